This design comes from an exercise in tuning for small area on the open sky130 flow, not from production work. Function was checked by simulation only, so behaviour that the tests miss may differ from the original. Runs are listed by start time; runs that overlapped did not see each other's results, and the first one shown may already differ from the original design. Not every run is shown, and edits may drop behaviour that the tests do not exercise. In runs 14 to 24 the design's own scripts or RTL, not TritonCTS, make the clock network. The clock input has no modelled driver; a real chip could not lean on it and would need a root buffer or a full tree. Power figures rest on the tool's default switching activity, not on a simulated workload.

--- design/flow/constraint.sdc ---
create_clock -name core_clock -period 35.0 [get_ports {clk}]
set_input_delay 7.0000 -clock core_clock [delete_from_list [all_inputs] [get_ports {clk}]]
set_output_delay 7.0000 -clock core_clock [all_outputs]
set_load 0.01 [all_outputs]
--- design/flow/design.v ---
`timescale 1ns / 1ps
module btn_debounce(
    input clk,               
    input rst,               
    input en,                
    input btn_in,            
    output wire btn_status   
    );
    reg [19:0] btn_shift;    
    always @ (posedge clk)
        if (rst)
            btn_shift <= 20'd0;
        else if (en)
        btn_shift <= {btn_shift[18:0], btn_in};  
    assign btn_status = &btn_shift;              
endmodule
`timescale 1ns / 1ps
module debounce_div(
    input clk,                   
    input rst,                   
    output clk_deb,              
    output deb_en                
    );
    reg [3:0] cnt;               
    assign clk_deb = cnt[3];     
    assign deb_en = (cnt == 4'b0111);
    always @(posedge clk)
        if (rst)
            cnt <= 0;            
        else
            cnt <= cnt + 1;      
endmodule
`timescale 1ns / 1ps
module clk_gen(
    output reg clk_div,
    output tick,                             
    input clk, rst);
    reg [2:0] cnt;       
    assign tick = cnt[2] & ~clk_div;
    always @ (posedge clk)                   
    begin
        if (rst == 1'b1) begin               
            cnt <= 0;
            clk_div <= 0;
            end
        else if (cnt[2] == 1'b1) begin       
            clk_div <= ~clk_div;             
            cnt <= 0;                        
            end
        else
            cnt <= cnt + 1;                  
    end
endmodule
`timescale 1ns / 1ps
module digit_selector(
    output reg [3:0] digit_sel,
    input clk, rst,
    input en                 
    );
    reg [1:0] dig_cnt;       
    always @ (posedge clk)
    begin   
        if (rst == 1'b1)             
            dig_cnt <= 0;
        else if (!en)
            dig_cnt <= dig_cnt;
        else if (dig_cnt == 2'b11)   
            dig_cnt <= 0;
        else
            dig_cnt <= dig_cnt + 1;  
     end
    always @ (*)
    begin
        case (dig_cnt)
            2'b00:      digit_sel = 4'b1110;
            2'b01:      digit_sel = 4'b1101;
            2'b10:      digit_sel = 4'b1011;
            2'b11:      digit_sel = 4'b0111;
            default:    digit_sel = 4'b1111;
        endcase
    end                                   
endmodule
`timescale 1ns / 1ps
module hex_num_gen(
    output reg [3:0] hex_num,
    input [3:0] digit_sel,
    input [15:0] sw
    );
    always @ (*)
    begin
        case (digit_sel)
            4'b1110:    hex_num = sw[3:0];
            4'b1101:    hex_num = sw[7:4];
            4'b1011:    hex_num = sw[11:8];
            4'b0111:    hex_num = sw[15:12];
            default:    hex_num = 4'b0000;
        endcase
    end
endmodule
`timescale 1ns / 1ps
module sseg_digit(
    input [3:0] sw,
    output [3:0] an,
    output dp,
    output reg [6:0] seg
    );
    assign an = 4'b1110;
    assign dp = 1'b1;
    always @ (*)
    begin
        if (sw==4'h0) seg = 7'b1000000;
        else if (sw==4'h1) seg = 7'b1111001;
        else if (sw==4'h2) seg = 7'b0100100;
        else if (sw==4'h3) seg = 7'b0110000;
        else if (sw==4'h4) seg = 7'b0011001;
        else if (sw==4'h5) seg = 7'b0010010;
        else if (sw==4'h6) seg = 7'b0000010;
        else if (sw==4'h7) seg = 7'b1111000;
        else if (sw==4'h8) seg = 7'b0000000;
        else if (sw==4'h9) seg = 7'b0011000;
        else if (sw==4'ha) seg = 7'b0001000;
        else if (sw==4'hb) seg = 7'b0000011;
        else if (sw==4'hc) seg = 7'b1000110;
        else if (sw==4'hd) seg = 7'b0100001;
        else if (sw==4'he) seg = 7'b0000110;
        else if (sw==4'hf) seg = 7'b0001110;
        else seg = 7'b1111111;
    end
endmodule
`timescale 1ns / 1ps
module sseg_disp(
    output [6:0] seg,
    output [3:0] an,
    output dp, clkd,
    input [15:0] sw,
    input btnC,
    input clk
    );
    wire [3:0] not_used;         
    wire [3:0] hex_num;          
    wire tick;                   
    clk_gen U1(                      
        .clk_div (clkd),
        .tick (tick),
        .clk (clk),
        .rst (btnC)
    );
    digit_selector U2(               
        .digit_sel (an),
        .clk (clk),
        .en (tick),
        .rst (btnC)
    );
    hex_num_gen U3(                  
        .hex_num (hex_num),
        .digit_sel (an),
        .sw (sw)
    );
    sseg_digit U4(                 
        .seg (seg),
        .an (not_used),
        .dp (dp),
        .sw (hex_num)
    );
endmodule
`timescale 1ns / 1ps
module mem_calc(
    input wire [15:0] data_in,       
    input wire clk,                  
    input wire rst,                  
    input [2:0] sel_func,            
    input wire [1:0] addr,           
    output [15:0] data_out           
    );
    reg [15:0] data_temp;            
    reg [15:0] mem [0:3];            
    assign data_out = data_temp;     
    always @ (posedge clk)
    begin
        if (rst) begin
            mem[0] <= 16'd0;
            mem[1] <= 16'd0;
            mem[2] <= 16'd0;
            mem[3] <= 16'd0;
            data_temp <= 16'd0;
        end
        else if (|sel_func)               
            mem[addr] <= data_in;    
        else
            data_temp <= mem[addr];  
    end
endmodule
`timescale 1ns / 1ps
module func_sel(
    input clk,                                   
    input rst,                                   
    input sel_add, sel_sub, sel_mult, sel_div,   
    output reg [2:0] sel_func                    
    );                                           
    parameter [2:0]
        wait2strt   = 3'b000,        
        add_func    = 3'b001,        
        mult_func   = 3'b010,        
        sub_func    = 3'b011,        
        div_func    = 3'b100;        
    reg [2:0] curr_state, next_state;    
    wire [3:0] sel;                                      
    assign sel = {sel_add, sel_mult, sel_sub, sel_div};  
    always @ (*) begin                                   
        next_state = wait2strt;
        case (curr_state)
            wait2strt   :   if      (sel == 4'b1000)     
                                next_state = add_func;   
                            else if (sel == 4'b0100)     
                                next_state = mult_func;  
                            else if (sel == 4'b0010)     
                                next_state = sub_func;   
                            else if (sel == 4'b0001)     
                                next_state = div_func;   
                            else                         
                                next_state = wait2strt;  
            add_func    :   if      (sel == 4'b0100)     
                                next_state = mult_func;  
                            else if (sel == 4'b0010)     
                                next_state = sub_func;   
                            else if (sel == 4'b0001)     
                                next_state = div_func;   
                            else if (sel == 4'b1000)     
                                next_state = add_func;   
                            else                         
                                next_state = wait2strt;  
            mult_func   :   if      (sel == 4'b0010)     
                                next_state = sub_func;   
                            else if (sel == 4'b0001)     
                                next_state = div_func;   
                            else if (sel == 4'b1000)     
                                next_state = add_func;   
                            else if (sel == 4'b0100)     
                                next_state = mult_func;  
                            else                         
                                next_state = wait2strt;  
            sub_func    :   if      (sel == 4'b0001)     
                                next_state = div_func;   
                            else if (sel == 4'b1000)     
                                next_state = add_func;   
                            else if (sel == 4'b0100)     
                                next_state = mult_func;  
                            else if (sel == 4'b0010)     
                                next_state = sub_func;   
                            else                         
                                next_state = wait2strt;  
            div_func    :   if      (sel == 4'b1000)     
                                next_state = add_func;   
                            else if (sel == 4'b0100)     
                                next_state = mult_func;  
                            else if (sel == 4'b0010)     
                                next_state = sub_func;   
                            else if (sel == 4'b0001)     
                                next_state = div_func;   
                            else                         
                                next_state = wait2strt;  
            default     :   next_state = wait2strt;
        endcase
    end
    always @ (*)                                 
    begin
        case (curr_state)
            add_func    :   sel_func = 3'b001;   
            mult_func   :   sel_func = 3'b010;   
            sub_func    :   sel_func = 3'b011;   
            div_func    :   sel_func = 3'b100;   
            default     :   sel_func = 3'b000;   
        endcase
    end
    always @ (posedge clk)
    begin
        if (rst)
            curr_state <= wait2strt;     
        else
        curr_state <= next_state;    
    end    
endmodule
`timescale 1ns / 1ps
module calc_func_top(
    input clk,           
    input rst,           
    input [15:0] sw,     
    input btnC,          
    input btnU,          
    input btnD,          
    input btnR,          
    input btnL,          
    output [3:0] an,     
    output [6:0] seg,    
    output dp,           
    output [15:0] led    
    );
    wire [15:0] data_out;                        
    wire clk_deb;                                
    wire deb_en;                                 
    wire [2:0] sel_func;                         
    wire add_in, mult_in, sub_in, div_in;        
    wire execute;                                
    reg [15:0] data_in;                          
    wire [15:0] disp_data;                       
    reg [1:0] addr;                              
    reg add_tml, mult_tml, sub_tml, div_tml;     
    reg sel_add, sel_sub, sel_mult, sel_div;     
    reg en_add, en_mult, en_sub, en_div;         
    reg add_p, mult_p, sub_p, div_p;             
    sseg_disp   disp    (.sw(disp_data), .clk(clk), .btnC(rst), .seg(seg), .an(an), .dp(dp));                   
    mem_calc    mem     (.clk(clk), .rst(rst), .data_in(data_in), .addr(addr), .sel_func(sel_func), .data_out(data_out));   
    debounce_div div1   (.clk(clk), .rst(rst), .clk_deb(clk_deb), .deb_en(deb_en));                                                          
    btn_debounce up     (.clk(clk), .rst(rst), .en(deb_en), .btn_in(btnU), .btn_status(add_in));                                     
    btn_debounce down   (.clk(clk), .rst(rst), .en(deb_en), .btn_in(btnD), .btn_status(sub_in));                                     
    btn_debounce left   (.clk(clk), .rst(rst), .en(deb_en), .btn_in(btnL), .btn_status(div_in));                                     
    btn_debounce right  (.clk(clk), .rst(rst), .en(deb_en), .btn_in(btnR), .btn_status(mult_in));                                    
    btn_debounce center (.clk(clk), .rst(rst), .en(deb_en), .btn_in(btnC), .btn_status(execute));                                    
    func_sel    f1      (.clk(clk), .rst(rst), .sel_add(sel_add), .sel_mult(sel_mult), .sel_sub(sel_sub), .sel_div(sel_div), .sel_func(sel_func));
    assign led[15:12] = {!sel_add, !sel_mult, !sel_sub, !sel_div};   
    assign led[6:4] = sel_func;                                      
    assign led[1:0] = addr;                                          
    assign led[3:2] = 0;                                             
    assign led[11:7] = 0;
    always @ (*)                             
    begin
        if (sel_func == 3'b001)              
            data_in = sw[15:8] + sw[7:0];    
        else if (sel_func == 3'b010)         
            data_in = sw[15:8] * sw[7:0];    
        else if (sel_func == 3'b011)         
            data_in = sw[15:8] - sw[7:0];    
        else if (sel_func == 3'b100)         
            data_in = (sw[7:0] == 8'd0) ? 16'hffff : sw[15:8] / sw[7:0];    
        else
            data_in = 16'h0000;              
    end
    assign disp_data = data_out;     
    always @ (*)                                             
    begin
        en_add = execute && add_in;                          
        en_mult = execute && mult_in;                        
        en_sub = execute && sub_in;                          
        en_div = execute && div_in;                          
        if (en_add)                  
        begin
            sel_add = 1;             
            sel_mult = 0;
            sel_sub = 0;
            sel_div = 0;
        end
        else if (en_mult)            
        begin
            sel_add = 0;             
            sel_mult = 1;
            sel_sub = 0;
            sel_div = 0;
        end
        else if (en_sub)             
        begin
            sel_add = 0;             
            sel_mult = 0;
            sel_sub = 1;
            sel_div = 0;
        end
        else if (en_div)             
        begin
            sel_add = 0;             
            sel_mult = 0;
            sel_sub = 0;
            sel_div = 1;
        end
        else
        begin                        
            sel_add = 0;
            sel_mult = 0;
            sel_sub = 0;
            sel_div = 0;
        end     
    end
    always @ (posedge clk)
    begin
        if (rst) begin
            add_tml <= 1'b0;
            mult_tml <= 1'b0;
            sub_tml <= 1'b0;
            div_tml <= 1'b0;
        end else begin
        add_tml <= add_in;                   
        mult_tml <= mult_in;                 
        sub_tml <= sub_in;                   
        div_tml <= div_in;                   
        end
    end
    always @ (*)
    begin                                   
        add_p = add_in && !add_tml;          
        mult_p = mult_in && !mult_tml;       
        sub_p = sub_in && !sub_tml;          
        div_p = div_in && !div_tml;          
    end
    always @ (posedge clk)
    begin
        if (rst)
            addr <= 2'b00;           
        else if (add_p)
            addr <= 2'b00;           
        else if (mult_p)
            addr <= 2'b01;           
        else if (sub_p)
            addr <= 2'b10;           
        else if (div_p)
            addr <= 2'b11;           
    end
endmodule
--- design/flow/config.mk ---
export PLATFORM = sky130hd
export DESIGN_NAME = calc_func_top
export DESIGN_NICKNAME = calc_func_top
export VERILOG_FILES = /design/flow/design.v
export SDC_FILE = /design/flow/constraint.sdc
export NUM_CORES = 4
export LEC_CHECK = 0
export CAP_MARGIN = 20
export CORE_MARGIN = 2
export CORE_UTILIZATION = 40
export SLEW_MARGIN = 20
--- design/flow/run.sh ---
#!/bin/bash
# synth_recipe.tcl (not shown) runs the flow's synth.tcl, then flattens the netlist and writes it again
# the make line also repeats each setting of config.mk as NAME=value (left out here)
make -C /OpenROAD-flow-scripts/flow DESIGN_CONFIG=/design/flow/config.mk WORK_HOME=/design/flow/orfs CLKGATE_MAP_FILE= SYNTH_SCRIPT=/design/flow/synth_recipe.tcl finish
==> impl_metrics.yaml, run 1 <==
status:
  outcome: "finished clean"
synthesis:
  yosysTopAreaCell: "dfxtp_1"
  synth_most_common_cell: "nand2_1"
  synth-async-reset-ratio_pct: 0
  synthAdderAreaFrac_pct: 17.0
  synth_cell_types: 116
  avgSynthCellArea_um2: 8.27
  synth_common_cells: "nand2_1, a21oi_1, nor2_1, ha_1, dfxtp_1"
  synth_xor_area_share_pct: 3.43
  synth_compound_area_share_pct: 20.2
  ys_ff_latch: 199
  synth_mux_area_share_pct: 4.36
  synth_ff_type: "dfxtp_1"
  yosysSeqAreaShare_pct: 27.8
  synth-simple-area-share_pct: 21.7
  yosys_warnings: 9
  netlist_instances: 2008
  netlist.area_leader.share_pct: 16.3
  synth_area_mm2: 0.0166
  netlist_top_cells_area: "dfxtp_1, ha_1, edfxtp_1"
  synth_edf_count: 64
  synth_top_family_by_area: "simple AND/OR/NAND/NOR gates"
grt:
  grt_pass1_vias: 14086
  track_usage_pct: 20.0
  grt_pass1_wl_um: 71900
  antenna_found_initial: 0
  grt_max_degree: 101
  grt-ovfl-total: 0
floorplan:
  fp.dieH_um: 208
  die_area_mm2: 0.0432
  start_util_pct: 40.6
  core-area_mm2: 0.0409
  fp-row-count: 74
  die_w_um: 208
  ios: 51
timing:
  relSlewSlack_pct: 34.5
  slew_viol_final: 0
  setup_viol: 0
  post-route-min-period_ns: 33.30
  finalHoldViolations: 0
  hold_ws_ns: 0.443
  fin_crit_sh_pct: 95.1
  skew_ns: 0.00957
  worstMarginPinSlew_ns: 0.982
  max_freq_mhz: 30.0
route:
  wl_um: 44300
  ant_nets: 0
  drcViolationCount: 0
  vias: 14505
  via_per_inst: 5.55
  avgRoutedWirePerCell_um: 16.9
  drtPass1Iterations: 5
  drt_iter0_drc: 943
setup_path:
  required_ns: 35.16
  critPathLaunchType: "input port"
  rr_startpoint: "f1.curr_state[0]"
  cpPeakStageDelay_ns: 0.54
  setup.worst_path.start: "sw[0]"
  endpoint_kind: "flip-flop"
  cpMostUsedCell: "o21a_1"
  path_max_fanout: 7
  worstPathArrival_ns: 33.46
  crit_slowest_cell: "clkdlybuf4s50_1"
  crit_type: "in2reg"
power_and_ir_drop:
  power_density_mw_per_mm2: 70.5
  finalPower_mw: 1.32
  ir_drop_uv: 99.4
  leakage_nw: 7.48
placement:
  place.gp.congestion: 0.943
  placed_cells: 2552
  dp_hpwl_um: 32500
  io_buffer_count: 42
hold_path:
  worstHoldStart: "disp.U1.cnt[0]"
  hold_path.class: "reg2reg"
clocking:
  clock_latency_ns: 0.43
  path_clk_slew_ns: 0.07
  clockRootBuffer: "clkbuf_16"
  htree_levels: 4
  hold_buffers: 0
  numCtsBuffers: 17
  cts_buffer_depth: 2
  cts_tree: "done"
  clock_sinks: 199
run:
  cap_violations: 0
finish:
  n_antenna_cell: 0
  layout.cells.non_filler: 2614
  drive_gt1_share_pct: 12.4
  syn2layout_area_growth_pct: 12.3
  fin_nets: 2293
placed cells by master (no fill, tap or decap), drive strengths merged, types with 11 or more instances in the layout:
cell type	instances
a21oi	233
nor3	60
xor2	25
o21bai	15
xnor2	40
or2	13
nand3	24
o31ai	18
nand2b	20
o21a	43
inv	123
o21ai	57
edfxtp	64
fa	38
o211ai	18
conb	16
nor2	181
mux4	16
nand4	39
a21o	21
nand2	345
a31oi	11
or3	16
dfxtp	135
ha	163
clkbuf	20
clkdlybuf4s50	40
buf	72
mux2	23
o22ai	11
and2	22
path summary, 6_finish.rpt:
path | to | cells after the start | slack, ns
worst max-delay path | mem.mem[2][0] | 130 | 1.70
worst min-delay path | disp.U1.cnt[0] | 1 | 0.44
worst max register to register | mem.mem[2][5] | 7 | 31.56
worst min register to register | disp.U1.cnt[0] | 1 | 0.44
critical path: cells and delay by family:
family                   cells  cell delay [ns]
AO/OA/AOI/OAI               72            13.73
AND/OR/NAND/NOR             36             6.31
adder cells (fa/ha/maj)     14             4.15
multiplexers                 4             1.22
buffers and inverters        4             0.99
power by group:
group | switching [mW] | internal (mW) | total, mW
Sequential | 0.00191 | 0.243 | 0.245
Clock | 0.0892 | 0.101 | 0.191
Combinational | 0.467 | 0.413 | 0.880
through the flow:
step,worst slack (ns),utilization [%],cell area [um2],setup TNS [ns]
2_1_floorplan,1.70,-,16700,0
3_3_place_gp,0.872,43.0,17600,0
3_5_place_dp,-0.248,43.0,17600,-0.952
4_1_cts,0.145,44.5,18200,0
5_1_grt,-0.176,45.6,18700,-0.633
6_report,1.70,45.6,18700,0
flip-flops by register name, indices dropped and copies added, names as in the netlist:
name,cells
right.btn_shift,20
mem.mem,64
f1.curr_state,3
sub_tml,1
disp.U1.cnt,3
center.btn_shift,20
div_tml,1
add_tml,1
disp.U1.clk_div,1
left.btn_shift,20
addr,2
down.btn_shift,20
mem.data_temp,16
up.btn_shift,20
div1.cnt,4
disp.U2.dig_cnt,2
mult_tml,1
per-layer routing:
layer | vias to the layer above | wire length, um | part of all wire [%] | track usage (%)
li1 | 7223 | - | - | -
met1 | 6837 | 20300 | 46 | 26.5
met2 | 383 | 21000 | 48 | 34.2
met3 | 62 | 2030 | 4.6 | 2.59
met4 | 0 | 901 | 2.0 | 5.82
met5 | - | 0 | 0 | 0
cell type report:
class / instances / area, um2
Clock inverter: 12 / 110
Clock buffer: 20 / 478
Multi-Input combinational cell: 1619 / 11400
Inverter: 119 / 448
Sequential cell: 199 / 4620
Timing Repair Buffer: 113 / 957
Fill cell: 4051 / 22300
Tap cell: 532 / 666
timing repair:
action / CTS / global route
resized for setup: 0 / 51
endpoints found under the setup margin: 0 / 8
endpoints found under the hold margin: 0 / 0
buffers inserted: 0 / 29
cell families (layout without fill, tap and decap cells):
group | after synthesis | count (layout)
and+or+nand+nor | 777 | 777
AOI/OAI and AO/OA | 509 | 510
buffers and inverters | 205 | 264
adders and majority gates | 203 | 203
DFF | 199 | 199
xor gates and xnor gates | 65 | 65
muxes | 48 | 48
other | 2 | 16
==> run 2: changes to the inputs <==
==> design/flow/design.v (replaced) <==
module calc_func_top(
    input clk,
    input rst,
    input [15:0] sw,
    input btnC,
    input btnU,
    input btnD,
    input btnR,
    input btnL,
    output [3:0] an,
    output [6:0] seg,
    output dp,
    output [15:0] led
    );
    wire [7:0] a = sw[15:8];
    wire [7:0] b = sw[7:0];
    reg [3:0] dcnt;
    always @(posedge clk)
        if (rst) dcnt <= 4'd0;
        else     dcnt <= dcnt + 4'd1;
    wire sen  = (dcnt == 4'd7);      
    wire post = (dcnt == 4'd8);      
    wire lvl_c, lvl_u, lvl_d, lvl_r, lvl_l;
    wire new_u, new_d, new_r, new_l;
    deb dc (.clk(clk), .rst(rst), .sen(sen), .btn(btnC), .lvl(lvl_c), .fresh());
    deb du (.clk(clk), .rst(rst), .sen(sen), .btn(btnU), .lvl(lvl_u), .fresh(new_u));
    deb dd (.clk(clk), .rst(rst), .sen(sen), .btn(btnD), .lvl(lvl_d), .fresh(new_d));
    deb dr (.clk(clk), .rst(rst), .sen(sen), .btn(btnR), .lvl(lvl_r), .fresh(new_r));
    deb dl (.clk(clk), .rst(rst), .sen(sen), .btn(btnL), .lvl(lvl_l), .fresh(new_l));
    wire add_p  = post & new_u;
    wire mult_p = post & new_r;
    wire sub_p  = post & new_d;
    wire div_p  = post & new_l;
    wire sel_add  = lvl_c & lvl_u;
    wire sel_mult = lvl_c & lvl_r & ~lvl_u;
    wire sel_sub  = lvl_c & lvl_d & ~lvl_u & ~lvl_r;
    wire sel_div  = lvl_c & lvl_l & ~lvl_u & ~lvl_r & ~lvl_d;
    reg [2:0] state;
    always @(posedge clk)
        if (rst) state <= 3'd0;
        else     state <= {sel_div, sel_mult | sel_sub, sel_add | sel_sub};
    reg [1:0] addr;
    always @(posedge clk)
        if (rst)         addr <= 2'd0;
        else if (add_p)  addr <= 2'd0;
        else if (mult_p) addr <= 2'd1;
        else if (sub_p)  addr <= 2'd2;
        else if (div_p)  addr <= 2'd3;
    assign led = {~sel_add, ~sel_mult, ~sel_sub, ~sel_div, 5'd0, state, 2'd0, addr};
    wire is_add  = (state == 3'd1);
    wire is_mult = (state == 3'd2);
    wire is_sub  = (state == 3'd3);
    wire is_div  = state[2];
    wire [8:0] as = {1'b0, a} + {1'b0, b ^ {8{is_sub}}} + {8'd0, is_sub};
    wire [15:0] r_as = is_sub ? {{8{~as[8]}}, as[7:0]} : {7'd0, as};
    wire [15:0] r_mul = a * b;
    wire bz = (b == 8'd0);
    wire [7:0] q;
    wire [7:0] r7, r6, r5, r4, r3, r2, r1;
    divstep #(1) s7 (.t(a[7]),           .b(b), .q(q[7]), .rout(r7[0:0]));
    divstep #(2) s6 (.t({r7[0:0], a[6]}), .b(b), .q(q[6]), .rout(r6[1:0]));
    divstep #(3) s5 (.t({r6[1:0], a[5]}), .b(b), .q(q[5]), .rout(r5[2:0]));
    divstep #(4) s4 (.t({r5[2:0], a[4]}), .b(b), .q(q[4]), .rout(r4[3:0]));
    divstep #(5) s3 (.t({r4[3:0], a[3]}), .b(b), .q(q[3]), .rout(r3[4:0]));
    divstep #(6) s2 (.t({r3[4:0], a[2]}), .b(b), .q(q[2]), .rout(r2[5:0]));
    divstep #(7) s1 (.t({r2[5:0], a[1]}), .b(b), .q(q[1]), .rout(r1[6:0]));
    divstep #(8) s0 (.t({r1[6:0], a[0]}), .b(b), .q(q[0]), .rout());
    assign r7[7:1] = 7'd0; assign r6[7:2] = 6'd0; assign r5[7:3] = 5'd0;
    assign r4[7:4] = 4'd0; assign r3[7:5] = 3'd0; assign r2[7:6] = 2'd0; assign r1[7] = 1'b0;
    wire [15:0] r_div = {{8{bz}}, q};
    wire [15:0] data_in = is_div ? r_div : is_mult ? r_mul : r_as;
    reg [15:0] mem0, mem1, mem2, mem3, disp;
    wire wr = |state;
    wire [15:0] wdata = rst ? 16'd0 : data_in;
    always @(posedge clk) begin
        if (rst | (wr & (addr == 2'd0))) mem0 <= wdata;
        if (rst | (wr & (addr == 2'd1))) mem1 <= wdata;
        if (rst | (wr & (addr == 2'd2))) mem2 <= wdata;
        if (rst | (wr & (addr == 2'd3))) mem3 <= wdata;
    end
    reg [15:0] rdata;
    always @(*)
        case (addr)
            2'd0: rdata = mem0;
            2'd1: rdata = mem1;
            2'd2: rdata = mem2;
            default: rdata = mem3;
        endcase
    always @(posedge clk)
        if (rst)      disp <= 16'd0;
        else if (!wr) disp <= rdata;
    reg [2:0] cnt;
    reg clkd;
    reg [1:0] dig;
    always @(posedge clk)
        if (rst) begin
            cnt <= 3'd0; clkd <= 1'b0; dig <= 2'd0;
        end else if (cnt[2]) begin
            cnt <= 3'd0; clkd <= ~clkd;
            if (!clkd) dig <= dig + 2'd1;
        end else
            cnt <= cnt + 3'd1;
    assign an = ~(4'd1 << dig);
    reg [3:0] nib;
    always @(*)
        case (dig)
            2'd0: nib = disp[3:0];
            2'd1: nib = disp[7:4];
            2'd2: nib = disp[11:8];
            default: nib = disp[15:12];
        endcase
    reg [6:0] s;
    always @(*)
        case (nib)
            4'h0: s = 7'b1000000;
            4'h1: s = 7'b1111001;
            4'h2: s = 7'b0100100;
            4'h3: s = 7'b0110000;
            4'h4: s = 7'b0011001;
            4'h5: s = 7'b0010010;
            4'h6: s = 7'b0000010;
            4'h7: s = 7'b1111000;
            4'h8: s = 7'b0000000;
            4'h9: s = 7'b0011000;
            4'ha: s = 7'b0001000;
            4'hb: s = 7'b0000011;
            4'hc: s = 7'b1000110;
            4'hd: s = 7'b0100001;
            4'he: s = 7'b0000110;
            default: s = 7'b0001110;
        endcase
    assign seg = s;
    assign dp = 1'b1;
endmodule
module deb(
    input clk,
    input rst,
    input sen,
    input btn,
    output lvl,
    output fresh
    );
    reg [4:0] c;
    always @(posedge clk)
        if (rst)
            c <= 5'd0;
        else if (sen)
            c <= !btn ? 5'd0 : (c >= 5'd20) ? 5'd21 : c + 5'd1;
    assign lvl = (c >= 5'd20);
    assign fresh = (c == 5'd20);
endmodule
module divstep #(parameter W = 8) (
    input [W-1:0] t,
    input [7:0] b,
    output q,
    output [W-1:0] rout
    );
    wire hi_zero;
    generate
        if (W < 8) begin : g_hi
            assign hi_zero = (b[7:W] == 0);
        end else begin : g_nohi
            assign hi_zero = 1'b1;
        end
    endgenerate
    wire [W:0] d = {1'b0, t} - {1'b0, b[W-1:0]};
    assign q = hi_zero & ~d[W];
    assign rout = q ? d[W-1:0] : t;
endmodule
==> impl_metrics.yaml, run 2 <==
status:
  outcome: "finished clean"
hold_path:
  holdPathEnd: "cnt[0]"
  hold_path.class: "reg2reg"
  worstHoldStart: "cnt[0]"
  min_path_cells: 1
route:
  vias: 7501
  drt_iter0_drc: 561
  avgRoutedWirePerCell_um: 15.8
  drtPass1Iterations: 6
  ant_nets: 0
  wl_um: 22000
  drcViolationCount: 0
  via_per_inst: 5.38
setup_path:
  setup.worst_path.start: "sw[7]"
  path_max_fanout: 12
  worstPathArrival_ns: 18.48
  crit_slowest_cell: "clkdlybuf4s50_1"
  rr_endpoint: "mem1[13]"
  ff2ff_setup_slack_ns: 30.67
  crit_type: "in2reg"
  endpoint_kind: "flip-flop"
  ff2ff_path_depth: 16
  rr_startpoint: "state[2]"
  required_ns: 35.14
  critPathLaunchType: "input port"
  cpPeakStageDelay_ns: 0.72
synthesis:
  synth_edf_count: 64
  yosys_warnings: 2
  avgSynthCellArea_um2: 9.41
  synth_most_common_cell: "nand2_1"
  netlist.area_leader.share_pct: 19.9
  synth-async-reset-ratio_pct: 0
  synth_ff_type: "edfxtp_1"
  yosysTopAreaCell: "edfxtp_1"
  ys_ff_latch: 120
  synth_common_cells: "nand2_1, ha_1, inv_1, nor2_1, a21oi_1"
  netlist_instances: 1026
  synth_area_mm2: 0.00966
  yosysSeqAreaShare_pct: 31.5
  synth_cell_types: 71
  netlist_top_cells_area: "edfxtp_1, ha_1, dfxtp_1"
placement:
  dp_hpwl_um: 16400
  place.gp.congestion: 0.885
  pre_cts_ws_ns: 16.28
  io_buffer_count: 42
  placed_cells: 1362
power_and_ir_drop:
  leakage_nw: 4.64
  p_int_mw: 0.330
  power_density_mw_per_mm2: 43.4
  combinationalPowerShare_pct: 30.2
  finalPower_mw: 0.477
  switchingPower_mw: 0.147
  clockPowerShare_pct: 36.6
  switching_share_pct: 30.8
  ir_drop_uv: 33.0
  seqPwrFrac_pct: 33.2
clocking:
  cts_tree: "done"
  clock_sinks: 120
  hold_buffers: 0
  clockRootBuffer: "clkbuf_16"
  htree_levels: 4
  cts_resized: 0
  numCtsBuffers: 17
  path_clk_slew_ns: 0.05
  clock_latency_ns: 0.41
  cts_buffer_depth: 2
  postCtsSetupRepairBufs: 0
grt:
  grt_max_degree: 64
  antenna_found_initial: 0
  grt-ovfl-total: 0
  track_usage_pct: 17.5
  grt_pass1_wl_um: 36400
  grt_pass1_vias: 7243
timing:
  setup_viol: 0
  slew_viol_final: 0
  post-route-min-period_ns: 18.34
  max_freq_mhz: 54.5
  worstMarginPinSlew_ns: 1.06
  skew_ns: 0.0105
  fin_crit_sh_pct: 52.4
  rsz0062_at_grt: "no"
  relSlewSlack_pct: 28.9
  hold_ws_ns: 0.428
  worst_slack_ns: 16.66
  tns_ns: 0
  finalHoldViolations: 0
finish:
  n_antenna_cell: 0
  fin_nets: 1238
  fillers: 2268
  most-common-layout-cells: "nand2_1, ha_1, inv_1"
  layout.cells.non_filler: 1394
  drive_gt1_share_pct: 6.98
  final_common_cell: "nand2_1"
  syn2layout_area_growth_pct: 13.7
floorplan:
  die_area_mm2: 0.0254
  core-area_mm2: 0.0236
  die_w_um: 159
  ios: 51
  fp.dieH_um: 159
  fp-row-count: 56
  start_util_pct: 40.9
run:
  cap_violations: 0
-- run 2: cell count changes in the layout (fill, tap and decap cells not counted), moves of 16 or more --
cell	before	now
nand2_1	343	113
xnor2_1	40	18
nor3_1	58	27
dfxtp_1	135	56
a21oi_1	212	71
nor2_1	176	72
nand4_1	39	6
buf_4	71	10
ha_1	163	110
o21a_1	43	11
a21oi_2	16	0
-- run 2: layout make-up --
type	instances	area (um2)	area share [%]
clock buffer	17	425	3.87
clock inverter	15	176	1.61
inverter	109	409	3.73
multi-input combinational	762	6040	55.0
sequential	120	3040	27.7
tap	319	399	3.63
timing repair buffer	52	490	4.47
-- run 2: cells by family after synthesis --
| family | after synthesis | share of synthesized area, % |
|---|---|---|
| buf+inv | 150 | 6.28 |
| simple gates | 319 | 15.8 |
| fa+ha+maj | 153 | 23.2 |
| xor+xnor | 28 | 2.54 |
| compound gates | 217 | 14.5 |
| flops | 120 | 31.5 |
| mux | 37 | 6.12 |
| other cells | 2 | 0.0778 |
-- run 2: layer usage --
| metal | share of wire (%) | track usage [%] | vias to the layer above |
|---|---|---|---|
| li1 | - | - | 3712 |
| met1 | 47 | 23.5 | 3561 |
| met2 | 47 | 29.2 | 198 |
| met3 | 4.0 | 2.63 | 30 |
| met4 | 1.8 | 5.25 | 0 |
| met5 | 0 | 0 | - |
-- run 2: per-stage QoR --
| stage | instance area, um2 | util, % |
|---|---|---|
| final | 11000 | 46.5 |
| after global routing | 11000 | 46.5 |
| after CTS | 11000 | 46.5 |
| after detailed placement | 10400 | 44.0 |
| after global placement | 10400 | 43.9 |
| after floorplan | 9680 | - |
-- run 2: power by group through the flow --
stage,combinational (mW),sequential [mW],clock [mW]
after floorplan,0.109,0.160,0
after global placement,0.143,0.161,0
after detailed placement,0.143,0.161,0
after CTS,0.145,0.158,0.178
after global routing,0.164,0.159,0.184
final,0.144,0.158,0.175
-- run 2: worst max path at each step --
stage | end | slack, ns
2_1_floorplan | mem0[0] | 17.94
3_5_place_dp | mem0[0] | 16.28
4_1_cts | mem2[0] | 16.70
3_3_place_gp | mem0[0] | 16.56
6_report | mem2[0] | 16.66
5_1_grt | mem2[0] | 15.80
-- run 2: critical path, delay by kind of cell --
kind	cells	cell delay [ns]
AO/OA/AOI/OAI	18	4.59
adder cells (fa/ha/maj)	7	2.24
buffers and inverters	4	0.94
multiplexers	3	0.91
AND/OR/NAND/NOR	12	2.79
==> run 3: changes to the inputs <==
==> design/flow/design.v (replaced) <==
module mul8(
    input [7:0] a,
    input [7:0] b,
    output [15:0] p
    );
    wire pp_0_0 = ~(a[0] & b[0]);
    wire pp_0_1 = ~(a[1] & b[0]);
    wire pp_0_2 = ~(a[2] & b[0]);
    wire pp_0_3 = ~(a[3] & b[0]);
    wire pp_0_4 = ~(a[4] & b[0]);
    wire pp_0_5 = ~(a[5] & b[0]);
    wire pp_0_6 = ~(a[6] & b[0]);
    wire pp_0_7 = ~(a[7] & b[0]);
    wire pp_1_0 = ~(a[0] & b[1]);
    wire pp_1_1 = ~(a[1] & b[1]);
    wire pp_1_2 = ~(a[2] & b[1]);
    wire pp_1_3 = ~(a[3] & b[1]);
    wire pp_1_4 = ~(a[4] & b[1]);
    wire pp_1_5 = ~(a[5] & b[1]);
    wire pp_1_6 = ~(a[6] & b[1]);
    wire pp_1_7 = ~(a[7] & b[1]);
    wire pp_2_0 = ~(a[0] & b[2]);
    wire pp_2_1 = ~(a[1] & b[2]);
    wire pp_2_2 = ~(a[2] & b[2]);
    wire pp_2_3 = ~(a[3] & b[2]);
    wire pp_2_4 = ~(a[4] & b[2]);
    wire pp_2_5 = ~(a[5] & b[2]);
    wire pp_2_6 = ~(a[6] & b[2]);
    wire pp_2_7 = ~(a[7] & b[2]);
    wire pp_3_0 = ~(a[0] & b[3]);
    wire pp_3_1 = ~(a[1] & b[3]);
    wire pp_3_2 = ~(a[2] & b[3]);
    wire pp_3_3 = ~(a[3] & b[3]);
    wire pp_3_4 = ~(a[4] & b[3]);
    wire pp_3_5 = ~(a[5] & b[3]);
    wire pp_3_6 = ~(a[6] & b[3]);
    wire pp_3_7 = ~(a[7] & b[3]);
    wire pp_4_0 = ~(a[0] & b[4]);
    wire pp_4_1 = ~(a[1] & b[4]);
    wire pp_4_2 = ~(a[2] & b[4]);
    wire pp_4_3 = ~(a[3] & b[4]);
    wire pp_4_4 = ~(a[4] & b[4]);
    wire pp_4_5 = ~(a[5] & b[4]);
    wire pp_4_6 = ~(a[6] & b[4]);
    wire pp_4_7 = ~(a[7] & b[4]);
    wire pp_5_0 = ~(a[0] & b[5]);
    wire pp_5_1 = ~(a[1] & b[5]);
    wire pp_5_2 = ~(a[2] & b[5]);
    wire pp_5_3 = ~(a[3] & b[5]);
    wire pp_5_4 = ~(a[4] & b[5]);
    wire pp_5_5 = ~(a[5] & b[5]);
    wire pp_5_6 = ~(a[6] & b[5]);
    wire pp_5_7 = ~(a[7] & b[5]);
    wire pp_6_0 = ~(a[0] & b[6]);
    wire pp_6_1 = ~(a[1] & b[6]);
    wire pp_6_2 = ~(a[2] & b[6]);
    wire pp_6_3 = ~(a[3] & b[6]);
    wire pp_6_4 = ~(a[4] & b[6]);
    wire pp_6_5 = ~(a[5] & b[6]);
    wire pp_6_6 = ~(a[6] & b[6]);
    wire pp_6_7 = ~(a[7] & b[6]);
    wire pp_7_0 = ~(a[0] & b[7]);
    wire pp_7_1 = ~(a[1] & b[7]);
    wire pp_7_2 = ~(a[2] & b[7]);
    wire pp_7_3 = ~(a[3] & b[7]);
    wire pp_7_4 = ~(a[4] & b[7]);
    wire pp_7_5 = ~(a[5] & b[7]);
    wire pp_7_6 = ~(a[6] & b[7]);
    wire pp_7_7 = ~(a[7] & b[7]);
    wire hs1, hc2;
    han u_hs1 (.x(pp_0_1), .y(pp_1_0), .s(hs1), .c(hc2));
    wire fs3, fc4;
    fa u_fs3 (.x(pp_0_2), .y(pp_1_1), .z(pp_2_0), .s(fs3), .c(fc4));
    wire hs5, hc6;
    han u_hs5 (.x(fs3), .y(hc2), .s(hs5), .c(hc6));
    wire fs7, fc8;
    fa u_fs7 (.x(pp_0_3), .y(pp_1_2), .z(pp_2_1), .s(fs7), .c(fc8));
    wire fs9, fc10;
    fa u_fs9 (.x(pp_3_0), .y(fc4), .z(fs7), .s(fs9), .c(fc10));
    wire hs11, hc12;
    han u_hs11 (.x(fs9), .y(hc6), .s(hs11), .c(hc12));
    wire fs13, fc14;
    fa u_fs13 (.x(pp_0_4), .y(pp_1_3), .z(pp_2_2), .s(fs13), .c(fc14));
    wire fs15, fc16;
    fa u_fs15 (.x(pp_3_1), .y(pp_4_0), .z(fc8), .s(fs15), .c(fc16));
    wire fs17, fc18;
    fa u_fs17 (.x(fs13), .y(fc10), .z(fs15), .s(fs17), .c(fc18));
    wire hs19, hc20;
    han u_hs19 (.x(fs17), .y(hc12), .s(hs19), .c(hc20));
    wire fs21, fc22;
    fa u_fs21 (.x(pp_0_5), .y(pp_1_4), .z(pp_2_3), .s(fs21), .c(fc22));
    wire fs23, fc24;
    fa u_fs23 (.x(pp_3_2), .y(pp_4_1), .z(pp_5_0), .s(fs23), .c(fc24));
    wire fs25, fc26;
    fa u_fs25 (.x(fc14), .y(fs21), .z(fs23), .s(fs25), .c(fc26));
    wire fs27, fc28;
    fa u_fs27 (.x(fc16), .y(fs25), .z(fc18), .s(fs27), .c(fc28));
    wire hs29, hc30;
    han u_hs29 (.x(fs27), .y(hc20), .s(hs29), .c(hc30));
    wire fs31, fc32;
    fa u_fs31 (.x(pp_0_6), .y(pp_1_5), .z(pp_2_4), .s(fs31), .c(fc32));
    wire fs33, fc34;
    fa u_fs33 (.x(pp_3_3), .y(pp_4_2), .z(pp_5_1), .s(fs33), .c(fc34));
    wire fs35, fc36;
    fa u_fs35 (.x(pp_6_0), .y(fc22), .z(fc24), .s(fs35), .c(fc36));
    wire fs37, fc38;
    fa u_fs37 (.x(fs31), .y(fs33), .z(fc26), .s(fs37), .c(fc38));
    wire fs39, fc40;
    fa u_fs39 (.x(fs35), .y(fs37), .z(fc28), .s(fs39), .c(fc40));
    wire hs41, hc42;
    han u_hs41 (.x(fs39), .y(hc30), .s(hs41), .c(hc42));
    wire fs43, fc44;
    fa u_fs43 (.x(pp_0_7), .y(pp_1_6), .z(pp_2_5), .s(fs43), .c(fc44));
    wire fs45, fc46;
    fa u_fs45 (.x(pp_3_4), .y(pp_4_3), .z(pp_5_2), .s(fs45), .c(fc46));
    wire fs47, fc48;
    fa u_fs47 (.x(pp_6_1), .y(pp_7_0), .z(fc32), .s(fs47), .c(fc48));
    wire fs49, fc50;
    fa u_fs49 (.x(fc34), .y(fs43), .z(fs45), .s(fs49), .c(fc50));
    wire fs51, fc52;
    fa u_fs51 (.x(fc36), .y(fs47), .z(fs49), .s(fs51), .c(fc52));
    wire fs53, fc54;
    fa u_fs53 (.x(fc38), .y(fs51), .z(fc40), .s(fs53), .c(fc54));
    wire hs55, hc56;
    han u_hs55 (.x(fs53), .y(hc42), .s(hs55), .c(hc56));
    wire fs57, fc58;
    fa u_fs57 (.x(pp_1_7), .y(pp_2_6), .z(pp_3_5), .s(fs57), .c(fc58));
    wire fs59, fc60;
    fa u_fs59 (.x(pp_4_4), .y(pp_5_3), .z(pp_6_2), .s(fs59), .c(fc60));
    wire fs61, fc62;
    fa u_fs61 (.x(pp_7_1), .y(fc44), .z(fc46), .s(fs61), .c(fc62));
    wire fs63, fc64;
    fa u_fs63 (.x(fs57), .y(fs59), .z(fc48), .s(fs63), .c(fc64));
    wire fs65, fc66;
    fa u_fs65 (.x(fc50), .y(fs61), .z(fc52), .s(fs65), .c(fc66));
    wire fs67, fc68;
    fa u_fs67 (.x(fs63), .y(fs65), .z(fc54), .s(fs67), .c(fc68));
    wire hs69, hc70;
    han u_hs69 (.x(fs67), .y(hc56), .s(hs69), .c(hc70));
    wire fs71, fc72;
    fa u_fs71 (.x(pp_2_7), .y(pp_3_6), .z(pp_4_5), .s(fs71), .c(fc72));
    wire fs73, fc74;
    fa u_fs73 (.x(pp_5_4), .y(pp_6_3), .z(pp_7_2), .s(fs73), .c(fc74));
    wire fs75, fc76;
    fa u_fs75 (.x(fc58), .y(fc60), .z(fs71), .s(fs75), .c(fc76));
    wire fs77, fc78;
    fa u_fs77 (.x(fs73), .y(fc62), .z(fs75), .s(fs77), .c(fc78));
    wire fs79, fc80;
    fa u_fs79 (.x(fc64), .y(fs77), .z(fc66), .s(fs79), .c(fc80));
    wire fs81, fc82;
    fa u_fs81 (.x(fs79), .y(fc68), .z(hc70), .s(fs81), .c(fc82));
    wire fs83, fc84;
    fa u_fs83 (.x(pp_3_7), .y(pp_4_6), .z(pp_5_5), .s(fs83), .c(fc84));
    wire fs85, fc86;
    fa u_fs85 (.x(pp_6_4), .y(pp_7_3), .z(fc72), .s(fs85), .c(fc86));
    wire fs87, fc88;
    fa u_fs87 (.x(fc74), .y(fs83), .z(fc76), .s(fs87), .c(fc88));
    wire fs89, fc90;
    fa u_fs89 (.x(fs85), .y(fc78), .z(fs87), .s(fs89), .c(fc90));
    wire fs91, fc92;
    fa u_fs91 (.x(fs89), .y(fc80), .z(fc82), .s(fs91), .c(fc92));
    wire fs93, fc94;
    fa u_fs93 (.x(pp_4_7), .y(pp_5_6), .z(pp_6_5), .s(fs93), .c(fc94));
    wire fs95, fc96;
    fa u_fs95 (.x(pp_7_4), .y(fc84), .z(fs93), .s(fs95), .c(fc96));
    wire fs97, fc98;
    fa u_fs97 (.x(fc86), .y(fs95), .z(fc88), .s(fs97), .c(fc98));
    wire fs99, fc100;
    fa u_fs99 (.x(fc90), .y(fs97), .z(fc92), .s(fs99), .c(fc100));
    wire fs101, fc102;
    fa u_fs101 (.x(pp_5_7), .y(pp_6_6), .z(pp_7_5), .s(fs101), .c(fc102));
    wire fs103, fc104;
    fa u_fs103 (.x(fc94), .y(fs101), .z(fc96), .s(fs103), .c(fc104));
    wire fs105, fc106;
    fa u_fs105 (.x(fs103), .y(fc98), .z(fc100), .s(fs105), .c(fc106));
    wire fs107, fc108;
    fa u_fs107 (.x(pp_6_7), .y(pp_7_6), .z(fc102), .s(fs107), .c(fc108));
    wire fs109, fc110;
    fa u_fs109 (.x(fs107), .y(fc104), .z(fc106), .s(fs109), .c(fc110));
    wire fs111, fc112;
    fa u_fs111 (.x(pp_7_7), .y(fc108), .z(fc110), .s(fs111), .c(fc112));
    assign p[0] = ~pp_0_0;
    assign p[1] = ~hs1;
    assign p[2] = ~hs5;
    assign p[3] = ~hs11;
    assign p[4] = ~hs19;
    assign p[5] = ~hs29;
    assign p[6] = ~hs41;
    assign p[7] = ~hs55;
    assign p[8] = ~hs69;
    assign p[9] = ~fs81;
    assign p[10] = ~fs91;
    assign p[11] = ~fs99;
    assign p[12] = ~fs105;
    assign p[13] = ~fs109;
    assign p[14] = ~fs111;
    assign p[15] = ~fc112;
endmodule
module han(input x, input y, output s, output c);
    assign s = ~(x ^ y);
    assign c = x | y;
endmodule
module calc_func_top(
    input clk,
    input rst,
    input [15:0] sw,
    input btnC,
    input btnU,
    input btnD,
    input btnR,
    input btnL,
    output [3:0] an,
    output [6:0] seg,
    output dp,
    output [15:0] led
    );
    wire [7:0] a = sw[15:8];
    wire [7:0] b = sw[7:0];
    reg [3:0] dcnt;
    always @(posedge clk)
        if (rst) dcnt <= 4'd0;
        else     dcnt <= dcnt + 4'd1;
    wire sen  = (dcnt == 4'd7);      
    wire post = (dcnt == 4'd8);      
    localparam [4:0] S20 = 5'b11011, S21 = 5'b10110;
    reg [4:0] cc, cu, cd, cr, cl;
    always @(posedge clk)
        if (rst | sen) begin
            cc <= (btnC & ~rst) ? step(cc) : 5'd0;
            cu <= (btnU & ~rst) ? step(cu) : 5'd0;
            cd <= (btnD & ~rst) ? step(cd) : 5'd0;
            cr <= (btnR & ~rst) ? step(cr) : 5'd0;
            cl <= (btnL & ~rst) ? step(cl) : 5'd0;
        end
    function [4:0] step(input [4:0] c);
        step = (c == S21) ? S21 : {c[3:0], ~(c[4] ^ c[2])};
    endfunction
    wire lvl_c = (cc == S20) | (cc == S21);
    wire lvl_u = (cu == S20) | (cu == S21);
    wire lvl_d = (cd == S20) | (cd == S21);
    wire lvl_r = (cr == S20) | (cr == S21);
    wire lvl_l = (cl == S20) | (cl == S21);
    wire add_p  = post & (cu == S20);
    wire mult_p = post & (cr == S20);
    wire sub_p  = post & (cd == S20);
    wire div_p  = post & (cl == S20);
    wire sel_add  = lvl_c & lvl_u;
    wire sel_mult = lvl_c & lvl_r & ~lvl_u;
    wire sel_sub  = lvl_c & lvl_d & ~lvl_u & ~lvl_r;
    wire sel_div  = lvl_c & lvl_l & ~lvl_u & ~lvl_r & ~lvl_d;
    reg [2:0] state;
    always @(posedge clk)
        if (rst) state <= 3'd0;
        else     state <= {sel_div, sel_mult | sel_sub, sel_add | sel_sub};
    reg [1:0] addr;
    always @(posedge clk)
        if (rst)         addr <= 2'd0;
        else if (add_p)  addr <= 2'd0;
        else if (mult_p) addr <= 2'd1;
        else if (sub_p)  addr <= 2'd2;
        else if (div_p)  addr <= 2'd3;
    assign led = {~sel_add, ~sel_mult, ~sel_sub, ~sel_div, 5'd0, state, 2'd0, addr};
    wire wr      = |state;
    wire is_div  = state[2];
    wire is_mult = state[1] & ~state[0];
    wire is_sub  = state[1] & state[0];
    wire [7:0] as;
    wire       as_c;
    addsub8 u_as (.a(a), .b(b), .sub(is_sub), .s(as), .co(as_c));
    wire [15:0] p;
    mul8 u_mul (.a(a), .b(b), .p(p));
    wire [7:0] q;
    wire bz;
    div8 u_div (.a(a), .b(b), .q(q), .bz(bz));
    wire [15:0] r_as  = {{7{is_sub & ~as_c}}, as_c ^ is_sub, as};
    wire [15:0] r_div = {{8{bz}}, q};
    wire g_div = is_div & ~rst;
    wire g_mul = is_mult & ~rst;
    wire g_as  = ~is_div & ~is_mult & ~rst;
    wire [15:0] wdata = ({16{g_div}} & r_div) | ({16{g_mul}} & p) | ({16{g_as}} & r_as);
    reg [15:0] mem0, mem1, mem2, mem3, disp;
    always @(posedge clk) begin
        if (rst | (wr & (addr == 2'd0))) mem0 <= wdata;
        if (rst | (wr & (addr == 2'd1))) mem1 <= wdata;
        if (rst | (wr & (addr == 2'd2))) mem2 <= wdata;
        if (rst | (wr & (addr == 2'd3))) mem3 <= wdata;
    end
    wire r0 = ~rst & (addr == 2'd0);
    wire r1 = ~rst & (addr == 2'd1);
    wire r2 = ~rst & (addr == 2'd2);
    wire r3 = ~rst & (addr == 2'd3);
    wire [15:0] rdata = ({16{r0}} & mem0) | ({16{r1}} & mem1) | ({16{r2}} & mem2) | ({16{r3}} & mem3);
    always @(posedge clk)
        if (rst | ~wr) disp <= rdata;
    reg [2:0] cnt;
    reg clkd;
    reg [1:0] dig;
    always @(posedge clk)
        if (rst) begin
            cnt <= 3'd0; clkd <= 1'b0; dig <= 2'd0;
        end else if (cnt[2]) begin
            cnt <= 3'd0; clkd <= ~clkd;
            if (!clkd) dig <= dig + 2'd1;
        end else
            cnt <= cnt + 3'd1;
    assign an = ~(4'd1 << dig);
    reg [3:0] nib;
    always @(*)
        case (dig)
            2'd0: nib = disp[3:0];
            2'd1: nib = disp[7:4];
            2'd2: nib = disp[11:8];
            default: nib = disp[15:12];
        endcase
    reg [6:0] s;
    always @(*)
        case (nib)
            4'h0: s = 7'b1000000;
            4'h1: s = 7'b1111001;
            4'h2: s = 7'b0100100;
            4'h3: s = 7'b0110000;
            4'h4: s = 7'b0011001;
            4'h5: s = 7'b0010010;
            4'h6: s = 7'b0000010;
            4'h7: s = 7'b1111000;
            4'h8: s = 7'b0000000;
            4'h9: s = 7'b0011000;
            4'ha: s = 7'b0001000;
            4'hb: s = 7'b0000011;
            4'hc: s = 7'b1000110;
            4'hd: s = 7'b0100001;
            4'he: s = 7'b0000110;
            default: s = 7'b0001110;
        endcase
    assign seg = s;
    assign dp = 1'b1;
endmodule
module addsub8(
    input [7:0] a,
    input [7:0] b,
    input sub,
    output [7:0] s,
    output co
    );
    wire [8:0] c;
    assign c[0] = sub;
    genvar i;
    generate
        for (i = 0; i < 8; i = i + 1) begin : g_bit
            fa u_fa (.x(a[i]), .y(b[i] ^ sub), .z(c[i]), .s(s[i]), .c(c[i+1]));
        end
    endgenerate
    assign co = c[8];
endmodule
module div8(
    input [7:0] a,
    input [7:0] b,
    output [7:0] q,
    output bz
    );
    wire [7:0] nb = ~b;
    wire [8:1] hz;
    assign hz[8] = 1'b1;
    genvar w, j;
    generate
        for (w = 7; w >= 1; w = w - 1) begin : g_hz
            assign hz[w] = hz[w+1] & nb[w];
        end
    endgenerate
    assign bz = hz[1] & nb[0];
    wire [71:0] rem;
    generate
        for (w = 1; w <= 8; w = w + 1) begin : g_step
            wire [w-1:0] tt;
            if (w == 1) begin : g_first
                assign tt = a[7];
            end else begin : g_next
                assign tt = {rem[8*(w-1) +: w-1], a[8-w]};
            end
            wire [w:0] c;
            wire [w-1:0] d;
            assign d[0] = tt[0] ^ b[0];
            assign c[1] = tt[0] | nb[0];
            for (j = 1; j < w; j = j + 1) begin : g_bit
                if (w < 8) begin : g_fa
                    fa u_fa (.x(tt[j]), .y(nb[j]), .z(c[j]), .s(d[j]), .c(c[j+1]));
                end else begin : g_cmp
                    assign d[j] = 1'b0;
                    assign c[j+1] = (tt[j] & nb[j]) | (tt[j] & c[j]) | (nb[j] & c[j]);
                end
            end
            assign q[8-w] = hz[w] & c[w];
            assign rem[8*w +: w] = q[8-w] ? d : tt;
        end
    endgenerate
endmodule
module fa(input x, input y, input z, output s, output c);
    assign s = x ^ y ^ z;
    assign c = (x & y) | (x & z) | (y & z);
endmodule
--- a/design/flow/config.mk
+++ b/design/flow/config.mk
@@ -10,2 +10,4 @@
 export CORE_UTILIZATION = 40
+export CTS_BUF_LIST = sky130_fd_sc_hd__clkbuf_8
+export CTS_CLUSTER_SIZE = 30
 export SLEW_MARGIN = 20
==> impl_metrics.yaml, run 3 <==
finish:
  final_common_cell: "edfxtp_1"
  fin_nets: 952
  fillers: 1969
  most-common-layout-cells: "edfxtp_1, inv_1, nand2_1"
  finalInstanceArea_mm2: 0.00962
  n_antenna_cell: 0
  syn2layout_area_growth_pct: 12.1
  drive_gt1_share_pct: 8.59
synthesis:
  netlist_instances: 771
  yosysTopAreaCell: "edfxtp_1"
  synth_common_cells: "edfxtp_1, inv_1, nand2_1, nor2_1, fa_1"
  synth-async-reset-ratio_pct: 0
  synth_edf_count: 105
  synth_ff_type: "edfxtp_1"
  yosysSeqAreaShare_pct: 40.2
  avgSynthCellArea_um2: 11.1
  netlist_top_cells_area: "edfxtp_1, fa_1, ha_1"
  synth_area_mm2: 0.00858
  netlist.area_leader.share_pct: 36.7
  synth_cell_types: 68
  synth_most_common_cell: "edfxtp_1"
  yosys_warnings: 1
  ys_ff_latch: 120
setup_path:
  cpPeakStageDelay_ns: 0.91
  required_ns: 35.16
  crit_type: "in2reg"
  worstPathArrival_ns: 21.20
  endpoint_kind: "flip-flop"
  cpMostUsedCell: "fa_1"
  crit_slowest_cell: "clkdlybuf4s50_1"
  path_max_fanout: 18
  critPathLaunchType: "input port"
power_and_ir_drop:
  clockPowerShare_pct: 29.1
  seqPwrFrac_pct: 44.3
  combinationalPowerShare_pct: 26.6
  finalPower_mw: 0.381
  power_density_mw_per_mm2: 39.6
  leakage_nw: 3.88
  switching_share_pct: 29.3
  ir_drop_uv: 22.0
  switchingPower_mw: 0.112
  p_int_mw: 0.269
clocking:
  clockRootBuffer: "clkbuf_8"
  hold_buffers: 0
  cts_tree: "done"
  cts_buffer_depth: 2
  path_clk_slew_ns: 0.06
  clock_sinks: 120
  numCtsBuffers: 17
  cts_resized: 0
  postCtsSetupRepairBufs: 0
  clock_latency_ns: 0.42
  htree_levels: 4
floorplan:
  die_w_um: 150
  fp-row-count: 53
  fp.dieH_um: 150
  core-area_mm2: 0.0210
  ios: 51
  die_area_mm2: 0.0226
  start_util_pct: 40.8
status:
  outcome: "finished clean"
grt:
  grt_pass1_wl_um: 29600
  track_usage_pct: 16.9
  grt_max_degree: 26
  grt_pass1_vias: 5649
  grt-ovfl-total: 0
  antenna_found_initial: 0
route:
  drt_iter0_drc: 354
  drtPass1Iterations: 5
  vias: 5657
  avgRoutedWirePerCell_um: 16.2
  ant_nets: 0
  via_per_inst: 5.13
  drcViolationCount: 0
  wl_um: 17900
timing:
  post-route-min-period_ns: 21.04
  relSlewSlack_pct: 36.4
  tns_ns: 0
  setup_viol: 0
  slew_viol_final: 0
  rsz0062_at_grt: "no"
  max_freq_mhz: 47.5
  finalHoldViolations: 0
  skew_ns: 0.00873
  fin_crit_sh_pct: 60.1
  worstMarginPinSlew_ns: 0.952
  hold_ws_ns: 0.420
placement:
  place.gp.congestion: 0.868
  io_buffer_count: 42
  placed_area_mm2: 0.00927
  dp_hpwl_um: 13100
run:
  cap_violations: 0
hold_path:
  hold_path.class: "reg2reg"
==> run 3: cell types whose count changed after synthesis, moves of 25 or more <==
cell / before / now
ha_1: 110 / 44
and2_1: 3 / 53
a21oi_1: 71 / 27
dfxtp_1: 56 / 15
edfxtp_1: 64 / 105
nand2_1: 113 / 79
fa_1: 43 / 70
inv_1: 106 / 81
==> run 3: final cells by class <==
class / count / area (um2) / area share [%]
Sequential cell: 120 / 3450 / 35.9
Multi-Input combinational cell: 543 / 4680 / 48.6
Clock buffer: 17 / 234 / 2.43
Inverter: 82 / 308 / 3.20
Clock inverter: 14 / 118 / 1.22
Tap cell: 275 / 344 / 3.58
Timing Repair Buffer: 51 / 488 / 5.07
==> run 3: stage by stage <==
step                      setup WS [ns]  util [%]  cells
after floorplan                   15.62         -    777
after global placement            13.97      44.1   1071
after detailed placement          13.61      44.1   1071
after CTS                         14.04      45.8   1102
after global routing              12.94      45.8   1102
final                             13.96      45.8   1102
==> run 3: cell families (layout without fill, tap and decap cells) <==
family          after synthesis  count (layout)  share of synthesized area [%]
fa+ha+maj                   115             115                           22.9
buf+inv                     114             164                           5.60
other cells                   2               8                         0.0875
simple gates                271             271                           15.7
xor+xnor                     22              22                           2.24
flops                       120             120                           40.2
mux                          21              21                           4.81
compound gates              106             106                           8.43
==> run 3: power groups by stage <==
stage                     sequential, mW  combinational, mW  clock (mW)
after floorplan                    0.170             0.0717           0
after global placement             0.171              0.101           0
after detailed placement           0.172              0.102           0
after CTS                          0.169              0.103       0.114
after global routing               0.169              0.118       0.120
final                              0.169              0.101       0.111
==> run 3: worst paths after layout <==
check                 from       end  slack (ns)  cells past startpoint
hold / removal      cnt[0]    cnt[0]        0.42                      1
hold reg to reg     cnt[0]    cnt[0]        0.42                      1
setup / recovery     sw[3]   mem0[0]       13.96                     53
setup reg to reg  state[0]  mem1[14]       30.38                     14
==> run 3: routing by layer <==
layer	vias up	GRT usage [%]	share of wire, %	wire [um]
met2	127	27.5	48	8660
met3	18	2.64	3.4	602
met4	0	4.20	1.1	204
li1	2718	-	-	-
met5	-	0	0	0
met1	2794	23.9	47	8430
==> run 3: worst max-delay path, delay by kind of cell <==
family / cells / cell delay, ns
multiplexers: 1 / 0.50
AND/OR/NAND/NOR: 17 / 3.00
buffers and inverters: 2 / 0.97
adder cells (fa/ha/maj): 21 / 7.26
AO/OA/AOI/OAI: 12 / 2.44
==> run 4: changes to the inputs <==
--- a/design/flow/config.mk
+++ b/design/flow/config.mk
@@ -10,4 +10,3 @@
 export CORE_UTILIZATION = 40
-export CTS_BUF_LIST = sky130_fd_sc_hd__clkbuf_8
-export CTS_CLUSTER_SIZE = 30
+export CTS_BUF_LIST = sky130_fd_sc_hd__clkbuf_4
 export SLEW_MARGIN = 20
==> impl_metrics.yaml, run 4 <==
synthesis:
  synth-async-reset-ratio_pct: 0
  synth_mux_area_share_pct: 4.81
  yosysSeqAreaShare_pct: 40.2
  synth_top_family_by_area: "adder cells"
  synth_most_common_cell: "edfxtp_1"
  synth_common_cells: "edfxtp_1, inv_1, nand2_1, nor2_1, fa_1"
  synth_cell_types: 68
  netlist.area_leader.share_pct: 36.7
  yosysTopAreaCell: "edfxtp_1"
  synth_xor_area_share_pct: 2.24
  avgSynthCellArea_um2: 11.1
  synth_area_mm2: 0.00858
  synth_edf_count: 105
  netlist_instances: 771
  synth_compound_area_share_pct: 8.43
  synth_ff_type: "edfxtp_1"
  synthAdderAreaFrac_pct: 22.9
  synth-simple-area-share_pct: 15.7
  ys_ff_latch: 120
  netlist_top_cells_area: "edfxtp_1, fa_1, ha_1"
  yosys_warnings: 1
placement:
  io_buffer_count: 42
  pre_cts_ws_ns: 13.61
  placed_area_mm2: 0.00927
  dp_hpwl_um: 13100
  place.gp.congestion: 0.868
route:
  drtPass1Iterations: 5
  drcViolationCount: 0
  ant_nets: 0
  drt_iter0_drc: 310
  avgRoutedWirePerCell_um: 16.1
  via_per_inst: 5.12
  wl_um: 17800
  vias: 5643
clocking:
  numCtsBuffers: 17
  clockRootBuffer: "clkbuf_4"
  cts_tree: "done"
  clock_sinks: 120
  cts_buffer_depth: 2
  clock_latency_ns: 0.51
  postCtsSetupRepairBufs: 0
  hold_buffers: 0
  cts_resized: 0
  path_clk_slew_ns: 0.10
  htree_levels: 4
finish:
  syn2layout_area_growth_pct: 11.0
  final_common_cell: "edfxtp_1"
  fin_nets: 952
  fillers: 1973
  most-common-layout-cells: "edfxtp_1, inv_1, nand2_1"
  finalInstanceArea_mm2: 0.00953
  drive_gt1_share_pct: 8.83
timing:
  worstMarginPinSlew_ns: 0.999
  slew_viol_final: 0
  post-route-min-period_ns: 20.96
  tns_ns: 0
  worst_slack_ns: 14.04
  fin_crit_sh_pct: 59.9
  skew_ns: 0.0181
  rsz0062_at_grt: "no"
  hold_ws_ns: 0.424
  relSlewSlack_pct: 33.2
  finalHoldViolations: 0
  setup_viol: 0
  max_freq_mhz: 47.7
hold_path:
  hold_path.class: "reg2reg"
grt:
  grt_pass1_wl_um: 29300
  grt_pass1_vias: 5639
  grt_max_degree: 26
  track_usage_pct: 16.7
  antenna_found_initial: 1
  grt-ovfl-total: 0
setup_path:
  crit_type: "in2reg"
  worstPathArrival_ns: 21.22
  cpMostUsedCell: "fa_1"
  critPathLaunchType: "input port"
  path_max_fanout: 18
  path_delay_family: "adder cells"
  cpPeakStageDelay_ns: 0.94
  endpoint_kind: "flip-flop"
  crit_slowest_cell: "clkdlybuf4s50_1"
  required_ns: 35.25
  path_buf_inv: 2
status:
  outcome: "finished clean"
floorplan:
  die_w_um: 150
  die_area_mm2: 0.0226
  ios: 51
  fp-row-count: 53
  core-area_mm2: 0.0210
  fp.dieH_um: 150
  start_util_pct: 40.8
power_and_ir_drop:
  leakage_nw: 3.83
  power_density_mw_per_mm2: 37.7
  ir_drop_uv: 18.0
run:
  cap_violations: 0
-- run 4: cell counts after synthesis --
No cell type changed its count.
-- run 4: cell type report --
type / instances / area (um2) / area share (%)
Multi-Input combinational cell: 543 / 4680 / 49.1
Sequential cell: 120 / 3450 / 36.3
Timing Repair Buffer: 51 / 488 / 5.12
Tap cell: 275 / 344 / 3.61
Inverter: 82 / 308 / 3.23
Clock buffer: 19 / 143 / 1.50
Clock inverter: 12 / 110 / 1.16
Antenna cell: 1 / 2.50 / 0.0263
-- run 4: worst reg2reg max path, delay by kind of cell, from the launching register on --
family / cells / cell delay (ns)
compound gates: 2 / 0.39
xor+xnor: 1 / 0.35
simple gates: 1 / 0.34
buf+inv: 2 / 0.13
fa+ha+maj: 8 / 2.72
flops: 1 / 0.44
-- run 4: cells by family (layout without fill, tap and decap cells) --
family,count (synthesis),count (layout)
flip-flops,120,120
buffers and inverters,114,164
multiplexers,21,21
other,2,9
adder cells (fa/ha/maj),115,115
XOR/XNOR,22,22
AND/OR/NAND/NOR,271,271
AO/OA/AOI/OAI,106,106
-- run 4: power by group --
| group | switching, mW | internal (mW) |
|---|---|---|
| Sequential | 0.00344 | 0.165 |
| Combinational | 0.0577 | 0.0435 |
| Clock | 0.0477 | 0.0421 |
-- run 4: metal layers --
layer,track usage [%],vias to the layer above,routed length (um)
li1,-,2722,-
met5,0,-,0
met3,2.27,15,536
met1,23.6,2795,8470
met4,4.62,0,221
met2,27.2,111,8540
-- run 4: metrics by stage --
| step | utilization, % | cells | power [mW] |
|---|---|---|---|
| after floorplan | - | 777 | 0.242 |
| after global placement | 44.1 | 1071 | 0.272 |
| after detailed placement | 44.1 | 1071 | 0.274 |
| after CTS | 45.3 | 1102 | 0.364 |
| after global routing | 45.3 | 1103 | 0.385 |
| final | 45.3 | 1103 | 0.359 |
-- run 4: path summary, 6_finish.rpt --
check	startpoint	endpoint	slack, ns	cells after the start
min reg2reg	cnt[0]	cnt[0]	0.42	1
max	sw[3]	mem0[0]	14.04	53
min	cnt[0]	cnt[0]	0.42	1
max reg2reg	state[0]	mem0[14]	30.37	14
==> run 5: changes to the inputs <==
==> design/flow/flow/run.sh (new file) <==
#!/bin/bash
# Standard layout, with plain buf_1 cells as the port buffers and the
# synthesis buffers removed at floorplan (timing has ample slack).
set -euo pipefail
bash standard.sh "BUFFER_PORTS_ARGS=-buffer_cell sky130_fd_sc_hd__buf_1" REMOVE_ABC_BUFFERS=1 finish > standard_flow.log 2>&1
==> design/flow/standard.sh (new file) <==
#!/bin/bash
# synth_recipe.tcl (not shown) runs the flow's synth.tcl, then flattens the netlist and writes it again
# the make line also repeats each setting of config.mk as NAME=value (left out here)
make -C /OpenROAD-flow-scripts/flow DESIGN_CONFIG=/design/flow/config.mk WORK_HOME=/design/flow/orfs CLKGATE_MAP_FILE= SYNTH_SCRIPT=/design/flow/synth_recipe.tcl "${@:-finish}"
removed: design/flow/run.sh
==> impl_metrics.yaml, run 5 <==
timing:
  finalHoldViolations: 0
  rsz0062_at_grt: "no"
  slew_viol_final: 0
  worstMarginPinSlew_ns: 0.807
  post-route-min-period_ns: 20.16
  tns_ns: 0
  max_freq_mhz: 49.6
  fin_crit_sh_pct: 57.6
  skew_ns: 0.0125
  relSlewSlack_pct: 46.1
  setup_viol: 0
floorplan:
  ios: 51
  die_area_mm2: 0.0226
  core-area_mm2: 0.0210
  fp-row-count: 53
  die_w_um: 150
  fp.dieH_um: 150
  start_util_pct: 40.8
clocking:
  hold_buffers: 0
  numCtsBuffers: 17
  htree_levels: 4
  clockRootBuffer: "clkbuf_4"
  clock_sinks: 120
  postCtsSetupRepairBufs: 0
  cts_buffer_depth: 2
  cts_tree: "done"
  clock_latency_ns: 0.50
  path_clk_slew_ns: 0.10
  cts_resized: 0
grt:
  grt_pass1_vias: 5619
  grt-ovfl-total: 0
  antenna_found_initial: 1
  grt_pass1_wl_um: 29600
  grt_max_degree: 26
  track_usage_pct: 16.9
route:
  drt_iter0_drc: 400
  avgRoutedWirePerCell_um: 16.2
  drtPass1Iterations: 4
  wl_um: 17900
  vias: 5606
  via_per_inst: 5.07
  ant_nets: 0
  drcViolationCount: 0
synthesis:
  netlist.area_leader.share_pct: 36.7
  synth_cell_types: 68
  ys_ff_latch: 120
  synth_edf_count: 105
  synth_common_cells: "edfxtp_1, inv_1, nand2_1, nor2_1, fa_1"
  synth_most_common_cell: "edfxtp_1"
  yosysTopAreaCell: "edfxtp_1"
  netlist_top_cells_area: "edfxtp_1, fa_1, ha_1"
  yosys_warnings: 1
  synth-async-reset-ratio_pct: 0
  avgSynthCellArea_um2: 11.1
  synth_ff_type: "edfxtp_1"
  yosysSeqAreaShare_pct: 40.2
  synth_area_mm2: 0.00858
  netlist_instances: 771
finish:
  final_common_cell: "edfxtp_1"
  final_util_pct: 44.3
  fillers: 2000
  most-common-layout-cells: "edfxtp_1, inv_1, nand2_1"
  syn2layout_area_growth_pct: 8.38
  drive_gt1_share_pct: 8.93
  fin_nets: 955
setup_path:
  crit_type: "in2reg"
  cpMostUsedCell: "fa_1"
  endpoint_kind: "flip-flop"
  path_max_fanout: 12
  required_ns: 35.26
  cpPeakStageDelay_ns: 0.52
  critPathLaunchType: "input port"
  worstPathArrival_ns: 20.41
  crit_slowest_cell: "or3_1"
placement:
  place.gp.congestion: 0.860
  io_buffer_count: 42
  dp_hpwl_um: 12800
power_and_ir_drop:
  power_density_mw_per_mm2: 38.9
  finalPower_mw: 0.362
  ir_drop_uv: 15.8
  leakage_nw: 3.74
run:
  cap_violations: 0
hold_path:
  hold_path.class: "reg2reg"
status:
  outcome: "finished clean"
[run 5: path summary, 6_finish.rpt]
path,cells after the start,start,slack [ns],end
min reg2reg,1,cnt[0],0.43,cnt[0]
min,1,cnt[0],0.43,cnt[0]
max reg2reg,14,state[0],30.43,mem0[14]
max,55,sw[15],14.84,mem3[0]
[run 5: layout make-up]
cell class	instances	area [um2]	share of cell area (%)
Multi-Input combinational cell	543	4680	50.3
Inverter	82	308	3.31
Antenna cell	1	2.50	0.0269
Timing Repair Buffer	54	248	2.66
Clock inverter	12	135	1.45
Sequential cell	120	3450	37.1
Clock buffer	18	135	1.45
Tap cell	275	344	3.70
[run 5: cells by family (layout without fill, tap and decap cells)]
group | after synthesis | in the layout | share of synthesized area, %
fa+ha+maj | 115 | 115 | 22.9
compound gates | 106 | 106 | 8.43
mux | 21 | 21 | 4.81
flops | 120 | 120 | 40.2
other cells | 2 | 9 | 0.0875
xor+xnor | 22 | 22 | 2.24
simple gates | 271 | 271 | 15.7
buf+inv | 114 | 166 | 5.60
[run 5: power breakdown]
part | internal, mW | switching (mW)
combinational | 0.0406 | 0.0577
clock | 0.0482 | 0.0474
sequential | 0.165 | 0.00330
total | 0.254 | 0.108
[run 5: stage by stage]
| stage | cells | setup WS, ns | hold WS [ns] | instance area [um2] |
|---|---|---|---|---|
| 5_1_grt | 1105 | 13.91 | 0.476 | 9300 |
| 6_report | 1105 | 14.84 | 0.432 | 9300 |
| 2_1_floorplan | 745 | 15.86 | 0.396 | 8430 |
| 3_5_place_dp | 1074 | 14.39 | 0.412 | 9030 |
| 4_1_cts | 1104 | 14.92 | 0.432 | 9300 |
| 3_3_place_gp | 1074 | 14.74 | 0.412 | 9030 |
[run 5: per-layer routing]
layer	global-route usage [%]	share of wire (%)	vias up
li1	-	-	2729
met1	23.7	48	2766
met2	27.8	48	106
met3	2.42	3.1	5
met4	3.92	0.52	0
met5	0	0	-
[run 5: worst max-delay path, delay by kind of cell]
family / cells / cell delay (ns)
adder cells (fa/ha/maj): 22 / 7.41
AND/OR/NAND/NOR: 16 / 2.49
AO/OA/AOI/OAI: 12 / 2.33
buffers and inverters: 4 / 0.72
multiplexers: 1 / 0.46
==> run 6: changes to the inputs <==
==> design/flow/flow/run.sh (replaced) <==
#!/bin/bash
set -euo pipefail
bash standard.sh "BUFFER_PORTS_ARGS=-buffer_cell sky130_fd_sc_hd__buf_1" REMOVE_ABC_BUFFERS=1 \
  "CTS_ARGS=-sink_clustering_enable -repair_clock_nets -dont_use_dummy_load -sink_clustering_size 30 -sink_clustering_max_diameter 150 -buf_list sky130_fd_sc_hd__clkbuf_8 -root_buf sky130_fd_sc_hd__clkbuf_4" \
  finish > standard_flow.log 2>&1
==> impl_metrics.yaml, run 6 <==
status:
  outcome: "finished clean"
synthesis:
  netlist_instances: 771
  synth_edf_count: 105
  ys_ff_latch: 120
  synth_mux_area_share_pct: 4.81
  netlist.area_leader.share_pct: 36.7
  synth_cell_types: 68
  synth_top_family_by_area: "adder cells"
  synth_compound_area_share_pct: 8.43
  synth_area_mm2: 0.00858
  synth-simple-area-share_pct: 15.7
  yosys_warnings: 1
  avgSynthCellArea_um2: 11.1
  yosysSeqAreaShare_pct: 40.2
  yosysTopAreaCell: "edfxtp_1"
  synthAdderAreaFrac_pct: 22.9
  netlist_top_cells_area: "edfxtp_1, fa_1, ha_1"
  synth_xor_area_share_pct: 2.24
  synth_ff_type: "edfxtp_1"
  synth-async-reset-ratio_pct: 0
  synth_common_cells: "edfxtp_1, inv_1, nand2_1, nor2_1, fa_1"
  synth_most_common_cell: "edfxtp_1"
setup_path:
  cpPeakStageDelay_ns: 0.51
  crit_type: "in2reg"
  rr_endpoint: "mem3[14]"
  ff2ff_path_depth: 14
  rr_startpoint: "state[0]"
  endpoint_kind: "flip-flop"
  cpMostUsedCell: "fa_1"
  critPathLaunchType: "input port"
  required_ns: 35.31
  worstPathArrival_ns: 20.41
  crit_slowest_cell: "or3_1"
  ff2ff_setup_slack_ns: 30.44
  path_max_fanout: 12
grt:
  antenna_found_initial: 1
  track_usage_pct: 16.9
  grt_pass1_wl_um: 29500
  grt-ovfl-total: 0
  grt_pass1_vias: 5578
  grt_max_degree: 26
hold_path:
  holdPathEnd: "cnt[0]"
  min_path_cells: 1
  worstHoldStart: "cnt[0]"
  hold_path.class: "reg2reg"
run:
  cap_violations: 0
timing:
  rsz0062_at_grt: "no"
  slew_viol_final: 0
  worstMarginPinSlew_ns: 0.809
  setup_viol: 0
  finalHoldViolations: 0
  worst_slack_ns: 14.89
  fin_crit_sh_pct: 57.4
  post-route-min-period_ns: 20.11
  max_freq_mhz: 49.7
  tns_ns: 0
  relSlewSlack_pct: 46.0
  skew_ns: 0.0262
clocking:
  path_clk_slew_ns: 0.07
  clock_latency_ns: 0.56
  postCtsSetupRepairBufs: 0
  hold_buffers: 0
  cts_buffer_depth: 2
  htree_levels: 4
  cts_tree: "done"
  numCtsBuffers: 17
  cts_resized: 0
  clock_sinks: 120
  clockRootBuffer: "clkbuf_4"
floorplan:
  start_util_pct: 40.8
  die_area_mm2: 0.0226
  fp.dieH_um: 150
  ios: 51
  fp-row-count: 53
  die_w_um: 150
  core-area_mm2: 0.0210
route:
  drtPass1Iterations: 4
  ant_nets: 0
  via_per_inst: 5.08
  avgRoutedWirePerCell_um: 16.3
  vias: 5545
  drt_iter0_drc: 350
  drcViolationCount: 0
  wl_um: 17700
finish:
  fillers: 1997
  final_util_pct: 44.1
  finalInstanceArea_mm2: 0.00926
  final_common_cell: "edfxtp_1"
  drive_gt1_share_pct: 8.09
  most-common-layout-cells: "edfxtp_1, inv_1, nand2_1"
  syn2layout_area_growth_pct: 7.89
  layout.cells.non_filler: 1092
  fin_nets: 955
placement:
  pre_cts_ws_ns: 14.39
  placed_area_mm2: 0.00903
  io_buffer_count: 42
  placed_cells: 1074
  place.gp.congestion: 0.860
  dp_hpwl_um: 12800
power_and_ir_drop:
  ir_drop_uv: 19.1
  leakage_nw: 3.71
  power_density_mw_per_mm2: 37.9
==> run 6: how the worst max path moves through the flow <==
stage | from | to | slack, ns | cells after the start
after global placement | sw[15] | mem1[0] | 14.74 | 55
after global routing | sw[15] | mem1[0] | 13.96 | 56
after detailed placement | sw[15] | mem1[0] | 14.39 | 55
after CTS | sw[15] | mem3[0] | 14.97 | 55
after floorplan | sw[2] | mem0[0] | 15.86 | 50
final | sw[15] | mem3[0] | 14.89 | 55
==> run 6: worst max-delay path: cells and delay by family <==
kind	cells	cell delay, ns
AO/OA/AOI/OAI	12	2.33
adder cells (fa/ha/maj)	22	7.42
buffers and inverters	4	0.70
multiplexers	1	0.47
AND/OR/NAND/NOR	16	2.49
==> run 6: per-stage QoR <==
step	total power, mW	hold slack [ns]
CTS	0.356	0.426
global route	0.377	0.470
global placement	0.269	0.412
detailed placement	0.271	0.412
finish	0.351	0.426
floorplan	0.239	0.396
==> run 6: final cells by class <==
class                      count  area (um2)  share of cell area (%)
tap                          275         344                    3.72
timing repair buffer          54         248                    2.68
clock buffer                  17         228                    2.46
sequential                   120        3450                    37.3
multi-input combinational    543        4680                    50.5
inverter                      82         308                    3.32
antenna                        1        2.50                  0.0270
==> run 6: where the power goes <==
part	total [mW]	internal [mW]	switching (mW)
logic	0.0982	0.0406	0.0576
registers	0.169	0.165	0.00326
clock network	0.0846	0.0409	0.0437
==> run 6: kinds of logic after synthesis <==
logic type               Yosys count
AO/OA/AOI/OAI                    106
XOR/XNOR                          22
adder cells (fa/ha/maj)          115
buffers and inverters            114
flip-flops                       120
multiplexers                      21
other                              2
AND/OR/NAND/NOR                  271
==> run 6: routing by layer <==
| layer | global-route usage [%] | routed length [um] |
|---|---|---|
| met1 | 23.6 | 8360 |
| met2 | 27.6 | 8610 |
| met3 | 2.79 | 631 |
| met4 | 4.06 | 148 |
| met5 | 0 | 0 |
==> run 7: changes to the inputs <==
==> design/flow/flow/run.sh (replaced) <==
#!/bin/bash
set -euo pipefail
bash standard.sh "BUFFER_PORTS_ARGS=-buffer_cell sky130_fd_sc_hd__buf_1" REMOVE_ABC_BUFFERS=1 \
  "CTS_ARGS=-sink_clustering_enable -repair_clock_nets -dont_use_dummy_load -buf_list sky130_fd_sc_hd__clkbuf_4" \
  finish > standard_flow.log 2>&1
==> impl_metrics.yaml, run 7 <==
status:
  outcome: "finished clean"
finish:
  fin_nets: 955
  drive_gt1_share_pct: 8.09
  final_common_cell: "edfxtp_1"
  layout.cells.non_filler: 1092
  finalInstanceArea_mm2: 0.00916
  syn2layout_area_growth_pct: 6.72
  most-common-layout-cells: "edfxtp_1, inv_1, nand2_1"
timing:
  slew_viol_final: 0
  skew_ns: 0.0389
  finalHoldViolations: 0
  fin_crit_sh_pct: 57.5
  post-route-min-period_ns: 20.14
  max_freq_mhz: 49.6
  setup_viol: 0
  rsz0062_at_grt: "no"
  relSlewSlack_pct: 45.5
  worstMarginPinSlew_ns: 0.815
  tns_ns: 0
synthesis:
  synth_area_mm2: 0.00858
  yosysTopAreaCell: "edfxtp_1"
  synth-async-reset-ratio_pct: 0
  netlist_top_cells_area: "edfxtp_1, fa_1, ha_1"
  synth_ff_type: "edfxtp_1"
  avgSynthCellArea_um2: 11.1
  netlist.area_leader.share_pct: 36.7
  synth_cell_types: 68
  ys_ff_latch: 120
  synth_common_cells: "edfxtp_1, inv_1, nand2_1, nor2_1, fa_1"
  netlist_instances: 771
  yosys_warnings: 1
  yosysSeqAreaShare_pct: 40.2
  synth_edf_count: 105
  synth_most_common_cell: "edfxtp_1"
floorplan:
  ios: 51
  die_area_mm2: 0.0226
  die_w_um: 150
  core-area_mm2: 0.0210
  fp.dieH_um: 150
  start_util_pct: 40.8
  fp-row-count: 53
power_and_ir_drop:
  p_int_mw: 0.228
  ir_drop_uv: 15.0
  switching_share_pct: 30.9
  switchingPower_mw: 0.102
  power_density_mw_per_mm2: 36.0
  clockPowerShare_pct: 19.1
  leakage_nw: 3.67
  seqPwrFrac_pct: 51.1
  combinationalPowerShare_pct: 29.8
clocking:
  postCtsSetupRepairBufs: 0
  cts_resized: 0
  numCtsBuffers: 17
  cts_tree: "done"
  clockRootBuffer: "clkbuf_4"
  path_clk_slew_ns: 0.10
  hold_buffers: 0
  clock_sinks: 120
  clock_latency_ns: 0.50
  htree_levels: 4
  cts_buffer_depth: 2
route:
  drt_iter0_drc: 337
  ant_nets: 0
  drtPass1Iterations: 8
  avgRoutedWirePerCell_um: 16.3
  vias: 5596
  via_per_inst: 5.12
  drcViolationCount: 0
  wl_um: 17800
placement:
  dp_hpwl_um: 12800
  place.gp.congestion: 0.860
  placed_area_mm2: 0.00903
  io_buffer_count: 42
  placed_cells: 1074
setup_path:
  required_ns: 35.26
  critPathLaunchType: "input port"
  endpoint_kind: "flip-flop"
  path_max_fanout: 12
  crit_slowest_cell: "or3_1"
  worstPathArrival_ns: 20.40
  cpMostUsedCell: "fa_1"
  cpPeakStageDelay_ns: 0.51
  crit_type: "in2reg"
grt:
  track_usage_pct: 16.8
  grt_max_degree: 26
  grt-ovfl-total: 0
  antenna_found_initial: 1
  grt_pass1_wl_um: 29500
  grt_pass1_vias: 5588
run:
  cap_violations: 0
hold_path:
  hold_path.class: "reg2reg"
run 7: path summary, 6_finish.rpt:
check / from / endpoint / slack, ns / cells after the start
worst max register to register: state[0] / mem3[14] / 30.42 / 14
worst max-delay path: sw[15] / mem3[0] / 14.86 / 55
worst min-delay path: cnt[0] / cnt[0] / 0.43 / 1
worst min register to register: cnt[0] / cnt[0] / 0.43 / 1
run 7: area by class of cell:
class | instances | area, um2
inverters | 82 | 308
repair buffers | 54 | 248
clock buffers | 17 | 128
diodes | 1 | 2.50
well taps | 275 | 344
multi-input cells | 543 | 4680
fillers | 2014 | 11900
flip-flops and latches | 120 | 3450
run 7: cell families after synthesis:
family | Yosys count | synth area share (%)
xor gates and xnor gates | 22 | 2.24
DFF | 120 | 40.2
buffers and inverters | 114 | 5.60
adders and majority gates | 115 | 22.9
AOI/OAI and AO/OA | 106 | 8.43
other | 2 | 0.0875
and+or+nand+nor | 271 | 15.7
muxes | 21 | 4.81
run 7: metal layers:
metal	part of all wire [%]	vias up	track usage, %
li1	-	2711	-
met1	48	2760	23.6
met2	48	119	27.7
met3	3.5	6	2.79
met4	0.59	0	3.63
met5	0	-	0
run 7: critical path: cells and delay by family:
family          cells  cell delay, ns
fa+ha+maj          22            7.42
mux                 1            0.47
buf+inv             4            0.69
compound gates     12            2.33
simple gates       16            2.48
run 7: through the flow:
stage	worst slack (ns)	util, %	power (mW)	hold WS [ns]
floorplan	15.86	-	0.239	0.396
global placement	14.74	43.0	0.269	0.412
detailed placement	14.39	43.0	0.271	0.412
CTS	14.92	43.6	0.334	0.428
global route	13.92	43.6	0.355	0.472
finish	14.86	43.6	0.329	0.428
run 7: power by group through the flow:
stage | Sequential [mW] | Clock, mW | Combinational, mW
2_1_floorplan | 0.170 | 0 | 0.0691
3_3_place_gp | 0.171 | 0 | 0.0977
3_5_place_dp | 0.172 | 0 | 0.0992
4_1_cts | 0.168 | 0.0653 | 0.100
5_1_grt | 0.169 | 0.0703 | 0.115
6_report | 0.168 | 0.0629 | 0.0983
==> run 8: changes to the inputs <==
==> design/flow/flow/run.sh (replaced) <==
#!/bin/bash
set -euo pipefail
bash standard.sh "BUFFER_PORTS_ARGS=-buffer_cell sky130_fd_sc_hd__buf_1" REMOVE_ABC_BUFFERS=1 \
  "CTS_ARGS=-sink_clustering_enable -repair_clock_nets -dont_use_dummy_load -sink_clustering_size 30 -sink_buffer_max_cap_derate 1.0 -buf_list sky130_fd_sc_hd__clkbuf_4" \
  finish > standard_flow.log 2>&1
==> impl_metrics.yaml, run 8 <==
grt:
  track_usage_pct: 16.8
  grt_max_degree: 26
  grt-ovfl-total: 0
  use_met2_pct: 27.7
  grt_use_met3_pct: 2.79
  antenna_found_initial: 1
  grt_pass1_wl_um: 29500
  busiest_layer: "met2"
  grt_pass1_vias: 5588
  grtUsageMet1_pct: 23.6
finish:
  multi_input_area_mm2: 0.00468
  regArea_mm2: 0.00345
  finalInstanceArea_mm2: 0.00916
  drive_gt1_share_pct: 8.09
  fin_nets: 955
  fillers: 2014
  layout.cells.non_filler: 1092
  most-common-layout-cells: "edfxtp_1, inv_1, nand2_1"
  final_common_cell: "edfxtp_1"
  syn2layout_area_growth_pct: 6.72
synthesis:
  synth-simple-area-share_pct: 15.7
  synth-async-reset-ratio_pct: 0
  netlist_top_cells_area: "edfxtp_1, fa_1, ha_1"
  avgSynthCellArea_um2: 11.1
  yosysTopAreaCell: "edfxtp_1"
  yosys_warnings: 1
  synth_most_common_cell: "edfxtp_1"
  synth_ff_type: "edfxtp_1"
  synth_xor_area_share_pct: 2.24
  synth_common_cells: "edfxtp_1, inv_1, nand2_1, nor2_1, fa_1"
  synth_edf_count: 105
  synth_mux_area_share_pct: 4.81
  netlist_instances: 771
  synth_cell_types: 68
  ys_ff_latch: 120
  synth_compound_area_share_pct: 8.43
  netlist.area_leader.share_pct: 36.7
  synth_top_family_by_area: "adder cells"
  synth_area_mm2: 0.00858
  yosysSeqAreaShare_pct: 40.2
  synthAdderAreaFrac_pct: 22.9
route:
  drt_iter0_drc: 337
  vias: 5596
  wl_um: 17800
  avgRoutedWirePerCell_um: 16.3
  drtPass1Iterations: 8
  ant_nets: 0
  via_per_inst: 5.12
  drcViolationCount: 0
setup_path:
  required_ns: 35.26
  crit_type: "in2reg"
  ff2ff_path_depth: 14
  cpPeakStageDelay_ns: 0.51
  endpoint_kind: "flip-flop"
  critPathLaunchType: "input port"
  crit_slowest_cell: "or3_1"
  worstPathArrival_ns: 20.40
  cpMostUsedCell: "fa_1"
  path_max_fanout: 12
placement:
  placed_area_mm2: 0.00903
  dp_hpwl_um: 12800
  pre_cts_ws_ns: 14.39
  io_buffer_count: 42
  place.gp.congestion: 0.860
  placed_cells: 1074
timing:
  finalHoldViolations: 0
  worst_slack_ns: 14.86
  rsz0062_at_grt: "no"
  post-route-min-period_ns: 20.14
  worstMarginPinSlew_ns: 0.815
  relSlewSlack_pct: 45.5
  fin_crit_sh_pct: 57.5
  setup_viol: 0
  max_freq_mhz: 49.6
  skew_ns: 0.0389
  slew_viol_final: 0
  tns_ns: 0
clocking:
  clock_latency_ns: 0.50
  path_clk_slew_ns: 0.10
  postCtsSetupRepairBufs: 0
  htree_levels: 4
  cts_buffer_depth: 2
  clock_sinks: 120
  clockRootBuffer: "clkbuf_4"
  numCtsBuffers: 17
  cts_tree: "done"
  cts_resized: 0
  hold_buffers: 0
power_and_ir_drop:
  ir_drop_uv: 15.0
  leakage_nw: 3.67
  power_density_mw_per_mm2: 36.0
  finalPower_mw: 0.329
hold_path:
  min_path_cells: 1
  hold_path.class: "reg2reg"
floorplan:
  die_area_mm2: 0.0226
  core-area_mm2: 0.0210
  ios: 51
  die_w_um: 150
  fp.dieH_um: 150
  fp-row-count: 53
  start_util_pct: 40.8
run:
  cap_violations: 0
status:
  outcome: "finished clean"
-- run 8: final timing paths --
kind	slack [ns]	from	to
worst min-delay path	0.43	cnt[0]	cnt[0]
worst min register to register	0.43	cnt[0]	cnt[0]
worst max-delay path	14.86	sw[15]	mem3[0]
worst max register to register	30.42	state[0]	mem3[14]
-- run 8: logic make-up (layout without fill, tap and decap cells) --
kind of cell,after synthesis,count (layout)
flip-flops,120,120
buffers and inverters,114,153
XOR/XNOR,22,22
AND/OR/NAND/NOR,271,271
AO/OA/AOI/OAI,106,106
multiplexers,21,21
other,2,9
adder cells (fa/ha/maj),115,115
-- run 8: worst max-delay path: cells and delay by family --
| kind | cells | cell delay, ns |
|---|---|---|
| adders and majority gates | 22 | 7.42 |
| AOI/OAI and AO/OA | 12 | 2.33 |
| and+or+nand+nor | 16 | 2.48 |
| buffers and inverters | 4 | 0.69 |
| muxes | 1 | 0.47 |
-- run 8: report_power, final --
part	switching [mW]	total (mW)	internal, mW	leakage [nW]
registers	0.00327	0.168	0.165	1.22
logic	0.0577	0.0983	0.0406	2.37
clock network	0.0407	0.0629	0.0221	0.0782
-- run 8: through the flow --
step           utilization [%]  hold slack, ns
2_1_floorplan                -           0.396
3_3_place_gp              43.0           0.412
3_5_place_dp              43.0           0.412
4_1_cts                   43.6           0.428
5_1_grt                   43.6           0.472
6_report                  43.6           0.428
-- run 8: metal layers --
| layer | up-vias | wire length [um] |
|---|---|---|
| met5 | - | 0 |
| met2 | 119 | 8540 |
| li1 | 2711 | - |
| met1 | 2760 | 8510 |
| met3 | 6 | 622 |
| met4 | 0 | 105 |
-- run 8: area by class of cell --
| cell class | instances | share of cell area [%] |
|---|---|---|
| sequential | 120 | 37.7 |
| timing repair buffer | 54 | 2.70 |
| antenna | 1 | 0.0273 |
| inverter | 82 | 3.36 |
| multi-input combinational | 543 | 51.1 |
| clock buffer | 17 | 1.39 |
| tap | 275 | 3.76 |
==> run 9: changes to the inputs <==
==> design/flow/design.v (replaced) <==
module mul8(
    input [7:0] a,
    input [7:0] b,
    output [15:0] p
    );
    wire pp_0_0 = a[0] & b[0];
    wire pp_0_1 = a[1] & b[0];
    wire pp_0_2 = a[2] & b[0];
    wire pp_0_3 = a[3] & b[0];
    wire pp_0_4 = a[4] & b[0];
    wire pp_0_5 = a[5] & b[0];
    wire pp_0_6 = a[6] & b[0];
    wire pp_0_7 = a[7] & b[0];
    wire pp_1_0 = a[0] & b[1];
    wire pp_1_1 = a[1] & b[1];
    wire pp_1_2 = a[2] & b[1];
    wire pp_1_3 = a[3] & b[1];
    wire pp_1_4 = a[4] & b[1];
    wire pp_1_5 = a[5] & b[1];
    wire pp_1_6 = a[6] & b[1];
    wire pp_1_7 = a[7] & b[1];
    wire pp_2_0 = a[0] & b[2];
    wire pp_2_1 = a[1] & b[2];
    wire pp_2_2 = a[2] & b[2];
    wire pp_2_3 = a[3] & b[2];
    wire pp_2_4 = a[4] & b[2];
    wire pp_2_5 = a[5] & b[2];
    wire pp_2_6 = a[6] & b[2];
    wire pp_2_7 = a[7] & b[2];
    wire pp_3_0 = a[0] & b[3];
    wire pp_3_1 = a[1] & b[3];
    wire pp_3_2 = a[2] & b[3];
    wire pp_3_3 = a[3] & b[3];
    wire pp_3_4 = a[4] & b[3];
    wire pp_3_5 = a[5] & b[3];
    wire pp_3_6 = a[6] & b[3];
    wire pp_3_7 = a[7] & b[3];
    wire pp_4_0 = a[0] & b[4];
    wire pp_4_1 = a[1] & b[4];
    wire pp_4_2 = a[2] & b[4];
    wire pp_4_3 = a[3] & b[4];
    wire pp_4_4 = a[4] & b[4];
    wire pp_4_5 = a[5] & b[4];
    wire pp_4_6 = a[6] & b[4];
    wire pp_4_7 = a[7] & b[4];
    wire pp_5_0 = a[0] & b[5];
    wire pp_5_1 = a[1] & b[5];
    wire pp_5_2 = a[2] & b[5];
    wire pp_5_3 = a[3] & b[5];
    wire pp_5_4 = a[4] & b[5];
    wire pp_5_5 = a[5] & b[5];
    wire pp_5_6 = a[6] & b[5];
    wire pp_5_7 = a[7] & b[5];
    wire pp_6_0 = a[0] & b[6];
    wire pp_6_1 = a[1] & b[6];
    wire pp_6_2 = a[2] & b[6];
    wire pp_6_3 = a[3] & b[6];
    wire pp_6_4 = a[4] & b[6];
    wire pp_6_5 = a[5] & b[6];
    wire pp_6_6 = a[6] & b[6];
    wire pp_6_7 = a[7] & b[6];
    wire pp_7_0 = a[0] & b[7];
    wire pp_7_1 = a[1] & b[7];
    wire pp_7_2 = a[2] & b[7];
    wire pp_7_3 = a[3] & b[7];
    wire pp_7_4 = a[4] & b[7];
    wire pp_7_5 = a[5] & b[7];
    wire pp_7_6 = a[6] & b[7];
    wire pp_7_7 = a[7] & b[7];
    wire hs1 = pp_0_1 ^ pp_1_0;
    wire hc2 = pp_0_1 & pp_1_0;
    wire fs3 = pp_0_2 ^ pp_1_1 ^ pp_2_0;
    wire fc4 = (pp_0_2 & pp_1_1) | (pp_0_2 & pp_2_0) | (pp_1_1 & pp_2_0);
    wire hs5 = fs3 ^ hc2;
    wire hc6 = fs3 & hc2;
    wire fs7 = pp_0_3 ^ pp_1_2 ^ pp_2_1;
    wire fc8 = (pp_0_3 & pp_1_2) | (pp_0_3 & pp_2_1) | (pp_1_2 & pp_2_1);
    wire fs9 = pp_3_0 ^ fc4 ^ fs7;
    wire fc10 = (pp_3_0 & fc4) | (pp_3_0 & fs7) | (fc4 & fs7);
    wire hs11 = fs9 ^ hc6;
    wire hc12 = fs9 & hc6;
    wire fs13 = pp_0_4 ^ pp_1_3 ^ pp_2_2;
    wire fc14 = (pp_0_4 & pp_1_3) | (pp_0_4 & pp_2_2) | (pp_1_3 & pp_2_2);
    wire fs15 = pp_3_1 ^ pp_4_0 ^ fc8;
    wire fc16 = (pp_3_1 & pp_4_0) | (pp_3_1 & fc8) | (pp_4_0 & fc8);
    wire fs17 = fs13 ^ fc10 ^ fs15;
    wire fc18 = (fs13 & fc10) | (fs13 & fs15) | (fc10 & fs15);
    wire hs19 = fs17 ^ hc12;
    wire hc20 = fs17 & hc12;
    wire fs21 = pp_0_5 ^ pp_1_4 ^ pp_2_3;
    wire fc22 = (pp_0_5 & pp_1_4) | (pp_0_5 & pp_2_3) | (pp_1_4 & pp_2_3);
    wire fs23 = pp_3_2 ^ pp_4_1 ^ pp_5_0;
    wire fc24 = (pp_3_2 & pp_4_1) | (pp_3_2 & pp_5_0) | (pp_4_1 & pp_5_0);
    wire fs25 = fc14 ^ fs21 ^ fs23;
    wire fc26 = (fc14 & fs21) | (fc14 & fs23) | (fs21 & fs23);
    wire fs27 = fc16 ^ fs25 ^ fc18;
    wire fc28 = (fc16 & fs25) | (fc16 & fc18) | (fs25 & fc18);
    wire hs29 = fs27 ^ hc20;
    wire hc30 = fs27 & hc20;
    wire fs31 = pp_0_6 ^ pp_1_5 ^ pp_2_4;
    wire fc32 = (pp_0_6 & pp_1_5) | (pp_0_6 & pp_2_4) | (pp_1_5 & pp_2_4);
    wire fs33 = pp_3_3 ^ pp_4_2 ^ pp_5_1;
    wire fc34 = (pp_3_3 & pp_4_2) | (pp_3_3 & pp_5_1) | (pp_4_2 & pp_5_1);
    wire fs35 = pp_6_0 ^ fc22 ^ fc24;
    wire fc36 = (pp_6_0 & fc22) | (pp_6_0 & fc24) | (fc22 & fc24);
    wire fs37 = fs31 ^ fs33 ^ fc26;
    wire fc38 = (fs31 & fs33) | (fs31 & fc26) | (fs33 & fc26);
    wire fs39 = fs35 ^ fs37 ^ fc28;
    wire fc40 = (fs35 & fs37) | (fs35 & fc28) | (fs37 & fc28);
    wire hs41 = fs39 ^ hc30;
    wire hc42 = fs39 & hc30;
    wire fs43 = pp_0_7 ^ pp_1_6 ^ pp_2_5;
    wire fc44 = (pp_0_7 & pp_1_6) | (pp_0_7 & pp_2_5) | (pp_1_6 & pp_2_5);
    wire fs45 = pp_3_4 ^ pp_4_3 ^ pp_5_2;
    wire fc46 = (pp_3_4 & pp_4_3) | (pp_3_4 & pp_5_2) | (pp_4_3 & pp_5_2);
    wire fs47 = pp_6_1 ^ pp_7_0 ^ fc32;
    wire fc48 = (pp_6_1 & pp_7_0) | (pp_6_1 & fc32) | (pp_7_0 & fc32);
    wire fs49 = fc34 ^ fs43 ^ fs45;
    wire fc50 = (fc34 & fs43) | (fc34 & fs45) | (fs43 & fs45);
    wire fs51 = fc36 ^ fs47 ^ fs49;
    wire fc52 = (fc36 & fs47) | (fc36 & fs49) | (fs47 & fs49);
    wire fs53 = fc38 ^ fs51 ^ fc40;
    wire fc54 = (fc38 & fs51) | (fc38 & fc40) | (fs51 & fc40);
    wire hs55 = fs53 ^ hc42;
    wire hc56 = fs53 & hc42;
    wire fs57 = pp_1_7 ^ pp_2_6 ^ pp_3_5;
    wire fc58 = (pp_1_7 & pp_2_6) | (pp_1_7 & pp_3_5) | (pp_2_6 & pp_3_5);
    wire fs59 = pp_4_4 ^ pp_5_3 ^ pp_6_2;
    wire fc60 = (pp_4_4 & pp_5_3) | (pp_4_4 & pp_6_2) | (pp_5_3 & pp_6_2);
    wire fs61 = pp_7_1 ^ fc44 ^ fc46;
    wire fc62 = (pp_7_1 & fc44) | (pp_7_1 & fc46) | (fc44 & fc46);
    wire fs63 = fs57 ^ fs59 ^ fc48;
    wire fc64 = (fs57 & fs59) | (fs57 & fc48) | (fs59 & fc48);
    wire fs65 = fc50 ^ fs61 ^ fc52;
    wire fc66 = (fc50 & fs61) | (fc50 & fc52) | (fs61 & fc52);
    wire fs67 = fs63 ^ fs65 ^ fc54;
    wire fc68 = (fs63 & fs65) | (fs63 & fc54) | (fs65 & fc54);
    wire hs69 = fs67 ^ hc56;
    wire hc70 = fs67 & hc56;
    wire fs71 = pp_2_7 ^ pp_3_6 ^ pp_4_5;
    wire fc72 = (pp_2_7 & pp_3_6) | (pp_2_7 & pp_4_5) | (pp_3_6 & pp_4_5);
    wire fs73 = pp_5_4 ^ pp_6_3 ^ pp_7_2;
    wire fc74 = (pp_5_4 & pp_6_3) | (pp_5_4 & pp_7_2) | (pp_6_3 & pp_7_2);
    wire fs75 = fc58 ^ fc60 ^ fs71;
    wire fc76 = (fc58 & fc60) | (fc58 & fs71) | (fc60 & fs71);
    wire fs77 = fs73 ^ fc62 ^ fs75;
    wire fc78 = (fs73 & fc62) | (fs73 & fs75) | (fc62 & fs75);
    wire fs79 = fc64 ^ fs77 ^ fc66;
    wire fc80 = (fc64 & fs77) | (fc64 & fc66) | (fs77 & fc66);
    wire fs81 = fs79 ^ fc68 ^ hc70;
    wire fc82 = (fs79 & fc68) | (fs79 & hc70) | (fc68 & hc70);
    wire fs83 = pp_3_7 ^ pp_4_6 ^ pp_5_5;
    wire fc84 = (pp_3_7 & pp_4_6) | (pp_3_7 & pp_5_5) | (pp_4_6 & pp_5_5);
    wire fs85 = pp_6_4 ^ pp_7_3 ^ fc72;
    wire fc86 = (pp_6_4 & pp_7_3) | (pp_6_4 & fc72) | (pp_7_3 & fc72);
    wire fs87 = fc74 ^ fs83 ^ fc76;
    wire fc88 = (fc74 & fs83) | (fc74 & fc76) | (fs83 & fc76);
    wire fs89 = fs85 ^ fc78 ^ fs87;
    wire fc90 = (fs85 & fc78) | (fs85 & fs87) | (fc78 & fs87);
    wire fs91 = fs89 ^ fc80 ^ fc82;
    wire fc92 = (fs89 & fc80) | (fs89 & fc82) | (fc80 & fc82);
    wire fs93 = pp_4_7 ^ pp_5_6 ^ pp_6_5;
    wire fc94 = (pp_4_7 & pp_5_6) | (pp_4_7 & pp_6_5) | (pp_5_6 & pp_6_5);
    wire fs95 = pp_7_4 ^ fc84 ^ fs93;
    wire fc96 = (pp_7_4 & fc84) | (pp_7_4 & fs93) | (fc84 & fs93);
    wire fs97 = fc86 ^ fs95 ^ fc88;
    wire fc98 = (fc86 & fs95) | (fc86 & fc88) | (fs95 & fc88);
    wire fs99 = fc90 ^ fs97 ^ fc92;
    wire fc100 = (fc90 & fs97) | (fc90 & fc92) | (fs97 & fc92);
    wire fs101 = pp_5_7 ^ pp_6_6 ^ pp_7_5;
    wire fc102 = (pp_5_7 & pp_6_6) | (pp_5_7 & pp_7_5) | (pp_6_6 & pp_7_5);
    wire fs103 = fc94 ^ fs101 ^ fc96;
    wire fc104 = (fc94 & fs101) | (fc94 & fc96) | (fs101 & fc96);
    wire fs105 = fs103 ^ fc98 ^ fc100;
    wire fc106 = (fs103 & fc98) | (fs103 & fc100) | (fc98 & fc100);
    wire fs107 = pp_6_7 ^ pp_7_6 ^ fc102;
    wire fc108 = (pp_6_7 & pp_7_6) | (pp_6_7 & fc102) | (pp_7_6 & fc102);
    wire fs109 = fs107 ^ fc104 ^ fc106;
    wire fc110 = (fs107 & fc104) | (fs107 & fc106) | (fc104 & fc106);
    wire fs111 = pp_7_7 ^ fc108 ^ fc110;
    wire fc112 = (pp_7_7 & fc108) | (pp_7_7 & fc110) | (fc108 & fc110);
    assign p[0] = pp_0_0;
    assign p[1] = hs1;
    assign p[2] = hs5;
    assign p[3] = hs11;
    assign p[4] = hs19;
    assign p[5] = hs29;
    assign p[6] = hs41;
    assign p[7] = hs55;
    assign p[8] = hs69;
    assign p[9] = fs81;
    assign p[10] = fs91;
    assign p[11] = fs99;
    assign p[12] = fs105;
    assign p[13] = fs109;
    assign p[14] = fs111;
    assign p[15] = fc112;
endmodule
module calc_func_top(
    input clk,
    input rst,
    input [15:0] sw,
    input btnC,
    input btnU,
    input btnD,
    input btnR,
    input btnL,
    output [3:0] an,
    output [6:0] seg,
    output dp,
    output [15:0] led
    );
    wire [7:0] a = sw[15:8];
    wire [7:0] b = sw[7:0];
    reg [3:0] dcnt;
    always @(posedge clk)
        if (rst) dcnt <= 4'd0;
        else     dcnt <= {dcnt[2:0], dcnt[3] ^ dcnt[2] ^ (dcnt[2:0] == 3'd0)};
    wire sen  = (dcnt == 4'd13);     
    wire post = (dcnt == 4'd10);     
    localparam [4:0] S20 = 5'b11011, S21 = 5'b10110;
    reg [4:0] cc, cu, cd, cr, cl;
    always @(posedge clk)
        if (rst | sen) begin
            cc <= (btnC & ~rst) ? step(cc) : 5'd0;
            cu <= (btnU & ~rst) ? step(cu) : 5'd0;
            cd <= (btnD & ~rst) ? step(cd) : 5'd0;
            cr <= (btnR & ~rst) ? step(cr) : 5'd0;
            cl <= (btnL & ~rst) ? step(cl) : 5'd0;
        end
    function [4:0] step(input [4:0] c);
        step = (c == S21) ? S21 : {c[3:0], ~(c[4] ^ c[2])};
    endfunction
    wire lvl_c = (cc == S20) | (cc == S21);
    wire lvl_u = (cu == S20) | (cu == S21);
    wire lvl_d = (cd == S20) | (cd == S21);
    wire lvl_r = (cr == S20) | (cr == S21);
    wire lvl_l = (cl == S20) | (cl == S21);
    wire add_p  = post & (cu == S20);
    wire mult_p = post & (cr == S20);
    wire sub_p  = post & (cd == S20);
    wire div_p  = post & (cl == S20);
    wire sel_add  = lvl_c & lvl_u;
    wire sel_mult = lvl_c & lvl_r & ~lvl_u;
    wire sel_sub  = lvl_c & lvl_d & ~lvl_u & ~lvl_r;
    wire sel_div  = lvl_c & lvl_l & ~lvl_u & ~lvl_r & ~lvl_d;
    reg [2:0] state;
    always @(posedge clk)
        if (rst) state <= 3'd0;
        else     state <= {sel_div, sel_mult | sel_sub, sel_add | sel_sub};
    reg [1:0] addr;
    always @(posedge clk)
        if (rst)         addr <= 2'd0;
        else if (add_p)  addr <= 2'd0;
        else if (mult_p) addr <= 2'd1;
        else if (sub_p)  addr <= 2'd2;
        else if (div_p)  addr <= 2'd3;
    assign led = {~sel_add, ~sel_mult, ~sel_sub, ~sel_div, 5'd0, state, 2'd0, addr};
    wire wr      = |state;
    wire is_div  = state[2];
    wire is_mult = state[1] & ~state[0];
    wire is_sub  = state[1] & state[0];
    wire [7:0] as;
    wire       as_c;
    addsub8 u_as (.a(a), .b(b), .sub(is_sub), .s(as), .co(as_c));
    wire [15:0] p;
    mul8 u_mul (.a(a), .b(b), .p(p));
    wire [7:0] q;
    wire bz;
    div8 u_div (.a(a), .b(b), .q(q), .bz(bz));
    wire [15:0] r_as  = {{7{is_sub & ~as_c}}, as_c ^ is_sub, as};
    wire [15:0] r_div = {{8{bz}}, q};
    wire g_div = is_div & ~rst;
    wire g_mul = is_mult & ~rst;
    wire g_as  = ~is_div & ~is_mult & ~rst;
    wire [15:0] wdata = ({16{g_div}} & r_div) | ({16{g_mul}} & p) | ({16{g_as}} & r_as);
    reg [15:0] mem0, mem1, mem2, mem3, disp;
    always @(posedge clk) begin
        if (rst | (wr & (addr == 2'd0))) mem0 <= wdata;
        if (rst | (wr & (addr == 2'd1))) mem1 <= wdata;
        if (rst | (wr & (addr == 2'd2))) mem2 <= wdata;
        if (rst | (wr & (addr == 2'd3))) mem3 <= wdata;
    end
    wire r0 = ~rst & (addr == 2'd0);
    wire r1 = ~rst & (addr == 2'd1);
    wire r2 = ~rst & (addr == 2'd2);
    wire r3 = ~rst & (addr == 2'd3);
    wire [15:0] rdata = ({16{r0}} & mem0) | ({16{r1}} & mem1) | ({16{r2}} & mem2) | ({16{r3}} & mem3);
    always @(posedge clk)
        if (rst | ~wr) disp <= rdata;
    reg [2:0] cnt;
    reg clkd;
    reg [1:0] dig;
    always @(posedge clk)
        if (rst) begin
            cnt <= 3'd0; clkd <= 1'b0; dig <= 2'd0;
        end else if (cnt[2]) begin
            cnt <= 3'd0; clkd <= ~clkd;
            if (!clkd) dig <= {dig[0], ~dig[1]};    
        end else
            cnt <= cnt + 3'd1;
    assign an = {~(dig == 2'b10), ~(dig == 2'b11), ~(dig == 2'b01), ~(dig == 2'b00)};
    reg [3:0] nib;
    always @(*)
        case (dig)
            2'd0: nib = disp[3:0];
            2'd1: nib = disp[7:4];
            2'd3: nib = disp[11:8];
            default: nib = disp[15:12];
        endcase
    reg [6:0] s;
    always @(*)
        case (nib)
            4'h0: s = 7'b1000000;
            4'h1: s = 7'b1111001;
            4'h2: s = 7'b0100100;
            4'h3: s = 7'b0110000;
            4'h4: s = 7'b0011001;
            4'h5: s = 7'b0010010;
            4'h6: s = 7'b0000010;
            4'h7: s = 7'b1111000;
            4'h8: s = 7'b0000000;
            4'h9: s = 7'b0011000;
            4'ha: s = 7'b0001000;
            4'hb: s = 7'b0000011;
            4'hc: s = 7'b1000110;
            4'hd: s = 7'b0100001;
            4'he: s = 7'b0000110;
            default: s = 7'b0001110;
        endcase
    assign seg = s;
    assign dp = 1'b1;
endmodule
module addsub8(
    input [7:0] a,
    input [7:0] b,
    input sub,
    output [7:0] s,
    output co
    );
    wire [8:0] c;
    wire [7:0] bs = b ^ {8{sub}};
    assign c[0] = sub;
    genvar i;
    generate
        for (i = 0; i < 8; i = i + 1) begin : g_bit
            assign s[i] = a[i] ^ bs[i] ^ c[i];
            assign c[i+1] = (a[i] & bs[i]) | (a[i] & c[i]) | (bs[i] & c[i]);
        end
    endgenerate
    assign co = c[8];
endmodule
module div8(
    input [7:0] a,
    input [7:0] b,
    output [7:0] q,
    output bz
    );
    wire [7:0] nb = ~b;
    wire [8:1] hz;
    assign hz[8] = 1'b1;
    genvar w, j;
    generate
        for (w = 7; w >= 1; w = w - 1) begin : g_hz
            assign hz[w] = hz[w+1] & nb[w];
        end
    endgenerate
    assign bz = hz[1] & nb[0];
    wire [71:0] rem;
    generate
        for (w = 1; w <= 8; w = w + 1) begin : g_step
            wire [w-1:0] tt;
            if (w == 1) begin : g_first
                assign tt = a[7];
            end else begin : g_next
                assign tt = {rem[8*(w-1) +: w-1], a[8-w]};
            end
            wire [w:0] c;
            wire [w-1:0] d;
            assign c[1] = tt[0] | nb[0];
            for (j = 1; j < w; j = j + 1) begin : g_bit
                if (w < 8) begin : g_fa
                    assign d[j] = tt[j] ^ nb[j] ^ c[j];
                    assign c[j+1] = (tt[j] & nb[j]) | (tt[j] & c[j]) | (nb[j] & c[j]);
                end else begin : g_cmp
                    assign c[j+1] = (tt[j] & nb[j]) | (tt[j] & c[j]) | (nb[j] & c[j]);
                end
            end
            assign q[8-w] = hz[w] & c[w];
            if (w > 1) begin : g_rhi
                assign rem[8*w+1 +: w-1] = q[8-w] ? d[w-1:1] : tt[w-1:1];
            end
            assign rem[8*w] = tt[0] ^ (q[8-w] & b[0]);
        end
    endgenerate
endmodule
==> design/flow/flow/run.sh (replaced) <==
#!/bin/bash
# Layout flow: the standard flow (standard.sh) with these changes.
#  - Synthesis: synth_recipe.tcl with Yosys's internal "abc -fast" skipped
#    (synth -noabc), so extract_fa sees the adder cells as the RTL writes
#    them, and the final abc run using flow/abc_area.script (the ORFS speed
#    script with delay relaxed and without the buffering and upsizing steps).
#    Register inference and mapping are unchanged.
#  - Port buffers are buf_1 cells; synthesis buffers are removed at floorplan.
#  - Clock tree built from clkbuf_4 cells, without dummy loads.
# Each tool's output goes to standard_flow.log; ORFS also keeps its per-step
# logs under orfs/logs.
set -euo pipefail
work=$PWD
{
  sed '1s/yosys synth -nofsm -noshare /yosys synth -nofsm -noshare -noabc /' synth_recipe.tcl | head -1
  cat <<TCL
proc abc {args} {
  set i [lsearch -exact \$args -script]
  if { \$i >= 0 } { lset args [expr {\$i + 1}] $work/flow/abc_area.script }
  yosys abc {*}\$args
}
TCL
  tail -n +2 synth_recipe.tcl
} > custom_synth.tcl
grep -q -- '-noabc' custom_synth.tcl
bash standard.sh "SYNTH_SCRIPT=$work/custom_synth.tcl" \
  "BUFFER_PORTS_ARGS=-buffer_cell sky130_fd_sc_hd__buf_1" REMOVE_ABC_BUFFERS=1 \
  "CTS_ARGS=-sink_clustering_enable -repair_clock_nets -dont_use_dummy_load -buf_list sky130_fd_sc_hd__clkbuf_4" \
  finish > standard_flow.log 2>&1
==> design/flow/flow/abc_area.script (new file) <==
&get -n
&st
&dch
&nf -R 1000
&st
&syn2
&if -g -K 6
&synch2
&nf -R 1000
&st
&syn2
&if -g -K 6
&synch2
&nf -R 1000
&st
&syn2
&if -g -K 6
&synch2
&nf -R 1000
&st
&syn2
&if -g -K 6
&synch2
&nf -R 1000
&st
&syn2
&if -g -K 6
&synch2
&nf -R 1000
&put
topo
stime -c
dnsize -c
--- a/design/flow/config.mk
+++ b/design/flow/config.mk
@@ -10,3 +10,2 @@
 export CORE_UTILIZATION = 40
-export CTS_BUF_LIST = sky130_fd_sc_hd__clkbuf_4
 export SLEW_MARGIN = 20
==> impl_metrics.yaml, run 9 <==
status:
  outcome: "finished clean"
clocking:
  clock_sinks: 120
  numCtsBuffers: 17
  cts_resized: 0
  cts_tree: "done"
  cts_buffer_depth: 2
  clockRootBuffer: "clkbuf_4"
  clock_latency_ns: 0.53
  path_clk_slew_ns: 0.09
  htree_levels: 4
  postCtsSetupRepairBufs: 0
  hold_buffers: 0
finish:
  layout.cells.non_filler: 949
  drive_gt1_share_pct: 7.47
  most-common-layout-cells: "edfxtp_1, and2_0, fa_1"
  final_common_cell: "edfxtp_1"
  fin_nets: 798
  fillers: 1808
  syn2layout_area_growth_pct: 8.58
route:
  met3_length_um: 695
  avgRoutedWirePerCell_um: 17.4
  vias: 5014
  route.met2.wl_um: 8000
  drt_iter0_drc: 383
  drcViolationCount: 0
  m1WireLength_um: 7390
  drtPass1Iterations: 5
  ant_nets: 0
  via_per_inst: 5.28
  wl_um: 16500
  top_layer: "met4"
grt:
  track_usage_pct: 16.7
  grt_pass1_wl_um: 26400
  grt_pass1_vias: 5117
  grt_max_degree: 26
  antenna_found_initial: 1
  grt-ovfl-total: 0
setup_path:
  path_max_fanout: 16
  crit_type: "in2reg"
  crit_slowest_cell: "buf_1"
  cpPeakStageDelay_ns: 0.65
  setup.worst_path.start: "sw[4]"
  cpMostUsedCell: "fa_1"
  critPathLaunchType: "input port"
  rr_startpoint: "state[0]"
  worstPathArrival_ns: 23.10
  required_ns: 35.25
  ff2ff_path_depth: 16
  rr_endpoint: "mem3[8]"
  endpoint_kind: "flip-flop"
  ff2ff_setup_slack_ns: 29.45
floorplan:
  die_w_um: 144
  start_util_pct: 40.7
  core-area_mm2: 0.0194
  ios: 51
  fp.dieH_um: 144
  die_area_mm2: 0.0209
  fp-row-count: 51
synthesis:
  synth_common_cells: "edfxtp_1, and2_0, fa_1, nor2_1, nand2_1"
  yosysTopAreaCell: "edfxtp_1"
  synth_edf_count: 105
  netlist.area_leader.share_pct: 40.0
  avgSynthCellArea_um2: 12.8
  synth_cell_types: 51
  yosys_warnings: 1
  netlist_top_cells_area: "edfxtp_1, fa_1, and2_0"
  synth_most_common_cell: "edfxtp_1"
  ys_ff_latch: 120
  synth-async-reset-ratio_pct: 0
  yosysSeqAreaShare_pct: 43.8
  synth_ff_type: "edfxtp_1"
  synth_area_mm2: 0.00789
  netlist_instances: 616
timing:
  skew_ns: 0.0340
  setup_viol: 0
  relSlewSlack_pct: 25.2
  slew_viol_final: 0
  max_freq_mhz: 43.8
  finalHoldViolations: 0
  post-route-min-period_ns: 22.84
  fin_crit_sh_pct: 65.3
  worstMarginPinSlew_ns: 1.12
  tns_ns: 0
  rsz0062_at_grt: "no"
placement:
  io_buffer_count: 42
  place.gp.congestion: 0.833
  placed_cells: 931
  dp_hpwl_um: 12100
power_and_ir_drop:
  ir_drop_uv: 15.4
  power_density_mw_per_mm2: 37.8
  leakage_nw: 3.12
hold_path:
  holdPathEnd: "cnt[0]"
  worstHoldStart: "cnt[0]"
  hold_path.class: "reg2reg"
  min_path_cells: 1
run:
  cap_violations: 0
==> run 9: cells by family after synthesis <==
group | after synthesis | synth area share (%)
AND/OR/NAND/NOR | 250 | 16.8
flip-flops | 120 | 43.8
adder cells (fa/ha/maj) | 94 | 22.1
AO/OA/AOI/OAI | 80 | 6.84
multiplexers | 27 | 6.66
buffers and inverters | 23 | 1.52
XOR/XNOR | 20 | 2.22
other | 2 | 0.0952
==> run 9: routing by layer <==
metal,GRT usage [%],vias to the layer above
li1,-,2334
met1,22.2,2491
met2,27.5,155
met3,3.11,34
met4,6.29,0
met5,0,-
==> run 9: layout make-up <==
cell class | count | area, um2 | share of cell area [%]
Multi-Input combinational cell | 479 | 4360 | 50.9
Timing Repair Buffer | 53 | 240 | 2.80
Clock buffer | 17 | 128 | 1.49
Antenna cell | 1 | 2.50 | 0.0292
Tap cell | 265 | 332 | 3.87
Sequential cell | 120 | 3450 | 40.3
Inverter | 14 | 52.6 | 0.613
==> run 9: where the power goes <==
| part | internal, mW | switching, mW | leakage, nW |
|---|---|---|---|
| Clock | 0.0221 | 0.0407 | 0.0782 |
| Combinational | 0.0400 | 0.0515 | 1.82 |
| Sequential | 0.166 | 0.00369 | 1.22 |
| Total | 0.228 | 0.0959 | 3.12 |
==> run 9: how the worst max path moves through the flow <==
stage / to / slack [ns] / depth (start not counted)
6_report: mem0[0] / 12.16 / 52
3_5_place_dp: mem0[0] / 11.60 / 52
5_1_grt: mem0[0] / 11.21 / 52
3_3_place_gp: mem0[0] / 12.06 / 52
2_1_floorplan: mem0[0] / 12.74 / 50
4_1_cts: mem3[0] / 12.18 / 52
==> run 9: per-stage QoR <==
step / hold slack, ns / utilization (%) / setup slack (ns) / power [mW] / cell area, um2
after floorplan: 0.396 / - / 12.74 / 0.236 / 7840
after global placement: 0.406 / 43.5 / 12.06 / 0.262 / 8430
after detailed placement: 0.425 / 43.5 / 11.60 / 0.265 / 8430
after CTS: 0.440 / 44.1 / 12.18 / 0.328 / 8560
after global routing: 0.478 / 44.2 / 11.21 / 0.347 / 8570
final: 0.444 / 44.2 / 12.16 / 0.324 / 8570
==> run 9: worst max-delay path: cells and delay by family <==
family,cells,cell delay [ns]
AND/OR/NAND/NOR,12,2.62
adder cells (fa/ha/maj),25,10.43
buffers and inverters,3,0.97
XOR/XNOR,6,1.15
AO/OA/AOI/OAI,6,0.88
==> run 10: changes to the inputs <==
--- a/design/flow/config.mk
+++ b/design/flow/config.mk
@@ -7,5 +7,5 @@
 export LEC_CHECK = 0
-export CAP_MARGIN = 20
+export CAP_MARGIN = 0
 export CORE_MARGIN = 2
 export CORE_UTILIZATION = 40
-export SLEW_MARGIN = 20
+export SLEW_MARGIN = 0
==> impl_metrics.yaml, run 10 <==
synthesis:
  yosysTopAreaCell: "edfxtp_1"
  synth-async-reset-ratio_pct: 0
  netlist.area_leader.share_pct: 40.0
  synth_area_mm2: 0.00789
  yosys_warnings: 1
  yosysSeqAreaShare_pct: 43.8
  netlist_instances: 616
  synth_most_common_cell: "edfxtp_1"
  synth_common_cells: "edfxtp_1, and2_0, fa_1, nor2_1, nand2_1"
  synth_cell_types: 51
  synth_edf_count: 105
  netlist_top_cells_area: "edfxtp_1, fa_1, and2_0"
  synth_ff_type: "edfxtp_1"
  ys_ff_latch: 120
  avgSynthCellArea_um2: 12.8
finish:
  fin_nets: 798
  fillers: 1809
  syn2layout_area_growth_pct: 8.55
  layout.cells.non_filler: 949
  most-common-layout-cells: "edfxtp_1, and2_0, fa_1"
  final_common_cell: "edfxtp_1"
  drive_gt1_share_pct: 7.32
floorplan:
  core-area_mm2: 0.0194
  start_util_pct: 40.7
  ios: 51
  fp-row-count: 51
  die_w_um: 144
  die_area_mm2: 0.0209
  fp.dieH_um: 144
power_and_ir_drop:
  p_int_mw: 0.228
  leakage_nw: 3.13
  switching_share_pct: 29.6
  power_density_mw_per_mm2: 37.8
  combinationalPowerShare_pct: 28.3
  switchingPower_mw: 0.0960
  finalPower_mw: 0.324
  seqPwrFrac_pct: 52.3
  clockPowerShare_pct: 19.4
  ir_drop_uv: 15.4
clocking:
  hold_buffers: 0
  clock_latency_ns: 0.53
  path_clk_slew_ns: 0.09
  htree_levels: 4
  cts_tree: "done"
  cts_resized: 0
  cts_buffer_depth: 2
  clock_sinks: 120
  clockRootBuffer: "clkbuf_4"
  numCtsBuffers: 17
  postCtsSetupRepairBufs: 0
timing:
  fin_crit_sh_pct: 65.3
  setup_viol: 0
  rsz0062_at_grt: "no"
  max_freq_mhz: 43.8
  relSlewSlack_pct: 25.4
  worstMarginPinSlew_ns: 1.12
  slew_viol_final: 0
  tns_ns: 0
  finalHoldViolations: 0
  skew_ns: 0.0341
  post-route-min-period_ns: 22.84
grt:
  track_usage_pct: 16.7
  grt_pass1_vias: 5117
  grt_max_degree: 26
  antenna_found_initial: 1
  grt-ovfl-total: 0
  grt_pass1_wl_um: 26400
setup_path:
  worstPathArrival_ns: 23.10
  path_max_fanout: 16
  rr_startpoint: "state[0]"
  cpMostUsedCell: "fa_1"
  crit_type: "in2reg"
  setup.worst_path.start: "sw[4]"
  crit_slowest_cell: "buf_1"
  critPathLaunchType: "input port"
  endpoint_kind: "flip-flop"
  required_ns: 35.26
  cpPeakStageDelay_ns: 0.65
hold_path:
  worstHoldStart: "cnt[0]"
  hold_path.class: "reg2reg"
placement:
  placed_cells: 931
  dp_hpwl_um: 12100
  io_buffer_count: 42
  place.gp.congestion: 0.833
run:
  cap_violations: 0
route:
  avgRoutedWirePerCell_um: 17.4
  wl_um: 16500
  drt_iter0_drc: 383
  drcViolationCount: 0
  ant_nets: 0
  vias: 5010
  drtPass1Iterations: 5
  via_per_inst: 5.28
status:
  outcome: "finished clean"
-- run 10: cell counts after synthesis --
No cell type changed its count.
-- run 10: kinds of logic (layout without fill, tap and decap cells) --
kind of cell	after synthesis	count (layout)	synth area share, %
AO/OA/AOI/OAI	80	80	6.84
other	2	9	0.0952
multiplexers	27	27	6.66
buffers and inverters	23	84	1.52
adder cells (fa/ha/maj)	94	94	22.1
AND/OR/NAND/NOR	250	250	16.8
flip-flops	120	120	43.8
XOR/XNOR	20	20	2.22
-- run 10: final cells by class --
type	instances	area [um2]	area share (%)
sequential	120	3450	40.3
clock buffer	17	128	1.49
timing repair buffer	53	240	2.81
antenna	1	2.50	0.0292
inverter	14	52.6	0.614
multi-input combinational	479	4360	50.9
tap	265	332	3.87
-- run 10: power groups by stage --
stage	Clock, mW	Sequential [mW]	Combinational (mW)
6_report	0.0629	0.169	0.0915
5_1_grt	0.0709	0.170	0.105
4_1_cts	0.0654	0.170	0.0934
3_5_place_dp	0	0.173	0.0924
3_3_place_gp	0	0.172	0.0898
2_1_floorplan	0	0.171	0.0647
-- run 10: through the flow --
| step | setup slack [ns] | instance area [um2] | hold slack [ns] | util, % |
|---|---|---|---|---|
| after floorplan | 12.74 | 7840 | 0.396 | - |
| after global placement | 12.06 | 8430 | 0.406 | 43.5 |
| after detailed placement | 11.60 | 8430 | 0.425 | 43.5 |
| after CTS | 12.18 | 8560 | 0.440 | 44.1 |
| after global routing | 11.21 | 8560 | 0.478 | 44.1 |
| final | 12.16 | 8560 | 0.444 | 44.1 |
-- run 10: metal layers --
layer / up-vias / wire, um / GRT usage [%]
met5: - / 0 / 0
met4: 0 / 422 / 6.29
met3: 34 / 693 / 3.11
met2: 153 / 8000 / 27.5
met1: 2489 / 7390 / 22.2
li1: 2334 / - / -
-- run 10: worst max-delay path, delay by kind of cell --
family | cells | cell delay, ns
fa+ha+maj | 25 | 10.43
compound gates | 6 | 0.88
simple gates | 12 | 2.62
xor+xnor | 6 | 1.15
buf+inv | 3 | 0.97
-- run 10: final timing paths --
path | end | slack, ns | cells after the start
min reg2reg | cnt[0] | 0.44 | 1
max | mem0[0] | 12.16 | 52
min | cnt[0] | 0.44 | 1
max reg2reg | mem3[8] | 29.46 | 16
==> run 11: changes to the inputs <==
--- a/design/flow/config.mk
+++ b/design/flow/config.mk
@@ -9,3 +9,4 @@
 export CORE_MARGIN = 2
-export CORE_UTILIZATION = 40
+export CORE_UTILIZATION = 60
+export GPL_TIMING_DRIVEN = 0
 export SLEW_MARGIN = 0
==> impl_metrics.yaml, run 11 <==
setup_path:
  worstPathArrival_ns: 23.96
  critPathLaunchType: "input port"
  path_max_fanout: 16
  endpoint_kind: "flip-flop"
  required_ns: 35.21
  ff2ff_path_depth: 16
  rr_startpoint: "state[1]"
  crit_slowest_cell: "nor4_2"
  setup.worst_path.start: "sw[4]"
  cpPeakStageDelay_ns: 0.74
  crit_end: "mem1[0]"
  cpMostUsedCell: "fa_1"
  ff2ff_setup_slack_ns: 29.60
  rr_endpoint: "mem3[8]"
  crit_type: "in2reg"
grt:
  antenna_found_initial: 0
  grt_pass1_wl_um: 25100
  track_usage_pct: 23.2
  grt_max_degree: 27
  grt-ovfl-total: 0
  grt_pass1_vias: 5099
hold_path:
  hold_path.class: "reg2reg"
synthesis:
  yosysTopAreaCell: "edfxtp_1"
  yosysSeqAreaShare_pct: 43.8
  ys_ff_latch: 120
  synth-async-reset-ratio_pct: 0
  netlist_top_cells_area: "edfxtp_1, fa_1, and2_0"
  synth_common_cells: "edfxtp_1, and2_0, fa_1, nor2_1, nand2_1"
  avgSynthCellArea_um2: 12.8
  netlist_instances: 616
  synth_most_common_cell: "edfxtp_1"
  synth_area_mm2: 0.00789
  synth_ff_type: "edfxtp_1"
  netlist.area_leader.share_pct: 40.0
  yosys_warnings: 1
  synth_edf_count: 105
  synth_cell_types: 51
placement:
  placed_cells: 827
  dp_hpwl_um: 11100
  place.gp.congestion: 0.783
  io_buffer_count: 42
  pre_cts_ws_ns: 10.82
power_and_ir_drop:
  seqPwrFrac_pct: 52.7
  clockPowerShare_pct: 19.4
  p_int_mw: 0.227
  ir_drop_uv: 16.9
  combinationalPowerShare_pct: 27.8
  switching_share_pct: 29.3
  power_density_mw_per_mm2: 38.3
  switchingPower_mw: 0.0940
  leakage_nw: 3.07
clocking:
  postCtsSetupRepairBufs: 0
  clock_sinks: 120
  clock_latency_ns: 0.50
  clockRootBuffer: "clkbuf_4"
  htree_levels: 4
  path_clk_slew_ns: 0.08
  numCtsBuffers: 17
  cts_tree: "done"
  hold_buffers: 0
  cts_buffer_depth: 2
  cts_resized: 0
timing:
  post-route-min-period_ns: 23.76
  max_freq_mhz: 42.1
  worstMarginPinSlew_ns: 1.19
  tns_ns: 0
  skew_ns: 0.0335
  rsz0062_at_grt: "no"
  finalHoldViolations: 0
  slew_viol_final: 0
  fin_crit_sh_pct: 67.9
  relSlewSlack_pct: 20.6
  worst_slack_ns: 11.24
  hold_ws_ns: 0.431
  setup_viol: 0
finish:
  layout.cells.non_filler: 844
  multi_input_area_mm2: 0.00436
  fin_nets: 787
  syn2layout_area_growth_pct: 6.09
  drive_gt1_share_pct: 6.10
  regArea_mm2: 0.00345
  most-common-layout-cells: "edfxtp_1, and2_0, fa_1"
  fillers: 1002
  final_common_cell: "edfxtp_1"
  n_antenna_cell: 0
route:
  drt_iter0_drc: 319
  via_per_inst: 5.86
  wl_um: 15200
  ant_nets: 0
  drtPass1Iterations: 5
  avgRoutedWirePerCell_um: 18.1
  vias: 4945
  drcViolationCount: 0
floorplan:
  fp-row-count: 41
  die_area_mm2: 0.0141
  core-area_mm2: 0.0127
  die_w_um: 119
  start_util_pct: 62.0
  ios: 51
  fp.dieH_um: 119
run:
  cap_violations: 0
status:
  outcome: "finished clean"
-- run 11: stage by stage --
| stage | utilization (%) | power [mW] | area [um2] |
|---|---|---|---|
| 2_1_floorplan | - | 0.236 | 7840 |
| 3_3_place_gp | 64.6 | 0.258 | 8220 |
| 3_5_place_dp | 64.8 | 0.262 | 8240 |
| 4_1_cts | 65.8 | 0.324 | 8370 |
| 5_1_grt | 65.8 | 0.342 | 8370 |
| 6_report | 65.8 | 0.321 | 8370 |
-- run 11: worst min-delay path by stage --
stage          cells past startpoint   start     end
5_1_grt                            1  cnt[0]  cnt[0]
3_3_place_gp                       1  cnt[0]  cnt[0]
2_1_floorplan                      1  cnt[0]  cnt[0]
3_5_place_dp                       1  cnt[0]  cnt[0]
4_1_cts                            1  cnt[0]  cnt[0]
6_report                           1  cnt[0]  cnt[0]
-- run 11: logic make-up after synthesis --
kind of cell | Yosys count | share of synthesized area [%]
and+or+nand+nor | 250 | 16.8
DFF | 120 | 43.8
adders and majority gates | 94 | 22.1
AOI/OAI and AO/OA | 80 | 6.84
muxes | 27 | 6.66
buffers and inverters | 23 | 1.52
xor gates and xnor gates | 20 | 2.22
other | 2 | 0.0952
-- run 11: routing by layer --
layer	track usage [%]	share of wire, %	up-vias
met5	0	0	-
met4	6.92	1.2	0
met3	3.91	4.5	15
met2	38.9	49	157
met1	31.2	45	2463
li1	-	-	2310
-- run 11: layout make-up --
| class | count | area share (%) |
|---|---|---|
| multi-input combinational | 479 | 52.1 |
| sequential | 120 | 41.3 |
| tap | 172 | 2.57 |
| timing repair buffer | 42 | 1.88 |
| clock buffer | 17 | 1.52 |
| inverter | 14 | 0.628 |
-- run 11: power by group through the flow --
stage	clock network, mW	registers, mW	logic (mW)
after global placement	0	0.172	0.0858
after CTS	0.0645	0.169	0.0904
after detailed placement	0	0.173	0.0898
after floorplan	0	0.171	0.0647
final	0.0624	0.169	0.0893
after global routing	0.0695	0.170	0.103
-- run 11: critical path: cells and delay by family --
family / cells / cell delay (ns)
adder cells (fa/ha/maj): 25 / 10.55
AND/OR/NAND/NOR: 12 / 3.43
XOR/XNOR: 6 / 1.16
AO/OA/AOI/OAI: 6 / 0.95
buffers and inverters: 2 / 0.86
==> run 12: changes to the inputs <==
--- a/design/flow/config.mk
+++ b/design/flow/config.mk
@@ -9,3 +9,3 @@
 export CORE_MARGIN = 2
-export CORE_UTILIZATION = 60
+export CORE_UTILIZATION = 75
 export GPL_TIMING_DRIVEN = 0
==> impl_metrics.yaml, run 12 <==
power_and_ir_drop:
  p_int_mw: 0.227
  ir_drop_uv: 23.0
  finalPower_mw: 0.321
  switching_share_pct: 29.2
  switchingPower_mw: 0.0937
  combinationalPowerShare_pct: 28.3
  leakage_nw: 3.07
  power_density_mw_per_mm2: 38.6
  seqPwrFrac_pct: 52.8
  clockPowerShare_pct: 18.8
hold_path:
  hold_path.class: "reg2reg"
finish:
  final_util_pct: 81.0
  fin_nets: 787
  n_antenna_cell: 0
  layout.cells.non_filler: 808
  most-common-layout-cells: "edfxtp_1, and2_0, fa_1"
  fillers: 606
  final_common_cell: "edfxtp_1"
  finalInstanceArea_mm2: 0.00832
  syn2layout_area_growth_pct: 5.52
  drive_gt1_share_pct: 6.10
synthesis:
  ys_ff_latch: 120
  netlist_instances: 616
  synth_area_mm2: 0.00789
  netlist_top_cells_area: "edfxtp_1, fa_1, and2_0"
  avgSynthCellArea_um2: 12.8
  netlist.area_leader.share_pct: 40.0
  synth_cell_types: 51
  yosys_warnings: 1
  synth_most_common_cell: "edfxtp_1"
  synth_ff_type: "edfxtp_1"
  synth-async-reset-ratio_pct: 0
  yosysTopAreaCell: "edfxtp_1"
  yosysSeqAreaShare_pct: 43.8
  synth_common_cells: "edfxtp_1, and2_0, fa_1, nor2_1, nand2_1"
  synth_edf_count: 105
timing:
  tns_ns: 0
  rsz0062_at_grt: "no"
  setup_viol: 0
  worst_slack_ns: 11.54
  max_freq_mhz: 42.6
  slew_viol_final: 0
  hold_ws_ns: 0.419
  worstMarginPinSlew_ns: 1.13
  relSlewSlack_pct: 24.3
  skew_ns: 0.0249
  fin_crit_sh_pct: 67.0
  finalHoldViolations: 0
  post-route-min-period_ns: 23.46
setup_path:
  path_delay_family: "adder cells"
  path_buf_inv: 2
  required_ns: 35.25
  worstPathArrival_ns: 23.71
  crit_slowest_cell: "buf_1"
  endpoint_kind: "flip-flop"
  cpMostUsedCell: "fa_1"
  cpPeakStageDelay_ns: 0.69
  path_max_fanout: 18
  critPathLaunchType: "input port"
  crit_type: "in2reg"
placement:
  io_buffer_count: 42
  placed_area_mm2: 0.00819
  place.gp.congestion: 0.819
  pre_cts_ws_ns: 10.60
  placed_cells: 791
  dp_hpwl_um: 11400
floorplan:
  fp-row-count: 37
  die_area_mm2: 0.0114
  start_util_pct: 76.8
  fp.dieH_um: 107
  ios: 51
  core-area_mm2: 0.0103
  die_w_um: 107
run:
  cap_violations: 0
status:
  outcome: "finished clean"
route:
  drtPass1Iterations: 6
  ant_nets: 0
  via_per_inst: 6.24
  avgRoutedWirePerCell_um: 19.2
  vias: 5039
  drcViolationCount: 0
  drt_iter0_drc: 416
  wl_um: 15500
grt:
  grt-ovfl-total: 0
  grt_pass1_vias: 5169
  track_usage_pct: 29.7
  antenna_found_initial: 0
  grt_pass1_wl_um: 25300
  grt_max_degree: 27
clocking:
  htree_levels: 4
  cts_resized: 0
  path_clk_slew_ns: 0.10
  cts_buffer_depth: 2
  hold_buffers: 0
  clock_sinks: 120
  clockRootBuffer: "clkbuf_4"
  postCtsSetupRepairBufs: 0
  clock_latency_ns: 0.50
  numCtsBuffers: 17
  cts_tree: "done"
==> run 12: cell counts in the layout (fill, tap and decap cells not counted) <==
Identical to the previous run, type by type.
==> run 12: cell type report <==
type,instances,area [um2],area share (%)
tap,136,170,2.04
clock buffer,17,128,1.53
multi-input combinational,479,4360,52.4
sequential,120,3450,41.5
inverter,14,52.6,0.631
timing repair buffer,42,158,1.89
==> run 12: layer usage <==
layer	routed length (um)	share of wire (%)	GRT usage, %
met1	6170	40	38.1
met3	847	5.5	6.74
met5	0	0	0
met2	8240	53	51.8
met4	218	1.4	7.70
==> run 12: path summary, 6_finish.rpt <==
path / start / endpoint / slack, ns / cells after the start
min reg2reg: cnt[0] / cnt[0] / 0.42 / 1
max reg2reg: state[0] / mem1[8] / 29.55 / 16
max: sw[6] / mem0[0] / 11.54 / 51
min: cnt[0] / cnt[0] / 0.42 / 1
==> run 12: cells by family after synthesis <==
logic type	after synthesis	synth area share (%)
xor gates and xnor gates	20	2.22
AOI/OAI and AO/OA	80	6.84
muxes	27	6.66
and+or+nand+nor	250	16.8
adders and majority gates	94	22.1
buffers and inverters	23	1.52
DFF	120	43.8
other	2	0.0952
==> run 12: power groups by stage <==
| stage | Clock (mW) | Combinational, mW | Sequential (mW) |
|---|---|---|---|
| detailed placement | 0 | 0.0907 | 0.173 |
| finish | 0.0604 | 0.0910 | 0.170 |
| floorplan | 0 | 0.0647 | 0.171 |
| global route | 0.0672 | 0.103 | 0.171 |
| global placement | 0 | 0.0863 | 0.172 |
| CTS | 0.0614 | 0.0914 | 0.170 |
==> run 12: worst reg2reg max path: cells and delay by family, from the launching register on <==
kind            cells  cell delay (ns)
compound gates      1             0.37
flops               1             0.38
simple gates        1             0.39
buf+inv             4             0.45
fa+ha+maj          10             3.58
==> run 13: changes to the inputs <==
--- a/design/flow/config.mk
+++ b/design/flow/config.mk
@@ -7,6 +7,7 @@
 export LEC_CHECK = 0
-export CAP_MARGIN = 0
+export CAP_MARGIN = 20
 export CORE_MARGIN = 2
-export CORE_UTILIZATION = 75
+export CORE_UTILIZATION = 60
+export GPL_ROUTABILITY_DRIVEN = 0
 export GPL_TIMING_DRIVEN = 0
-export SLEW_MARGIN = 0
+export SLEW_MARGIN = 20
==> impl_metrics.yaml, run 13 <==
status:
  outcome: "finished clean"
timing:
  fin_crit_sh_pct: 66.9
  tns_ns: 0
  max_freq_mhz: 42.7
  finalHoldViolations: 0
  relSlewSlack_pct: 31.4
  post-route-min-period_ns: 23.42
  skew_ns: 0.0279
  slew_viol_final: 0
  worstMarginPinSlew_ns: 1.03
  setup_viol: 0
  rsz0062_at_grt: "no"
power_and_ir_drop:
  leakage_nw: 3.09
  combinationalPowerShare_pct: 28.4
  power_density_mw_per_mm2: 38.4
  clockPowerShare_pct: 19.2
  switchingPower_mw: 0.0950
  ir_drop_uv: 15.4
  p_int_mw: 0.228
  seqPwrFrac_pct: 52.4
  switching_share_pct: 29.4
floorplan:
  die_w_um: 119
  fp.dieH_um: 119
  fp-row-count: 41
  start_util_pct: 62.0
  ios: 51
  die_area_mm2: 0.0141
  core-area_mm2: 0.0127
clocking:
  hold_buffers: 0
  clock_sinks: 120
  path_clk_slew_ns: 0.08
  clockRootBuffer: "clkbuf_4"
  cts_buffer_depth: 2
  htree_levels: 4
  numCtsBuffers: 17
  clock_latency_ns: 0.49
  cts_resized: 0
  postCtsSetupRepairBufs: 0
  cts_tree: "done"
setup_path:
  endpoint_kind: "flip-flop"
  rr_endpoint: "mem2[8]"
  crit_slowest_cell: "buf_1"
  rr_startpoint: "state[0]"
  setup.worst_path.start: "sw[6]"
  worstPathArrival_ns: 23.62
  critPathLaunchType: "input port"
  crit_end: "mem3[0]"
  crit_type: "in2reg"
  ff2ff_path_depth: 16
  required_ns: 35.21
  cpMostUsedCell: "fa_1"
  cpPeakStageDelay_ns: 0.72
  path_max_fanout: 18
  ff2ff_setup_slack_ns: 29.59
route:
  avgRoutedWirePerCell_um: 18.2
  drcViolationCount: 0
  ant_nets: 0
  vias: 4991
  wl_um: 15400
  drt_iter0_drc: 237
  via_per_inst: 5.89
  drtPass1Iterations: 4
synthesis:
  synth_edf_count: 105
  netlist.area_leader.share_pct: 40.0
  netlist_instances: 616
  yosysSeqAreaShare_pct: 43.8
  synth_most_common_cell: "edfxtp_1"
  ys_ff_latch: 120
  avgSynthCellArea_um2: 12.8
  synth_area_mm2: 0.00789
  synth_common_cells: "edfxtp_1, and2_0, fa_1, nor2_1, nand2_1"
  yosys_warnings: 1
  synth_ff_type: "edfxtp_1"
  synth_cell_types: 51
  synth-async-reset-ratio_pct: 0
  yosysTopAreaCell: "edfxtp_1"
  netlist_top_cells_area: "edfxtp_1, fa_1, and2_0"
grt:
  track_usage_pct: 23.6
  grt_max_degree: 27
  grt_pass1_wl_um: 25700
  grt-ovfl-total: 0
  antenna_found_initial: 0
  grt_pass1_vias: 5087
placement:
  dp_hpwl_um: 11300
  io_buffer_count: 42
finish:
  fin_nets: 790
  final_common_cell: "edfxtp_1"
  multi_input_area_mm2: 0.00437
  fillers: 1003
  most-common-layout-cells: "edfxtp_1, and2_0, fa_1"
  regArea_mm2: 0.00345
  n_antenna_cell: 0
  final_util_pct: 66.1
  drive_gt1_share_pct: 6.96
  syn2layout_area_growth_pct: 6.63
run:
  cap_violations: 0
hold_path:
  hold_path.class: "reg2reg"
==> run 13: cell types whose count changed in the layout (fill, tap and decap cells not counted) <==
cell	before	now
clkbuf_2	0	1
buf_8	0	1
nor3_2	0	1
buf_6	0	1
nand2_1	48	47
nand2_2	0	1
buf_1	42	41
nor3_1	13	12
buf_4	0	1
==> run 13: metal layers <==
layer | vias to the layer above | global-route usage (%) | share of wire [%]
met2 | 131 | 38.8 | 50
met1 | 2540 | 32.9 | 46
met5 | - | 0 | 0
li1 | 2310 | - | -
met4 | 0 | 6.40 | 0.70
met3 | 10 | 3.81 | 3.9
==> run 13: layout make-up <==
type | instances | area share [%]
well taps | 172 | 2.56
inverters | 14 | 0.625
multi-input cells | 479 | 51.9
flip-flops and latches | 120 | 41.1
clock buffers | 17 | 1.52
repair buffers | 45 | 2.29
==> run 13: worst max-delay path: cells and delay by family <==
kind	cells	cell delay [ns]
fa+ha+maj	25	10.53
xor+xnor	6	1.16
buf+inv	3	1.07
simple gates	12	2.89
compound gates	6	0.92
==> run 13: power by group through the flow <==
| stage | Clock, mW | Sequential, mW | Combinational (mW) |
|---|---|---|---|
| 2_1_floorplan | 0 | 0.171 | 0.0647 |
| 6_report | 0.0620 | 0.169 | 0.0917 |
| 3_5_place_dp | 0 | 0.172 | 0.0920 |
| 5_1_grt | 0.0698 | 0.170 | 0.105 |
| 3_3_place_gp | 0 | 0.172 | 0.0858 |
| 4_1_cts | 0.0648 | 0.169 | 0.0924 |
==> run 13: cell families (layout without fill, tap and decap cells) <==
kind of cell,after synthesis,in the layout,share of synthesized area [%]
AOI/OAI and AO/OA,80,80,6.84
xor gates and xnor gates,20,20,2.22
adders and majority gates,94,94,22.1
buffers and inverters,23,76,1.52
DFF,120,120,43.8
muxes,27,27,6.66
other,2,8,0.0952
and+or+nand+nor,250,250,16.8
==> run 13: worst min-delay path by stage <==
stage          slack [ns]      to  depth (start not counted)    from
2_1_floorplan        0.40  cnt[0]                          1  cnt[0]
3_3_place_gp         0.41  cnt[0]                          1  cnt[0]
3_5_place_dp         0.42  cnt[0]                          1  cnt[0]
4_1_cts              0.43  cnt[0]                          1  cnt[0]
5_1_grt              0.43  cnt[0]                          1  cnt[0]
6_report             0.43  cnt[0]                          1  cnt[0]
==> run 13: through the flow <==
step | hold WS [ns] | power [mW] | setup slack (ns) | area [um2] | instances
3_3_place_gp | 0.406 | 0.258 | 10.69 | 8220 | 827
4_1_cts | 0.432 | 0.326 | 11.66 | 8400 | 847
6_report | 0.430 | 0.323 | 11.58 | 8410 | 847
3_5_place_dp | 0.419 | 0.264 | 11.15 | 8280 | 830
5_1_grt | 0.434 | 0.345 | 10.64 | 8410 | 847
2_1_floorplan | 0.396 | 0.236 | 12.74 | 7840 | 613
==> run 14: changes to the inputs <==
--- a/design/flow/flow/run.sh
+++ b/design/flow/flow/run.sh
@@ -12,2 +12,3 @@
 set -euo pipefail
+export CLK_LEAVES=4 CLK_ROWS=2 CLK_LEAF_CELL=sky130_fd_sc_hd__clkbuf_16
 work=$PWD
@@ -28,2 +29,3 @@
   "CTS_ARGS=-sink_clustering_enable -repair_clock_nets -dont_use_dummy_load -buf_list sky130_fd_sc_hd__clkbuf_4" \
+  "POST_CTS_TCL=$work/flow/clock_tree.tcl" \
   finish > standard_flow.log 2>&1
==> design/flow/flow/clock_tree.tcl (new file) <==
# POST_CTS hook: replace the clock tree that clock_tree_synthesis built with
# a two-level tree: the clock port drives N leaf buffers, each driving one
# cluster of flip-flops (equal-sized clusters by placed location).
set nleaf [expr { [info exists ::env(CLK_LEAVES)] ? $::env(CLK_LEAVES) : 4 }]
set leaf_cell [expr { [info exists ::env(CLK_LEAF_CELL)] ? $::env(CLK_LEAF_CELL) : "sky130_fd_sc_hd__clkbuf_8" }]
set db [ord::get_db]
set block [ord::get_db_block]
set clk_net [$block findNet clk]

# Collect the clock sinks (register clock pins) behind the CTS buffers and
# remove those buffers and their nets.
proc collect_sinks { net } {
  set sinks {}
  foreach it [$net getITerms] {
    if { [$it isInputSignal] == 0 && [$it isOutputSignal] } { continue }
    set inst [$it getInst]
    set m [[$inst getMaster] getName]
    if { [string match "*clkbuf*" $m] && [[$it getMTerm] getName] eq "A" } {
      set onet [[$inst findITerm X] getNet]
      lappend ::to_delete_insts $inst
      lappend ::to_delete_nets $onet
      set sinks [concat $sinks [collect_sinks $onet]]
    } else {
      lappend sinks $it
    }
  }
  return $sinks
}
set ::to_delete_insts {}
set ::to_delete_nets {}
set sinks [collect_sinks $clk_net]
puts "clock_tree.tcl: [llength $sinks] sinks, [llength $::to_delete_insts] CTS buffers removed, $nleaf leaves of $leaf_cell"
foreach it $sinks { $it disconnect }
foreach inst $::to_delete_insts { odb::dbInst_destroy $inst }
foreach n $::to_delete_nets { if { $n ne "NULL" && $n ne "" } { odb::dbNet_destroy $n } }

# Sink locations (centre of each instance).
set pts {}
foreach it $sinks {
  set bb [[$it getInst] getBBox]
  lappend pts [list [expr { ([$bb xMin] + [$bb xMax]) / 2.0 }] [expr { ([$bb yMin] + [$bb yMax]) / 2.0 }]]
}
# Balanced clusters: split the sinks into CLK_ROWS bands by y, then each
# band into equal groups by x.
set nrows [expr { [info exists ::env(CLK_ROWS)] ? $::env(CLK_ROWS) : 2 }]
set ncols [expr { $nleaf / $nrows }]
set n [llength $pts]
set idx {}
for { set i 0 } { $i < $n } { incr i } { lappend idx [list $i {*}[lindex $pts $i]] }
set byy [lsort -real -index 2 $idx]
set assign [lrepeat $n 0]
set cent {}
set k 0
for { set r 0 } { $r < $nrows } { incr r } {
  set lo [expr { $r * $n / $nrows }]; set hi [expr { ($r + 1) * $n / $nrows }]
  set band [lsort -real -index 1 [lrange $byy $lo [expr { $hi - 1 }]]]
  set m [llength $band]
  for { set c 0 } { $c < $ncols } { incr c } {
    set glo [expr { $c * $m / $ncols }]; set ghi [expr { ($c + 1) * $m / $ncols }]
    set sx 0.0; set sy 0.0
    foreach e [lrange $band $glo [expr { $ghi - 1 }]] {
      lset assign [lindex $e 0] $k
      set sx [expr { $sx + [lindex $e 1] }]; set sy [expr { $sy + [lindex $e 2] }]
    }
    set cnt [expr { $ghi - $glo }]
    lappend cent [list [expr { $sx / $cnt }] [expr { $sy / $cnt }]]
    incr k
  }
}
set nleaf $k

set master [$db findMaster $leaf_cell]
for { set k 0 } { $k < $nleaf } { incr k } {
  set inst [odb::dbInst_create $block $master "clkbuf_leaf_$k"]
  set net [odb::dbNet_create $block "clknet_leaf_$k"]
  $net setSigType CLOCK
  [$inst findITerm A] connect $clk_net
  [$inst findITerm X] connect $net
  set c 0
  for { set i 0 } { $i < $n } { incr i } {
    if { [lindex $assign $i] == $k } { [lindex $sinks $i] connect $net; incr c }
  }
  lassign [lindex $cent $k] cx cy
  $inst setLocation [expr { int($cx) }] [expr { int($cy) }]
  $inst setPlacementStatus PLACED
  puts "clock_tree.tcl: leaf $k drives $c sinks"
}
detailed_placement
check_placement -verbose
estimate_parasitics -placement
report_clock_skew
report_check_types -max_slew -max_capacitance -violators
--- a/design/flow/config.mk
+++ b/design/flow/config.mk
@@ -7,7 +7,6 @@
 export LEC_CHECK = 0
-export CAP_MARGIN = 20
+export CAP_MARGIN = 0
 export CORE_MARGIN = 2
 export CORE_UTILIZATION = 60
-export GPL_ROUTABILITY_DRIVEN = 0
 export GPL_TIMING_DRIVEN = 0
-export SLEW_MARGIN = 20
+export SLEW_MARGIN = 0
==> impl_metrics.yaml, run 14 <==
timing:
  hold_ws_ns: 0.435
  setup_viol: 0
  relSlewSlack_pct: 19.9
  post-route-min-period_ns: 24.06
  rsz0062_at_grt: "no"
  finalHoldViolations: 0
  worst_slack_ns: 10.94
  max_freq_mhz: 41.6
  tns_ns: 0
  skew_ns: 0.0124
  worstMarginPinSlew_ns: 1.20
  slew_viol_final: 0
  fin_crit_sh_pct: 68.8
finish:
  drive_gt1_share_pct: 4.25
  fillers: 994
  n_antenna_cell: 0
  finalInstanceArea_mm2: 0.00834
  fin_nets: 774
  syn2layout_area_growth_pct: 5.74
  final_util_pct: 65.6
  final_common_cell: "edfxtp_1"
  regArea_mm2: 0.00345
  layout.cells.non_filler: 831
  multi_input_area_mm2: 0.00436
  most-common-layout-cells: "edfxtp_1, and2_0, fa_1"
synthesis:
  synth_compound_area_share_pct: 6.84
  synth_edf_count: 105
  yosysTopAreaCell: "edfxtp_1"
  synth-simple-area-share_pct: 16.8
  synth_cell_types: 51
  synth_top_family_by_area: "adder cells"
  synth_ff_type: "edfxtp_1"
  synth_area_mm2: 0.00789
  synth-async-reset-ratio_pct: 0
  yosysSeqAreaShare_pct: 43.8
  avgSynthCellArea_um2: 12.8
  synthAdderAreaFrac_pct: 22.1
  synth_mux_area_share_pct: 6.66
  netlist_top_cells_area: "edfxtp_1, fa_1, and2_0"
  synth_most_common_cell: "edfxtp_1"
  synth_common_cells: "edfxtp_1, and2_0, fa_1, nor2_1, nand2_1"
  yosys_warnings: 1
  synth_xor_area_share_pct: 2.22
  netlist_instances: 616
  ys_ff_latch: 120
  netlist.area_leader.share_pct: 40.0
setup_path:
  path_max_fanout: 16
  path_delay_family: "adder cells"
  path_buf_inv: 2
  crit_type: "in2reg"
  ff2ff_path_depth: 16
  worstPathArrival_ns: 23.96
  required_ns: 34.90
  critPathLaunchType: "input port"
  endpoint_kind: "flip-flop"
  crit_slowest_cell: "nor4_2"
  cpMostUsedCell: "fa_1"
  cpPeakStageDelay_ns: 0.75
  ff2ff_setup_slack_ns: 29.61
  rr_startpoint: "state[1]"
  rr_endpoint: "mem0[8]"
clocking:
  clock_sinks: 120
  path_clk_slew_ns: 0.11
  clock_latency_ns: 0.17
route:
  vias: 4863
  wl_um: 15000
  drcViolationCount: 0
  avgRoutedWirePerCell_um: 18.1
  ant_nets: 0
  via_per_inst: 5.85
  drt_iter0_drc: 285
  drtPass1Iterations: 4
grt:
  grt_pass1_wl_um: 24800
  grt-ovfl-total: 0
  grt_max_degree: 31
  track_usage_pct: 22.4
  grt_pass1_vias: 4981
  antenna_found_initial: 0
placement:
  place.gp.congestion: 0.783
  io_buffer_count: 42
  dp_hpwl_um: 11100
  pre_cts_ws_ns: 10.82
  placed_cells: 827
  placed_area_mm2: 0.00824
floorplan:
  start_util_pct: 62.0
  fp.dieH_um: 119
  die_w_um: 119
  ios: 51
  core-area_mm2: 0.0127
  fp-row-count: 41
  die_area_mm2: 0.0141
run:
  cap_violations: 0
hold_path:
  holdPathEnd: "cnt[0]"
  worstHoldStart: "cnt[0]"
  hold_path.class: "reg2reg"
  min_path_cells: 1
status:
  outcome: "finished clean"
power_and_ir_drop:
  leakage_nw: 3.04
  ir_drop_uv: 24.3
  finalPower_mw: 0.313
  power_density_mw_per_mm2: 37.5
==> run 14: cell count changes in the layout (fill, tap and decap cells not counted), sizes merged <==
cell    before  now
clkbuf      18    4
buf         44   42
==> run 14: cell type report <==
type                       instances  area share (%)
sequential                       120            41.4
inverter                          14           0.630
buffer                             4            1.20
timing repair buffer              42            1.89
tap                              172            2.58
multi-input combinational        479            52.3
==> run 14: worst reg2reg max path, stage by stage (launching register included) <==
cell      delay (ns)
dfxtp_1         0.38
nand2_1         0.33
clkinv_1        0.25
ha_1            0.34
clkinv_1        0.07
fa_1            0.38
fa_1            0.40
fa_1            0.40
fa_1            0.40
fa_1            0.39
fa_1            0.40
fa_1            0.43
fa_1            0.39
clkinv_1        0.06
ha_1            0.11
clkinv_1        0.05
a221o_1         0.37
==> run 14: worst max-delay path by stage <==
stage                     start  endpoint  depth (start not counted)  slack (ns)
after global placement    sw[4]   mem0[0]                         51       10.69
final                     sw[4]   mem1[0]                         51       10.94
after floorplan           sw[7]   mem0[0]                         50       12.74
after global routing      sw[4]   mem1[0]                         51        9.99
after detailed placement  sw[5]   mem1[0]                         51       10.82
==> run 14: power breakdown <==
| part | switching (mW) | internal [mW] | total (mW) |
|---|---|---|---|
| combinational | 0.0502 | 0.0388 | 0.0890 |
| sequential | 0.00345 | 0.166 | 0.169 |
| clock | 0.0332 | 0.0212 | 0.0544 |
| total | 0.0868 | 0.226 | 0.313 |
==> run 14: logic make-up (layout without fill, tap and decap cells) <==
group                    after synthesis  in the layout
AND/OR/NAND/NOR                      250            250
buffers and inverters                 23             60
other                                  2              8
adder cells (fa/ha/maj)               94             94
XOR/XNOR                              20             20
AO/OA/AOI/OAI                         80             80
flip-flops                           120            120
multiplexers                          27             27
==> run 14: layer usage <==
layer | vias up | track usage, % | share of wire, %
met5 | - | 0 | 0
met4 | 0 | 3.72 | 1.1
met3 | 12 | 2.46 | 4.3
met2 | 140 | 38.7 | 49
met1 | 2435 | 31.4 | 45
li1 | 2276 | - | -
==> run 15: changes to the inputs <==
--- a/design/flow/design.v
+++ b/design/flow/design.v
@@ -222,14 +222,17 @@
     reg [4:0] cc, cu, cd, cr, cl;
-    always @(posedge clk)
-        if (rst | sen) begin
-            cc <= (btnC & ~rst) ? step(cc) : 5'd0;
-            cu <= (btnU & ~rst) ? step(cu) : 5'd0;
-            cd <= (btnD & ~rst) ? step(cd) : 5'd0;
-            cr <= (btnR & ~rst) ? step(cr) : 5'd0;
-            cl <= (btnL & ~rst) ? step(cl) : 5'd0;
-        end
+    wire keep = ~sen & ~rst;
+    always @(posedge clk) begin
+        cc <= ({5{sen & btnC & ~rst}} & ((cc == S20) ? S20 : shift(cc))) | ({5{keep}} & cc);
+        cu <= ({5{sen & btnU & ~rst}} & step(cu)) | ({5{keep}} & cu);
+        cd <= ({5{sen & btnD & ~rst}} & step(cd)) | ({5{keep}} & cd);
+        cr <= ({5{sen & btnR & ~rst}} & step(cr)) | ({5{keep}} & cr);
+        cl <= ({5{sen & btnL & ~rst}} & step(cl)) | ({5{keep}} & cl);
+    end
+    function [4:0] shift(input [4:0] c);
+        shift = {c[3:0], ~(c[4] ^ c[2])};
+    endfunction
     function [4:0] step(input [4:0] c);
-        step = (c == S21) ? S21 : {c[3:0], ~(c[4] ^ c[2])};
+        step = (c == S21) ? S21 : shift(c);
     endfunction
-    wire lvl_c = (cc == S20) | (cc == S21);
+    wire lvl_c = (cc == S20);
     wire lvl_u = (cu == S20) | (cu == S21);
@@ -283,9 +286,11 @@
     end
-    wire r0 = ~rst & (addr == 2'd0);
-    wire r1 = ~rst & (addr == 2'd1);
-    wire r2 = ~rst & (addr == 2'd2);
-    wire r3 = ~rst & (addr == 2'd3);
-    wire [15:0] rdata = ({16{r0}} & mem0) | ({16{r1}} & mem1) | ({16{r2}} & mem2) | ({16{r3}} & mem3);
+    wire ld = ~rst & ~wr;
+    wire r0 = ld & (addr == 2'd0);
+    wire r1 = ld & (addr == 2'd1);
+    wire r2 = ld & (addr == 2'd2);
+    wire r3 = ld & (addr == 2'd3);
+    wire hold = ~rst & wr;
     always @(posedge clk)
-        if (rst | ~wr) disp <= rdata;
+        disp <= ({16{r0}} & mem0) | ({16{r1}} & mem1) | ({16{r2}} & mem2) | ({16{r3}} & mem3)
+              | ({16{hold}} & disp);
     reg [2:0] cnt;
--- a/design/flow/flow/run.sh
+++ b/design/flow/flow/run.sh
@@ -29,3 +29,3 @@
   "CTS_ARGS=-sink_clustering_enable -repair_clock_nets -dont_use_dummy_load -buf_list sky130_fd_sc_hd__clkbuf_4" \
-  "POST_CTS_TCL=$work/flow/clock_tree.tcl" \
+  "POST_CTS_TCL=$work/flow/clock_tree.tcl" SKIP_REPAIR_TIE_FANOUT=1 \
   finish > standard_flow.log 2>&1
==> impl_metrics.yaml, run 15 <==
synthesis:
  synth-async-reset-ratio_pct: 0
  synth_compound_area_share_pct: 12.2
  yosysTopAreaCell: "edfxtp_1"
  yosys_warnings: 1
  synth-simple-area-share_pct: 16.7
  synth_top_family_by_area: "adder cells"
  avgSynthCellArea_um2: 11.2
  synth_ff_type: "edfxtp_1"
  synth_mux_area_share_pct: 5.27
  synth_cell_types: 45
  netlist_instances: 685
  synth_edf_count: 64
  ys_ff_latch: 120
  synth_xor_area_share_pct: 1.49
  yosysSeqAreaShare_pct: 39.8
  synthAdderAreaFrac_pct: 22.8
  netlist.area_leader.share_pct: 25.1
  netlist_top_cells_area: "edfxtp_1, fa_1, dfxtp_1"
  synth_common_cells: "fa_1, nor2_1, and2_0, edfxtp_1, dfxtp_1"
  synth_area_mm2: 0.00764
  synth_most_common_cell: "fa_1"
setup_path:
  cpMostUsedCell: "fa_1"
  required_ns: 34.94
  crit_type: "in2reg"
  path_max_fanout: 15
  path_delay_family: "adder cells"
  endpoint_kind: "flip-flop"
  critPathLaunchType: "input port"
  crit_slowest_cell: "nor3_1"
  cpPeakStageDelay_ns: 0.73
  worstPathArrival_ns: 23.55
  path_buf_inv: 2
placement:
  io_buffer_count: 42
  placed_cells: 893
  dp_hpwl_um: 11800
  place.gp.congestion: 0.823
clocking:
  clock_latency_ns: 0.17
  clock_sinks: 120
  path_clk_slew_ns: 0.11
route:
  drt_iter0_drc: 336
  drcViolationCount: 0
  drtPass1Iterations: 5
  via_per_inst: 5.99
  vias: 5370
  avgRoutedWirePerCell_um: 18.1
  ant_nets: 0
  wl_um: 16300
grt:
  track_usage_pct: 24.7
  grt_pass1_wl_um: 26200
  antenna_found_initial: 0
  grt_max_degree: 31
  grt_pass1_vias: 5156
  grt-ovfl-total: 0
power_and_ir_drop:
  power_density_mw_per_mm2: 36.7
  finalPower_mw: 0.298
  leakage_nw: 2.85
  ir_drop_uv: 23.3
finish:
  most-common-layout-cells: "fa_1, nor2_1, and2_0"
  n_antenna_cell: 0
  drive_gt1_share_pct: 2.07
  final_util_pct: 64.8
  syn2layout_area_growth_pct: 6.06
  fin_nets: 840
  layout.cells.non_filler: 897
  final_common_cell: "fa_1"
  fillers: 1010
timing:
  slew_viol_final: 0
  fin_crit_sh_pct: 67.5
  post-route-min-period_ns: 23.61
  hold_ws_ns: 0.434
  worstMarginPinSlew_ns: 1.35
  skew_ns: 0.0133
  relSlewSlack_pct: 9.89
  rsz0062_at_grt: "no"
  setup_viol: 0
  tns_ns: 0
  finalHoldViolations: 0
  max_freq_mhz: 42.3
floorplan:
  ios: 51
  fp.dieH_um: 117
  die_area_mm2: 0.0137
  die_w_um: 117
  core-area_mm2: 0.0125
  start_util_pct: 61.1
  fp-row-count: 41
run:
  cap_violations: 0
hold_path:
  hold_path.class: "reg2reg"
status:
  outcome: "finished clean"
-- run 15: changes by cell type after synthesis, sizes merged, moves of 16 or more --
cell    delta
a22oi     +19
a21oi     +20
mux2i     +17
mux4      -16
nor2      +18
dfxtp     +41
o21ai     +23
edfxtp    -41
and2      -17
-- run 15: final timing paths --
| check | start | to | slack (ns) | depth (start not counted) |
|---|---|---|---|---|
| worst max register to register | state[0] | mem3[8] | 29.63 | 16 |
| worst max-delay path | sw[5] | mem0[0] | 11.39 | 51 |
| worst min register to register | cnt[0] | cnt[0] | 0.43 | 1 |
| worst min-delay path | cnt[0] | cnt[0] | 0.43 | 1 |
-- run 15: final cells by class --
type	count	area, um2	share of cell area, %
inverters	15	56.3	0.695
well taps	172	215	2.66
repair buffers	45	199	2.45
plain buffers	4	100	1.23
flip-flops and latches	120	3040	37.5
multi-input cells	541	4490	55.4
-- run 15: stage by stage --
stage          worst slack, ns  cell area [um2]
2_1_floorplan            13.46             7570
3_3_place_gp             11.44             7950
3_5_place_dp             11.29             8000
5_1_grt                  10.39             8110
6_report                 11.39             8110
-- run 15: routing by layer --
metal	global-route usage, %	part of all wire (%)
met5	0	0
met1	35.0	44
met3	2.16	4.6
met4	3.53	0.66
met2	43.1	51
-- run 15: kinds of logic after synthesis --
logic type                 count (synthesis)
other                                      2
DFF                                      120
muxes                                     34
xor gates and xnor gates                  13
buffers and inverters                     24
and+or+nand+nor                          254
AOI/OAI and AO/OA                        144
adders and majority gates                 94
-- run 15: report_power, final --
| part | switching (mW) | total [mW] | leakage, nW | internal (mW) |
|---|---|---|---|---|
| Clock | 0.0338 | 0.0550 | 0.0493 | 0.0213 |
| Combinational | 0.0482 | 0.0848 | 1.73 | 0.0366 |
| Sequential | 0.00259 | 0.158 | 1.07 | 0.155 |
==> run 16: changes to the inputs <==
--- a/design/flow/flow/run.sh
+++ b/design/flow/flow/run.sh
@@ -4,8 +4,11 @@
 #    (synth -noabc), so extract_fa sees the adder cells as the RTL writes
-#    them, and the final abc run using flow/abc_area.script (the ORFS speed
-#    script with delay relaxed and without the buffering and upsizing steps).
-#    Register inference and mapping are unchanged.
-#  - Port buffers are buf_1 cells; synthesis buffers are removed at floorplan.
-#  - Clock tree built from clkbuf_4 cells, without dummy loads.
-# Each tool's output goes to standard_flow.log; ORFS also keeps its per-step
+#    them, and the final abc run using flow/abc_area.script, an area-only
+#    mapping (the clock period leaves ample slack). Register inference and
+#    flip-flop mapping are unchanged.
+#  - Port buffers are buf_1 cells; synthesis buffers are removed at floorplan;
+#    one tie cell per constant value.
+#  - Clock tree: after clock_tree_synthesis, flow/clock_tree.tcl rebuilds it
+#    as four clkbuf_16 buffers driven by the clock port, each driving a
+#    quarter of the flip-flops grouped by location.
+# The flow's output goes to standard_flow.log; ORFS also keeps its per-step
 # logs under orfs/logs.
@@ -28,4 +31,5 @@
   "BUFFER_PORTS_ARGS=-buffer_cell sky130_fd_sc_hd__buf_1" REMOVE_ABC_BUFFERS=1 \
+  SKIP_REPAIR_TIE_FANOUT=1 \
   "CTS_ARGS=-sink_clustering_enable -repair_clock_nets -dont_use_dummy_load -buf_list sky130_fd_sc_hd__clkbuf_4" \
-  "POST_CTS_TCL=$work/flow/clock_tree.tcl" SKIP_REPAIR_TIE_FANOUT=1 \
+  "POST_CTS_TCL=$work/flow/clock_tree.tcl" \
   finish > standard_flow.log 2>&1
==> design/flow/flow/abc_area.script (replaced) <==
strash
dc2
dch -f
amap
topo
dnsize -c
==> impl_metrics.yaml, run 16 <==
grt:
  antenna_found_initial: 0
  grt_pass1_wl_um: 26500
  grt_pass1_vias: 5319
  grt_max_degree: 31
  track_usage_pct: 25.7
  grt-ovfl-total: 0
timing:
  tns_ns: 0
  skew_ns: 0.0114
  hold_ws_ns: 0.431
  setup_viol: 0
  max_freq_mhz: 42.1
  post-route-min-period_ns: 23.73
  slew_viol_final: 0
  rsz0062_at_grt: "no"
  relSlewSlack_pct: 25.3
  worstMarginPinSlew_ns: 1.11
  finalHoldViolations: 0
  fin_crit_sh_pct: 67.8
synthesis:
  synth_area_mm2: 0.00729
  synth-async-reset-ratio_pct: 0
  netlist_instances: 697
  netlist.area_leader.share_pct: 26.4
  yosysTopAreaCell: "edfxtp_1"
  yosys_warnings: 1
  synth_most_common_cell: "clkinv_1"
  netlist_top_cells_area: "edfxtp_1, fa_1, dfxtp_1"
  synth_cell_types: 35
  synth_edf_count: 64
  synth_ff_type: "edfxtp_1"
  avgSynthCellArea_um2: 10.5
  yosysSeqAreaShare_pct: 41.8
  ys_ff_latch: 120
  synth_common_cells: "clkinv_1, nor2_1, fa_1, edfxtp_1, dfxtp_1"
setup_path:
  cpPeakStageDelay_ns: 0.76
  worstPathArrival_ns: 23.63
  required_ns: 34.90
  critPathLaunchType: "input port"
  path_delay_family: "adder cells"
  cpMostUsedCell: "fa_1"
  path_max_fanout: 10
  crit_type: "in2reg"
  crit_slowest_cell: "nor4_1"
  endpoint_kind: "flip-flop"
  path_buf_inv: 3
finish:
  n_antenna_cell: 0
  fin_nets: 851
  drive_gt1_share_pct: 1.90
  most-common-layout-cells: "clkinv_1, nor2_1, fa_1"
  syn2layout_area_growth_pct: 6.47
  finalInstanceArea_mm2: 0.00776
  final_common_cell: "clkinv_1"
floorplan:
  fp-row-count: 40
  fp.dieH_um: 114
  core-area_mm2: 0.0119
  die_w_um: 114
  die_area_mm2: 0.0130
  ios: 51
  start_util_pct: 61.2
power_and_ir_drop:
  finalPower_mw: 0.301
  power_density_mw_per_mm2: 38.8
  leakage_nw: 2.71
  ir_drop_uv: 26.4
route:
  avgRoutedWirePerCell_um: 18.3
  drcViolationCount: 0
  via_per_inst: 6.21
  ant_nets: 0
  drtPass1Iterations: 5
  wl_um: 16100
  vias: 5487
  drt_iter0_drc: 445
clocking:
  clock_sinks: 120
  clock_latency_ns: 0.17
  path_clk_slew_ns: 0.11
placement:
  placed_area_mm2: 0.00765
  io_buffer_count: 42
  place.gp.congestion: 0.897
  dp_hpwl_um: 12100
status:
  outcome: "finished clean"
hold_path:
  hold_path.class: "reg2reg"
run:
  cap_violations: 0
[run 16: cells by family after synthesis]
group	share of synthesized area, %
flip-flops	41.8
AND/OR/NAND/NOR	10.1
AO/OA/AOI/OAI	17.6
adder cells (fa/ha/maj)	23.4
buffers and inverters	7.06
other	0.103
[run 16: metrics by stage]
stage | std cells | worst slack (ns) | util [%]
after global routing | 883 | 9.81 | 65.1
final | 883 | 11.27 | 65.1
after floorplan | 688 | 13.29 | -
after global placement | 877 | 11.38 | 63.5
after detailed placement | 879 | 11.07 | 64.3
[run 16: routing by layer]
metal / global-route usage [%] / vias to the layer above / wire (um)
met5: 0 / - / 0
met4: 4.96 / 0 / 176
met3: 2.59 / 13 / 845
met2: 44.8 / 179 / 8010
met1: 35.6 / 2739 / 7090
li1: - / 2556 / -
[run 16: report_power, final]
part / internal (mW) / total [mW] / switching, mW
registers: 0.156 / 0.158 / 0.00245
logic: 0.0368 / 0.0885 / 0.0517
clock network: 0.0212 / 0.0543 / 0.0330
total: 0.214 / 0.301 / 0.0871
[run 16: layout make-up]
cell class / count / area (um2)
flip-flops and latches: 120 / 3040
fillers: 997 / 4150
inverters: 119 / 447
repair buffers: 44 / 180
well taps: 147 / 184
multi-input cells: 449 / 3800
plain buffers: 4 / 100
[run 16: path summary, 6_finish.rpt]
path / from / endpoint / slack [ns] / cells after the start
max: sw[5] / mem2[0] / 11.27 / 51
min: cnt[0] / cnt[0] / 0.43 / 1
max reg2reg: state[0] / mem2[13] / 29.33 / 16
min reg2reg: cnt[0] / cnt[0] / 0.43 / 1
==> run 17: changes to the inputs <==
==> design/flow/flow/run.sh (replaced) <==
#!/bin/bash
# Layout flow: the standard flow (standard.sh) with these changes.
#  - Synthesis: synth_recipe.tcl with Yosys's internal "abc -fast" skipped
#    (synth -noabc), so extract_fa sees the adder cells as the RTL writes
#    them, and the final abc run using an area-only mapping script (the
#    clock period leaves ample slack). Synthesis is run once with each of
#    flow/abc_*.script and the script giving the smallest cell area is used
#    for the layout. Register inference and flip-flop mapping are unchanged.
#  - Port buffers are buf_1 cells; synthesis buffers are removed at floorplan;
#    one tie cell per constant value.
#  - Clock tree: after clock_tree_synthesis, flow/clock_tree.tcl rebuilds it
#    as four clkbuf_16 buffers driven by the clock port, each driving a
#    quarter of the flip-flops grouped by location.
#  - The resizer's repairs may not use buffers larger than buf_4
#    (flow/dont_use_big.tcl).
# Each synthesis trial logs to synth_trial_N.log, the layout to
# standard_flow.log; ORFS also keeps its per-step logs under orfs/logs.
set -euo pipefail
export CLK_LEAVES=4 CLK_ROWS=2 CLK_LEAF_CELL=sky130_fd_sc_hd__clkbuf_16
work=$PWD
reports=$work/orfs/reports/$FLOW_PLATFORM/calc_func_top/base

make_synth_tcl() {
  {
    sed '1s/yosys synth -nofsm -noshare /yosys synth -nofsm -noshare -noabc /' synth_recipe.tcl | head -1
    cat <<TCL
proc abc {args} {
  set i [lsearch -exact \$args -script]
  if { \$i >= 0 } { lset args [expr {\$i + 1}] $1 }
  yosys abc {*}\$args
}
TCL
    tail -n +2 synth_recipe.tcl
  } > custom_synth.tcl
  grep -q -- '-noabc' custom_synth.tcl
}

best=""
best_area=""
for script in "$work"/flow/abc_*.script; do
  n=$(basename "$script" .script)
  make_synth_tcl "$script"
  bash standard.sh "SYNTH_SCRIPT=$work/custom_synth.tcl" synth > "synth_trial_${n#abc_}.log" 2>&1 || continue
  area=$(awk '/Chip area for/ {print $NF}' "$reports/synth_stat.txt" | tail -1)
  echo "$n $area" >> synth_trials.txt
  if [[ -z "$best" ]] || awk -v a="$area" -v b="$best_area" 'BEGIN { exit !(a < b) }'; then
    best=$script
    best_area=$area
  fi
  bash standard.sh clean_synth > /dev/null 2>&1
done
echo "chosen: $(basename "$best") $best_area" >> synth_trials.txt
make_synth_tcl "$best"

bash standard.sh "SYNTH_SCRIPT=$work/custom_synth.tcl" \
  "BUFFER_PORTS_ARGS=-buffer_cell sky130_fd_sc_hd__buf_1" REMOVE_ABC_BUFFERS=1 \
  SKIP_REPAIR_TIE_FANOUT=1 \
  "CTS_ARGS=-sink_clustering_enable -repair_clock_nets -dont_use_dummy_load -buf_list sky130_fd_sc_hd__clkbuf_4" \
  "POST_CTS_TCL=$work/flow/clock_tree.tcl" \
  "PRE_GLOBAL_PLACE_TCL=$work/flow/dont_use_big.tcl" "PRE_RESIZE_TCL=$work/flow/dont_use_big.tcl" \
  "PRE_REPAIR_TIMING_POST_PLACE_TCL=$work/flow/dont_use_big.tcl" "PRE_GLOBAL_ROUTE_TCL=$work/flow/dont_use_big.tcl" \
  finish > standard_flow.log 2>&1
==> design/flow/flow/abc_1.script (new file) <==
strash
dc2
dch -f
map -a
strash
dc2
dch -f
map -a
topo
dnsize -c
==> design/flow/flow/abc_2.script (new file) <==
strash
dc2
dc2
dch -f
amap
topo
dnsize -c
==> design/flow/flow/abc_3.script (new file) <==
strash
dc2
dch -f
map -a
strash
dch -f
map -a
topo
dnsize -c
==> design/flow/flow/abc_4.script (new file) <==
strash
dc2
dch -f
map -a
strash
dc2
dch -f
map -a
strash
dc2
dch -f
amap
topo
dnsize -c
==> design/flow/flow/abc_5.script (new file) <==
strash
dc2
dch -f
amap
topo
dnsize -c
==> design/flow/flow/dont_use_big.tcl (new file) <==
# Keep the resizer's slew and fanout repairs to small buffers: at this clock
# period the large ones only add area.
set_dont_use [get_lib_cells {sky130_fd_sc_hd__buf_6 sky130_fd_sc_hd__buf_8 sky130_fd_sc_hd__buf_12 sky130_fd_sc_hd__buf_16 sky130_fd_sc_hd__clkbuf_8}]
removed: design/flow/flow/abc_area.script
==> impl_metrics.yaml, run 17 <==
timing:
  skew_ns: 0.0126
  setup_viol: 0
  relSlewSlack_pct: 18.8
  max_freq_mhz: 41.1
  tns_ns: 0
  worstMarginPinSlew_ns: 1.21
  finalHoldViolations: 0
  worst_slack_ns: 10.65
  post-route-min-period_ns: 24.35
  rsz0062_at_grt: "no"
  slew_viol_final: 0
  fin_crit_sh_pct: 69.6
power_and_ir_drop:
  leakage_nw: 2.74
  switching_share_pct: 28.9
  switchingPower_mw: 0.0867
  power_density_mw_per_mm2: 38.7
  p_int_mw: 0.214
  clockPowerShare_pct: 17.9
  finalPower_mw: 0.301
  ir_drop_uv: 26.6
  combinationalPowerShare_pct: 29.5
  seqPwrFrac_pct: 52.7
synthesis:
  synth_edf_count: 64
  netlist.area_leader.share_pct: 26.4
  synth_mux_area_share_pct: 0
  synthAdderAreaFrac_pct: 23.4
  yosysSeqAreaShare_pct: 41.8
  ys_ff_latch: 120
  netlist_top_cells_area: "edfxtp_1, fa_1, dfxtp_1"
  synth_common_cells: "clkinv_1, nor2_1, fa_1, edfxtp_1, dfxtp_1"
  synth-async-reset-ratio_pct: 0
  synth_area_mm2: 0.00727
  yosysTopAreaCell: "edfxtp_1"
  synth_cell_types: 39
  synth_compound_area_share_pct: 17.1
  yosys_warnings: 1
  netlist_instances: 693
  synth_top_family_by_area: "adder cells"
  avgSynthCellArea_um2: 10.5
  synth-simple-area-share_pct: 10.2
  synth_ff_type: "edfxtp_1"
  synth_xor_area_share_pct: 0
  synth_most_common_cell: "clkinv_1"
setup_path:
  cpPeakStageDelay_ns: 0.82
  cpMostUsedCell: "fa_1"
  path_depth: 55
  path_delay_family: "adder cells"
  required_ns: 34.90
  path_buf_inv: 2
  crit_type: "in2reg"
  crit_slowest_cell: "nor4_1"
  ff2ff_path_depth: 16
  endpoint_kind: "flip-flop"
  worstPathArrival_ns: 24.25
  critPathLaunchType: "input port"
  path_max_fanout: 12
grt:
  grt_pass1_vias: 5581
  track_usage_pct: 26.5
  grt_max_degree: 31
  grt-ovfl-total: 0
  grt_pass1_wl_um: 27100
  antenna_found_initial: 0
finish:
  multi_input_area_mm2: 0.00377
  finalInstanceArea_mm2: 0.00776
  fillers: 966
  regArea_mm2: 0.00304
  fin_nets: 852
  syn2layout_area_growth_pct: 6.76
  n_antenna_cell: 0
  most-common-layout-cells: "clkinv_1, nor2_1, fa_1"
  drive_gt1_share_pct: 2.44
  final_common_cell: "clkinv_1"
  layout.cells.non_filler: 884
route:
  drtPass1Iterations: 5
  via_per_inst: 6.15
  vias: 5436
  ant_nets: 0
  drcViolationCount: 0
  avgRoutedWirePerCell_um: 18.1
  drt_iter0_drc: 365
  wl_um: 16000
floorplan:
  start_util_pct: 61.1
  die_area_mm2: 0.0130
  fp.dieH_um: 114
  ios: 51
  core-area_mm2: 0.0119
  die_w_um: 114
  fp-row-count: 40
status:
  outcome: "finished clean"
placement:
  placed_area_mm2: 0.00766
  place.gp.congestion: 0.894
  io_buffer_count: 42
  placed_cells: 879
  dp_hpwl_um: 12300
  pre_cts_ws_ns: 10.45
run:
  cap_violations: 0
hold_path:
  min_path_cells: 1
  hold_path.class: "reg2reg"
clocking:
  path_clk_slew_ns: 0.11
  clock_latency_ns: 0.17
  clock_sinks: 120
## run 17: cell types whose count changed after synthesis, sizes merged, moves of 4 or more
cell / change
nor2: -16
o22ai: +15
o22a: -13
o32ai: -9
or2: +6
clkinv: +5
nor2b: +5
a22o: +4
## run 17: power groups by stage
stage                     combinational, mW  sequential [mW]  clock, mW
after floorplan                      0.0653            0.161          0
after global placement               0.0846            0.161          0
after detailed placement             0.0898            0.162          0
after global routing                  0.104            0.159     0.0594
final                                0.0886            0.158     0.0537
## run 17: cell type report
class                   count  area share, %
multi-input cells         440           48.5
flip-flops and latches    120           39.2
inverters                 124           6.00
repair buffers             49           2.64
well taps                 147           2.37
plain buffers               4           1.29
## run 17: cell families (layout without fill, tap and decap cells)
kind of cell	Yosys count	in the layout
other	2	2
AO/OA/AOI/OAI	179	179
flip-flops	120	120
buffers and inverters	133	177
adder cells (fa/ha/maj)	90	90
AND/OR/NAND/NOR	169	169
## run 17: path summary, 6_finish.rpt
| check | end | slack (ns) | startpoint |
|---|---|---|---|
| worst max-delay path | mem2[0] | 10.65 | sw[4] |
| worst min-delay path | cnt[0] | 0.44 | cnt[0] |
| worst max register to register | mem0[10] | 29.33 | state[0] |
| worst min register to register | cnt[0] | 0.44 | cnt[0] |
## run 17: worst register-to-register path: stages (launching register included)
cell	delay, ns
dfxtp_1	0.36
nand2_1	0.26
clkinv_1	0.39
ha_1	0.42
clkinv_1	0.07
fa_1	0.38
fa_1	0.41
fa_1	0.41
fa_1	0.40
fa_1	0.40
fa_1	0.41
fa_1	0.41
fa_1	0.38
clkinv_1	0.06
ha_1	0.13
a21oi_1	0.15
o21ai_0	0.34
## run 17: stage by stage
| step | hold WS (ns) | util (%) |
|---|---|---|
| 6_report | 0.435 | 65.2 |
| 2_1_floorplan | 0.396 | - |
| 3_5_place_dp | 0.415 | 64.3 |
| 5_1_grt | 0.443 | 65.2 |
| 3_3_place_gp | 0.407 | 63.4 |
## run 17: routing by layer
layer / global-route usage (%) / up-vias / part of all wire [%]
met5: 0 / - / 0
met4: 8.21 / 0 / 2.0
met3: 2.17 / 22 / 5.6
met2: 46.0 / 198 / 50
met1: 35.8 / 2665 / 42
li1: - / 2551 / -
==> run 18: changes to the inputs <==
--- a/design/flow/flow/run.sh
+++ b/design/flow/flow/run.sh
@@ -18,3 +18,3 @@
 set -euo pipefail
-export CLK_LEAVES=4 CLK_ROWS=2 CLK_LEAF_CELL=sky130_fd_sc_hd__clkbuf_16
+export CLK_LEAVES=4 CLK_ROWS=2 CLK_LEAF_CELL=sky130_fd_sc_hd__buf_12
 work=$PWD
==> impl_metrics.yaml, run 18 <==
finish:
  n_antenna_cell: 0
  fillers: 971
  final_common_cell: "clkinv_1"
  most-common-layout-cells: "clkinv_1, nor2_1, fa_1"
  syn2layout_area_growth_pct: 6.49
  fin_nets: 851
  drive_gt1_share_pct: 2.45
hold_path:
  hold_path.class: "reg2reg"
  worstHoldStart: "cnt[2]"
  holdPathEnd: "cnt[0]"
  min_path_cells: 1
grt:
  antenna_found_initial: 0
  grt_pass1_vias: 5563
  track_usage_pct: 26.4
  grt_max_degree: 31
  grt-ovfl-total: 0
  grt_pass1_wl_um: 27000
power_and_ir_drop:
  p_int_mw: 0.211
  switchingPower_mw: 0.0866
  clockPowerShare_pct: 17.1
  power_density_mw_per_mm2: 38.5
  ir_drop_uv: 23.5
  seqPwrFrac_pct: 53.1
  switching_share_pct: 29.1
  leakage_nw: 2.72
  combinationalPowerShare_pct: 29.7
route:
  drcViolationCount: 0
  ant_nets: 0
  via_per_inst: 6.12
  drt_iter0_drc: 365
  vias: 5404
  avgRoutedWirePerCell_um: 18.2
  drtPass1Iterations: 8
  wl_um: 16000
synthesis:
  synth_mux_area_share_pct: 0
  netlist.area_leader.share_pct: 26.4
  yosysTopAreaCell: "edfxtp_1"
  netlist_instances: 693
  yosysSeqAreaShare_pct: 41.8
  synth_edf_count: 64
  synth_ff_type: "edfxtp_1"
  synth_xor_area_share_pct: 0
  synth-simple-area-share_pct: 10.2
  netlist_top_cells_area: "edfxtp_1, fa_1, dfxtp_1"
  yosys_warnings: 1
  synth_most_common_cell: "clkinv_1"
  ys_ff_latch: 120
  synth_area_mm2: 0.00727
  synth_cell_types: 39
  synthAdderAreaFrac_pct: 23.4
  synth-async-reset-ratio_pct: 0
  synth_common_cells: "clkinv_1, nor2_1, fa_1, edfxtp_1, dfxtp_1"
  avgSynthCellArea_um2: 10.5
  synth_compound_area_share_pct: 17.1
  synth_top_family_by_area: "adder cells"
clocking:
  path_clk_slew_ns: 0.11
  clock_latency_ns: 0.14
  clock_sinks: 120
timing:
  rsz0062_at_grt: "no"
  fin_crit_sh_pct: 69.8
  max_freq_mhz: 41.0
  hold_ws_ns: 0.433
  post-route-min-period_ns: 24.42
  slew_viol_final: 0
  setup_viol: 0
  worstMarginPinSlew_ns: 1.24
  finalHoldViolations: 0
  worst_slack_ns: 10.59
  tns_ns: 0
  relSlewSlack_pct: 16.4
  skew_ns: 0.0115
floorplan:
  ios: 51
  die_area_mm2: 0.0130
  die_w_um: 114
  core-area_mm2: 0.0119
  fp.dieH_um: 114
  fp-row-count: 40
  start_util_pct: 61.1
run:
  cap_violations: 0
setup_path:
  crit_slowest_cell: "nor4_1"
  crit_type: "in2reg"
  rr_endpoint: "mem0[10]"
  path_max_fanout: 10
  cpMostUsedCell: "fa_1"
  ff2ff_setup_slack_ns: 29.29
  critPathLaunchType: "input port"
  rr_startpoint: "state[0]"
  endpoint_kind: "flip-flop"
  ff2ff_path_depth: 16
  cpPeakStageDelay_ns: 0.83
  worstPathArrival_ns: 24.29
  required_ns: 34.87
placement:
  pre_cts_ws_ns: 10.45
  dp_hpwl_um: 12300
  io_buffer_count: 42
  place.gp.congestion: 0.894
status:
  outcome: "finished clean"
-- run 18: cell counts after synthesis --
No cell type changed its count.
-- run 18: power by group through the flow --
stage | clock [mW] | combinational, mW | sequential [mW]
floorplan | 0 | 0.0653 | 0.161
global placement | 0 | 0.0846 | 0.161
detailed placement | 0 | 0.0898 | 0.162
global route | 0.0562 | 0.104 | 0.159
finish | 0.0511 | 0.0886 | 0.158
-- run 18: worst max path at each step --
| stage | start | end | depth (start not counted) |
|---|---|---|---|
| floorplan | sw[4] | mem0[0] | 55 |
| global placement | sw[4] | mem0[0] | 55 |
| detailed placement | sw[5] | mem1[0] | 55 |
| global route | sw[5] | mem2[0] | 55 |
| finish | sw[5] | mem2[0] | 55 |
-- run 18: worst max-delay path: cells and delay by family --
family | cells | cell delay, ns
simple gates | 11 | 4.06
compound gates | 21 | 3.45
buf+inv | 2 | 0.82
fa+ha+maj | 21 | 8.94
-- run 18: kinds of logic (layout without fill, tap and decap cells) --
logic type | after synthesis | after routing
simple gates | 169 | 169
buf+inv | 133 | 176
flops | 120 | 120
compound gates | 179 | 179
fa+ha+maj | 90 | 90
other cells | 2 | 2
-- run 18: final cells by class --
| cell class | count | area (um2) | area share [%] |
|---|---|---|---|
| tap | 147 | 184 | 2.38 |
| sequential | 120 | 3040 | 39.3 |
| timing repair buffer | 48 | 200 | 2.59 |
| multi-input combinational | 440 | 3770 | 48.7 |
| inverter | 124 | 465 | 6.01 |
| buffer | 4 | 80.1 | 1.03 |
-- run 18: metrics by stage --
stage / cells / power, mW / util (%) / instance area, um2
after floorplan: 684 / 0.226 / - / 7200
after global placement: 873 / 0.246 / 63.4 / 7550
after detailed placement: 879 / 0.251 / 64.3 / 7660
after global routing: 883 / 0.319 / 65.0 / 7740
final: 883 / 0.298 / 65.0 / 7740
-- run 18: routing by layer --
layer  vias up  share of wire (%)  global-route usage [%]  wire length, um
met1      2669                 43                    35.5             6950
li1       2548                  -                       -                -
met4         0                2.1                    7.48              330
met3        23                4.6                    2.33              736
met5         -                  0                       0                0
met2       164                 50                    46.3             8020
==> run 19: changes to the inputs <==
--- a/design/flow/flow/run.sh
+++ b/design/flow/flow/run.sh
@@ -11,3 +11,3 @@
 #  - Clock tree: after clock_tree_synthesis, flow/clock_tree.tcl rebuilds it
-#    as four clkbuf_16 buffers driven by the clock port, each driving a
+#    as four buf_12 buffers driven by the clock port, each driving a
 #    quarter of the flip-flops grouped by location.
==> design/flow/flow/abc_1.script (replaced) <==
strash
dc2
dch -f
map -a
strash
dc2
dch -f
amap
topo
dnsize -c
==> design/flow/flow/abc_2.script (replaced) <==
strash
dc2
dch -f
map -a
strash
dc2
dch -f
map -a
strash
dc2
dch -f
amap
topo
dnsize -c
==> design/flow/flow/abc_3.script (replaced) <==
strash
dc2
dch -f
map -a
strash
dc2
dch -f
map -a
strash
dc2
dch -f
map -a
strash
dc2
dch -f
amap
topo
dnsize -c
==> design/flow/flow/abc_4.script (replaced) <==
strash
dc2
dch -f
amap
topo
dnsize -c
==> design/flow/flow/abc_5.script (replaced) <==
strash
dc2
dc2
dch -f
amap
topo
dnsize -c
==> design/flow/flow/abc_6.script (new file) <==
strash
dc2
dch -f
map -a
strash
dc2
dch -f
map -a
topo
dnsize -c
==> impl_metrics.yaml, run 19 <==
synthesis:
  synth-async-reset-ratio_pct: 0
  netlist_top_cells_area: "edfxtp_1, fa_1, dfxtp_1"
  yosys_warnings: 1
  synth_edf_count: 64
  yosysTopAreaCell: "edfxtp_1"
  netlist.area_leader.share_pct: 26.4
  avgSynthCellArea_um2: 10.5
  synth_cell_types: 39
  synth_area_mm2: 0.00727
  synth_most_common_cell: "clkinv_1"
  synth_common_cells: "clkinv_1, nor2_1, fa_1, edfxtp_1, dfxtp_1"
  netlist_instances: 693
  synth_ff_type: "edfxtp_1"
  yosysSeqAreaShare_pct: 41.8
  ys_ff_latch: 120
route:
  drcViolationCount: 0
  via_per_inst: 6.12
  avgRoutedWirePerCell_um: 18.2
  vias: 5404
  top_layer: "met4"
  drtPass1Iterations: 8
  m1WireLength_um: 6950
  met3_length_um: 736
  wl_um: 16000
  drt_iter0_drc: 365
  route.met2.wl_um: 8020
  ant_nets: 0
grt:
  grt_pass1_wl_um: 27000
  track_usage_pct: 26.4
  grt-ovfl-total: 0
  grt_pass1_vias: 5563
  antenna_found_initial: 0
  grt_max_degree: 31
finish:
  most-common-layout-cells: "clkinv_1, nor2_1, fa_1"
  n_antenna_cell: 0
  fillers: 971
  syn2layout_area_growth_pct: 6.49
  drive_gt1_share_pct: 2.45
  final_common_cell: "clkinv_1"
  fin_nets: 851
  final_util_pct: 65.0
setup_path:
  required_ns: 34.87
  critPathLaunchType: "input port"
  cpMostUsedCell: "fa_1"
  endpoint_kind: "flip-flop"
  crit_slowest_cell: "nor4_1"
  crit_type: "in2reg"
  worstPathArrival_ns: 24.29
  path_max_fanout: 10
  cpPeakStageDelay_ns: 0.83
clocking:
  clock_latency_ns: 0.14
  clock_sinks: 120
  path_clk_slew_ns: 0.11
floorplan:
  die_area_mm2: 0.0130
  core-area_mm2: 0.0119
  ios: 51
  fp.dieH_um: 114
  fp-row-count: 40
  die_w_um: 114
  start_util_pct: 61.1
timing:
  post-route-min-period_ns: 24.42
  skew_ns: 0.0115
  worstMarginPinSlew_ns: 1.24
  fin_crit_sh_pct: 69.8
  tns_ns: 0
  max_freq_mhz: 41.0
  finalHoldViolations: 0
  setup_viol: 0
  rsz0062_at_grt: "no"
  relSlewSlack_pct: 16.4
  slew_viol_final: 0
placement:
  dp_hpwl_um: 12300
  place.gp.congestion: 0.894
  io_buffer_count: 42
run:
  cap_violations: 0
power_and_ir_drop:
  switchingPower_mw: 0.0866
  leakage_nw: 2.72
  ir_drop_uv: 23.5
  combinationalPowerShare_pct: 29.7
  power_density_mw_per_mm2: 38.5
  seqPwrFrac_pct: 53.1
  switching_share_pct: 29.1
  clockPowerShare_pct: 17.1
  p_int_mw: 0.211
hold_path:
  hold_path.class: "reg2reg"
status:
  outcome: "finished clean"
## run 19: cell counts after synthesis
No cell type changed its count.
## run 19: per-stage QoR
stage	cells	hold slack, ns	instance area, um2	power [mW]	setup WS [ns]
global route	883	0.443	7740	0.319	9.15
global placement	873	0.407	7550	0.246	10.74
finish	883	0.433	7740	0.298	10.59
detailed placement	879	0.415	7660	0.251	10.45
floorplan	684	0.396	7200	0.226	12.91
## run 19: area by class of cell
| class | count | area, um2 | share of cell area (%) |
|---|---|---|---|
| Timing Repair Buffer | 48 | 200 | 2.59 |
| Multi-Input combinational cell | 440 | 3770 | 48.7 |
| Tap cell | 147 | 184 | 2.38 |
| Buffer | 4 | 80.1 | 1.03 |
| Inverter | 124 | 465 | 6.01 |
| Sequential cell | 120 | 3040 | 39.3 |
## run 19: worst max-delay path: cells and delay by family
kind	cells	cell delay [ns]
compound gates	21	3.45
simple gates	11	4.06
buf+inv	2	0.82
fa+ha+maj	21	8.94
## run 19: worst paths after layout
path / slack, ns / depth (start not counted) / end / start
max: 10.59 / 55 / mem2[0] / sw[5]
max reg2reg: 29.29 / 16 / mem0[10] / state[0]
min reg2reg: 0.43 / 1 / cnt[0] / cnt[2]
min: 0.43 / 1 / cnt[0] / cnt[2]
## run 19: metal layers
layer / vias up / global-route usage [%]
met5: - / 0
met4: 0 / 7.48
met3: 23 / 2.33
met2: 164 / 46.3
met1: 2669 / 35.5
li1: 2548 / -
## run 19: cell families (layout without fill, tap and decap cells)
group                    after synthesis  after routing  share of synthesized area (%)
AO/OA/AOI/OAI                        179            179                           17.1
adder cells (fa/ha/maj)               90             90                           23.4
buffers and inverters                133            176                           7.33
flip-flops                           120            120                           41.8
other                                  2              2                          0.103
AND/OR/NAND/NOR                      169            169                           10.2
## run 19: power groups by stage
| stage | Clock (mW) | Combinational [mW] | Sequential, mW |
|---|---|---|---|
| final | 0.0511 | 0.0886 | 0.158 |
| after global routing | 0.0562 | 0.104 | 0.159 |
| after detailed placement | 0 | 0.0898 | 0.162 |
| after global placement | 0 | 0.0846 | 0.161 |
| after floorplan | 0 | 0.0653 | 0.161 |
==> run 20: changes to the inputs <==
--- a/design/flow/flow/run.sh
+++ b/design/flow/flow/run.sh
@@ -13,3 +13,3 @@
 #    quarter of the flip-flops grouped by location.
-#  - The resizer's repairs may not use buffers larger than buf_4
+#  - The resizer's repairs may not use buffers larger than buf_2
 #    (flow/dont_use_big.tcl).
==> design/flow/flow/dont_use_big.tcl (replaced) <==
# Keep the resizer's slew and fanout repairs to small buffers: at this clock
# period the large ones only add area.
set_dont_use [get_lib_cells {sky130_fd_sc_hd__buf_4 sky130_fd_sc_hd__clkbuf_4 sky130_fd_sc_hd__bufbuf_8 sky130_fd_sc_hd__bufbuf_16 sky130_fd_sc_hd__clkbuf_16 sky130_fd_sc_hd__buf_6 sky130_fd_sc_hd__buf_8 sky130_fd_sc_hd__buf_12 sky130_fd_sc_hd__buf_16 sky130_fd_sc_hd__clkbuf_8}]
==> impl_metrics.yaml, run 20 <==
synthesis:
  synth_cell_types: 39
  yosys_warnings: 1
  synth_most_common_cell: "clkinv_1"
  netlist_instances: 693
  synth_common_cells: "clkinv_1, nor2_1, fa_1, edfxtp_1, dfxtp_1"
  synth_ff_type: "edfxtp_1"
  yosysTopAreaCell: "edfxtp_1"
  ys_ff_latch: 120
  yosysSeqAreaShare_pct: 41.8
  netlist_top_cells_area: "edfxtp_1, fa_1, dfxtp_1"
  synth_area_mm2: 0.00727
  synth_edf_count: 64
  netlist.area_leader.share_pct: 26.4
  avgSynthCellArea_um2: 10.5
  synth-async-reset-ratio_pct: 0
timing:
  slew_viol_final: 0
  hold_ws_ns: 0.435
  fin_crit_sh_pct: 69.9
  finalHoldViolations: 0
  worst_slack_ns: 10.54
  relSlewSlack_pct: 17.2
  setup_viol: 0
  max_freq_mhz: 40.9
  tns_ns: 0
  skew_ns: 0.00995
  rsz0062_at_grt: "no"
  worstMarginPinSlew_ns: 1.23
  post-route-min-period_ns: 24.46
power_and_ir_drop:
  leakage_nw: 2.72
  finalPower_mw: 0.297
  power_density_mw_per_mm2: 38.5
  ir_drop_uv: 21.2
setup_path:
  path_buf_inv: 2
  ff2ff_path_depth: 16
  ff2ff_setup_slack_ns: 29.21
  setup.worst_path.start: "sw[4]"
  crit_type: "in2reg"
  worstPathArrival_ns: 24.44
  crit_end: "mem2[0]"
  endpoint_kind: "flip-flop"
  critPathLaunchType: "input port"
  path_delay_family: "adder cells"
  cpMostUsedCell: "fa_1"
  rr_startpoint: "state[0]"
  crit_slowest_cell: "nor4_1"
  required_ns: 34.98
  path_max_fanout: 12
  rr_endpoint: "mem0[10]"
  cpPeakStageDelay_ns: 0.84
  path_depth: 54
clocking:
  clock_latency_ns: 0.14
  clock_sinks: 120
  path_clk_slew_ns: 0.11
route:
  wl_um: 16100
  avgRoutedWirePerCell_um: 18.2
  drtPass1Iterations: 5
  via_per_inst: 6.18
  ant_nets: 0
  drt_iter0_drc: 472
  drcViolationCount: 0
  vias: 5461
placement:
  place.gp.congestion: 0.894
  dp_hpwl_um: 12300
  io_buffer_count: 42
  pre_cts_ws_ns: 10.52
floorplan:
  core-area_mm2: 0.0119
  ios: 51
  die_w_um: 114
  fp.dieH_um: 114
  start_util_pct: 61.1
  fp-row-count: 40
  die_area_mm2: 0.0130
grt:
  antenna_found_initial: 0
  track_usage_pct: 26.9
  grt-ovfl-total: 0
  grt_pass1_vias: 5595
  grt_max_degree: 31
  grt_pass1_wl_um: 27500
finish:
  final_common_cell: "clkinv_1"
  fin_nets: 851
  n_antenna_cell: 0
  syn2layout_area_growth_pct: 6.31
  fillers: 989
  most-common-layout-cells: "clkinv_1, nor2_1, fa_1"
  drive_gt1_share_pct: 2.45
status:
  outcome: "finished clean"
run:
  cap_violations: 0
hold_path:
  hold_path.class: "reg2reg"
-- run 20: cell types whose count changed in the layout (fill, tap and decap cells not counted) --
cell / delta
buf_2: +5
buf_4: -5
-- run 20: power by group --
part           switching (mW)  internal, mW
combinational          0.0518        0.0366
clock                  0.0321        0.0187
sequential            0.00246         0.156
total                  0.0863         0.211
-- run 20: layer usage --
layer | vias to the layer above | track usage [%] | wire length [um]
li1 | 2551 | - | -
met1 | 2686 | 36.4 | 6770
met2 | 195 | 46.5 | 8060
met3 | 29 | 3.28 | 922
met4 | 0 | 7.24 | 350
met5 | - | 0 | 0
-- run 20: area by class of cell --
| class | count | area, um2 | share of cell area (%) |
|---|---|---|---|
| Multi-Input combinational cell | 440 | 3770 | 48.8 |
| Inverter | 124 | 465 | 6.02 |
| Buffer | 4 | 80.1 | 1.04 |
| Timing Repair Buffer | 48 | 188 | 2.43 |
| Tap cell | 147 | 184 | 2.38 |
| Sequential cell | 120 | 3040 | 39.4 |
-- run 20: per-stage QoR --
stage | area (um2) | util (%) | instances
floorplan | 7200 | - | 684
global placement | 7550 | 63.4 | 873
detailed placement | 7650 | 64.2 | 879
global route | 7730 | 64.9 | 883
finish | 7730 | 64.9 | 883
-- run 20: worst min-delay path by stage --
| stage | endpoint | depth (start not counted) | slack [ns] | startpoint |
|---|---|---|---|---|
| final | cnt[0] | 1 | 0.44 | cnt[2] |
| after global routing | cnt[0] | 1 | 0.46 | cnt[2] |
| after detailed placement | cnt[0] | 1 | 0.42 | cnt[2] |
| after global placement | cnt[0] | 1 | 0.41 | cnt[0] |
| after floorplan | cnt[0] | 1 | 0.40 | cnt[0] |
-- run 20: cell families (layout without fill, tap and decap cells) --
kind of cell	count (synthesis)	count (layout)	share of synthesized area, %
and+or+nand+nor	169	169	10.2
AOI/OAI and AO/OA	179	179	17.1
adders and majority gates	90	90	23.4
DFF	120	120	41.8
other	2	2	0.103
buffers and inverters	133	176	7.33
==> run 21: changes to the inputs <==
--- a/design/flow/flow/run.sh
+++ b/design/flow/flow/run.sh
@@ -13,3 +13,3 @@
 #    quarter of the flip-flops grouped by location.
-#  - The resizer's repairs may not use buffers larger than buf_2
+#  - The resizer's repairs may not use buffers larger than buf_4
 #    (flow/dont_use_big.tcl).
==> design/flow/flow/dont_use_big.tcl (replaced) <==
# Keep the resizer's slew and fanout repairs to small buffers: at this clock
# period the large ones only add area.
set_dont_use [get_lib_cells {sky130_fd_sc_hd__buf_6 sky130_fd_sc_hd__buf_8 sky130_fd_sc_hd__buf_12 sky130_fd_sc_hd__buf_16 sky130_fd_sc_hd__clkbuf_8}]
--- a/design/flow/config.mk
+++ b/design/flow/config.mk
@@ -9,3 +9,3 @@
 export CORE_MARGIN = 2
-export CORE_UTILIZATION = 60
+export CORE_UTILIZATION = 80
 export GPL_TIMING_DRIVEN = 0
==> impl_metrics.yaml, run 21 <==
placement:
  pre_cts_ws_ns: 10.47
  placed_area_mm2: 0.00757
  place.gp.congestion: 0.978
  dp_hpwl_um: 13200
  io_buffer_count: 42
synthesis:
  synth_common_cells: "clkinv_1, nor2_1, fa_1, edfxtp_1, dfxtp_1"
  yosysTopAreaCell: "edfxtp_1"
  netlist_top_cells_area: "edfxtp_1, fa_1, dfxtp_1"
  ys_ff_latch: 120
  netlist_instances: 693
  synth_ff_type: "edfxtp_1"
  yosysSeqAreaShare_pct: 41.8
  avgSynthCellArea_um2: 10.5
  synth_most_common_cell: "clkinv_1"
  synth-async-reset-ratio_pct: 0
  synth_area_mm2: 0.00727
  yosys_warnings: 1
  synth_cell_types: 39
  synth_edf_count: 64
  netlist.area_leader.share_pct: 26.4
power_and_ir_drop:
  switchingPower_mw: 0.0918
  seqPwrFrac_pct: 52.4
  leakage_nw: 2.71
  p_int_mw: 0.212
  ir_drop_uv: 25.1
  power_density_mw_per_mm2: 39.6
  clockPowerShare_pct: 17.2
  combinationalPowerShare_pct: 30.4
  switching_share_pct: 30.2
  finalPower_mw: 0.304
timing:
  slew_viol_final: 0
  skew_ns: 0.00950
  rsz0062_at_grt: "no"
  max_freq_mhz: 40.6
  post-route-min-period_ns: 24.62
  setup_viol: 0
  finalHoldViolations: 0
  fin_crit_sh_pct: 70.4
  relSlewSlack_pct: 23.1
  worst_slack_ns: 10.38
  worstMarginPinSlew_ns: 1.14
  tns_ns: 0
floorplan:
  start_util_pct: 83.0
  core-area_mm2: 0.00876
  die_w_um: 99.3
  ios: 51
  die_area_mm2: 0.00987
  fp.dieH_um: 99.3
  fp-row-count: 34
grt:
  antenna_found_initial: 0
  grt-ovfl-total: 0
  grt_pass1_wl_um: 29400
  grt_max_degree: 31
  grt_pass1_vias: 5991
  track_usage_pct: 38.3
hold_path:
  hold_path.class: "reg2reg"
  holdPathEnd: "cnt[0]"
  worstHoldStart: "cnt[0]"
  min_path_cells: 1
setup_path:
  crit_slowest_cell: "nor3_1"
  cpMostUsedCell: "fa_1"
  required_ns: 34.88
  rr_endpoint: "mem2[10]"
  ff2ff_path_depth: 16
  worstPathArrival_ns: 24.51
  cpPeakStageDelay_ns: 0.79
  rr_startpoint: "state[0]"
  endpoint_kind: "flip-flop"
  ff2ff_setup_slack_ns: 29.27
  path_max_fanout: 12
  critPathLaunchType: "input port"
  crit_type: "in2reg"
route:
  via_per_inst: 7.04
  drt_iter0_drc: 797
  avgRoutedWirePerCell_um: 21.7
  vias: 5910
  drtPass1Iterations: 6
  ant_nets: 0
  drcViolationCount: 0
  wl_um: 18300
finish:
  final_common_cell: "clkinv_1"
  fin_nets: 847
  n_antenna_cell: 0
  most-common-layout-cells: "clkinv_1, nor2_1, fa_1"
  finalInstanceArea_mm2: 0.00766
  syn2layout_area_growth_pct: 5.40
  fillers: 414
  drive_gt1_share_pct: 1.91
clocking:
  clock_latency_ns: 0.15
  path_clk_slew_ns: 0.11
  clock_sinks: 120
status:
  outcome: "finished clean"
run:
  cap_violations: 0
==> run 21: cell counts after synthesis <==
No cell type changed its count.
==> run 21: kinds of logic (layout without fill, tap and decap cells) <==
kind of cell | after synthesis | in the layout | synth area share [%]
buf+inv | 133 | 172 | 7.33
fa+ha+maj | 90 | 90 | 23.4
other cells | 2 | 2 | 0.103
compound gates | 179 | 179 | 17.1
flops | 120 | 120 | 41.8
simple gates | 169 | 169 | 10.2
==> run 21: metrics by stage <==
stage               util (%)  instances  hold slack (ns)
finish                  87.5        840            0.437
detailed placement      86.4        836            0.420
global placement        85.6        834            0.406
global route            87.5        840            0.466
floorplan                  -        684            0.396
==> run 21: layer usage <==
metal | routed length, um | share of wire, % | global-route usage, % | vias up
met5 | 0 | 0 | 0 | -
met4 | 744 | 4.1 | 17.2 | 0
met3 | 1680 | 9.2 | 5.20 | 83
met2 | 9170 | 50 | 64.7 | 434
met1 | 6660 | 36 | 50.4 | 2856
li1 | - | - | - | 2537
==> run 21: final cells by class <==
type                    count  area (um2)  area share, %
multi-input cells         440        3770           49.2
flip-flops and latches    120        3040           39.7
inverters                 124         465           6.07
repair buffers             44         170           2.22
well taps                 108         135           1.76
plain buffers               4        80.1           1.04
==> run 21: critical path, delay by kind of cell <==
| kind | cells | cell delay (ns) |
|---|---|---|
| and+or+nand+nor | 11 | 4.17 |
| adders and majority gates | 21 | 9.01 |
| AOI/OAI and AO/OA | 21 | 3.52 |
| buffers and inverters | 2 | 0.83 |
==> run 21: power groups by stage <==
stage,sequential (mW),combinational [mW],clock [mW]
floorplan,0.161,0.0653,0
global placement,0.161,0.0829,0
detailed placement,0.162,0.0904,0
global route,0.159,0.103,0.0568
finish,0.159,0.0922,0.0523
==> run 21: worst max-delay path by stage <==
stage               cells after the start      end  start  slack [ns]
finish                                 55  mem0[0]  sw[4]       10.38
global route                           55  mem3[0]  sw[5]        9.32
detailed placement                     55  mem2[0]  sw[4]       10.47
global placement                       55  mem0[0]  sw[4]       11.10
floorplan                              55  mem0[0]  sw[4]       12.91
==> run 22: changes to the inputs <==
--- a/design/flow/flow/run.sh
+++ b/design/flow/flow/run.sh
@@ -4,6 +4,7 @@
 #    (synth -noabc), so extract_fa sees the adder cells as the RTL writes
-#    them, and the final abc run using an area-only mapping script (the
-#    clock period leaves ample slack). Synthesis is run once with each of
-#    flow/abc_*.script and the script giving the smallest cell area is used
-#    for the layout. Register inference and flip-flop mapping are unchanged.
+#    them, and the final abc run using an area-oriented script (the clock
+#    period leaves ample slack): ABC's &deepsyn (40 s, with a given seed)
+#    followed by area-only mapping. Synthesis is run once with each of
+#    flow/abc_*.script and the one giving the smallest cell area is used for
+#    the layout. Register inference and flip-flop mapping are unchanged.
 #  - Port buffers are buf_1 cells; synthesis buffers are removed at floorplan;
@@ -37,2 +38,5 @@
 
+# Each trial's synthesis results (the whole orfs folder after the synth
+# step) are kept, and the chosen one is put back, so that the layout uses
+# exactly the netlist that was measured (&deepsyn stops on a time limit).
 best=""
@@ -41,14 +45,20 @@
   n=$(basename "$script" .script)
+  n=${n#abc_}
   make_synth_tcl "$script"
-  bash standard.sh "SYNTH_SCRIPT=$work/custom_synth.tcl" synth > "synth_trial_${n#abc_}.log" 2>&1 || continue
+  rm -rf orfs
+  bash standard.sh "SYNTH_SCRIPT=$work/custom_synth.tcl" synth > "synth_trial_$n.log" 2>&1 || continue
   area=$(awk '/Chip area for/ {print $NF}' "$reports/synth_stat.txt" | tail -1)
-  echo "$n $area" >> synth_trials.txt
+  echo "trial $n ($(basename "$script")): $area" >> synth_trials.txt
+  cp -a orfs "synth_trial_$n.orfs"
   if [[ -z "$best" ]] || awk -v a="$area" -v b="$best_area" 'BEGIN { exit !(a < b) }'; then
-    best=$script
+    best=$n
     best_area=$area
   fi
-  bash standard.sh clean_synth > /dev/null 2>&1
 done
-echo "chosen: $(basename "$best") $best_area" >> synth_trials.txt
-make_synth_tcl "$best"
+echo "chosen: trial $best, $best_area" >> synth_trials.txt
+rm -rf orfs
+cp -a "synth_trial_$best.orfs" orfs
+rm -rf synth_trial_*.orfs
+cp "$work/flow/abc_$best.script" chosen_abc.script
+make_synth_tcl "$work/chosen_abc.script"
 
==> design/flow/flow/abc_1.script (replaced) <==
strash
&get -n
&deepsyn -T 40 -S 0
&put
dch -f
map -a
strash
dc2
dch -f
amap
topo
dnsize -c
==> design/flow/flow/abc_2.script (replaced) <==
strash
&get -n
&deepsyn -T 40 -S 1
&put
dch -f
map -a
strash
dc2
dch -f
amap
topo
dnsize -c
==> design/flow/flow/abc_3.script (replaced) <==
strash
&get -n
&deepsyn -T 40 -S 2
&put
dch -f
map -a
strash
dc2
dch -f
amap
topo
dnsize -c
==> design/flow/flow/abc_4.script (replaced) <==
strash
&get -n
&deepsyn -T 40 -S 7
&put
dch -f
map -a
strash
dc2
dch -f
amap
topo
dnsize -c
==> design/flow/flow/abc_5.script (replaced) <==
strash
&get -n
&deepsyn -T 40 -S 11
&put
dch -f
map -a
strash
dc2
dch -f
amap
topo
dnsize -c
==> design/flow/flow/abc_6.script (replaced) <==
strash
dc2
dch -f
map -a
strash
dc2
dch -f
amap
topo
dnsize -c
==> impl_metrics.yaml, run 22 <==
status:
  outcome: "finished clean"
grt:
  grt_pass1_wl_um: 30200
  grt_pass1_vias: 6066
  track_usage_pct: 39.8
  grt_max_degree: 31
  grt-ovfl-total: 0
  antenna_found_initial: 0
finish:
  finalInstanceArea_mm2: 0.00758
  drive_gt1_share_pct: 2.21
  fin_nets: 839
  syn2layout_area_growth_pct: 5.72
  final_util_pct: 87.0
  n_antenna_cell: 0
  most-common-layout-cells: "nor2_1, clkinv_1, fa_1"
  fillers: 424
  final_common_cell: "nor2_1"
timing:
  tns_ns: 0
  skew_ns: 0.0116
  setup_viol: 0
  max_freq_mhz: 40.9
  slew_viol_final: 0
  relSlewSlack_pct: 17.8
  worstMarginPinSlew_ns: 1.22
  post-route-min-period_ns: 24.43
  fin_crit_sh_pct: 69.8
  finalHoldViolations: 0
  hold_ws_ns: 0.433
  rsz0062_at_grt: "no"
synthesis:
  synth-async-reset-ratio_pct: 0
  netlist_top_cells_area: "edfxtp_1, fa_1, dfxtp_1"
  ys_ff_latch: 120
  synth_most_common_cell: "nor2_1"
  yosysSeqAreaShare_pct: 42.4
  synth_area_mm2: 0.00717
  netlist.area_leader.share_pct: 26.8
  synth_common_cells: "nor2_1, clkinv_1, fa_1, edfxtp_1, dfxtp_1"
  synth_ff_type: "edfxtp_1"
  yosysTopAreaCell: "edfxtp_1"
  synth_edf_count: 64
  avgSynthCellArea_um2: 10.5
  synth_cell_types: 37
  netlist_instances: 683
  yosys_warnings: 1
placement:
  placed_area_mm2: 0.00750
  dp_hpwl_um: 13400
  place.gp.congestion: 0.927
  io_buffer_count: 42
floorplan:
  die_area_mm2: 0.00974
  die_w_um: 98.7
  start_util_pct: 82.3
  fp-row-count: 34
  fp.dieH_um: 98.7
  core-area_mm2: 0.00872
  ios: 51
route:
  wl_um: 18600
  drtPass1Iterations: 8
  via_per_inst: 7.18
  drcViolationCount: 0
  drt_iter0_drc: 659
  ant_nets: 0
  vias: 5970
  avgRoutedWirePerCell_um: 22.3
power_and_ir_drop:
  ir_drop_uv: 22.6
  power_density_mw_per_mm2: 40.5
  finalPower_mw: 0.307
  leakage_nw: 2.75
setup_path:
  cpMostUsedCell: "fa_1"
  crit_type: "in2reg"
  required_ns: 34.97
  path_max_fanout: 12
  worstPathArrival_ns: 24.41
  cpPeakStageDelay_ns: 0.88
  crit_slowest_cell: "nor4_1"
  endpoint_kind: "flip-flop"
  critPathLaunchType: "input port"
hold_path:
  hold_path.class: "reg2reg"
run:
  cap_violations: 0
clocking:
  path_clk_slew_ns: 0.11
  clock_sinks: 120
  clock_latency_ns: 0.15
## run 22: final timing paths
| check | from | end | slack, ns | depth (start not counted) |
|---|---|---|---|---|
| worst max-delay path | sw[6] | mem1[0] | 10.57 | 55 |
| worst max register to register | state[0] | mem2[11] | 29.16 | 16 |
| worst min-delay path | cnt[0] | cnt[0] | 0.43 | 1 |
| worst min register to register | cnt[0] | cnt[0] | 0.43 | 1 |
## run 22: metrics by stage
| stage | worst slack (ns) | instances |
|---|---|---|
| 2_1_floorplan | 13.12 | 674 |
| 3_3_place_gp | 11.26 | 824 |
| 3_5_place_dp | 10.55 | 828 |
| 5_1_grt | 9.56 | 832 |
| 6_report | 10.57 | 832 |
## run 22: worst max-delay path, delay by kind of cell
family	cells	cell delay, ns
AOI/OAI and AO/OA	20	3.62
and+or+nand+nor	12	4.02
buffers and inverters	2	0.80
adders and majority gates	21	8.97
## run 22: kinds of logic after synthesis
kind of cell,after synthesis,share of synthesized area [%]
buffers and inverters,101,5.76
AND/OR/NAND/NOR,196,11.7
AO/OA/AOI/OAI,174,16.3
other,2,0.105
adder cells (fa/ha/maj),90,23.8
flip-flops,120,42.4
## run 22: metal layers
layer / global-route usage [%] / part of all wire (%)
met1: 50.7 / 35
met2: 69.3 / 50
met3: 6.17 / 10
met4: 15.7 / 5.2
met5: 0 / 0
## run 22: area by class of cell
class	instances	area, um2	share of cell area, %
plain buffers	4	80.1	1.06
inverters	92	345	4.55
multi-input cells	462	3790	50.0
flip-flops and latches	120	3040	40.1
well taps	108	135	1.78
repair buffers	46	188	2.47
## run 22: power by group
| part | total, mW | switching, mW | internal, mW |
|---|---|---|---|
| Clock | 0.0517 | 0.0330 | 0.0187 |
| Combinational | 0.0952 | 0.0574 | 0.0378 |
| Sequential | 0.160 | 0.00348 | 0.157 |
==> run 23: changes to the inputs <==
==> design/flow/flow/abc_1.script (replaced) <==
strash
&get -n
&deepsyn -T 40 -S 21
&put
dch -f
map -a
strash
dc2
dch -f
amap
topo
dnsize -c
==> design/flow/flow/abc_3.script (replaced) <==
strash
&get -n
&deepsyn -T 40 -S 11
&put
dch -f
map -a
strash
dc2
dch -f
amap
topo
dnsize -c
==> design/flow/flow/abc_4.script (replaced) <==
strash
&get -n
&deepsyn -T 40 -S 2
&put
dch -f
map -a
strash
dc2
dch -f
amap
topo
dnsize -c
==> design/flow/flow/abc_5.script (replaced) <==
strash
&get -n
&deepsyn -T 40 -S 7
&put
dch -f
map -a
strash
dc2
dch -f
amap
topo
dnsize -c
==> design/flow/flow/abc_6.script (replaced) <==
strash
&get -n
&deepsyn -T 40 -S 33
&put
dch -f
map -a
strash
dc2
dch -f
amap
topo
dnsize -c
==> design/flow/flow/abc_7.script (new file) <==
strash
&get -n
&deepsyn -T 40 -S 0
&put
dch -f
map -a
strash
dc2
dch -f
amap
topo
dnsize -c
==> design/flow/flow/abc_8.script (new file) <==
strash
dc2
dch -f
map -a
strash
dc2
dch -f
amap
topo
dnsize -c
==> impl_metrics.yaml, run 23 <==
synthesis:
  synth_edf_count: 64
  synth_mux_area_share_pct: 0
  yosysTopAreaCell: "edfxtp_1"
  ys_ff_latch: 120
  netlist.area_leader.share_pct: 26.8
  synth_most_common_cell: "nor2_1"
  synth-simple-area-share_pct: 11.7
  synth_top_family_by_area: "adder cells"
  avgSynthCellArea_um2: 10.5
  yosys_warnings: 1
  netlist_top_cells_area: "edfxtp_1, fa_1, dfxtp_1"
  synthAdderAreaFrac_pct: 23.8
  synth-async-reset-ratio_pct: 0
  yosysSeqAreaShare_pct: 42.4
  synth_ff_type: "edfxtp_1"
  synth_common_cells: "nor2_1, clkinv_1, fa_1, edfxtp_1, dfxtp_1"
  synth_area_mm2: 0.00717
  synth_compound_area_share_pct: 16.3
  synth_xor_area_share_pct: 0
  synth_cell_types: 37
  netlist_instances: 683
setup_path:
  worstPathArrival_ns: 24.41
  critPathLaunchType: "input port"
  crit_type: "in2reg"
  path_max_fanout: 12
  cpPeakStageDelay_ns: 0.88
  required_ns: 34.97
  cpMostUsedCell: "fa_1"
  crit_slowest_cell: "nor4_1"
  endpoint_kind: "flip-flop"
finish:
  syn2layout_area_growth_pct: 5.72
  final_common_cell: "nor2_1"
  n_antenna_cell: 0
  fin_nets: 839
  fillers: 424
  most-common-layout-cells: "nor2_1, clkinv_1, fa_1"
  final_util_pct: 87.0
  drive_gt1_share_pct: 2.21
  finalInstanceArea_mm2: 0.00758
grt:
  track_usage_pct: 39.8
  grt_max_degree: 31
  grt_pass1_wl_um: 30200
  grt_pass1_vias: 6066
  antenna_found_initial: 0
  grt-ovfl-total: 0
floorplan:
  core-area_mm2: 0.00872
  fp.dieH_um: 98.7
  start_util_pct: 82.3
  ios: 51
  fp-row-count: 34
  die_w_um: 98.7
  die_area_mm2: 0.00974
timing:
  max_freq_mhz: 40.9
  worstMarginPinSlew_ns: 1.22
  fin_crit_sh_pct: 69.8
  finalHoldViolations: 0
  skew_ns: 0.0116
  post-route-min-period_ns: 24.43
  tns_ns: 0
  setup_viol: 0
  rsz0062_at_grt: "no"
  relSlewSlack_pct: 17.8
  slew_viol_final: 0
placement:
  place.gp.congestion: 0.927
  dp_hpwl_um: 13400
  placed_area_mm2: 0.00750
  io_buffer_count: 42
power_and_ir_drop:
  leakage_nw: 2.75
  finalPower_mw: 0.307
  power_density_mw_per_mm2: 40.5
  ir_drop_uv: 22.6
route:
  drt_iter0_drc: 659
  via_per_inst: 7.18
  drcViolationCount: 0
  avgRoutedWirePerCell_um: 22.3
  drtPass1Iterations: 8
  vias: 5970
  wl_um: 18600
  ant_nets: 0
run:
  cap_violations: 0
clocking:
  path_clk_slew_ns: 0.11
  clock_latency_ns: 0.15
  clock_sinks: 120
status:
  outcome: "finished clean"
hold_path:
  hold_path.class: "reg2reg"
## run 23: cell counts after synthesis
Identical to the previous run, type by type.
## run 23: worst max-delay path, delay by kind of cell
family          cells  cell delay (ns)
simple gates       12             4.02
buf+inv             2             0.80
fa+ha+maj          21             8.97
compound gates     20             3.62
## run 23: path summary, 6_finish.rpt
path / from / endpoint / slack (ns) / cells past startpoint
setup / recovery: sw[6] / mem1[0] / 10.57 / 55
hold / removal: cnt[0] / cnt[0] / 0.43 / 1
setup reg to reg: state[0] / mem2[11] / 29.16 / 16
hold reg to reg: cnt[0] / cnt[0] / 0.43 / 1
## run 23: metrics by stage
step	cells	setup WS [ns]	hold WS, ns
6_report	832	10.57	0.433
5_1_grt	832	9.56	0.441
3_5_place_dp	828	10.55	0.420
3_3_place_gp	824	11.26	0.408
2_1_floorplan	674	13.12	0.396
## run 23: cell type report
cell class	instances	area, um2	area share [%]
Timing Repair Buffer	46	188	2.47
Multi-Input combinational cell	462	3790	50.0
Inverter	92	345	4.55
Tap cell	108	135	1.78
Buffer	4	80.1	1.06
Sequential cell	120	3040	40.1
## run 23: cells by family (layout without fill, tap and decap cells)
logic type | Yosys count | count (layout)
DFF | 120 | 120
adders and majority gates | 90 | 90
and+or+nand+nor | 196 | 196
other | 2 | 2
buffers and inverters | 101 | 142
AOI/OAI and AO/OA | 174 | 174
## run 23: power by group
part	leakage, nW	internal, mW	total, mW	switching [mW]
clock network	0.0376	0.0187	0.0517	0.0330
registers	1.12	0.157	0.160	0.00348
logic	1.59	0.0378	0.0952	0.0574
## run 23: layer usage
metal | vias up | track usage (%) | wire (um)
met5 | - | 0 | 0
met4 | 0 | 15.7 | 974
met3 | 111 | 6.17 | 1900
met2 | 508 | 69.3 | 9270
met1 | 2828 | 50.7 | 6420
li1 | 2523 | - | -
==> run 24: changes to the inputs <==
--- a/design/flow/flow/run.sh
+++ b/design/flow/flow/run.sh
@@ -14,3 +14,3 @@
 #    quarter of the flip-flops grouped by location.
-#  - The resizer's repairs may not use buffers larger than buf_4
+#  - The resizer's repairs may not use buffers larger than buf_2
 #    (flow/dont_use_big.tcl).
==> design/flow/flow/dont_use_big.tcl (replaced) <==
# Keep the resizer's slew and fanout repairs to small buffers: at this clock
# period the large ones only add area.
set_dont_use [get_lib_cells {sky130_fd_sc_hd__buf_4 sky130_fd_sc_hd__clkbuf_4 sky130_fd_sc_hd__bufbuf_8 sky130_fd_sc_hd__bufbuf_16 sky130_fd_sc_hd__clkbuf_16 sky130_fd_sc_hd__buf_6 sky130_fd_sc_hd__buf_8 sky130_fd_sc_hd__buf_12 sky130_fd_sc_hd__buf_16 sky130_fd_sc_hd__clkbuf_8}]
==> impl_metrics.yaml, run 24 <==
status:
  outcome: "finished clean"
grt:
  grt_max_degree: 31
  grt_pass1_wl_um: 30600
  antenna_found_initial: 0
  grt-ovfl-total: 0
  grt_pass1_vias: 6203
  track_usage_pct: 40.4
floorplan:
  die_w_um: 98.7
  ios: 51
  fp-row-count: 34
  core-area_mm2: 0.00872
  fp.dieH_um: 98.7
  die_area_mm2: 0.00974
  start_util_pct: 82.3
timing:
  finalHoldViolations: 0
  worst_slack_ns: 10.53
  skew_ns: 0.00885
  hold_ws_ns: 0.429
  worstMarginPinSlew_ns: 1.13
  slew_viol_final: 0
  setup_viol: 0
  fin_crit_sh_pct: 69.9
  relSlewSlack_pct: 24.1
  tns_ns: 0
  max_freq_mhz: 40.9
  post-route-min-period_ns: 24.47
  rsz0062_at_grt: "no"
route:
  via_per_inst: 7.22
  drt_iter0_drc: 637
  vias: 6003
  drcViolationCount: 0
  avgRoutedWirePerCell_um: 23.0
  wl_um: 19100
  ant_nets: 0
  drtPass1Iterations: 8
synthesis:
  synth_common_cells: "nor2_1, clkinv_1, fa_1, edfxtp_1, dfxtp_1"
  yosys_warnings: 1
  netlist_top_cells_area: "edfxtp_1, fa_1, dfxtp_1"
  synth_edf_count: 64
  ys_ff_latch: 120
  synth_ff_type: "edfxtp_1"
  netlist_instances: 683
  synth-async-reset-ratio_pct: 0
  synth_area_mm2: 0.00717
  synth_most_common_cell: "nor2_1"
  synth_cell_types: 37
  netlist.area_leader.share_pct: 26.8
  avgSynthCellArea_um2: 10.5
  yosysSeqAreaShare_pct: 42.4
  yosysTopAreaCell: "edfxtp_1"
finish:
  most-common-layout-cells: "nor2_1, clkinv_1, fa_1"
  fin_nets: 839
  drive_gt1_share_pct: 2.21
  syn2layout_area_growth_pct: 5.58
  final_common_cell: "nor2_1"
  fillers: 432
  n_antenna_cell: 0
power_and_ir_drop:
  power_density_mw_per_mm2: 40.7
  leakage_nw: 2.75
  ir_drop_uv: 21.4
placement:
  pre_cts_ws_ns: 10.61
  place.gp.congestion: 0.927
  io_buffer_count: 42
  dp_hpwl_um: 13500
setup_path:
  endpoint_kind: "flip-flop"
  worstPathArrival_ns: 24.44
  cpPeakStageDelay_ns: 0.85
  critPathLaunchType: "input port"
  crit_type: "in2reg"
  required_ns: 34.97
  crit_slowest_cell: "nor4_1"
  cpMostUsedCell: "fa_1"
  path_max_fanout: 12
clocking:
  clock_latency_ns: 0.14
  clock_sinks: 120
  path_clk_slew_ns: 0.11
run:
  cap_violations: 0
hold_path:
  hold_path.class: "reg2reg"
-- run 24: logic make-up (layout without fill, tap and decap cells) --
group,Yosys count,in the layout,synth area share [%]
AND/OR/NAND/NOR,196,196,11.7
AO/OA/AOI/OAI,174,174,16.3
flip-flops,120,120,42.4
buffers and inverters,101,142,5.76
adder cells (fa/ha/maj),90,90,23.8
other,2,2,0.105
-- run 24: power breakdown --
group	total (mW)	internal [mW]	switching [mW]
registers	0.160	0.157	0.00340
logic	0.0954	0.0377	0.0578
clock network	0.0524	0.0187	0.0337
total	0.308	0.213	0.0948
-- run 24: path summary, 6_finish.rpt --
kind	startpoint	end	slack, ns	cells after the start
worst min register to register	cnt[0]	cnt[0]	0.43	1
worst max register to register	state[0]	mem0[11]	29.23	16
worst max-delay path	sw[6]	mem1[0]	10.53	55
worst min-delay path	cnt[0]	cnt[0]	0.43	1
-- run 24: layer usage --
layer | track usage [%] | routed length [um] | vias up
li1 | - | - | 2515
met1 | 50.3 | 6560 | 2841
met2 | 69.1 | 9500 | 533
met3 | 6.67 | 2000 | 114
met4 | 20.3 | 1050 | 0
met5 | 0 | 0 | -
-- run 24: worst max-delay path, delay by kind of cell --
family	cells	cell delay, ns
fa+ha+maj	21	8.96
simple gates	12	3.99
buf+inv	2	0.81
compound gates	20	3.64
-- run 24: layout make-up --
class	count	area (um2)	share of cell area, %
buffer	4	80.1	1.06
inverter	92	345	4.56
multi-input combinational	462	3790	50.1
sequential	120	3040	40.2
tap	108	135	1.78
timing repair buffer	46	178	2.35
-- run 24: stage by stage --
step | std cells | utilization, % | area [um2] | total power [mW]
5_1_grt | 832 | 86.9 | 7570 | 0.321
6_report | 832 | 86.9 | 7570 | 0.308
2_1_floorplan | 674 | - | 7110 | 0.228
3_5_place_dp | 828 | 85.9 | 7490 | 0.257
3_3_place_gp | 824 | 84.8 | 7400 | 0.248

## afterwards: timing with drivers on the ports
Ports are ideal in the flow. The routed layouts listed here were re-timed in OpenROAD.
Step 1, drivers: a clkbuf_16 drives clk and a buf_2 each remaining input, both assumed.
Step 2 moves the port delays by t, midway between the first and last clock arrival at a register: inputs arrive t later, outputs are due t later. That takes back most of the time a late clock gives input paths.
Slacks: no drivers / after step 1 / after step 2; pairs: no drivers / after step 1.
run	t (ns)	setup slack, ns	cell pins on the clock port's net
run 1	0.464	1.700 / 1.666 / 1.202	1
run 2	0.449	16.665 / 16.686 / 16.237	1
run 3	0.452	13.961 / 13.973 / 13.521	1
run 4	0.534	14.037 / 14.049 / 13.515	1
run 5	0.530	14.843 / 14.853 / 14.324	1
run 6	0.579	14.893 / 14.904 / 14.325	1
run 7	0.518	14.858 / 14.869 / 14.351	1
run 8	0.518	14.858 / 14.869 / 14.351	1
run 9	0.543	12.158 / 12.164 / 11.621	1
run 10	0.542	12.159 / 12.162 / 11.620	1
run 11	0.508	11.243 / 11.241 / 10.734	1
run 12	0.502	11.542 / 11.543 / 11.041	1
run 13	0.501	11.583 / 11.581 / 11.080	1
run 14	0.242	10.936 / 10.983 / 10.741	4
run 15	0.244	11.386 / 11.442 / 11.197	4
run 16	0.245	11.266 / 11.320 / 11.075	4
run 17	0.240	10.653 / 10.704 / 10.463	4
run 18	0.225	10.585 / 10.646 / 10.421	4
run 19	0.225	10.585 / 10.646 / 10.421	4
run 20	0.224	10.541 / 10.602 / 10.378	4
run 21	0.226	10.376 / 10.436 / 10.210	4
run 22	0.226	10.566 / 10.629 / 10.403	4
run 23	0.226	10.566 / 10.629 / 10.403	4
run 24	0.227	10.529 / 10.593 / 10.366	4
After both steps setup and hold are still met in every run listed. The setup slack of run 6, which loses most, moves by +0.011 ns with the drivers and by -0.568 ns with both steps.
